Background: an optimization exercise with open tools, aiming at small area. Do not read the settings as production practice.
Function was checked by simulation only, so behaviour that the tests miss may differ from the original.
Order is by start time. A run may have started before the one above it ended, and the first run may already hold edits.
Some runs may be left out. An edit can pass the tests and still lose a function that they never use.

### flow/run.sh
#!/bin/bash
# synth_recipe.tcl (not shown) runs the flow's synth.tcl, then flattens the netlist and writes it again
# the make line also repeats each setting of config.mk as NAME=value (left out here)
make -C /OpenROAD-flow-scripts/flow DESIGN_CONFIG=/design/flow/config.mk WORK_HOME=/design/flow/orfs CLKGATE_MAP_FILE= SYNTH_SCRIPT=/design/flow/synth_recipe.tcl finish
### flow/config.mk
export PLATFORM = sky130hd
export DESIGN_NAME = fir
export DESIGN_NICKNAME = fir
export VERILOG_FILES = /design/flow/design.v
export SDC_FILE = /design/flow/constraint.sdc
export NUM_CORES = 4
export LEC_CHECK = 0
export CAP_MARGIN = 20
export CORE_MARGIN = 2
export CORE_UTILIZATION = 40
export SLEW_MARGIN = 20
### flow/design.v
`timescale 1ns / 1ps
module fir
#(
    parameter   DIN_WIDTH    = 8    ,    
                FIR_TAP      = 16   ,    
                COEF_WIDTH   = 8    ,    
                DOUT_WIDTH   = 8        
)
(
    input           clk         ,
    input           rst_n       ,
    input           load_sw     ,                
    input       [ DIN_WIDTH-1:0]    data_in ,    
    input       [COEF_WIDTH-1:0]    coff_in ,    
    output      [DOUT_WIDTH-1:0]    data_out     
    );
localparam  PROD_WIDTH   = DIN_WIDTH + COEF_WIDTH,  
            ADD_WIDTH    = PROD_WIDTH + clogb2(FIR_TAP) ; 
reg [DIN_WIDTH-1:0] data_in_r;
wire [ADD_WIDTH-1:0] data_out_w;
reg [COEF_WIDTH-1:0] coff [FIR_TAP-1:0];     
wire [PROD_WIDTH-1:0] prod [FIR_TAP-1:0];    
reg [ADD_WIDTH-1:0] sum [FIR_TAP-1:0];       
always @(posedge clk or negedge rst_n) begin: LOAD
    integer i;
    if (!rst_n) begin
        for (i = 0; i <= FIR_TAP-1; i = i +1) begin
            coff[i] <= 'd0;
        end
        data_in_r <= 'd0;
    end else if(!load_sw) begin      
        coff[FIR_TAP-1] <= coff_in;
        for (i = FIR_TAP-1; i > 0; i = i -1) begin
            coff[i-1] <= coff[i];
        end
    end else begin
        data_in_r <= data_in;        
    end
end
genvar k;
generate
    for (k = 0; k < FIR_TAP; k = k + 1) begin
        assign prod[k] = data_in_r * coff[k];
    end
endgenerate
always @(posedge clk or negedge rst_n) begin: SOP
    integer m;
    if (!rst_n) begin
        for (m = 0; m < FIR_TAP; m = m + 1) begin
            sum[m] <= 'd0;
        end
    end else begin
        sum[FIR_TAP-1] <= prod[FIR_TAP-1];
        for (m = FIR_TAP-1; m > 0; m = m - 1) begin
            sum[m-1] <= prod[m-1] + sum[m];
        end
    end
end
assign data_out_w = sum[0];
assign data_out = data_out_w[ADD_WIDTH-1:ADD_WIDTH-DOUT_WIDTH];
function integer clogb2 (input integer depth);
    begin
        for(clogb2=0; depth>1; clogb2=clogb2+1)
        depth = depth >> 1;
    end
endfunction
endmodule
### flow/constraint.sdc
create_clock -name core_clock -period 7.0 [get_ports {clk}]
set_input_delay 1.4000 -clock core_clock [delete_from_list [all_inputs] [get_ports {clk}]]
set_output_delay 1.4000 -clock core_clock [all_outputs]
set_load 0.01 [all_outputs]
==> results of run 1 <==
## worst max path at each step
stage,to,startpoint,cells past startpoint,slack [ns]
2_1_floorplan,sum[9][18],data_in_r[7],20,1.92
6_report,sum[10][19],data_in_r[5],17,1.28
3_3_place_gp,sum[1][19],data_in_r[4],17,1.42
5_1_grt,sum[10][19],data_in_r[4],17,0.99
3_5_place_dp,sum[0][19],data_in_r[5],17,1.30
4_1_cts,sum[0][16],data_in_r[5],17,1.31
## state kept, by name, indices dropped and copies added (netlist names)
| name | cells |
|---|---|
| sum | 298 |
| data_in_r | 8 |
| coff | 128 |
## worst max-delay path: stages (launching register included)
cell and delay [ns]:
dfrtp_4 1.05, buf_4 0.47, nand2_1 0.13, fa_1 0.53, inv_1 0.06, fa_1 0.48
fa_1 0.49, inv_1 0.05, fa_1 0.47, inv_1 0.04, ha_1 0.20, a2111o_1 0.40
a31oi_1 0.25, o21ai_0 0.21, a31oi_1 0.29, nor2b_1 0.07, o21ai_0 0.24, xnor2_1 0.16
## routing by layer
layer,wire length [µm],up-vias
li1,-,17000
met1,54700,18100
met4,1830,0
met5,0,-
met3,2950,110
met2,55600,375
## layout make-up
cell class,count,area (µm²),share of cell area
clock inverters,26,357,0.00611
repair buffers,63,582,0.00997
flip-flops and latches,434,10900,0.187
multi-input cells,3596,37100,0.636
inverters,1480,5560,0.0952
clock buffers,79,1620,0.0278
well taps,1781,2230,0.0382
## cell families after synthesis
| logic type | after synthesis |
|---|---|
| buffers and inverters | 1711 |
| adders and majority gates | 1427 |
| and+or+nand+nor | 1350 |
| AOI/OAI and AO/OA | 479 |
| DFF | 434 |
| xor gates and xnor gates | 201 |
| muxes | 139 |
## metrics by stage
step,instances,worst slack (ns)
2_1_floorplan,5741,1.92
3_3_place_gp,7354,1.42
4_1_cts,7459,1.31
3_5_place_dp,7354,1.30
6_report,7459,1.28
5_1_grt,7459,0.993
## cells in the final DEF, fill, tap and decap left out, types with 24 or more instances in the layout
| cell | instances |
|---|---|
| mux2_2 | 136 |
| inv_1 | 1480 |
| clkdlybuf4s50_1 | 24 |
| clkbuf_16 | 58 |
| nor2_1 | 94 |
| o21a_1 | 40 |
| a21oi_1 | 135 |
| nand2_1 | 543 |
| dfrtp_1 | 426 |
| xor2_1 | 54 |
| xnor2_1 | 147 |
| buf_4 | 34 |
| and2_1 | 551 |
| a21o_1 | 71 |
| o21ai_0 | 82 |
| nor3_1 | 31 |
| fa_1 | 786 |
| ha_1 | 641 |
| nor2b_1 | 26 |
| nand3_1 | 27 |
==> out/qor.csv, run 1 <==
stage;metric;value;unit
outcome;status;finished clean;
floorplanning;Top Ports;27;
global_route;initial antenna violation count;1;
drt;WL/cell;15.4;µm
yosys;largest family of logic cells by synthesized area;adder cells;
yosys;Unique masters post-synth;78;
worst_setup_path;critical path endpoint category;register;
floorplanning;Die Span Y;373;µm
sta;Final min period;5.72;ns
global_route;global route total overflow;0;
place;port buffer count;26;
layout;share of layout cells above drive strength 1;0.0542;
floorplanning;number of core rows;135;
flow_run;max-cap viol count;0;
hold_path;Min-Delay Endpoint;sum[0][19];
yosys;most instantiated cells after synthesis;1480 x inv_1, 786 x fa_1, 641 x ha_1, 551 x and2_1, 543 x nand2_1;
layout;Core Util, Final;0.431;
clock_tree;TritonCTS Buffers;57;
hold_path;hold depth;1;
clock_tree;CTS hold repair buffers;0;
sta;f_max;0.175;GHz
clock_tree;Setup Buffers After CTS;0;
floorplanning;Initial Util;0.402;
global_route;met2 Use GR;0.302;
drt;initial DRC count;1379;
worst_setup_path;FF-to-FF End;sum[10][19];
layout;Area Growth Syn to Fin;7.26;%
yosys;Post-Syn Area per Cell;9.48;µm²
global_route;first-pass GRT wire length;199000;µm
yosys;synthesized area;54400;µm²
yosys;adder-cell share of the synthesized area;0.437;
yosys;syn_nets;7187;
layout;filler instances;13100;
global_route;gr busiest metal;met2;
sta;Max transition margin;0.346;
drt;Via density;4.77;
yosys;sequential share of the synthesized area;0.200;
floorplanning;die area;139000;µm²
worst_setup_path;Critical Path RT;7.58;ns
global_route;GRT met3 Usage;0.0153;
sta;Worst Tran Pin Value;0.980;ns
global_route;largest net degree at the start of global routing;120;
yosys;Top FF cell, synth;dfrtp_1;
layout;Post-Layout Inst Area;58400;µm²
sta;Final setup viols;0;
drt;drt first pass iters;5;
worst_setup_path;critical path type;register to register;
place;GPL Wtd Cong;0.821;
place;post-DP HPWL;86400;µm
place;Placed Area;56400;µm²
clock_tree;# clock sinks;434;
yosys;synthesis warning total;3;
yosys;post-synthesis simple-gate area fraction;0.125;
yosys;Gate Count Post-Synth;5741;
worst_setup_path;Crit Path Max Fanout;62;
drt;Routed Antenna Nets;0;
worst_setup_path;Register-to-Register Path Depth;17;
clock_tree;clock-pin slew on the worst setup and hold paths;0.06;ns
global_route;met1 usage;0.237;
drt;via count;35600;
yosys;Compound-Gate Fraction of Synth Area;0.0593;
yosys;most common cell in the netlist;inv_1;
sta;Final Hold Viols;0;
yosys;synth top area cells;fa_1 29%, dfrtp_1 20%, ha_1 15%;
floorplanning;CORE AREA;135000;µm²
clock_tree;Worst-Skew Late Latency;0.67;ns
worst_setup_path;r2r setup slk;1.28;ns
yosys;mux cell area share after synthesis;0.0287;
clock_tree;CTS tree;built;
sta;Fin Hold WS;0.432;ns
floorplanning;Chip Width;373;µm
global_route;GRT Resource Usage Total;0.174;
global_route;number of global-route vias before repair;38900;
clock_tree;Root Buffer Master;clkbuf_16;
drt;drt drc;0;
yosys;Post-synth ARST share;1.00;
yosys;xor/xnor cell area share of the yosys netlist;0.0324;
hold_path;worst min-delay path category;register to register;
yosys;top-area cell type share of the netlist area;0.289;
worst_setup_path;Worst R2R Start;data_in_r[5];
clock_tree;clk buf depth;3;
drt;Routed Wire Length;115000;µm
hold_path;min-delay src;sum[1][19];
worst_setup_path;CP arrival;6.30;ns
sta;Final Max Tran Viols;0;
sta;setup tns final;0;ns
clock_tree;post-cts sizing count;0;
layout;n_diodes;0;
clock_tree;H-tree Lvls;2;
sta;RSZ-0062 raised after global routing;false;
yosys;Post-synth EDFFs;0;
worst_setup_path;CP startpoint kind;register;
yosys;number of synthesized register bits;434;
yosys;Synth area leader;fa_1;
layout;Final nets;7078;
sta;fin crit share;0.818;
sta;clock skew;0.0398;ns
Power of run 1 is left out: the tool's default activity adds up to more than one toggle a clock period on the data nets, which glitch-free logic cannot reach.
## Run 2: large edit since run 1, in outline
flow/design.v: 67 -> 3096 lines; modules unchanged: 0
  fir: edited, 66 -> 3092 lines, shown in part
  fa: new, 4 lines
  code outside the modules changed too, not shown
==> module fir, changes in run 2, first 58 of 3154 lines <==
@@ -1,66 +1,3092 @@
-module fir
-#(
-    parameter   DIN_WIDTH    = 8    ,    
-                FIR_TAP      = 16   ,    
-                COEF_WIDTH   = 8    ,    
-                DOUT_WIDTH   = 8        
-)
-(
-    input           clk         ,
-    input           rst_n       ,
-    input           load_sw     ,                
-    input       [ DIN_WIDTH-1:0]    data_in ,    
-    input       [COEF_WIDTH-1:0]    coff_in ,    
-    output      [DOUT_WIDTH-1:0]    data_out     
-    );
-localparam  PROD_WIDTH   = DIN_WIDTH + COEF_WIDTH,  
-            ADD_WIDTH    = PROD_WIDTH + clogb2(FIR_TAP) ; 
-reg [DIN_WIDTH-1:0] data_in_r;
-wire [ADD_WIDTH-1:0] data_out_w;
-reg [COEF_WIDTH-1:0] coff [FIR_TAP-1:0];     
-wire [PROD_WIDTH-1:0] prod [FIR_TAP-1:0];    
-reg [ADD_WIDTH-1:0] sum [FIR_TAP-1:0];       
-always @(posedge clk or negedge rst_n) begin: LOAD
-    integer i;
+module fir (
+    input        clk,
+    input        rst_n,
+    input        load_sw,
+    input  [7:0] data_in,
+    input  [7:0] coff_in,
+    output [7:0] data_out
+);
+reg [7:0] coff [0:15];    
+reg [7:0] smp  [0:15];    
+reg [7:0] dout;
+integer i;
+always @(posedge clk or negedge rst_n) begin
     if (!rst_n) begin
-        for (i = 0; i <= FIR_TAP-1; i = i +1) begin
-            coff[i] <= 'd0;
-        end
-        data_in_r <= 'd0;
-    end else if(!load_sw) begin      
-        coff[FIR_TAP-1] <= coff_in;
-        for (i = FIR_TAP-1; i > 0; i = i -1) begin
-            coff[i-1] <= coff[i];
-        end
-    end else begin
-        data_in_r <= data_in;        
+        for (i = 0; i < 16; i = i + 1) coff[i] <= 8'd0;
+    end else if (!load_sw) begin
+        for (i = 0; i < 15; i = i + 1) coff[i] <= coff[i+1];
+        coff[15] <= coff_in;
     end
 end
-genvar k;
-generate
==> module fa as of run 2 <==
module fa (input a, input b, input c, output s, output co);
assign s = a ^ b ^ c;
assign co = (a & b) | (a & c) | (b & c);
endmodule
--- a/flow/config.mk
+++ b/flow/config.mk
@@ -5,7 +5,9 @@
 export SDC_FILE = /design/flow/constraint.sdc
 export NUM_CORES = 4
 export LEC_CHECK = 0
+export ABC_AREA = 1
 export CAP_MARGIN = 20
 export CORE_MARGIN = 2
 export CORE_UTILIZATION = 40
 export SLEW_MARGIN = 20
+export SYNTH_HIERARCHICAL = 1
==> run 2 against run 1 <==
The layout now fails its checks (setup timing). Worst setup slack lost 4.0 ns. Sequential share of layout area shrank 3.2 points. Final area shrank 33%. Routed wire length grew 9.2%. Synthesized cell count shrank 49%.
==> out/qor.csv, run 2 <==
stage;metric;value;unit
outcome;status;failed layout checks;
outcome;Fail Reasons;setup timing;
hold_path;min-delay src;smp[2][0];
worst_setup_path;Largest stage delay, worst path;0.64;ns
clock_tree;clk buf depth;3;
floorplanning;Top Ports;27;
clock_tree;clock-pin slew on the worst setup and hold paths;0.06;ns
yosys;most instantiated cells after synthesis;1106 x nand2_1, 1004 x fa_1, 257 x clkbuf_1, 136 x dfxtp_1, 128 x dfrtp_1;
yosys;Post-synth EDFFs;0;
drt;drt drc;0;
flow_run;max-cap viol count;0;
drt;initial DRC count;2560;
clock_tree;# clock sinks;264;
clock_tree;CTS tree;built;
floorplanning;Die Span Y;289;µm
worst_setup_path;CP startpoint kind;register;
layout;Final nets;4281;
sta;fin crit share;1.38;
yosys;top-area cell type share of the netlist area;0.618;
hold_path;worst min-delay path category;register to register;
global_route;first-pass GRT wire length;181000;µm
layout;share of layout cells above drive strength 1;0.259;
floorplanning;Initial Util;0.404;
worst_setup_path;CP arrival;10.17;ns
sta;setup slack after layout;-2.68;ns
yosys;synthesis warning total;9;
sta;Max transition margin;0.337;
sta;Final Max Tran Viols;0;
yosys;syn_nets;3957;
sta;clock skew;0.0302;ns
sta;Final setup viols;8;
layout;Area Growth Syn to Fin;20.8;%
worst_setup_path;most frequent CP cell;fa_1;
yosys;Synth area leader;fa_1;
worst_setup_path;FF-to-FF End;dout[6];
sta;RSZ-0062 raised after global routing;true;
clock_tree;Worst-Skew Late Latency;0.58;ns
drt;WL/cell;28.9;µm
floorplanning;die area;83500;µm²
global_route;largest net degree at the start of global routing;133;
yosys;Top FF cell, synth;dfxtp_1;
yosys;number of synthesized register bits;264;
clock_tree;Root Buffer Master;clkbuf_16;
global_route;initial antenna violation count;4;
worst_setup_path;Crit Path Max Fanout;5;
worst_setup_path;Register-to-Register Path Depth;27;
drt;Routed Wire Length;126000;µm
sta;setup tns final;-14.33;ns
hold_path;hold depth;0;
layout;n_diodes;0;
yosys;synth top area cells;fa_1 62%, nand2_1 13%, dfrtp_1 9.9%;
place;port buffer count;26;
worst_setup_path;critical path type;register to register;
sta;f_max;0.103;GHz
layout;Finished Layout Cells;4347;
yosys;most common cell in the netlist;nand2_1;
drt;Via density;5.30;
clock_tree;TritonCTS Buffers;38;
drt;via count;23000;
sta;Final Hold Viols;0;
place;Cells after DPL;4241;
yosys;Post-Syn Area per Cell;11.1;µm²
yosys;synthesized area;32500;µm²
yosys;Gate Count Post-Synth;2933;
yosys;sequential share of the synthesized area;0.182;
sta;Final min period;9.68;ns
worst_setup_path;slowest stage cell, crit path;fa_1;
global_route;number of global-route vias before repair;25300;
floorplanning;CORE AREA;80400;µm²
sta;Worst Tran Pin Value;0.995;ns
layout;commonest non-fill, non-tap cell in the layout;nand2_1;
drt;drt first pass iters;6;
floorplanning;number of core rows;104;
hold_path;Min-Delay Endpoint;smp[3][0];
floorplanning;Chip Width;289;µm
worst_setup_path;Worst R2R Start;coff[2][3];
yosys;Post-synth ARST share;0.485;
yosys;Unique masters post-synth;13;
layout;Top Registers;coff x128, smp x128, dout x8;
global_route;GRT Resource Usage Total;0.316;
worst_setup_path;Critical Path RT;7.48;ns
place;post-DP HPWL;111000;µm
global_route;global route total overflow;0;
drt;Routed Antenna Nets;0;
clock_tree;H-tree Lvls;2;
place;GPL Wtd Cong;1.04;
worst_setup_path;r2r setup slk;-2.68;ns
layout;most frequent cells in the layout;1083 x nand2_1, 892 x fa_1, 493 x buf_4;
worst_setup_path;critical path endpoint category;register;
[run 2: cell types whose count changed in the layout (fill, tap and decap cells not counted), sizes merged, moves of 147 or more]
cell and delta:
nand2 +563, and2 -551, ha -640, inv -1390, buf +504, xnor2 -147, fa +218, dfrtp -306
[run 2: worst max-delay path by stage]
stage / start / endpoint / slack (ns) / cells past startpoint
detailed placement: smp[5][1] / dout[6] / -2.94 / 27
finish: coff[2][3] / dout[6] / -2.68 / 27
CTS: coff[7][1] / dout[6] / -2.69 / 27
floorplan: coff[14][0] / dout[6] / -2.20 / 27
global route: coff[5][1] / dout[6] / -2.85 / 27
global placement: smp[5][1] / dout[6] / -2.97 / 27
[run 2: area by class of cell]
| cell class | count | area [µm²] |
|---|---|---|
| tap | 1060 | 1330 |
| clock buffer | 56 | 1100 |
| inverter | 89 | 334 |
| clock inverter | 14 | 178 |
| multi-input combinational | 2296 | 25500 |
| sequential | 264 | 6070 |
| timing repair buffer | 568 | 4740 |
| fill | 7291 | 41200 |
[run 2: layer usage]
layer  global-route usage  vias to the layer above  routed length [µm]  part of all wire
li1                     -                     9268                   -                 -
met1                0.426                    12300               49000              0.39
met2                0.473                     1207               56000              0.45
met3               0.0915                      262               13200              0.11
met4                0.150                        4                7450             0.059
met5                    0                        -                  27           0.00021
[run 2: kinds of logic (layout without fill, tap and decap cells)]
kind of cell / after synthesis / in the layout / share of synthesized area
adder cells (fa/ha/maj): 1005 / 1005 / 0.619
AO/OA/AOI/OAI: 128 / 128 / 0.0197
buffers and inverters: 373 / 727 / 0.0446
AND/OR/NAND/NOR: 1163 / 1163 / 0.134
flip-flops: 264 / 264 / 0.182
[run 2: repair_timing]
action                     4_1_cts  5_1_grt
pin swaps                       54       28
resized for setup              184       40
setup buffers                   32        5
cloned                           0        0
setup endpoints to repair        8        8
hold buffers                     0        0
[run 2: modules after synthesis (local to each module, per instance)]
module / cells / cell area (µm²) / times used / flops+latches
fa: 1 / 20.0 / 1004 / 0
fir: 1929 / 12400 / 1 / 264
[run 2: through the flow]
| stage | instance area [µm²] | utilization | setup WS, ns | hold WS, ns |
|---|---|---|---|---|
| after CTS | 39100 | 0.487 | -2.69 | 0.414 |
| after global placement | 37200 | 0.463 | -2.97 | 0.448 |
| after global routing | 39200 | 0.488 | -2.85 | 0.425 |
| after detailed placement | 37200 | 0.463 | -2.94 | 0.455 |
| final | 39200 | 0.488 | -2.68 | 0.418 |
| after floorplan | 33300 | - | -2.20 | 0.329 |
[run 2: critical path: cells and delay by family, from the launching register on]
| kind | cells | cell delay (ns) |
|---|---|---|
| adders and majority gates | 20 | 8.44 |
| buffers and inverters | 6 | 0.58 |
| DFF | 1 | 0.44 |
| and+or+nand+nor | 1 | 0.10 |
Power of run 2 is left out for the same reason.
==> run 3: too many edits to list; what changed since run 2 <==
flow/design.v: 3096 -> 3123 lines; modules unchanged: 1
  fir: edited, 3092 -> 3119 lines, shown in part
==> module fir, changes in run 3, first 44 of 1738 lines <==
@@ -8,7 +8,6 @@
 );
 reg [7:0] coff [0:15];    
 reg [7:0] smp  [0:15];    
-reg [7:0] dout;
 integer i;
 always @(posedge clk or negedge rst_n) begin
     if (!rst_n) begin
@@ -1093,13 +1092,13 @@
 wire s1069, c1070;
 fa u_s1069 (.a(s1051), .b(s1053), .c(s1055), .s(s1069), .co(c1070));
 wire s1071, c1072;
-fa u_s1071 (.a(s1057), .b(s1059), .c(c1036), .s(s1071), .co(c1072));
+fa u_s1071 (.a(s1057), .b(s1059), .c(s1061), .s(s1071), .co(c1072));
 wire s1073, c1074;
-fa u_s1073 (.a(c1038), .b(s1061), .c(s1063), .s(s1073), .co(c1074));
+fa u_s1073 (.a(c1036), .b(c1038), .c(s1063), .s(s1073), .co(c1074));
 wire s1075, c1076;
 fa u_s1075 (.a(s1065), .b(s1067), .c(s1069), .s(s1075), .co(c1076));
 wire s1077, c1078;
-fa u_s1077 (.a(c1040), .b(s1071), .c(s1073), .s(s1077), .co(c1078));
+fa u_s1077 (.a(s1071), .b(c1040), .c(s1073), .s(s1077), .co(c1078));
 wire s1079 = ~(s1075 ^ s1077);
 wire c1080 = s1075 | s1077;
 wire s1081, c1082;
@@ -1161,13 +1160,13 @@
 wire s1137, c1138;
 fa u_s1137 (.a(s1123), .b(s1125), .c(s1127), .s(s1137), .co(c1138));
 wire s1139, c1140;
-fa u_s1139 (.a(c1072), .b(c1074), .c(s1129), .s(s1139), .co(c1140));
+fa u_s1139 (.a(c1072), .b(s1129), .c(c1074), .s(s1139), .co(c1140));
 wire s1141, c1142;
 fa u_s1141 (.a(c1076), .b(s1131), .c(s1133), .s(s1141), .co(c1142));
 wire s1143, c1144;
-fa u_s1143 (.a(s1135), .b(s1137), .c(c1078), .s(s1143), .co(c1144));
+fa u_s1143 (.a(s1135), .b(s1137), .c(s1139), .s(s1143), .co(c1144));
 wire s1145, c1146;
-fa u_s1145 (.a(s1139), .b(s1141), .c(c1080), .s(s1145), .co(c1146));
+fa u_s1145 (.a(c1078), .b(s1141), .c(c1080), .s(s1145), .co(c1146));
 wire s1147 = ~(s1143 ^ s1145);
 wire c1148 = s1143 | s1145;
 wire s1149, c1150;
@@ -1251,11 +1250,11 @@
 wire s1227, c1228;
--- a/flow/config.mk
+++ b/flow/config.mk
@@ -8,6 +8,6 @@
 export ABC_AREA = 1
 export CAP_MARGIN = 20
 export CORE_MARGIN = 2
-export CORE_UTILIZATION = 40
+export CORE_UTILIZATION = 50
 export SLEW_MARGIN = 20
 export SYNTH_HIERARCHICAL = 1
==> run 3 against run 2 <==
The layout still fails its checks (setup timing). Core utilization is 11 points higher. Global-route usage is 9.2 points higher. Via count increased by 0.73%. Fmax increased by 35%. Synthesized cell count increased by 0.44%.
==> out/qor.csv, run 3 <==
stage;metric;value;unit
global_route;largest net degree at the start of global routing;122;
layout;commonest non-fill, non-tap cell in the layout;nand2_1;
yosys;synthesis warning total;9;
layout;Multi-input gate area;25600;µm²
worst_setup_path;Crit Path Max Fanout;4;
yosys;top-area cell type share of the netlist area;0.614;
drt;WL/cell;31.9;µm
place;GPL Wtd Cong;1.04;
clock_tree;CTS hold repair buffers;0;
global_route;met1 usage;0.562;
layout;share of layout cells above drive strength 1;0.249;
outcome;Fail Reasons;setup timing;
hold_path;min-delay src;smp[8][2];
clock_tree;clock-pin slew on the worst setup and hold paths;0.06;ns
yosys;sequential share of the synthesized area;0.187;
sta;Fin Hold WS;0.412;ns
yosys;Gate Count Post-Synth;2946;
worst_setup_path;worst path bufs/invs;3;
sta;clock skew;0.0208;ns
sta;fin crit share;1.03;
global_route;global route total overflow;0;
sta;RSZ-0062 raised after global routing;true;
floorplanning;number of core rows;93;
worst_setup_path;CP startpoint kind;register;
clock_tree;# clock sinks;274;
layout;register area;6270;µm²
clock_tree;Root Buffer Master;clkbuf_16;
worst_setup_path;critical path endpoint category;register;
yosys;Post-synth EDFFs;0;
drt;Routed Wire Length;130000;µm
sta;Final Max Tran Viols;0;
global_route;GRT Resource Usage Total;0.408;
sta;Final Hold Viols;0;
sta;setup tns final;-0.243;ns
drt;via count;23200;
floorplanning;Top Ports;27;
sta;Final min period;7.19;ns
floorplanning;Die Span Y;260;µm
floorplanning;Initial Util;0.507;
yosys;number of synthesized register bits;274;
sta;Final setup viols;2;
sta;setup slack after layout;-0.187;ns
sta;Max transition margin;0.349;
outcome;status;failed layout checks;
yosys;Top FF cell, synth;dfxtp_1;
clock_tree;TritonCTS Buffers;37;
worst_setup_path;critical path type;register to register;
yosys;most instantiated cells after synthesis;1107 x nand2_1, 1004 x fa_1, 257 x clkbuf_1, 146 x dfxtp_1, 128 x dfrtp_1;
global_route;initial antenna violation count;1;
global_route;gr busiest metal;met2;
hold_path;worst min-delay path category;register to register;
worst_setup_path;Register-to-Register Path Depth;17;
drt;Routed Antenna Nets;0;
worst_setup_path;CP Depth;17;
place;Place WS;-0.655;ns
yosys;most common cell in the netlist;nand2_1;
floorplanning;die area;67600;µm²
drt;drt drc;0;
yosys;synth top area cells;fa_1 61%, nand2_1 13%, dfrtp_1 9.8%;
worst_setup_path;Critical Path RT;7.52;ns
global_route;first-pass GRT wire length;187000;µm
yosys;Unique masters post-synth;14;
yosys;Post-Syn Area per Cell;11.1;µm²
floorplanning;CORE AREA;64600;µm²
global_route;GRT met3 Usage;0.102;
yosys;synthesized area;32800;µm²
drt;drt first pass iters;5;
place;port buffer count;26;
worst_setup_path;r2r setup slk;-0.19;ns
yosys;Post-synth ARST share;0.467;
sta;f_max;0.139;GHz
worst_setup_path;Worst R2R Start;coff[4][3];
hold_path;hold depth;0;
place;post-DP HPWL;113000;µm
sta;Worst Tran Pin Value;0.977;ns
clock_tree;H-tree Lvls;2;
global_route;met2 Use GR;0.604;
global_route;number of global-route vias before repair;25800;
drt;Via density;5.71;
clock_tree;clk buf depth;3;
yosys;Synth area leader;fa_1;
worst_setup_path;crit path cell chain;buf_4 -> buf_4 -> buf_4 -> nand2_1 -> fa_1 -> fa_1 -> fa_1 -> fa_1 -> fa_1 -> fa_1 -> fa_1 -> fa_1 -> fa_1 -> fa_2 -> fa_2 -> fa_2 -> fa_2;
clock_tree;CTS tree;built;
place;Cells after DPL;3953;
worst_setup_path;CP delay by family, top;adder cells;
layout;filler instances;5365;
layout;Final nets;4206;
worst_setup_path;slowest stage cell, crit path;fa_1;
clock_tree;Worst-Skew Late Latency;0.58;ns
floorplanning;Chip Width;260;µm
worst_setup_path;Largest stage delay, worst path;0.63;ns
layout;Top Registers;coff x128, smp x128;
yosys;syn_nets;3970;
hold_path;Min-Delay Endpoint;smp[9][2];
layout;most frequent cells in the layout;1101 x nand2_1, 823 x fa_1, 419 x buf_4;
worst_setup_path;CP arrival;7.71;ns
flow_run;max-cap viol count;0;
drt;initial DRC count;2610;
worst_setup_path;FF-to-FF End;r12_0;
layout;n_diodes;0;
layout;Area Growth Syn to Fin;17.5;%
worst_setup_path;most frequent CP cell;fa_1;
layout;Finished Layout Cells;4066;
run 3: cell types whose count changed after synthesis:
cell / previous run / this run
buf_6: 0 / 4
nor2_1: 55 / 54
inv_1: 89 / 92
buf_4: 6 / 14
dfxtp_1: 136 / 146
buf_2: 21 / 9
nand2_1: 1106 / 1107
run 3: kinds of logic after synthesis:
kind of cell | after synthesis | share of synthesized area
flops | 274 | 0.187
buf+inv | 376 | 0.0460
simple gates | 1163 | 0.133
fa+ha+maj | 1005 | 0.614
compound gates | 128 | 0.0196
run 3: worst max path at each step:
stage | from | end | slack (ns)
2_1_floorplan | coff[0][4] | r12_0 | 0.002
3_3_place_gp | coff[0][0] | r12_0 | -0.65
3_5_place_dp | coff[0][0] | r12_0 | -0.66
4_1_cts | coff[6][3] | r12_0 | -0.15
5_1_grt | coff[0][0] | r12_0 | -0.23
6_report | coff[4][3] | r12_0 | -0.19
run 3: stage by stage:
| step | utilization | cell area [µm²] |
|---|---|---|
| floorplan | - | 33200 |
| global placement | 0.563 | 36400 |
| detailed placement | 0.563 | 36400 |
| CTS | 0.592 | 38200 |
| global route | 0.596 | 38500 |
| finish | 0.596 | 38500 |
run 3: layout make-up:
class,count,area share
inverter,92,0.00897
sequential,274,0.163
clock inverter,9,0.00208
timing repair buffer,481,0.105
clock buffer,59,0.0286
multi-input combinational,2296,0.665
tap,855,0.0278
run 3: routing by layer:
metal,vias to the layer above,share of wire
met5,-,0.000093
met4,2,0.065
met3,269,0.10
met2,1292,0.44
met1,12500,0.39
li1,9137,-
run 3: worst reg2reg max path, stage by stage, from the launching register on:
cell     delay, ns
dfrtp_2       0.43
buf_4         0.16
buf_4         0.13
buf_4         0.14
nand2_1       0.09
fa_1          0.45
fa_1          0.57
fa_1          0.63
fa_1          0.47
fa_1          0.61
fa_1          0.44
fa_1          0.51
fa_1          0.43
fa_1          0.47
fa_2          0.37
fa_2          0.35
fa_2          0.35
fa_2          0.52
run 3: per-module statistics from Yosys, one instance, submodules excluded:
module / times used / flip-flops and latches / cell area [µm²]
fir: 1 / 274 / 12700
fa: 1004 / 0 / 20.0
run 3: repair_timing:
item                                    in CTS  in global routing
setup buffers                               31                 14
gates resized for setup                    201                 80
endpoints found under the setup margin       3                  3
pin swaps                                   53                 50
Power of run 3 is left out for the same reason.
## Run 4: large edit since run 3, in outline
flow/design.v: 3123 -> 3227 lines; modules unchanged: 1
  fir: edited, 3119 -> 3223 lines, shown in part
==> module fir as of run 4, first 54 of 3223 lines <==
module fir (
    input        clk,
    input        rst_n,
    input        load_sw,
    input  [7:0] data_in,
    input  [7:0] coff_in,
    output [7:0] data_out
);
reg [7:0] coff [0:15];    
reg [7:0] smp  [0:14];    
integer i;
always @(posedge clk or negedge rst_n) begin
    if (!rst_n) begin
        for (i = 0; i < 16; i = i + 1) coff[i] <= 8'd0;
    end else if (!load_sw) begin
        for (i = 0; i < 15; i = i + 1) coff[i] <= coff[i+1];
        coff[15] <= coff_in;
    end
end
always @(posedge clk) begin
    smp[0] <= data_in;
    for (i = 1; i <= 14; i = i + 1) smp[i] <= smp[i-1];
end
wire p1 = ~(coff[8][0] & smp[7][0]);
wire p2 = ~(coff[8][0] & smp[7][1]);
wire p3 = ~(coff[8][0] & smp[7][2]);
wire p4 = ~(coff[8][0] & smp[7][3]);
wire p5 = ~(coff[8][0] & smp[7][4]);
wire p6 = ~(coff[8][0] & smp[7][5]);
wire p7 = ~(coff[8][0] & smp[7][6]);
wire p8 = ~(coff[8][0] & smp[7][7]);
wire p9 = ~(coff[8][1] & smp[7][0]);
wire p10 = ~(coff[8][1] & smp[7][1]);
wire p11 = ~(coff[8][1] & smp[7][2]);
wire p12 = ~(coff[8][1] & smp[7][3]);
wire p13 = ~(coff[8][1] & smp[7][4]);
wire p14 = ~(coff[8][1] & smp[7][5]);
wire p15 = ~(coff[8][1] & smp[7][6]);
wire p16 = ~(coff[8][1] & smp[7][7]);
wire p17 = ~(coff[8][2] & smp[7][0]);
wire p18 = ~(coff[8][2] & smp[7][1]);
wire p19 = ~(coff[8][2] & smp[7][2]);
wire p20 = ~(coff[8][2] & smp[7][3]);
wire p21 = ~(coff[8][2] & smp[7][4]);
wire p22 = ~(coff[8][2] & smp[7][5]);
wire p23 = ~(coff[8][2] & smp[7][6]);
wire p24 = ~(coff[8][2] & smp[7][7]);
wire p25 = ~(coff[8][3] & smp[7][0]);
wire p26 = ~(coff[8][3] & smp[7][1]);
wire p27 = ~(coff[8][3] & smp[7][2]);
wire p28 = ~(coff[8][3] & smp[7][3]);
wire p29 = ~(coff[8][3] & smp[7][4]);
wire p30 = ~(coff[8][3] & smp[7][5]);
wire p31 = ~(coff[8][3] & smp[7][6]);
--- a/flow/config.mk
+++ b/flow/config.mk
@@ -9,5 +9,6 @@
 export CAP_MARGIN = 20
 export CORE_MARGIN = 2
 export CORE_UTILIZATION = 50
+export GPL_TIMING_DRIVEN = 0
 export SLEW_MARGIN = 20
 export SYNTH_HIERARCHICAL = 1
==> run 4 against run 3 <==
The run now finishes clean. Critical path depth is 2 lower. Final cell count about the same. Routed wire length decreased by 14%. Critical path type unchanged. Fmax increased by 14%. Worst setup slack better by 0.88 ns. Register-to-register slack gained 0.88 ns. Sequential share of layout area is 1.8 points higher. Critical endpoint is now r11_1. Die area is 3.4% higher. Via count about the same.
==> out/qor.csv, run 4 <==
stage;metric;value;unit
outcome;status;finished clean;
sta;fin crit share;0.901;
worst_setup_path;Register-to-Register Path Depth;15;
worst_setup_path;CP delay by family, top;adder cells;
global_route;initial antenna violation count;2;
global_route;GRT met3 Usage;0.0808;
layout;n_diodes;0;
drt;drt first pass iters;6;
place;GPL Wtd Cong;0.976;
yosys;Top FF cell, synth;dfxtp_1;
yosys;synth top area cells;fa_1 60%, nand2_1 13%, dfxtp_1 10%;
layout;Finished Layout Cells;4062;
clock_tree;post-cts sizing count;0;
drt;drt drc;0;
global_route;global route total overflow;0;
worst_setup_path;CP arrival;6.77;ns
layout;Top Registers;coff x128, smp x120;
flow_run;max-cap viol count;0;
worst_setup_path;crit path from;smp[7][3];
worst_setup_path;r2r setup slk;0.69;ns
drt;Routed Wire Length;112000;µm
yosys;Synth area leader;fa_1;
floorplanning;Die Span Y;264;µm
yosys;Post-Syn Area per Cell;11.0;µm²
floorplanning;Initial Util;0.505;
worst_setup_path;crit path cell chain;clkbuf_1 -> buf_2 -> nand2_1 -> fa_1 -> fa_1 -> fa_1 -> fa_1 -> fa_1 -> fa_1 -> fa_1 -> fa_1 -> fa_1 -> inv_1 -> ha_1 -> inv_1;
clock_tree;Root Buffer Master;clkbuf_16;
hold_path;hold depth;0;
layout;max FFs per register;128;
layout;register area;6610;µm²
layout;Multi-input gate area;25500;µm²
global_route;first-pass GRT wire length;171000;µm
worst_setup_path;worst path bufs/invs;4;
clock_tree;clock-pin slew on the worst setup and hold paths;0.06;ns
drt;Routed Antenna Nets;0;
layout;most frequent cells in the layout;1159 x nand2_1, 1009 x fa_1, 255 x clkbuf_1;
clock_tree;Setup Buffers After CTS;0;
layout;Reg with most FFs;coff;
worst_setup_path;FF-to-FF End;r11_1;
sta;RSZ-0062 raised after global routing;false;
drt;WL/cell;27.6;µm
clock_tree;CTS tree;built;
yosys;sequential share of the synthesized area;0.195;
yosys;Post-synth ARST share;0.430;
floorplanning;CORE AREA;67200;µm²
drt;via count;23200;
global_route;met1 usage;0.505;
clock_tree;# clock sinks;298;
floorplanning;Top Ports;27;
hold_path;min-delay src;smp[0][2];
place;Cells after DPL;3993;
place;port buffer count;25;
worst_setup_path;most frequent CP cell;fa_1;
layout;filler instances;5878;
worst_setup_path;Worst R2R Start;smp[7][3];
yosys;Post-synth EDFFs;0;
place;post-DP HPWL;94100;µm
global_route;met2 Use GR;0.502;
worst_setup_path;slowest stage cell, crit path;fa_1;
worst_setup_path;Critical Path RT;7.46;ns
hold_path;worst min-delay path category;register to register;
global_route;number of global-route vias before repair;26500;
clock_tree;CTS hold repair buffers;0;
sta;clock skew;0.0268;ns
layout;share of layout cells above drive strength 1;0.0304;
drt;initial DRC count;2657;
floorplanning;number of core rows;95;
drt;Via density;5.71;
yosys;number of synthesized register bits;298;
sta;Worst Tran Pin Value;1.10;ns
global_route;largest net degree at the start of global routing;76;
clock_tree;H-tree Lvls;2;
sta;Final Max Tran Viols;0;
sta;Final setup viols;0;
worst_setup_path;Largest stage delay, worst path;0.54;ns
yosys;most common cell in the netlist;nand2_1;
sta;Final Hold Viols;0;
sta;Final min period;6.31;ns
yosys;most instantiated cells after synthesis;1159 x nand2_1, 1009 x fa_1, 245 x clkbuf_1, 186 x inv_1, 170 x dfxtp_1;
worst_setup_path;Crit Path Max Fanout;10;
global_route;gr busiest metal;met1;
yosys;synthesis warning total;9;
layout;Final nets;4204;
global_route;GRT Resource Usage Total;0.341;
clock_tree;TritonCTS Buffers;38;
layout;commonest non-fill, non-tap cell in the layout;nand2_1;
layout;Area Growth Syn to Fin;7.82;%
hold_path;Min-Delay Endpoint;smp[1][2];
floorplanning;die area;69900;µm²
yosys;Unique masters post-synth;15;
clock_tree;clk buf depth;3;
yosys;syn_nets;4138;
clock_tree;Worst-Skew Late Latency;0.58;ns
yosys;synthesized area;33900;µm²
yosys;Gate Count Post-Synth;3094;
worst_setup_path;critical path type;register to register;
sta;f_max;0.158;GHz
sta;Max transition margin;0.264;
floorplanning;Chip Width;264;µm
worst_setup_path;critical path endpoint category;register;
yosys;top-area cell type share of the netlist area;0.596;
worst_setup_path;CP startpoint kind;register;
run 4: worst max-delay path by stage:
stage                             end  slack (ns)  depth (start not counted)
after floorplan               q1_12_1        1.59                         13
after global placement    coff[13][7]       -1.41                          1
after detailed placement      q1_12_1        0.80                         13
after CTS                       r11_1        0.77                         15
after global routing            r11_1        0.51                         15
final                           r11_1        0.69                         15
run 4: stage by stage:
step | area, µm² | utilization | hold slack (ns) | setup slack (ns) | setup TNS [ns]
after global placement | 35200 | 0.525 | 0.333 | -1.41 | -174.32
final | 36500 | 0.544 | 0.342 | 0.691 | 0
after detailed placement | 35300 | 0.525 | 0.333 | 0.800 | 0
after floorplan | 33900 | - | 0.329 | 1.59 | 0
after global routing | 36500 | 0.544 | 0.346 | 0.513 | 0
after CTS | 36500 | 0.544 | 0.346 | 0.773 | 0
run 4: kinds of logic after synthesis:
logic type / synth area share
xor+xnor: 0.000259
simple gates: 0.129
buf+inv: 0.0537
flops: 0.195
fa+ha+maj: 0.602
compound gates: 0.0199
run 4: per-layer routing:
metal | vias to the layer above | wire length [µm]
met4 | 0 | 4190
met3 | 217 | 12100
met1 | 12400 | 45900
met5 | - | 0
li1 | 9143 | -
met2 | 1402 | 49900
run 4: area by class of cell:
| class | count | share of cell area |
|---|---|---|
| multi-input cells | 2325 | 0.697 |
| clock inverters | 11 | 0.00349 |
| clock buffers | 58 | 0.0314 |
| plain buffers | 285 | 0.0307 |
| repair buffers | 26 | 0.00774 |
| well taps | 873 | 0.0299 |
| flip-flops and latches | 298 | 0.181 |
| inverters | 186 | 0.0191 |
run 4: worst register-to-register path: cells and delay by family (launching register included):
family	cells	cell delay, ns
adder cells (fa/ha/maj)	10	4.74
buffers and inverters	4	0.98
flip-flops	1	0.33
AND/OR/NAND/NOR	1	0.14
run 4: Yosys stat by module (local to each module, per instance):
module / cell area [µm²] / flip-flops and latches / cells / copies in the design
fa: 20.0 / 0 / 1 / 1009
fir: 13700 / 298 / 2085 / 1
Power of run 4 is left out for the same reason.
==> run 5, diff against run 4 <==
--- a/flow/config.mk
+++ b/flow/config.mk
@@ -8,7 +8,7 @@
 export ABC_AREA = 1
 export CAP_MARGIN = 20
 export CORE_MARGIN = 2
-export CORE_UTILIZATION = 50
+export CORE_UTILIZATION = 65
 export GPL_TIMING_DRIVEN = 0
 export SLEW_MARGIN = 20
 export SYNTH_HIERARCHICAL = 1
==> run 5 against run 4 <==
Still clean on timing, DRC and antenna. Flip-flop and latch count unchanged. Routed wire length decreased by 1.2%. Synthesized cell count unchanged. Register-to-register slack worse by 0.03 ns. Final area is 0.76% lower. Critical path depth decreased by 2. Count of clock-buffer cells in the layout shrank 12. Final cell count decreased by 4.8%. Die area down 23%. Critical path type unchanged. Largest cell class unchanged.
==> out/qor.csv, run 5 <==
stage;metric;value;unit
global_route;largest net degree at the start of global routing;98;
floorplanning;Top Ports;27;
layout;share of layout cells above drive strength 1;0.0311;
layout;Top Registers;coff x128, smp x120;
yosys;Post-synth EDFFs;0;
sta;Final Hold Viols;0;
yosys;syn_nets;4138;
clock_tree;Setup Buffers After CTS;0;
place;Placed Area;35000;µm²
worst_setup_path;crit path cell chain;clkbuf_1 -> buf_2 -> nand2_1 -> fa_1 -> fa_1 -> fa_1 -> fa_1 -> fa_1 -> fa_1 -> fa_1 -> fa_1 -> fa_1 -> fa_1;
yosys;synthesized area;33900;µm²
drt;WL/cell;28.7;µm
yosys;sequential share of the synthesized area;0.195;
global_route;global route total overflow;0;
worst_setup_path;Critical Path RT;7.42;ns
yosys;synthesis warning total;9;
worst_setup_path;Register-to-Register Path Depth;13;
flow_run;max-cap viol count;0;
worst_setup_path;slowest stage cell, crit path;fa_1;
yosys;Post-Syn Area per Cell;11.0;µm²
hold_path;hold depth;0;
clock_tree;TritonCTS Buffers;35;
sta;clock skew;0.0234;ns
global_route;number of global-route vias before repair;27600;
clock_tree;CTS hold repair buffers;0;
worst_setup_path;Crit Path Max Fanout;10;
floorplanning;die area;54000;µm²
place;GPL Wtd Cong;0.971;
yosys;most common cell in the netlist;nand2_1;
outcome;status;finished clean;
floorplanning;CORE AREA;51400;µm²
yosys;most instantiated cells after synthesis;1159 x nand2_1, 1009 x fa_1, 245 x clkbuf_1, 186 x inv_1, 170 x dfxtp_1;
sta;Final Max Tran Viols;0;
yosys;Synth area leader;fa_1;
yosys;Unique masters post-synth;15;
sta;Final setup viols;0;
global_route;first-pass GRT wire length;167000;µm
sta;Worst Tran Pin Value;1.12;ns
clock_tree;Root Buffer Master;clkbuf_16;
layout;Area Growth Syn to Fin;7.00;%
yosys;Gate Count Post-Synth;3094;
worst_setup_path;most frequent CP cell;fa_1;
layout;most frequent cells in the layout;1159 x nand2_1, 1009 x fa_1, 249 x clkbuf_1;
layout;Final nets;4201;
yosys;number of synthesized register bits;298;
sta;Max transition margin;0.251;
sta;fin crit share;0.905;
worst_setup_path;r2r setup slk;0.66;ns
global_route;initial antenna violation count;0;
drt;Routed Antenna Nets;0;
worst_setup_path;critical path type;register to register;
layout;Reg with most FFs;coff;
clock_tree;clock-pin slew on the worst setup and hold paths;0.06;ns
global_route;GRT Resource Usage Total;0.439;
clock_tree;H-tree Lvls;2;
floorplanning;Die Span Y;232;µm
layout;commonest non-fill, non-tap cell in the layout;nand2_1;
worst_setup_path;CP startpoint kind;register;
hold_path;worst min-delay path category;register to register;
yosys;Top FF cell, synth;dfxtp_1;
hold_path;min-delay src;smp[11][4];
worst_setup_path;Largest stage delay, worst path;0.54;ns
worst_setup_path;Worst R2R Start;smp[7][4];
floorplanning;Initial Util;0.659;
layout;Post-Layout Inst Area;36300;µm²
clock_tree;Worst-Skew Late Latency;0.59;ns
layout;Core Util, Final;0.705;
drt;drt drc;0;
yosys;Post-synth ARST share;0.430;
clock_tree;CTS tree;built;
clock_tree;# clock sinks;298;
worst_setup_path;FF-to-FF End;q1_8_1;
sta;Final min period;6.34;ns
drt;Via density;6.37;
layout;max FFs per register;128;
drt;via count;24600;
yosys;top-area cell type share of the netlist area;0.596;
drt;drt first pass iters;6;
worst_setup_path;critical path endpoint category;register;
floorplanning;number of core rows;83;
clock_tree;post-cts sizing count;0;
drt;Routed Wire Length;111000;µm
drt;initial DRC count;3142;
place;post-DP HPWL;91200;µm
sta;f_max;0.158;GHz
place;port buffer count;25;
worst_setup_path;CP arrival;6.76;ns
floorplanning;Chip Width;232;µm
yosys;synth top area cells;fa_1 60%, nand2_1 13%, dfxtp_1 10%;
hold_path;Min-Delay Endpoint;smp[12][4];
clock_tree;clk buf depth;3;
sta;RSZ-0062 raised after global routing;false;
[run 5: cell types whose count changed in the layout (fill, tap and decap cells not counted), sizes merged]
cell      change
bufinv        +1
diode         +1
clkbuf       -12
clkinv        +5
clkinvlp      +1
[run 5: kinds of logic after synthesis]
kind of cell	synth area share
compound gates	0.0199
xor+xnor	0.000259
fa+ha+maj	0.602
buf+inv	0.0537
flops	0.195
simple gates	0.129
[run 5: worst max path at each step]
stage / startpoint / endpoint / slack [ns] / cells past startpoint
2_1_floorplan: smp[7][7] / q1_12_1 / 1.59 / 13
3_3_place_gp: rst_n / coff[14][6] / -0.77 / 1
3_5_place_dp: smp[7][4] / q1_8_1 / 0.85 / 13
4_1_cts: smp[7][4] / q1_8_1 / 0.83 / 13
5_1_grt: smp[7][4] / q1_8_1 / 0.59 / 13
6_report: smp[7][4] / q1_8_1 / 0.66 / 13
[run 5: final cells by class]
cell class	instances	area (µm²)
Multi-Input combinational cell	2325	25500
Fill cell	3670	15100
Antenna cell	1	2.50
Timing Repair Buffer	26	283
Buffer	285	1120
Inverter	186	698
Clock inverter	18	238
Clock buffer	46	998
Sequential cell	298	6610
Tap cell	680	851
[run 5: modules after synthesis (local to each module, per instance)]
| module | cells inside | flops+latches | area [µm²] |
|---|---|---|---|
| fa | 1 | 0 | 20.0 |
| fir | 2085 | 298 | 13700 |
[run 5: worst max-delay path: cells and delay by family, from the launching register on]
family	cells	cell delay (ns)
flops	1	0.32
simple gates	1	0.13
buf+inv	2	0.92
fa+ha+maj	10	4.82
[run 5: metal layers]
| metal | wire length, µm | global-route usage |
|---|---|---|
| met1 | 39900 | 0.619 |
| met2 | 48900 | 0.632 |
| met3 | 15600 | 0.138 |
| met4 | 6440 | 0.205 |
| met5 | 0 | 0 |
[run 5: metrics by stage]
| stage | hold WS (ns) | setup slack (ns) | std cells | TNS (ns) |
|---|---|---|---|---|
| floorplan | 0.329 | 1.59 | 3094 | 0 |
| global placement | 0.332 | -0.771 | 3799 | -96.65 |
| detailed placement | 0.333 | 0.854 | 3800 | 0 |
| CTS | 0.349 | 0.826 | 3864 | 0 |
| global route | 0.350 | 0.590 | 3864 | 0 |
| finish | 0.349 | 0.664 | 3865 | 0 |
Power of run 5 is left out for the same reason.
## Run 6: large edit since run 5, in outline
flow/design.v: 3227 -> 2722 lines; modules unchanged: 1
  fir: edited, 3223 -> 2707 lines, shown in part
  sel3: new, 3 lines
  dec: new, 5 lines
  hold: new, 3 lines
==> module fir, changes in run 6, first 32 of 5420 lines <==
@@ -7,3128 +7,2618 @@
     output [7:0] data_out
 );
 reg [7:0] coff [0:15];    
-reg [7:0] smp  [0:14];    
+reg [7:0] smp  [0:15];    
 integer i;
+wire [7:0] cd0;
+hold u_h0_0 (.l(load_sw), .q(coff[0][0]), .n(coff[1][0]), .d(cd0[0]));
+hold u_h0_1 (.l(load_sw), .q(coff[0][1]), .n(coff[1][1]), .d(cd0[1]));
+hold u_h0_2 (.l(load_sw), .q(coff[0][2]), .n(coff[1][2]), .d(cd0[2]));
+hold u_h0_3 (.l(load_sw), .q(coff[0][3]), .n(coff[1][3]), .d(cd0[3]));
+hold u_h0_4 (.l(load_sw), .q(coff[0][4]), .n(coff[1][4]), .d(cd0[4]));
+hold u_h0_5 (.l(load_sw), .q(coff[0][5]), .n(coff[1][5]), .d(cd0[5]));
+hold u_h0_6 (.l(load_sw), .q(coff[0][6]), .n(coff[1][6]), .d(cd0[6]));
+hold u_h0_7 (.l(load_sw), .q(coff[0][7]), .n(coff[1][7]), .d(cd0[7]));
+wire [7:0] cd1;
+hold u_h1_0 (.l(load_sw), .q(coff[1][0]), .n(coff[2][0]), .d(cd1[0]));
+hold u_h1_1 (.l(load_sw), .q(coff[1][1]), .n(coff[2][1]), .d(cd1[1]));
+hold u_h1_2 (.l(load_sw), .q(coff[1][2]), .n(coff[2][2]), .d(cd1[2]));
+hold u_h1_3 (.l(load_sw), .q(coff[1][3]), .n(coff[2][3]), .d(cd1[3]));
+hold u_h1_4 (.l(load_sw), .q(coff[1][4]), .n(coff[2][4]), .d(cd1[4]));
+hold u_h1_5 (.l(load_sw), .q(coff[1][5]), .n(coff[2][5]), .d(cd1[5]));
+hold u_h1_6 (.l(load_sw), .q(coff[1][6]), .n(coff[2][6]), .d(cd1[6]));
+hold u_h1_7 (.l(load_sw), .q(coff[1][7]), .n(coff[2][7]), .d(cd1[7]));
+wire [7:0] cd2;
+hold u_h2_0 (.l(load_sw), .q(coff[2][0]), .n(coff[3][0]), .d(cd2[0]));
+hold u_h2_1 (.l(load_sw), .q(coff[2][1]), .n(coff[3][1]), .d(cd2[1]));
+hold u_h2_2 (.l(load_sw), .q(coff[2][2]), .n(coff[3][2]), .d(cd2[2]));
+hold u_h2_3 (.l(load_sw), .q(coff[2][3]), .n(coff[3][3]), .d(cd2[3]));
+hold u_h2_4 (.l(load_sw), .q(coff[2][4]), .n(coff[3][4]), .d(cd2[4]));
+hold u_h2_5 (.l(load_sw), .q(coff[2][5]), .n(coff[3][5]), .d(cd2[5]));
==> module sel3 as of run 6 <==
module sel3 (input a1, input b1, input a2, input b2, input a3, input b3, output y);
assign y = ~((a1 & b1) | (a2 & b2) | (a3 & b3));
endmodule
==> module dec as of run 6 <==
module dec (input xa, input xb, output sa, output sb, output sab);
assign sa = xa & ~xb;
assign sb = ~xa & xb;
assign sab = xa & xb;
endmodule
==> module hold as of run 6 <==
module hold (input l, input q, input n, output d);
assign d = l ? q : n;
endmodule
removed: flow/run.sh
==> flow/flow/run.sh (new file) <==
#!/bin/bash
# Own layout flow: the standard flow (standard.sh) unchanged, except that
# synthesis maps the RTL helper modules onto single cells (cells_map.v):
# sel3 -> a222oi (y = ~(a1&b1 | a2&b2 | a3&b3)), hold -> mux2, dec -> nor2b/and2,
# which ABC does not find on its own.  Registers, their names and cell types are those
# of the standard synthesis.
set -euo pipefail
W=$(pwd)

# synthesis script: synth_recipe.tcl with one techmap step inserted right
# after ORFS's synthesis (while the hierarchy is still kept)
awk -v map="$W/flow/cells_map.v" -v top="$FLOW_TOP" '
  { print }
  /^source .*synth\.tcl/ { print "techmap -map " map " " top; n++ }
  END { if (n != 1) exit 1 }' synth_recipe.tcl > own_synth.tcl

# standard.sh with that synthesis script
sed "s#SYNTH_SCRIPT=[^ ]*synth_recipe.tcl#SYNTH_SCRIPT=$W/own_synth.tcl#" standard.sh > own_standard.sh
grep -q "SYNTH_SCRIPT=$W/own_synth.tcl" own_standard.sh

bash own_standard.sh synth > synth.log 2>&1
grep -q a222oi orfs/results/*/fir/base/1_2_yosys.v
bash own_standard.sh finish > layout.log 2>&1
test -s out/final.def
==> flow/flow/cells_map.v (new file) <==
// Map the RTL's small helper modules onto single sky130 cells.

// y = ~((a1 & b1) | (a2 & b2) | (a3 & b3))
(* techmap_celltype = "sel3" *)
module _sel3_to_a222oi (a1, b1, a2, b2, a3, b3, y);
  input a1, b1, a2, b2, a3, b3;
  output y;
  sky130_fd_sc_hd__a222oi_1 _TECHMAP_REPLACE_ (
    .A1(a1), .A2(b1), .B1(a2), .B2(b2), .C1(a3), .C2(b3), .Y(y));
endmodule

// d = l ? q : n
(* techmap_celltype = "hold" *)
module _hold_to_mux2 (l, q, n, d);
  input l, q, n;
  output d;
  sky130_fd_sc_hd__mux2_1 _TECHMAP_REPLACE_ (.A0(n), .A1(q), .S(l), .X(d));
endmodule

// sa = xa & ~xb, sb = ~xa & xb, sab = xa & xb
(* techmap_celltype = "dec" *)
module _dec_to_cells (xa, xb, sa, sb, sab);
  input xa, xb;
  output sa, sb, sab;
  sky130_fd_sc_hd__nor2b_1 a (.A(xb), .B_N(xa), .Y(sa));
  sky130_fd_sc_hd__nor2b_1 b (.A(xa), .B_N(xb), .Y(sb));
  sky130_fd_sc_hd__and2_1 ab (.A(xa), .B(xb), .X(sab));
endmodule
==> flow/standard.sh (new file) <==
#!/bin/bash
# synth_recipe.tcl (not shown) runs the flow's synth.tcl, then flattens the netlist and writes it again
# the make line also repeats each setting of config.mk as NAME=value (left out here)
make -C /OpenROAD-flow-scripts/flow DESIGN_CONFIG=/design/flow/config.mk WORK_HOME=/design/flow/orfs CLKGATE_MAP_FILE= SYNTH_SCRIPT=/design/flow/synth_recipe.tcl "${@:-finish}"
--- a/flow/config.mk
+++ b/flow/config.mk
@@ -8,7 +8,7 @@
 export ABC_AREA = 1
 export CAP_MARGIN = 20
 export CORE_MARGIN = 2
-export CORE_UTILIZATION = 65
+export CORE_UTILIZATION = 40
 export GPL_TIMING_DRIVEN = 0
 export SLEW_MARGIN = 20
 export SYNTH_HIERARCHICAL = 1
==> run 6 against run 5 <==
Still clean. Clock skew fell by 0.0038 ns. Via count fell by 13%. Worst setup slack got worse by 0.049 ns. Fmax fell by 0.76%. Sequential share of layout area rose by 6.2 points. First-iteration DRC count rose by 120%. Critical path type unchanged.
==> out/qor.csv, run 6 <==
stage;metric;value;unit
global_route;initial antenna violation count;1;
drt;via count;21400;
global_route;number of global-route vias before repair;22000;
global_route;largest net degree at the start of global routing;67;
floorplanning;Die Span Y;270;µm
clock_tree;CTS hold repair buffers;0;
sta;Max transition margin;0.284;
sta;fin crit share;0.912;
layout;commonest non-fill, non-tap cell in the layout;fa_1;
global_route;global route total overflow;0;
worst_setup_path;Critical Path RT;7.46;ns
yosys;Gate Count Post-Synth;1925;
hold_path;min-delay src;smp[1][0];
clock_tree;TritonCTS Buffers;43;
worst_setup_path;critical path type;register to register;
worst_setup_path;Worst R2R Start;smp[2][1];
layout;Area Growth Syn to Fin;10.3;%
sta;Final min period;6.38;ns
hold_path;worst min-delay path category;register to register;
global_route;first-pass GRT wire length;159000;µm
floorplanning;CORE AREA;70100;µm²
clock_tree;H-tree Lvls;2;
clock_tree;Worst-Skew Late Latency;0.57;ns
sta;RSZ-0062 raised after global routing;false;
sta;Final setup viols;0;
hold_path;hold depth;0;
clock_tree;Setup Buffers After CTS;0;
drt;Top Metal Used;met4;
yosys;synthesis warning total;11;
drt;met2 WL;48800;µm
clock_tree;Root Buffer Master;clkbuf_16;
floorplanning;Initial Util;0.404;
outcome;status;finished clean;
flow_run;max-cap viol count;0;
sta;Fin Hold WS;0.370;ns
drt;met3 routed WL;12800;µm
place;GPL Wtd Cong;0.966;
drt;drt drc;0;
worst_setup_path;CP startpoint kind;register;
sta;Final Max Tran Viols;0;
floorplanning;Top Ports;27;
drt;Routed Antenna Nets;0;
drt;Via density;7.21;
worst_setup_path;CP arrival;6.84;ns
clock_tree;clock-pin slew on the worst setup and hold paths;0.06;ns
sta;Worst Tran Pin Value;1.07;ns
clock_tree;CTS tree;built;
worst_setup_path;critical path endpoint category;register;
worst_setup_path;Register-to-Register Path Depth;12;
floorplanning;die area;73100;µm²
drt;Routed Wire Length;108000;µm
worst_setup_path;Crit Path Max Fanout;8;
floorplanning;number of core rows;97;
place;post-DP HPWL;84900;µm
hold_path;Min-Delay Endpoint;smp[2][0];
yosys;Post-Syn Area per Cell;14.7;µm²
global_route;GRT Resource Usage Total;0.297;
drt;initial DRC count;6824;
worst_setup_path;FF-to-FF End;r8_1;
clock_tree;# clock sinks;350;
layout;n_diodes;0;
drt;WL/cell;36.4;µm
layout;Post-Layout Inst Area;31300;µm²
floorplanning;Chip Width;270;µm
yosys;syn_nets;2572;
layout;Final nets;2645;
worst_setup_path;r2r setup slk;0.62;ns
layout;most frequent cells in the layout;615 x fa_1, 512 x a222oi_1, 222 x dfxtp_1;
layout;share of layout cells above drive strength 1;0.0428;
drt;drt first pass iters;17;
layout;Top Registers;coff x128, smp x128;
drt;met1 wire length;41600;µm
yosys;synthesized area;28400;µm²
place;Placed Area;29900;µm²
sta;clock skew;0.0196;ns
clock_tree;clk buf depth;3;
sta;f_max;0.157;GHz
place;port buffer count;26;
clock_tree;post-cts sizing count;0;
sta;Final Hold Viols;0;
==> run 6: cell types whose count changed in the layout (fill, tap and decap cells not counted), sizes merged, moves of 64 or more <==
cell and change:
nand2 -1089, a222oi +512, fa -394, clkbuf -235, inv -161, o21ai -130
mux2 +128, nor2b +128, and2 +64
==> run 6: final cells by class <==
cell class	count	area, µm²
Buffer	9	51.3
Clock buffer	56	1170
Clock inverter	22	255
Fill cell	6351	38900
Inverter	24	90.1
Multi-Input combinational cell	1542	20600
Sequential cell	350	7650
Tap cell	940	1180
Timing Repair Buffer	28	325
==> run 6: worst max-delay path by stage <==
stage | cells after the start | endpoint | start
finish | 12 | r8_1 | smp[2][1]
detailed placement | 12 | r8_1 | smp[2][1]
global route | 12 | r8_1 | smp[2][1]
global placement | 1 | coff[4][4] | rst_n
CTS | 12 | r8_1 | smp[2][1]
floorplan | 12 | r8_1 | smp[0][3]
==> run 6: stage by stage <==
step                setup TNS, ns  utilization  instances  worst slack (ns)
finish                          0        0.446       2971             0.615
global route                    0        0.446       2971             0.460
CTS                             0        0.446       2971             0.623
detailed placement              0        0.426       2893             0.622
global placement          -154.58        0.425       2891             -1.08
floorplan                       0            -       1925              1.53
==> run 6: critical path, stage by stage (launching register included) <==
cell and delay [ns]:
dfxtp_1 0.44, nor2b_1 0.68, a222oi_1 0.32, fa_1 0.62
fa_1 0.52, fa_1 0.49, fa_1 0.60, fa_1 0.46
fa_1 0.49, fa_1 0.41, fa_1 0.41, fa_1 0.40
fa_1 0.43
==> run 6: per-layer routing <==
metal	GRT usage	up-vias
met3	0.0658	252
met4	0.113	0
li1	-	8181
met1	0.416	11200
met5	0	-
met2	0.453	1754
Power of run 6 is left out for the same reason.
==> run 7, diff against run 6 <==
--- a/flow/config.mk
+++ b/flow/config.mk
@@ -8,7 +8,9 @@
 export ABC_AREA = 1
 export CAP_MARGIN = 20
 export CORE_MARGIN = 2
-export CORE_UTILIZATION = 40
+export CORE_UTILIZATION = 35
+export CTS_BUF_LIST = sky130_fd_sc_hd__clkbuf_4 sky130_fd_sc_hd__clkbuf_8
 export GPL_TIMING_DRIVEN = 0
+export PLACE_DENSITY = 0.45
 export SLEW_MARGIN = 20
 export SYNTH_HIERARCHICAL = 1
==> run 7 against run 6 <==
Non-clock buffer count up 1. Routed wire length up 8.5%. Global-route usage down 1.3 points. Critical endpoint unchanged.
==> out/qor.csv, run 7 <==
stage;metric;value;unit
global_route;initial antenna violation count;4;
outcome;status;finished clean;
hold_path;worst min-delay path category;register to register;
drt;Routed Wire Length;117000;µm
clock_tree;clk buf depth;3;
worst_setup_path;critical path endpoint category;register;
layout;Finished Layout Cells;3141;
layout;Area Growth Syn to Fin;11.3;%
worst_setup_path;CP arrival;6.95;ns
drt;Routed Antenna Nets;0;
worst_setup_path;Critical Path RT;7.54;ns
global_route;global route total overflow;0;
clock_tree;Setup Buffers After CTS;0;
global_route;largest net degree at the start of global routing;76;
clock_tree;# clock sinks;350;
worst_setup_path;CP startpoint kind;register;
yosys;Post-Syn Area per Cell;14.7;µm²
place;Cells after DPL;3013;
floorplanning;Die Span Y;289;µm
drt;Via density;6.85;
clock_tree;CTS tree;built;
sta;Max transition margin;0.341;
flow_run;max-cap viol count;0;
layout;Final nets;2671;
worst_setup_path;worst path bufs/invs;0;
sta;Final min period;6.41;ns
sta;Final setup viols;0;
clock_tree;TritonCTS Buffers;68;
drt;drt drc;0;
clock_tree;H-tree Lvls;3;
clock_tree;Root Buffer Master;clkbuf_8;
drt;WL/cell;37.4;µm
global_route;first-pass GRT wire length;168000;µm
sta;clock skew;0.0452;ns
sta;Final Max Tran Viols;0;
place;Place WS;0.678;ns
clock_tree;clock-pin slew on the worst setup and hold paths;0.07;ns
layout;Top Registers;coff x128, smp x128;
sta;f_max;0.156;GHz
global_route;number of global-route vias before repair;22100;
floorplanning;Chip Width;289;µm
layout;most frequent cells in the layout;615 x fa_1, 512 x a222oi_1, 222 x dfxtp_1;
layout;commonest non-fill, non-tap cell in the layout;fa_1;
drt;drt first pass iters;17;
clock_tree;post-cts sizing count;0;
clock_tree;CTS hold repair buffers;0;
sta;Worst Tran Pin Value;0.989;ns
worst_setup_path;CP delay by family, top;adder cells;
global_route;GRT Resource Usage Total;0.284;
floorplanning;CORE AREA;80400;µm²
layout;share of layout cells above drive strength 1;0.0692;
worst_setup_path;Crit Path Max Fanout;8;
worst_setup_path;crit path cell chain;nor2b_1 -> a222oi_1 -> fa_1 -> fa_1 -> fa_1 -> fa_1 -> fa_1 -> fa_1 -> fa_1 -> fa_1 -> fa_1 -> fa_1;
worst_setup_path;slowest stage cell, crit path;nor2b_1;
yosys;Gate Count Post-Synth;1925;
floorplanning;Initial Util;0.353;
place;post-DP HPWL;92300;µm
floorplanning;die area;83300;µm²
yosys;syn_nets;2572;
worst_setup_path;Largest stage delay, worst path;0.65;ns
worst_setup_path;most frequent CP cell;fa_1;
yosys;synthesized area;28400;µm²
floorplanning;number of core rows;104;
sta;setup slack after layout;0.589;ns
worst_setup_path;critical path type;register to register;
place;GPL Wtd Cong;0.966;
drt;initial DRC count;6568;
place;port buffer count;26;
drt;via count;21500;
sta;fin crit share;0.916;
floorplanning;Top Ports;27;
sta;RSZ-0062 raised after global routing;false;
yosys;synthesis warning total;11;
clock_tree;Worst-Skew Late Latency;0.67;ns
sta;Final Hold Viols;0;
[run 7: cell type report]
cell class | count | area (µm²)
Timing Repair Buffer | 29 | 333
Sequential cell | 350 | 7650
Clock inverter | 16 | 186
Fill cell | 7565 | 48900
Inverter | 24 | 90.1
Buffer | 9 | 51.3
Antenna cell | 1 | 2.50
Tap cell | 1060 | 1330
Multi-Input combinational cell | 1542 | 20600
Clock buffer | 110 | 1350
[run 7: metal layers]
layer / wire, µm / part of all wire / global-route usage
met1: 47300 / 0.40 / 0.397
met2: 53800 / 0.46 / 0.442
met3: 11400 / 0.097 / 0.0579
met4: 4930 / 0.042 / 0.0972
met5: 0 / 0 / 0
[run 7: through the flow]
step | hold slack [ns] | instance area [µm²] | setup TNS (ns) | util
4_1_cts | 0.358 | 31600 | 0 | 0.392
3_3_place_gp | 0.361 | 30000 | -230.82 | 0.372
2_1_floorplan | 0.355 | 28400 | 0 | -
3_5_place_dp | 0.364 | 30000 | 0 | 0.373
6_report | 0.357 | 31600 | 0 | 0.392
5_1_grt | 0.374 | 31600 | 0 | 0.392
[run 7: worst paths after layout]
path,depth (start not counted),slack [ns],start,end
max,12,0.59,smp[2][3],r8_1
min,0,0.36,smp[4][7],smp[5][7]
max reg2reg,12,0.59,smp[2][3],r8_1
min reg2reg,0,0.36,smp[4][7],smp[5][7]
max in group asynchronous,2,5.49,rst_n,coff[5][6]
min in group asynchronous,1,0.64,rst_n,coff[12][3]
Power of run 7 is left out for the same reason.
==> run 8, diff against run 7 <==
--- a/flow/design.v
+++ b/flow/design.v
@@ -179,7 +179,7 @@
     smp[0] <= data_in;
     for (i = 1; i <= 15; i = i + 1) smp[i] <= smp[i-1];
 end
-reg [8:0] ps0;    
+wire [8:0] ps0;    
 wire [8:0] pn0;
 wire [7:0] pc0;
 assign pn0[0] = coff[0][0] ^ coff[1][0];
@@ -192,7 +192,9 @@
 fa u_ps0_6 (.a(coff[0][6]), .b(coff[1][6]), .c(pc0[5]), .s(pn0[6]), .co(pc0[6]));
 fa u_ps0_7 (.a(coff[0][7]), .b(coff[1][7]), .c(pc0[6]), .s(pn0[7]), .co(pc0[7]));
 assign pn0[8] = pc0[7];
-always @(posedge clk) ps0 <= pn0;
+reg [8:1] pr0;
+always @(posedge clk) pr0 <= pn0[8:1];
+assign ps0 = {pr0, pn0[0:0]};
 wire sa0_0, sb0_0, sab0_0;
 dec u_d0_0 (.xa(smp[0][0]), .xb(smp[1][0]), .sa(sa0_0), .sb(sb0_0), .sab(sab0_0));
 wire p1;
@@ -345,7 +347,7 @@
 wire p71;
 sel3 u_p71 (.a1(sa0_7), .b1(coff[0][7]), .a2(sb0_7), .b2(coff[1][7]), .a3(sab0_7), .b3(ps0[7]), .y(p71));
 wire p72 = ~(sab0_7 & ps0[8]);
-reg [8:0] ps1;    
+wire [8:0] ps1;    
 wire [8:0] pn1;
 wire [7:0] pc1;
 assign pn1[0] = coff[2][0] ^ coff[3][0];
@@ -358,7 +360,9 @@
 fa u_ps1_6 (.a(coff[2][6]), .b(coff[3][6]), .c(pc1[5]), .s(pn1[6]), .co(pc1[6]));
 fa u_ps1_7 (.a(coff[2][7]), .b(coff[3][7]), .c(pc1[6]), .s(pn1[7]), .co(pc1[7]));
 assign pn1[8] = pc1[7];
-always @(posedge clk) ps1 <= pn1;
+reg [8:1] pr1;
+always @(posedge clk) pr1 <= pn1[8:1];
+assign ps1 = {pr1, pn1[0:0]};
 wire sa1_0, sb1_0, sab1_0;
 dec u_d1_0 (.xa(smp[2][0]), .xb(smp[3][0]), .sa(sa1_0), .sb(sb1_0), .sab(sab1_0));
 wire p73;
@@ -511,7 +515,7 @@
 wire p143;
 sel3 u_p143 (.a1(sa1_7), .b1(coff[2][7]), .a2(sb1_7), .b2(coff[3][7]), .a3(sab1_7), .b3(ps1[7]), .y(p143));
 wire p144 = ~(sab1_7 & ps1[8]);
-reg [8:0] ps2;    
+wire [8:0] ps2;    
 wire [8:0] pn2;
 wire [7:0] pc2;
 assign pn2[0] = coff[4][0] ^ coff[5][0];
@@ -524,7 +528,9 @@
 fa u_ps2_6 (.a(coff[4][6]), .b(coff[5][6]), .c(pc2[5]), .s(pn2[6]), .co(pc2[6]));
 fa u_ps2_7 (.a(coff[4][7]), .b(coff[5][7]), .c(pc2[6]), .s(pn2[7]), .co(pc2[7]));
 assign pn2[8] = pc2[7];
-always @(posedge clk) ps2 <= pn2;
+reg [8:1] pr2;
+always @(posedge clk) pr2 <= pn2[8:1];
+assign ps2 = {pr2, pn2[0:0]};
 wire sa2_0, sb2_0, sab2_0;
 dec u_d2_0 (.xa(smp[4][0]), .xb(smp[5][0]), .sa(sa2_0), .sb(sb2_0), .sab(sab2_0));
 wire p145;
@@ -677,7 +683,7 @@
 wire p215;
 sel3 u_p215 (.a1(sa2_7), .b1(coff[4][7]), .a2(sb2_7), .b2(coff[5][7]), .a3(sab2_7), .b3(ps2[7]), .y(p215));
 wire p216 = ~(sab2_7 & ps2[8]);
-reg [8:0] ps3;    
+wire [8:0] ps3;    
 wire [8:0] pn3;
 wire [7:0] pc3;
 assign pn3[0] = coff[6][0] ^ coff[7][0];
@@ -690,7 +696,9 @@
 fa u_ps3_6 (.a(coff[6][6]), .b(coff[7][6]), .c(pc3[5]), .s(pn3[6]), .co(pc3[6]));
 fa u_ps3_7 (.a(coff[6][7]), .b(coff[7][7]), .c(pc3[6]), .s(pn3[7]), .co(pc3[7]));
 assign pn3[8] = pc3[7];
-always @(posedge clk) ps3 <= pn3;
+reg [8:1] pr3;
+always @(posedge clk) pr3 <= pn3[8:1];
+assign ps3 = {pr3, pn3[0:0]};
 wire sa3_0, sb3_0, sab3_0;
 dec u_d3_0 (.xa(smp[6][0]), .xb(smp[7][0]), .sa(sa3_0), .sb(sb3_0), .sab(sab3_0));
 wire p217;
@@ -843,7 +851,7 @@
 wire p287;
 sel3 u_p287 (.a1(sa3_7), .b1(coff[6][7]), .a2(sb3_7), .b2(coff[7][7]), .a3(sab3_7), .b3(ps3[7]), .y(p287));
 wire p288 = ~(sab3_7 & ps3[8]);
-reg [8:0] ps4;    
+wire [8:0] ps4;    
 wire [8:0] pn4;
 wire [7:0] pc4;
 assign pn4[0] = coff[8][0] ^ coff[9][0];
@@ -856,7 +864,9 @@
 fa u_ps4_6 (.a(coff[8][6]), .b(coff[9][6]), .c(pc4[5]), .s(pn4[6]), .co(pc4[6]));
 fa u_ps4_7 (.a(coff[8][7]), .b(coff[9][7]), .c(pc4[6]), .s(pn4[7]), .co(pc4[7]));
 assign pn4[8] = pc4[7];
-always @(posedge clk) ps4 <= pn4;
+reg [8:1] pr4;
+always @(posedge clk) pr4 <= pn4[8:1];
+assign ps4 = {pr4, pn4[0:0]};
 wire sa4_0, sb4_0, sab4_0;
 dec u_d4_0 (.xa(smp[8][0]), .xb(smp[9][0]), .sa(sa4_0), .sb(sb4_0), .sab(sab4_0));
 wire p289;
@@ -1009,7 +1019,7 @@
 wire p359;
 sel3 u_p359 (.a1(sa4_7), .b1(coff[8][7]), .a2(sb4_7), .b2(coff[9][7]), .a3(sab4_7), .b3(ps4[7]), .y(p359));
 wire p360 = ~(sab4_7 & ps4[8]);
-reg [8:0] ps5;    
+wire [8:0] ps5;    
 wire [8:0] pn5;
 wire [7:0] pc5;
 assign pn5[0] = coff[10][0] ^ coff[11][0];
@@ -1022,7 +1032,9 @@
 fa u_ps5_6 (.a(coff[10][6]), .b(coff[11][6]), .c(pc5[5]), .s(pn5[6]), .co(pc5[6]));
 fa u_ps5_7 (.a(coff[10][7]), .b(coff[11][7]), .c(pc5[6]), .s(pn5[7]), .co(pc5[7]));
 assign pn5[8] = pc5[7];
-always @(posedge clk) ps5 <= pn5;
+reg [8:1] pr5;
+always @(posedge clk) pr5 <= pn5[8:1];
+assign ps5 = {pr5, pn5[0:0]};
 wire sa5_0, sb5_0, sab5_0;
 dec u_d5_0 (.xa(smp[10][0]), .xb(smp[11][0]), .sa(sa5_0), .sb(sb5_0), .sab(sab5_0));
 wire p361;
@@ -1175,7 +1187,7 @@
 wire p431;
 sel3 u_p431 (.a1(sa5_7), .b1(coff[10][7]), .a2(sb5_7), .b2(coff[11][7]), .a3(sab5_7), .b3(ps5[7]), .y(p431));
 wire p432 = ~(sab5_7 & ps5[8]);
-reg [8:0] ps6;    
+wire [8:0] ps6;    
 wire [8:0] pn6;
 wire [7:0] pc6;
 assign pn6[0] = coff[12][0] ^ coff[13][0];
@@ -1188,7 +1200,9 @@
 fa u_ps6_6 (.a(coff[12][6]), .b(coff[13][6]), .c(pc6[5]), .s(pn6[6]), .co(pc6[6]));
 fa u_ps6_7 (.a(coff[12][7]), .b(coff[13][7]), .c(pc6[6]), .s(pn6[7]), .co(pc6[7]));
 assign pn6[8] = pc6[7];
-always @(posedge clk) ps6 <= pn6;
+reg [8:1] pr6;
+always @(posedge clk) pr6 <= pn6[8:1];
+assign ps6 = {pr6, pn6[0:0]};
 wire sa6_0, sb6_0, sab6_0;
 dec u_d6_0 (.xa(smp[12][0]), .xb(smp[13][0]), .sa(sa6_0), .sb(sb6_0), .sab(sab6_0));
 wire p433;
@@ -1341,7 +1355,7 @@
 wire p503;
 sel3 u_p503 (.a1(sa6_7), .b1(coff[12][7]), .a2(sb6_7), .b2(coff[13][7]), .a3(sab6_7), .b3(ps6[7]), .y(p503));
 wire p504 = ~(sab6_7 & ps6[8]);
-reg [8:0] ps7;    
+wire [8:0] ps7;    
 wire [8:0] pn7;
 wire [7:0] pc7;
 assign pn7[0] = coff[14][0] ^ coff[15][0];
@@ -1354,7 +1368,9 @@
 fa u_ps7_6 (.a(coff[14][6]), .b(coff[15][6]), .c(pc7[5]), .s(pn7[6]), .co(pc7[6]));
 fa u_ps7_7 (.a(coff[14][7]), .b(coff[15][7]), .c(pc7[6]), .s(pn7[7]), .co(pc7[7]));
 assign pn7[8] = pc7[7];
-always @(posedge clk) ps7 <= pn7;
+reg [8:1] pr7;
+always @(posedge clk) pr7 <= pn7[8:1];
+assign ps7 = {pr7, pn7[0:0]};
 wire sa7_0, sb7_0, sab7_0;
 dec u_d7_0 (.xa(smp[14][0]), .xb(smp[15][0]), .sa(sa7_0), .sb(sb7_0), .sab(sab7_0));
 wire p505;
@@ -1516,53 +1532,53 @@
 wire s583 = ~(s579 ^ s581);
 wire c584 = s579 | s581;
 wire s585, c586;
-fa u_s585 (.a(p2), .b(p10), .c(p74), .s(s585), .co(c586));
+fa u_s585 (.a(p2), .b(p74), .c(p146), .s(s585), .co(c586));
 wire s587, c588;
-fa u_s587 (.a(p82), .b(p146), .c(p154), .s(s587), .co(c588));
+fa u_s587 (.a(p218), .b(p290), .c(p362), .s(s587), .co(c588));
 wire s589, c590;
-fa u_s589 (.a(p218), .b(p226), .c(p290), .s(s589), .co(c590));
+fa u_s589 (.a(p434), .b(p506), .c(p10), .s(s589), .co(c590));
 wire s591, c592;
-fa u_s591 (.a(p298), .b(p362), .c(p370), .s(s591), .co(c592));
+fa u_s591 (.a(p82), .b(p154), .c(p226), .s(s591), .co(c592));
 wire s593, c594;
-fa u_s593 (.a(p434), .b(p442), .c(p506), .s(s593), .co(c594));
+fa u_s593 (.a(p298), .b(p370), .c(p442), .s(s593), .co(c594));
 wire s595, c596;
-fa u_s595 (.a(p514), .b(c578), .c(c580), .s(s595), .co(c596));
+fa u_s595 (.a(p514), .b(s585), .c(s587), .s(s595), .co(c596));
 wire s597, c598;
-fa u_s597 (.a(s585), .b(s587), .c(s589), .s(s597), .co(c598));
+fa u_s597 (.a(s589), .b(c578), .c(c580), .s(s597), .co(c598));
 wire s599, c600;
-fa u_s599 (.a(s591), .b(s593), .c(c582), .s(s599), .co(c600));
+fa u_s599 (.a(s591), .b(s593), .c(s595), .s(s599), .co(c600));
 wire s601, c602;
-fa u_s601 (.a(s595), .b(s597), .c(c584), .s(s601), .co(c602));
+fa u_s601 (.a(c582), .b(s597), .c(c584), .s(s601), .co(c602));
 wire s603 = ~(s599 ^ s601);
 wire c604 = s599 | s601;
 wire s605, c606;
-fa u_s605 (.a(p3), .b(p11), .c(p19), .s(s605), .co(c606));
+fa u_s605 (.a(p3), .b(p11), .c(p75), .s(s605), .co(c606));
 wire s607, c608;
-fa u_s607 (.a(p75), .b(p83), .c(p91), .s(s607), .co(c608));
+fa u_s607 (.a(p83), .b(p147), .c(p155), .s(s607), .co(c608));
 wire s609, c610;
-fa u_s609 (.a(p147), .b(p155), .c(p163), .s(s609), .co(c610));
+fa u_s609 (.a(p219), .b(p227), .c(p291), .s(s609), .co(c610));
 wire s611, c612;
-fa u_s611 (.a(p219), .b(p227), .c(p235), .s(s611), .co(c612));
+fa u_s611 (.a(p299), .b(p363), .c(p371), .s(s611), .co(c612));
 wire s613, c614;
-fa u_s613 (.a(p291), .b(p299), .c(p307), .s(s613), .co(c614));
+fa u_s613 (.a(p435), .b(p443), .c(p507), .s(s613), .co(c614));
 wire s615, c616;
-fa u_s615 (.a(p363), .b(p371), .c(p379), .s(s615), .co(c616));
+fa u_s615 (.a(p515), .b(p19), .c(p91), .s(s615), .co(c616));
 wire s617, c618;
-fa u_s617 (.a(p435), .b(p443), .c(p451), .s(s617), .co(c618));
+fa u_s617 (.a(p163), .b(p235), .c(p307), .s(s617), .co(c618));
 wire s619, c620;
-fa u_s619 (.a(p507), .b(p515), .c(p523), .s(s619), .co(c620));
+fa u_s619 (.a(p379), .b(p451), .c(p523), .s(s619), .co(c620));
 wire s621, c622;
-fa u_s621 (.a(c586), .b(c588), .c(c590), .s(s621), .co(c622));
+fa u_s621 (.a(c586), .b(c588), .c(s605), .s(s621), .co(c622));
 wire s623, c624;
-fa u_s623 (.a(c592), .b(c594), .c(s605), .s(s623), .co(c624));
+fa u_s623 (.a(s607), .b(s609), .c(s611), .s(s623), .co(c624));
 wire s625, c626;
-fa u_s625 (.a(s607), .b(s609), .c(s611), .s(s625), .co(c626));
+fa u_s625 (.a(s613), .b(c590), .c(c592), .s(s625), .co(c626));
 wire s627, c628;
-fa u_s627 (.a(s613), .b(s615), .c(s617), .s(s627), .co(c628));
+fa u_s627 (.a(c594), .b(s615), .c(s617), .s(s627), .co(c628));
 wire s629, c630;
-fa u_s629 (.a(s619), .b(c596), .c(c598), .s(s629), .co(c630));
+fa u_s629 (.a(s619), .b(c596), .c(s621), .s(s629), .co(c630));
 wire s631, c632;
-fa u_s631 (.a(s621), .b(s623), .c(s625), .s(s631), .co(c632));
+fa u_s631 (.a(s623), .b(s625), .c(c598), .s(s631), .co(c632));
 wire s633, c634;
 fa u_s633 (.a(s627), .b(c600), .c(s629), .s(s633), .co(c634));
 wire s635, c636;
@@ -1572,47 +1588,47 @@
 wire s639, c640;
 fa u_s639 (.a(p4), .b(p12), .c(p20), .s(s639), .co(c640));
 wire s641, c642;
-fa u_s641 (.a(p28), .b(p76), .c(p84), .s(s641), .co(c642));
+fa u_s641 (.a(p76), .b(p84), .c(p92), .s(s641), .co(c642));
 wire s643, c644;
-fa u_s643 (.a(p92), .b(p100), .c(p148), .s(s643), .co(c644));
+fa u_s643 (.a(p148), .b(p156), .c(p164), .s(s643), .co(c644));
 wire s645, c646;
-fa u_s645 (.a(p156), .b(p164), .c(p172), .s(s645), .co(c646));
+fa u_s645 (.a(p220), .b(p228), .c(p236), .s(s645), .co(c646));
 wire s647, c648;
-fa u_s647 (.a(p220), .b(p228), .c(p236), .s(s647), .co(c648));
+fa u_s647 (.a(p292), .b(p300), .c(p308), .s(s647), .co(c648));
 wire s649, c650;
-fa u_s649 (.a(p244), .b(p292), .c(p300), .s(s649), .co(c650));
+fa u_s649 (.a(p364), .b(p372), .c(p380), .s(s649), .co(c650));
 wire s651, c652;
-fa u_s651 (.a(p308), .b(p316), .c(p364), .s(s651), .co(c652));
+fa u_s651 (.a(p436), .b(p444), .c(p452), .s(s651), .co(c652));
 wire s653, c654;
-fa u_s653 (.a(p372), .b(p380), .c(p388), .s(s653), .co(c654));
+fa u_s653 (.a(p508), .b(p516), .c(p524), .s(s653), .co(c654));
 wire s655, c656;
-fa u_s655 (.a(p436), .b(p444), .c(p452), .s(s655), .co(c656));
+fa u_s655 (.a(p28), .b(p100), .c(p172), .s(s655), .co(c656));
 wire s657, c658;
-fa u_s657 (.a(p460), .b(p508), .c(p516), .s(s657), .co(c658));
+fa u_s657 (.a(p244), .b(p316), .c(p388), .s(s657), .co(c658));
 wire s659, c660;
-fa u_s659 (.a(p524), .b(p532), .c(c606), .s(s659), .co(c660));
+fa u_s659 (.a(p460), .b(p532), .c(c606), .s(s659), .co(c660));
 wire s661, c662;
 fa u_s661 (.a(c608), .b(c610), .c(c612), .s(s661), .co(c662));
 wire s663, c664;
-fa u_s663 (.a(c614), .b(c616), .c(c618), .s(s663), .co(c664));
+fa u_s663 (.a(c614), .b(s639), .c(s641), .s(s663), .co(c664));
 wire s665, c666;
-fa u_s665 (.a(c620), .b(s639), .c(s641), .s(s665), .co(c666));
+fa u_s665 (.a(s643), .b(s645), .c(s647), .s(s665), .co(c666));
 wire s667, c668;
-fa u_s667 (.a(s643), .b(s645), .c(s647), .s(s667), .co(c668));
+fa u_s667 (.a(s649), .b(s651), .c(s653), .s(s667), .co(c668));
 wire s669, c670;
-fa u_s669 (.a(s649), .b(s651), .c(s653), .s(s669), .co(c670));
+fa u_s669 (.a(c616), .b(c618), .c(c620), .s(s669), .co(c670));
 wire s671, c672;
 fa u_s671 (.a(s655), .b(s657), .c(s659), .s(s671), .co(c672));
 wire s673, c674;
-fa u_s673 (.a(c622), .b(c624), .c(c626), .s(s673), .co(c674));
+fa u_s673 (.a(c622), .b(c624), .c(s661), .s(s673), .co(c674));
 wire s675, c676;
-fa u_s675 (.a(c628), .b(s661), .c(s663), .s(s675), .co(c676));
+fa u_s675 (.a(s663), .b(s665), .c(s667), .s(s675), .co(c676));
 wire s677, c678;
-fa u_s677 (.a(s665), .b(s667), .c(s669), .s(s677), .co(c678));
+fa u_s677 (.a(c626), .b(c628), .c(s669), .s(s677), .co(c678));
 wire s679, c680;
-fa u_s679 (.a(s671), .b(c630), .c(c632), .s(s679), .co(c680));
+fa u_s679 (.a(s671), .b(c630), .c(s673), .s(s679), .co(c680));
 wire s681, c682;
-fa u_s681 (.a(s673), .b(s675), .c(s677), .s(s681), .co(c682));
+fa u_s681 (.a(s675), .b(c632), .c(s677), .s(s681), .co(c682));
 wire s683, c684;
 fa u_s683 (.a(c634), .b(s679), .c(s681), .s(s683), .co(c684));
 wire s685, c686;
@@ -1620,29 +1636,29 @@
 wire s687, c688;
 fa u_s687 (.a(p5), .b(p13), .c(p21), .s(s687), .co(c688));
 wire s689, c690;
-fa u_s689 (.a(p29), .b(p37), .c(p77), .s(s689), .co(c690));
+fa u_s689 (.a(p29), .b(p77), .c(p85), .s(s689), .co(c690));
 wire s691, c692;
-fa u_s691 (.a(p85), .b(p93), .c(p101), .s(s691), .co(c692));
+fa u_s691 (.a(p93), .b(p101), .c(p149), .s(s691), .co(c692));
 wire s693, c694;
-fa u_s693 (.a(p109), .b(p149), .c(p157), .s(s693), .co(c694));
+fa u_s693 (.a(p157), .b(p165), .c(p173), .s(s693), .co(c694));
 wire s695, c696;
-fa u_s695 (.a(p165), .b(p173), .c(p181), .s(s695), .co(c696));
+fa u_s695 (.a(p221), .b(p229), .c(p237), .s(s695), .co(c696));
 wire s697, c698;
-fa u_s697 (.a(p221), .b(p229), .c(p237), .s(s697), .co(c698));
+fa u_s697 (.a(p245), .b(p293), .c(p301), .s(s697), .co(c698));
 wire s699, c700;
-fa u_s699 (.a(p245), .b(p253), .c(p293), .s(s699), .co(c700));
+fa u_s699 (.a(p309), .b(p317), .c(p365), .s(s699), .co(c700));
 wire s701, c702;
-fa u_s701 (.a(p301), .b(p309), .c(p317), .s(s701), .co(c702));
+fa u_s701 (.a(p373), .b(p381), .c(p389), .s(s701), .co(c702));
 wire s703, c704;
-fa u_s703 (.a(p325), .b(p365), .c(p373), .s(s703), .co(c704));
+fa u_s703 (.a(p437), .b(p445), .c(p453), .s(s703), .co(c704));
 wire s705, c706;
-fa u_s705 (.a(p381), .b(p389), .c(p397), .s(s705), .co(c706));
+fa u_s705 (.a(p461), .b(p509), .c(p517), .s(s705), .co(c706));
 wire s707, c708;
-fa u_s707 (.a(p437), .b(p445), .c(p453), .s(s707), .co(c708));
+fa u_s707 (.a(p525), .b(p533), .c(p37), .s(s707), .co(c708));
 wire s709, c710;
-fa u_s709 (.a(p461), .b(p469), .c(p509), .s(s709), .co(c710));
+fa u_s709 (.a(p109), .b(p181), .c(p253), .s(s709), .co(c710));
 wire s711, c712;
-fa u_s711 (.a(p517), .b(p525), .c(p533), .s(s711), .co(c712));
+fa u_s711 (.a(p325), .b(p397), .c(p469), .s(s711), .co(c712));
 wire s713, c714;
 fa u_s713 (.a(p541), .b(c640), .c(c642), .s(s713), .co(c714));
 wire s715, c716;
@@ -1650,33 +1666,33 @@
 wire s717, c718;
 fa u_s717 (.a(c650), .b(c652), .c(c654), .s(s717), .co(c718));
 wire s719, c720;
-fa u_s719 (.a(c656), .b(c658), .c(s687), .s(s719), .co(c720));
+fa u_s719 (.a(s687), .b(s689), .c(s691), .s(s719), .co(c720));
 wire s721, c722;
-fa u_s721 (.a(s689), .b(s691), .c(s693), .s(s721), .co(c722));
+fa u_s721 (.a(s693), .b(s695), .c(s697), .s(s721), .co(c722));
 wire s723, c724;
-fa u_s723 (.a(s695), .b(s697), .c(s699), .s(s723), .co(c724));
+fa u_s723 (.a(s699), .b(s701), .c(s703), .s(s723), .co(c724));
 wire s725, c726;
-fa u_s725 (.a(s701), .b(s703), .c(s705), .s(s725), .co(c726));
+fa u_s725 (.a(s705), .b(s707), .c(c656), .s(s725), .co(c726));
 wire s727, c728;
-fa u_s727 (.a(s707), .b(s709), .c(s711), .s(s727), .co(c728));
+fa u_s727 (.a(c658), .b(s709), .c(s711), .s(s727), .co(c728));
 wire s729, c730;
 fa u_s729 (.a(c660), .b(c662), .c(c664), .s(s729), .co(c730));
 wire s731, c732;
-fa u_s731 (.a(c666), .b(c668), .c(c670), .s(s731), .co(c732));
+fa u_s731 (.a(c666), .b(c668), .c(s713), .s(s731), .co(c732));
 wire s733, c734;
-fa u_s733 (.a(s713), .b(s715), .c(s717), .s(s733), .co(c734));
+fa u_s733 (.a(s715), .b(s717), .c(s719), .s(s733), .co(c734));
 wire s735, c736;
-fa u_s735 (.a(s719), .b(s721), .c(s723), .s(s735), .co(c736));
+fa u_s735 (.a(s721), .b(s723), .c(c670), .s(s735), .co(c736));
 wire s737, c738;
 fa u_s737 (.a(s725), .b(s727), .c(c672), .s(s737), .co(c738));
 wire s739, c740;
-fa u_s739 (.a(c674), .b(c676), .c(s729), .s(s739), .co(c740));
+fa u_s739 (.a(c674), .b(s729), .c(c676), .s(s739), .co(c740));
 wire s741, c742;
-fa u_s741 (.a(c678), .b(s731), .c(s733), .s(s741), .co(c742));
+fa u_s741 (.a(s731), .b(s733), .c(s735), .s(s741), .co(c742));
 wire s743, c744;
-fa u_s743 (.a(s735), .b(s737), .c(c680), .s(s743), .co(c744));
+fa u_s743 (.a(c678), .b(s737), .c(c680), .s(s743), .co(c744));
 wire s745, c746;
-fa u_s745 (.a(s739), .b(c682), .c(s741), .s(s745), .co(c746));
+fa u_s745 (.a(s739), .b(s741), .c(c682), .s(s745), .co(c746));
 wire s747, c748;
 fa u_s747 (.a(s743), .b(c684), .c(s745), .s(s747), .co(c748));
 wire s749 = ~(s747 ^ c686);
@@ -1684,35 +1700,35 @@
 wire s751, c752;
 fa u_s751 (.a(p6), .b(p14), .c(p22), .s(s751), .co(c752));
 wire s753, c754;
-fa u_s753 (.a(p30), .b(p38), .c(p46), .s(s753), .co(c754));
+fa u_s753 (.a(p30), .b(p38), .c(p78), .s(s753), .co(c754));
 wire s755, c756;
-fa u_s755 (.a(p78), .b(p86), .c(p94), .s(s755), .co(c756));
+fa u_s755 (.a(p86), .b(p94), .c(p102), .s(s755), .co(c756));
 wire s757, c758;
-fa u_s757 (.a(p102), .b(p110), .c(p118), .s(s757), .co(c758));
+fa u_s757 (.a(p110), .b(p150), .c(p158), .s(s757), .co(c758));
 wire s759, c760;
-fa u_s759 (.a(p150), .b(p158), .c(p166), .s(s759), .co(c760));
+fa u_s759 (.a(p166), .b(p174), .c(p182), .s(s759), .co(c760));
 wire s761, c762;
-fa u_s761 (.a(p174), .b(p182), .c(p190), .s(s761), .co(c762));
+fa u_s761 (.a(p222), .b(p230), .c(p238), .s(s761), .co(c762));
 wire s763, c764;
-fa u_s763 (.a(p222), .b(p230), .c(p238), .s(s763), .co(c764));
+fa u_s763 (.a(p246), .b(p254), .c(p294), .s(s763), .co(c764));
 wire s765, c766;
-fa u_s765 (.a(p246), .b(p254), .c(p262), .s(s765), .co(c766));
+fa u_s765 (.a(p302), .b(p310), .c(p318), .s(s765), .co(c766));
 wire s767, c768;
-fa u_s767 (.a(p294), .b(p302), .c(p310), .s(s767), .co(c768));
+fa u_s767 (.a(p326), .b(p366), .c(p374), .s(s767), .co(c768));
 wire s769, c770;
-fa u_s769 (.a(p318), .b(p326), .c(p334), .s(s769), .co(c770));
+fa u_s769 (.a(p382), .b(p390), .c(p398), .s(s769), .co(c770));
 wire s771, c772;
-fa u_s771 (.a(p366), .b(p374), .c(p382), .s(s771), .co(c772));
+fa u_s771 (.a(p438), .b(p446), .c(p454), .s(s771), .co(c772));
 wire s773, c774;
-fa u_s773 (.a(p390), .b(p398), .c(p406), .s(s773), .co(c774));
+fa u_s773 (.a(p462), .b(p470), .c(p510), .s(s773), .co(c774));
 wire s775, c776;
-fa u_s775 (.a(p438), .b(p446), .c(p454), .s(s775), .co(c776));
+fa u_s775 (.a(p518), .b(p526), .c(p534), .s(s775), .co(c776));
 wire s777, c778;
-fa u_s777 (.a(p462), .b(p470), .c(p478), .s(s777), .co(c778));
+fa u_s777 (.a(p542), .b(p46), .c(p118), .s(s777), .co(c778));
 wire s779, c780;
-fa u_s779 (.a(p510), .b(p518), .c(p526), .s(s779), .co(c780));
+fa u_s779 (.a(p190), .b(p262), .c(p334), .s(s779), .co(c780));
 wire s781, c782;
-fa u_s781 (.a(p534), .b(p542), .c(p550), .s(s781), .co(c782));
+fa u_s781 (.a(p406), .b(p478), .c(p550), .s(s781), .co(c782));
 wire s783, c784;
 fa u_s783 (.a(c688), .b(c690), .c(c692), .s(s783), .co(c784));
 wire s785, c786;
@@ -1720,41 +1736,41 @@
 wire s787, c788;
 fa u_s787 (.a(c700), .b(c702), .c(c704), .s(s787), .co(c788));
 wire s789, c790;
-fa u_s789 (.a(c706), .b(c708), .c(c710), .s(s789), .co(c790));
+fa u_s789 (.a(c706), .b(s751), .c(s753), .s(s789), .co(c790));
 wire s791, c792;
-fa u_s791 (.a(c712), .b(s751), .c(s753), .s(s791), .co(c792));
+fa u_s791 (.a(s755), .b(s757), .c(s759), .s(s791), .co(c792));
 wire s793, c794;
-fa u_s793 (.a(s755), .b(s757), .c(s759), .s(s793), .co(c794));
+fa u_s793 (.a(s761), .b(s763), .c(s765), .s(s793), .co(c794));
 wire s795, c796;
-fa u_s795 (.a(s761), .b(s763), .c(s765), .s(s795), .co(c796));
+fa u_s795 (.a(s767), .b(s769), .c(s771), .s(s795), .co(c796));
 wire s797, c798;
-fa u_s797 (.a(s767), .b(s769), .c(s771), .s(s797), .co(c798));
+fa u_s797 (.a(s773), .b(s775), .c(c708), .s(s797), .co(c798));
 wire s799, c800;
-fa u_s799 (.a(s773), .b(s775), .c(s777), .s(s799), .co(c800));
+fa u_s799 (.a(c710), .b(c712), .c(s777), .s(s799), .co(c800));
 wire s801, c802;
 fa u_s801 (.a(s779), .b(s781), .c(c714), .s(s801), .co(c802));
 wire s803, c804;
 fa u_s803 (.a(c716), .b(c718), .c(c720), .s(s803), .co(c804));
 wire s805, c806;
-fa u_s805 (.a(c722), .b(c724), .c(c726), .s(s805), .co(c806));
+fa u_s805 (.a(c722), .b(c724), .c(s783), .s(s805), .co(c806));
 wire s807, c808;
-fa u_s807 (.a(c728), .b(s783), .c(s785), .s(s807), .co(c808));
+fa u_s807 (.a(s785), .b(s787), .c(s789), .s(s807), .co(c808));
 wire s809, c810;
-fa u_s809 (.a(s787), .b(s789), .c(s791), .s(s809), .co(c810));
+fa u_s809 (.a(s791), .b(s793), .c(s795), .s(s809), .co(c810));
 wire s811, c812;
-fa u_s811 (.a(s793), .b(s795), .c(s797), .s(s811), .co(c812));
+fa u_s811 (.a(s797), .b(c726), .c(c728), .s(s811), .co(c812));
 wire s813, c814;
 fa u_s813 (.a(s799), .b(s801), .c(c730), .s(s813), .co(c814));
 wire s815, c816;
 fa u_s815 (.a(c732), .b(c734), .c(s803), .s(s815), .co(c816));
 wire s817, c818;
-fa u_s817 (.a(c736), .b(s805), .c(s807), .s(s817), .co(c818));
+fa u_s817 (.a(s805), .b(s807), .c(s809), .s(s817), .co(c818));
 wire s819, c820;
-fa u_s819 (.a(s809), .b(s811), .c(c738), .s(s819), .co(c820));
+fa u_s819 (.a(c736), .b(s811), .c(c738), .s(s819), .co(c820));
 wire s821, c822;
 fa u_s821 (.a(s813), .b(c740), .c(s815), .s(s821), .co(c822));
 wire s823, c824;
-fa u_s823 (.a(c742), .b(s817), .c(s819), .s(s823), .co(c824));
+fa u_s823 (.a(s817), .b(c742), .c(s819), .s(s823), .co(c824));
 wire s825, c826;
 fa u_s825 (.a(c744), .b(s821), .c(c746), .s(s825), .co(c826));
 wire s827, c828;
@@ -1766,39 +1782,39 @@
 wire s833, c834;
 fa u_s833 (.a(p31), .b(p39), .c(p47), .s(s833), .co(c834));
 wire s835, c836;
-fa u_s835 (.a(p55), .b(p79), .c(p87), .s(s835), .co(c836));
+fa u_s835 (.a(p79), .b(p87), .c(p95), .s(s835), .co(c836));
 wire s837, c838;
-fa u_s837 (.a(p95), .b(p103), .c(p111), .s(s837), .co(c838));
+fa u_s837 (.a(p103), .b(p111), .c(p119), .s(s837), .co(c838));
 wire s839, c840;
-fa u_s839 (.a(p119), .b(p127), .c(p151), .s(s839), .co(c840));
+fa u_s839 (.a(p151), .b(p159), .c(p167), .s(s839), .co(c840));
 wire s841, c842;
-fa u_s841 (.a(p159), .b(p167), .c(p175), .s(s841), .co(c842));
+fa u_s841 (.a(p175), .b(p183), .c(p191), .s(s841), .co(c842));
 wire s843, c844;
-fa u_s843 (.a(p183), .b(p191), .c(p199), .s(s843), .co(c844));
+fa u_s843 (.a(p223), .b(p231), .c(p239), .s(s843), .co(c844));
 wire s845, c846;
-fa u_s845 (.a(p223), .b(p231), .c(p239), .s(s845), .co(c846));
+fa u_s845 (.a(p247), .b(p255), .c(p263), .s(s845), .co(c846));
 wire s847, c848;
-fa u_s847 (.a(p247), .b(p255), .c(p263), .s(s847), .co(c848));
+fa u_s847 (.a(p295), .b(p303), .c(p311), .s(s847), .co(c848));
 wire s849, c850;
-fa u_s849 (.a(p271), .b(p295), .c(p303), .s(s849), .co(c850));
+fa u_s849 (.a(p319), .b(p327), .c(p335), .s(s849), .co(c850));
 wire s851, c852;
-fa u_s851 (.a(p311), .b(p319), .c(p327), .s(s851), .co(c852));
+fa u_s851 (.a(p367), .b(p375), .c(p383), .s(s851), .co(c852));
 wire s853, c854;
-fa u_s853 (.a(p335), .b(p343), .c(p367), .s(s853), .co(c854));
+fa u_s853 (.a(p391), .b(p399), .c(p407), .s(s853), .co(c854));
 wire s855, c856;
-fa u_s855 (.a(p375), .b(p383), .c(p391), .s(s855), .co(c856));
+fa u_s855 (.a(p439), .b(p447), .c(p455), .s(s855), .co(c856));
 wire s857, c858;
-fa u_s857 (.a(p399), .b(p407), .c(p415), .s(s857), .co(c858));
+fa u_s857 (.a(p463), .b(p471), .c(p479), .s(s857), .co(c858));
 wire s859, c860;
-fa u_s859 (.a(p439), .b(p447), .c(p455), .s(s859), .co(c860));
+fa u_s859 (.a(p511), .b(p519), .c(p527), .s(s859), .co(c860));
 wire s861, c862;
-fa u_s861 (.a(p463), .b(p471), .c(p479), .s(s861), .co(c862));
+fa u_s861 (.a(p535), .b(p543), .c(p551), .s(s861), .co(c862));
 wire s863, c864;
-fa u_s863 (.a(p487), .b(p511), .c(p519), .s(s863), .co(c864));
+fa u_s863 (.a(p55), .b(p127), .c(p199), .s(s863), .co(c864));
 wire s865, c866;
-fa u_s865 (.a(p527), .b(p535), .c(p543), .s(s865), .co(c866));
+fa u_s865 (.a(p271), .b(p343), .c(p415), .s(s865), .co(c866));
 wire s867, c868;
-fa u_s867 (.a(p551), .b(p559), .c(c752), .s(s867), .co(c868));
+fa u_s867 (.a(p487), .b(p559), .c(c752), .s(s867), .co(c868));
 wire s869, c870;
 fa u_s869 (.a(c754), .b(c756), .c(c758), .s(s869), .co(c870));
 wire s871, c872;
@@ -1808,53 +1824,53 @@
 wire s875, c876;
 fa u_s875 (.a(c772), .b(c774), .c(c776), .s(s875), .co(c876));
 wire s877, c878;
-fa u_s877 (.a(c778), .b(c780), .c(c782), .s(s877), .co(c878));
+fa u_s877 (.a(s831), .b(s833), .c(s835), .s(s877), .co(c878));
 wire s879, c880;
-fa u_s879 (.a(s831), .b(s833), .c(s835), .s(s879), .co(c880));
+fa u_s879 (.a(s837), .b(s839), .c(s841), .s(s879), .co(c880));
 wire s881, c882;
-fa u_s881 (.a(s837), .b(s839), .c(s841), .s(s881), .co(c882));
+fa u_s881 (.a(s843), .b(s845), .c(s847), .s(s881), .co(c882));
 wire s883, c884;
-fa u_s883 (.a(s843), .b(s845), .c(s847), .s(s883), .co(c884));
+fa u_s883 (.a(s849), .b(s851), .c(s853), .s(s883), .co(c884));
 wire s885, c886;
-fa u_s885 (.a(s849), .b(s851), .c(s853), .s(s885), .co(c886));
+fa u_s885 (.a(s855), .b(s857), .c(s859), .s(s885), .co(c886));
 wire s887, c888;
-fa u_s887 (.a(s855), .b(s857), .c(s859), .s(s887), .co(c888));
+fa u_s887 (.a(s861), .b(c778), .c(c780), .s(s887), .co(c888));
 wire s889, c890;
-fa u_s889 (.a(s861), .b(s863), .c(s865), .s(s889), .co(c890));
+fa u_s889 (.a(c782), .b(s863), .c(s865), .s(s889), .co(c890));
 wire s891, c892;
 fa u_s891 (.a(s867), .b(c784), .c(c786), .s(s891), .co(c892));
 wire s893, c894;
 fa u_s893 (.a(c788), .b(c790), .c(c792), .s(s893), .co(c894));
 wire s895, c896;
-fa u_s895 (.a(c794), .b(c796), .c(c798), .s(s895), .co(c896));
+fa u_s895 (.a(c794), .b(c796), .c(s869), .s(s895), .co(c896));
 wire s897, c898;
-fa u_s897 (.a(c800), .b(s869), .c(s871), .s(s897), .co(c898));
+fa u_s897 (.a(s871), .b(s873), .c(s875), .s(s897), .co(c898));
 wire s899, c900;
-fa u_s899 (.a(s873), .b(s875), .c(s877), .s(s899), .co(c900));
+fa u_s899 (.a(c798), .b(s877), .c(s879), .s(s899), .co(c900));
 wire s901, c902;
-fa u_s901 (.a(s879), .b(s881), .c(s883), .s(s901), .co(c902));
+fa u_s901 (.a(s881), .b(s883), .c(s885), .s(s901), .co(c902));
 wire s903, c904;
-fa u_s903 (.a(s885), .b(s887), .c(s889), .s(s903), .co(c904));
+fa u_s903 (.a(c800), .b(s887), .c(s889), .s(s903), .co(c904));
 wire s905, c906;
 fa u_s905 (.a(c802), .b(c804), .c(c806), .s(s905), .co(c906));
 wire s907, c908;
-fa u_s907 (.a(c808), .b(c810), .c(s891), .s(s907), .co(c908));
+fa u_s907 (.a(c808), .b(s891), .c(c810), .s(s907), .co(c908));
 wire s909, c910;
-fa u_s909 (.a(s893), .b(c812), .c(s895), .s(s909), .co(c910));
+fa u_s909 (.a(s893), .b(s895), .c(s897), .s(s909), .co(c910));
 wire s911, c912;
-fa u_s911 (.a(s897), .b(s899), .c(s901), .s(s911), .co(c912));
+fa u_s911 (.a(s899), .b(s901), .c(c812), .s(s911), .co(c912));
 wire s913, c914;
 fa u_s913 (.a(s903), .b(c814), .c(c816), .s(s913), .co(c914));
 wire s915, c916;
-fa u_s915 (.a(s905), .b(s907), .c(c818), .s(s915), .co(c916));
+fa u_s915 (.a(s905), .b(c818), .c(s907), .s(s915), .co(c916));
 wire s917, c918;
 fa u_s917 (.a(s909), .b(s911), .c(c820), .s(s917), .co(c918));
 wire s919, c920;
 fa u_s919 (.a(s913), .b(c822), .c(s915), .s(s919), .co(c920));
 wire s921, c922;
-fa u_s921 (.a(c824), .b(s917), .c(c826), .s(s921), .co(c922));
+fa u_s921 (.a(c824), .b(s917), .c(s919), .s(s921), .co(c922));
 wire s923, c924;
-fa u_s923 (.a(s919), .b(c828), .c(s921), .s(s923), .co(c924));
+fa u_s923 (.a(c826), .b(s921), .c(c828), .s(s923), .co(c924));
 wire s925 = ~(c830 ^ s923);
 wire c926 = c830 | s923;
 wire s927, c928;
@@ -1862,43 +1878,43 @@
 wire s929, c930;
 fa u_s929 (.a(p32), .b(p40), .c(p48), .s(s929), .co(c930));
 wire s931, c932;
-fa u_s931 (.a(p56), .b(p64), .c(p80), .s(s931), .co(c932));
+fa u_s931 (.a(p56), .b(p80), .c(p88), .s(s931), .co(c932));
 wire s933, c934;
-fa u_s933 (.a(p88), .b(p96), .c(p104), .s(s933), .co(c934));
+fa u_s933 (.a(p96), .b(p104), .c(p112), .s(s933), .co(c934));
 wire s935, c936;
-fa u_s935 (.a(p112), .b(p120), .c(p128), .s(s935), .co(c936));
+fa u_s935 (.a(p120), .b(p128), .c(p152), .s(s935), .co(c936));
 wire s937, c938;
-fa u_s937 (.a(p136), .b(p152), .c(p160), .s(s937), .co(c938));
+fa u_s937 (.a(p160), .b(p168), .c(p176), .s(s937), .co(c938));
 wire s939, c940;
-fa u_s939 (.a(p168), .b(p176), .c(p184), .s(s939), .co(c940));
+fa u_s939 (.a(p184), .b(p192), .c(p200), .s(s939), .co(c940));
 wire s941, c942;
-fa u_s941 (.a(p192), .b(p200), .c(p208), .s(s941), .co(c942));
+fa u_s941 (.a(p224), .b(p232), .c(p240), .s(s941), .co(c942));
 wire s943, c944;
-fa u_s943 (.a(p224), .b(p232), .c(p240), .s(s943), .co(c944));
+fa u_s943 (.a(p248), .b(p256), .c(p264), .s(s943), .co(c944));
 wire s945, c946;
-fa u_s945 (.a(p248), .b(p256), .c(p264), .s(s945), .co(c946));
+fa u_s945 (.a(p272), .b(p296), .c(p304), .s(s945), .co(c946));
 wire s947, c948;
-fa u_s947 (.a(p272), .b(p280), .c(p296), .s(s947), .co(c948));
+fa u_s947 (.a(p312), .b(p320), .c(p328), .s(s947), .co(c948));
 wire s949, c950;
-fa u_s949 (.a(p304), .b(p312), .c(p320), .s(s949), .co(c950));
+fa u_s949 (.a(p336), .b(p344), .c(p368), .s(s949), .co(c950));
 wire s951, c952;
-fa u_s951 (.a(p328), .b(p336), .c(p344), .s(s951), .co(c952));
+fa u_s951 (.a(p376), .b(p384), .c(p392), .s(s951), .co(c952));
 wire s953, c954;
-fa u_s953 (.a(p352), .b(p368), .c(p376), .s(s953), .co(c954));
+fa u_s953 (.a(p400), .b(p408), .c(p416), .s(s953), .co(c954));
 wire s955, c956;
-fa u_s955 (.a(p384), .b(p392), .c(p400), .s(s955), .co(c956));
+fa u_s955 (.a(p440), .b(p448), .c(p456), .s(s955), .co(c956));
 wire s957, c958;
-fa u_s957 (.a(p408), .b(p416), .c(p424), .s(s957), .co(c958));
+fa u_s957 (.a(p464), .b(p472), .c(p480), .s(s957), .co(c958));
 wire s959, c960;
-fa u_s959 (.a(p440), .b(p448), .c(p456), .s(s959), .co(c960));
+fa u_s959 (.a(p488), .b(p512), .c(p520), .s(s959), .co(c960));
 wire s961, c962;
-fa u_s961 (.a(p464), .b(p472), .c(p480), .s(s961), .co(c962));
+fa u_s961 (.a(p528), .b(p536), .c(p544), .s(s961), .co(c962));
 wire s963, c964;
-fa u_s963 (.a(p488), .b(p496), .c(p512), .s(s963), .co(c964));
+fa u_s963 (.a(p552), .b(p560), .c(p64), .s(s963), .co(c964));
 wire s965, c966;
-fa u_s965 (.a(p520), .b(p528), .c(p536), .s(s965), .co(c966));
+fa u_s965 (.a(p136), .b(p208), .c(p280), .s(s965), .co(c966));
 wire s967, c968;
-fa u_s967 (.a(p544), .b(p552), .c(p560), .s(s967), .co(c968));
+fa u_s967 (.a(p352), .b(p424), .c(p496), .s(s967), .co(c968));
 wire s969, c970;
 fa u_s969 (.a(p568), .b(c832), .c(c834), .s(s969), .co(c970));
 wire s971, c972;
@@ -1910,21 +1926,21 @@
 wire s977, c978;
 fa u_s977 (.a(c854), .b(c856), .c(c858), .s(s977), .co(c978));
 wire s979, c980;
-fa u_s979 (.a(c860), .b(c862), .c(c864), .s(s979), .co(c980));
+fa u_s979 (.a(c860), .b(c862), .c(s927), .s(s979), .co(c980));
 wire s981, c982;
-fa u_s981 (.a(c866), .b(s927), .c(s929), .s(s981), .co(c982));
+fa u_s981 (.a(s929), .b(s931), .c(s933), .s(s981), .co(c982));
 wire s983, c984;
-fa u_s983 (.a(s931), .b(s933), .c(s935), .s(s983), .co(c984));
+fa u_s983 (.a(s935), .b(s937), .c(s939), .s(s983), .co(c984));
 wire s985, c986;
-fa u_s985 (.a(s937), .b(s939), .c(s941), .s(s985), .co(c986));
+fa u_s985 (.a(s941), .b(s943), .c(s945), .s(s985), .co(c986));
 wire s987, c988;
-fa u_s987 (.a(s943), .b(s945), .c(s947), .s(s987), .co(c988));
+fa u_s987 (.a(s947), .b(s949), .c(s951), .s(s987), .co(c988));
 wire s989, c990;
-fa u_s989 (.a(s949), .b(s951), .c(s953), .s(s989), .co(c990));
+fa u_s989 (.a(s953), .b(s955), .c(s957), .s(s989), .co(c990));
 wire s991, c992;
-fa u_s991 (.a(s955), .b(s957), .c(s959), .s(s991), .co(c992));
+fa u_s991 (.a(s959), .b(s961), .c(s963), .s(s991), .co(c992));
 wire s993, c994;
-fa u_s993 (.a(s961), .b(s963), .c(s965), .s(s993), .co(c994));
+fa u_s993 (.a(c864), .b(c866), .c(s965), .s(s993), .co(c994));
 wire s995, c996;
 fa u_s995 (.a(s967), .b(c868), .c(c870), .s(s995), .co(c996));
 wire s997, c998;
@@ -1932,35 +1948,35 @@
 wire s999, c1000;
 fa u_s999 (.a(c878), .b(c880), .c(c882), .s(s999), .co(c1000));
 wire s1001, c1002;
-fa u_s1001 (.a(c884), .b(c886), .c(c888), .s(s1001), .co(c1002));
+fa u_s1001 (.a(c884), .b(c886), .c(s969), .s(s1001), .co(c1002));
 wire s1003, c1004;
-fa u_s1003 (.a(c890), .b(s969), .c(s971), .s(s1003), .co(c1004));
+fa u_s1003 (.a(s971), .b(s973), .c(s975), .s(s1003), .co(c1004));
 wire s1005, c1006;
-fa u_s1005 (.a(s973), .b(s975), .c(s977), .s(s1005), .co(c1006));
+fa u_s1005 (.a(s977), .b(s979), .c(s981), .s(s1005), .co(c1006));
 wire s1007, c1008;
-fa u_s1007 (.a(s979), .b(s981), .c(s983), .s(s1007), .co(c1008));
+fa u_s1007 (.a(s983), .b(s985), .c(s987), .s(s1007), .co(c1008));
 wire s1009, c1010;
-fa u_s1009 (.a(s985), .b(s987), .c(s989), .s(s1009), .co(c1010));
+fa u_s1009 (.a(s989), .b(s991), .c(c888), .s(s1009), .co(c1010));
 wire s1011, c1012;
-fa u_s1011 (.a(s991), .b(s993), .c(s995), .s(s1011), .co(c1012));
+fa u_s1011 (.a(c890), .b(s993), .c(s995), .s(s1011), .co(c1012));
 wire s1013, c1014;
 fa u_s1013 (.a(c892), .b(c894), .c(c896), .s(s1013), .co(c1014));
 wire s1015, c1016;
-fa u_s1015 (.a(c898), .b(c900), .c(s997), .s(s1015), .co(c1016));
+fa u_s1015 (.a(c898), .b(s997), .c(c900), .s(s1015), .co(c1016));
 wire s1017, c1018;
-fa u_s1017 (.a(c902), .b(c904), .c(s999), .s(s1017), .co(c1018));
+fa u_s1017 (.a(c902), .b(s999), .c(s1001), .s(s1017), .co(c1018));
 wire s1019, c1020;
-fa u_s1019 (.a(s1001), .b(s1003), .c(s1005), .s(s1019), .co(c1020));
+fa u_s1019 (.a(s1003), .b(s1005), .c(s1007), .s(s1019), .co(c1020));
 wire s1021, c1022;
-fa u_s1021 (.a(s1007), .b(s1009), .c(s1011), .s(s1021), .co(c1022));
+fa u_s1021 (.a(s1009), .b(c904), .c(s1011), .s(s1021), .co(c1022));
 wire s1023, c1024;
 fa u_s1023 (.a(c906), .b(c908), .c(s1013), .s(s1023), .co(c1024));
 wire s1025, c1026;
-fa u_s1025 (.a(s1015), .b(c910), .c(c912), .s(s1025), .co(c1026));
+fa u_s1025 (.a(c910), .b(s1015), .c(s1017), .s(s1025), .co(c1026));
 wire s1027, c1028;
-fa u_s1027 (.a(s1017), .b(s1019), .c(s1021), .s(s1027), .co(c1028));
+fa u_s1027 (.a(s1019), .b(c912), .c(s1021), .s(s1027), .co(c1028));
 wire s1029, c1030;
-fa u_s1029 (.a(c914), .b(c916), .c(s1023), .s(s1029), .co(c1030));
+fa u_s1029 (.a(c914), .b(s1023), .c(c916), .s(s1029), .co(c1030));
 wire s1031, c1032;
 fa u_s1031 (.a(s1025), .b(c918), .c(s1027), .s(s1031), .co(c1032));
 wire s1033, c1034;
@@ -2024,23 +2040,23 @@
 wire s1091, c1092;
 fa u_s1091 (.a(c956), .b(c958), .c(c960), .s(s1091), .co(c1092));
 wire s1093, c1094;
-fa u_s1093 (.a(c962), .b(c964), .c(c966), .s(s1093), .co(c1094));
+fa u_s1093 (.a(c962), .b(s1039), .c(s1041), .s(s1093), .co(c1094));
 wire s1095, c1096;
-fa u_s1095 (.a(c968), .b(s1039), .c(s1041), .s(s1095), .co(c1096));
+fa u_s1095 (.a(s1043), .b(s1045), .c(s1047), .s(s1095), .co(c1096));
 wire s1097, c1098;
-fa u_s1097 (.a(s1043), .b(s1045), .c(s1047), .s(s1097), .co(c1098));
+fa u_s1097 (.a(s1049), .b(s1051), .c(s1053), .s(s1097), .co(c1098));
 wire s1099, c1100;
-fa u_s1099 (.a(s1049), .b(s1051), .c(s1053), .s(s1099), .co(c1100));
+fa u_s1099 (.a(s1055), .b(s1057), .c(s1059), .s(s1099), .co(c1100));
 wire s1101, c1102;
-fa u_s1101 (.a(s1055), .b(s1057), .c(s1059), .s(s1101), .co(c1102));
+fa u_s1101 (.a(s1061), .b(s1063), .c(s1065), .s(s1101), .co(c1102));
 wire s1103, c1104;
-fa u_s1103 (.a(s1061), .b(s1063), .c(s1065), .s(s1103), .co(c1104));
+fa u_s1103 (.a(s1067), .b(s1069), .c(s1071), .s(s1103), .co(c1104));
 wire s1105, c1106;
-fa u_s1105 (.a(s1067), .b(s1069), .c(s1071), .s(s1105), .co(c1106));
+fa u_s1105 (.a(s1073), .b(s1075), .c(s1077), .s(s1105), .co(c1106));
 wire s1107, c1108;
-fa u_s1107 (.a(s1073), .b(s1075), .c(s1077), .s(s1107), .co(c1108));
+fa u_s1107 (.a(s1079), .b(c964), .c(c966), .s(s1107), .co(c1108));
 wire s1109, c1110;
-fa u_s1109 (.a(s1079), .b(c970), .c(c972), .s(s1109), .co(c1110));
+fa u_s1109 (.a(c968), .b(c970), .c(c972), .s(s1109), .co(c1110));
 wire s1111, c1112;
 fa u_s1111 (.a(c974), .b(c976), .c(c978), .s(s1111), .co(c1112));
 wire s1113, c1114;
@@ -2048,27 +2064,27 @@
 wire s1115, c1116;
 fa u_s1115 (.a(c986), .b(c988), .c(c990), .s(s1115), .co(c1116));
 wire s1117, c1118;
-fa u_s1117 (.a(c992), .b(c994), .c(s1081), .s(s1117), .co(c1118));
+fa u_s1117 (.a(s1081), .b(s1083), .c(s1085), .s(s1117), .co(c1118));
 wire s1119, c1120;
-fa u_s1119 (.a(s1083), .b(s1085), .c(s1087), .s(s1119), .co(c1120));
+fa u_s1119 (.a(s1087), .b(s1089), .c(s1091), .s(s1119), .co(c1120));
 wire s1121, c1122;
-fa u_s1121 (.a(s1089), .b(s1091), .c(s1093), .s(s1121), .co(c1122));
+fa u_s1121 (.a(s1093), .b(s1095), .c(s1097), .s(s1121), .co(c1122));
 wire s1123, c1124;
-fa u_s1123 (.a(s1095), .b(s1097), .c(s1099), .s(s1123), .co(c1124));
+fa u_s1123 (.a(s1099), .b(s1101), .c(s1103), .s(s1123), .co(c1124));
 wire s1125, c1126;
-fa u_s1125 (.a(s1101), .b(s1103), .c(s1105), .s(s1125), .co(c1126));
+fa u_s1125 (.a(s1105), .b(c992), .c(s1107), .s(s1125), .co(c1126));
 wire s1127, c1128;
-fa u_s1127 (.a(s1107), .b(c996), .c(c998), .s(s1127), .co(c1128));
+fa u_s1127 (.a(c994), .b(c996), .c(c998), .s(s1127), .co(c1128));
 wire s1129, c1130;
 fa u_s1129 (.a(c1000), .b(c1002), .c(c1004), .s(s1129), .co(c1130));
 wire s1131, c1132;
 fa u_s1131 (.a(c1006), .b(s1109), .c(s1111), .s(s1131), .co(c1132));
 wire s1133, c1134;
-fa u_s1133 (.a(c1008), .b(c1010), .c(s1113), .s(s1133), .co(c1134));
+fa u_s1133 (.a(c1008), .b(s1113), .c(s1115), .s(s1133), .co(c1134));
 wire s1135, c1136;
-fa u_s1135 (.a(s1115), .b(s1117), .c(s1119), .s(s1135), .co(c1136));
+fa u_s1135 (.a(s1117), .b(s1119), .c(s1121), .s(s1135), .co(c1136));
 wire s1137, c1138;
-fa u_s1137 (.a(s1121), .b(s1123), .c(s1125), .s(s1137), .co(c1138));
+fa u_s1137 (.a(s1123), .b(s1125), .c(c1010), .s(s1137), .co(c1138));
 wire s1139, c1140;
 fa u_s1139 (.a(c1012), .b(s1127), .c(c1014), .s(s1139), .co(c1140));
 wire s1141, c1142;
@@ -2160,35 +2176,35 @@
 wire s1227, c1228;
 fa u_s1227 (.a(c1100), .b(c1102), .c(c1104), .s(s1227), .co(c1228));
 wire s1229, c1230;
-fa u_s1229 (.a(c1106), .b(c1108), .c(s1195), .s(s1229), .co(c1230));
+fa u_s1229 (.a(c1106), .b(s1195), .c(s1197), .s(s1229), .co(c1230));
 wire s1231, c1232;
-fa u_s1231 (.a(s1197), .b(s1199), .c(s1201), .s(s1231), .co(c1232));
+fa u_s1231 (.a(s1199), .b(s1201), .c(s1203), .s(s1231), .co(c1232));
 wire s1233, c1234;
-fa u_s1233 (.a(s1203), .b(s1205), .c(s1207), .s(s1233), .co(c1234));
+fa u_s1233 (.a(s1205), .b(s1207), .c(s1209), .s(s1233), .co(c1234));
 wire s1235, c1236;
-fa u_s1235 (.a(s1209), .b(s1211), .c(s1213), .s(s1235), .co(c1236));
+fa u_s1235 (.a(s1211), .b(s1213), .c(s1215), .s(s1235), .co(c1236));
 wire s1237, c1238;
-fa u_s1237 (.a(s1215), .b(s1217), .c(s1219), .s(s1237), .co(c1238));
+fa u_s1237 (.a(s1217), .b(c1108), .c(s1219), .s(s1237), .co(c1238));
 wire s1239, c1240;
 fa u_s1239 (.a(c1110), .b(c1112), .c(c1114), .s(s1239), .co(c1240));
 wire s1241, c1242;
 fa u_s1241 (.a(c1116), .b(c1118), .c(c1120), .s(s1241), .co(c1242));
 wire s1243, c1244;
-fa u_s1243 (.a(c1122), .b(s1221), .c(s1223), .s(s1243), .co(c1244));
+fa u_s1243 (.a(s1221), .b(s1223), .c(c1122), .s(s1243), .co(c1244));
 wire s1245, c1246;
-fa u_s1245 (.a(c1124), .b(c1126), .c(s1225), .s(s1245), .co(c1246));
+fa u_s1245 (.a(c1124), .b(s1225), .c(s1227), .s(s1245), .co(c1246));
 wire s1247, c1248;
-fa u_s1247 (.a(s1227), .b(s1229), .c(s1231), .s(s1247), .co(c1248));
+fa u_s1247 (.a(s1229), .b(s1231), .c(s1233), .s(s1247), .co(c1248));
 wire s1249, c1250;
-fa u_s1249 (.a(s1233), .b(s1235), .c(c1128), .s(s1249), .co(c1250));
+fa u_s1249 (.a(s1235), .b(c1126), .c(c1128), .s(s1249), .co(c1250));
 wire s1251, c1252;
 fa u_s1251 (.a(s1237), .b(c1130), .c(c1132), .s(s1251), .co(c1252));
 wire s1253, c1254;
 fa u_s1253 (.a(s1239), .b(s1241), .c(c1134), .s(s1253), .co(c1254));
 wire s1255, c1256;
-fa u_s1255 (.a(c1136), .b(s1243), .c(c1138), .s(s1255), .co(c1256));
+fa u_s1255 (.a(c1136), .b(s1243), .c(s1245), .s(s1255), .co(c1256));
 wire s1257, c1258;
-fa u_s1257 (.a(s1245), .b(s1247), .c(s1249), .s(s1257), .co(c1258));
+fa u_s1257 (.a(s1247), .b(c1138), .c(s1249), .s(s1257), .co(c1258));
 wire s1259, c1260;
 fa u_s1259 (.a(c1140), .b(c1142), .c(s1251), .s(s1259), .co(c1260));
 wire s1261, c1262;
--- a/flow/flow/run.sh
+++ b/flow/flow/run.sh
@@ -20,5 +20,6 @@
 
 bash own_standard.sh synth > synth.log 2>&1
 grep -q a222oi orfs/results/*/fir/base/1_2_yosys.v
-bash own_standard.sh finish > layout.log 2>&1
+# port buffers: the smallest buffer instead of ORFS's pick (clkdlybuf4s50_1)
+bash own_standard.sh "BUFFER_PORTS_ARGS=-buffer_cell sky130_fd_sc_hd__buf_1" finish > layout.log 2>&1
 test -s out/final.def
--- a/flow/config.mk
+++ b/flow/config.mk
@@ -8,9 +8,9 @@
 export ABC_AREA = 1
 export CAP_MARGIN = 20
 export CORE_MARGIN = 2
-export CORE_UTILIZATION = 35
-export CTS_BUF_LIST = sky130_fd_sc_hd__clkbuf_4 sky130_fd_sc_hd__clkbuf_8
+export CORE_UTILIZATION = 40
+export CTS_CLUSTER_DIAMETER = 100
+export CTS_CLUSTER_SIZE = 16
 export GPL_TIMING_DRIVEN = 0
-export PLACE_DENSITY = 0.45
 export SLEW_MARGIN = 20
 export SYNTH_HIERARCHICAL = 1
==> run 8 against run 7 <==
Still clean on timing, DRC and antenna. Fmax is 4.5% lower. Synthesized area shrank 0.56%. Non-clock buffer count is 5 higher. Via count is 0.33% higher. Core utilization rose by 4.5 points. Worst setup slack worse by 0.30 ns. Global-route usage is 1.8 points higher. Die area fell by 13%. Worst hold slack improved by 0.015 ns. Count of clock-buffer cells in the layout is 66 lower. Clock skew decreased by 0.030 ns. Critical endpoint unchanged. Highest routed layer unchanged.
==> out/qor.csv, run 8 <==
stage;metric;value;unit
sta;f_max;0.149;GHz
drt;drt first pass iters;23;
clock_tree;Worst-Skew Late Latency;0.62;ns
layout;Post-Layout Inst Area;30600;µm²
yosys;synthesized area;28200;µm²
worst_setup_path;CP delay by family, top;adder cells;
clock_tree;Root Buffer Master;clkbuf_16;
global_route;global route total overflow;0;
drt;initial DRC count;7023;
worst_setup_path;worst path bufs/invs;0;
worst_setup_path;critical path endpoint category;register;
yosys;synthesis warning total;11;
global_route;initial antenna violation count;0;
sta;Final min period;6.71;ns
hold_path;worst min-delay path category;register to register;
worst_setup_path;CP arrival;7.20;ns
flow_run;max-cap viol count;0;
floorplanning;Top Ports;27;
worst_setup_path;Crit Path Max Fanout;11;
clock_tree;Setup Buffers After CTS;0;
worst_setup_path;r2r setup slk;0.29;ns
layout;Finished Layout Cells;2943;
sta;Final setup viols;0;
floorplanning;Die Span Y;270;µm
drt;Routed Wire Length;111000;µm
worst_setup_path;slowest stage cell, crit path;a222oi_1;
layout;share of layout cells above drive strength 1;0.0305;
layout;commonest non-fill, non-tap cell in the layout;fa_1;
global_route;number of global-route vias before repair;22100;
sta;Final Hold Viols;0;
clock_tree;clock-pin slew on the worst setup and hold paths;0.08;ns
place;Cells after DPL;2891;
clock_tree;CTS hold repair buffers;0;
drt;Via density;7.33;
worst_setup_path;Critical Path RT;7.49;ns
layout;Top Registers;coff x128, smp x128;
sta;Max transition margin;0.289;
clock_tree;clk buf depth;3;
worst_setup_path;crit path cell chain;ha_1 -> a222oi_1 -> fa_1 -> fa_1 -> fa_1 -> fa_1 -> fa_1 -> fa_1 -> fa_1 -> fa_1 -> fa_1 -> fa_1;
yosys;syn_nets;2564;
sta;Worst Tran Pin Value;1.07;ns
outcome;status;finished clean;
worst_setup_path;CP startpoint kind;register;
worst_setup_path;critical path type;register to register;
layout;most frequent cells in the layout;615 x fa_1, 512 x a222oi_1, 214 x dfxtp_1;
worst_setup_path;most frequent CP cell;fa_1;
clock_tree;TritonCTS Buffers;28;
global_route;largest net degree at the start of global routing;32;
floorplanning;die area;72600;µm²
clock_tree;post-cts sizing count;0;
place;Placed Area;29600;µm²
drt;Routed Antenna Nets;0;
layout;Area Growth Syn to Fin;8.37;%
worst_setup_path;Largest stage delay, worst path;0.85;ns
layout;n_diodes;0;
sta;clock skew;0.0152;ns
sta;fin crit share;0.959;
clock_tree;# clock sinks;342;
place;post-DP HPWL;87200;µm
place;port buffer count;26;
drt;WL/cell;37.6;µm
sta;Final Max Tran Viols;0;
floorplanning;number of core rows;97;
drt;via count;21600;
yosys;Gate Count Post-Synth;1917;
layout;Final nets;2628;
drt;drt drc;0;
global_route;first-pass GRT wire length;161000;µm
floorplanning;Initial Util;0.403;
place;GPL Wtd Cong;0.999;
clock_tree;H-tree Lvls;1;
global_route;GRT Resource Usage Total;0.302;
floorplanning;Chip Width;270;µm
yosys;Post-Syn Area per Cell;14.7;µm²
clock_tree;CTS tree;built;
sta;RSZ-0062 raised after global routing;false;
floorplanning;CORE AREA;69900;µm²
-- run 8: final cells by class --
| cell class | instances | area (µm²) |
|---|---|---|
| Tap cell | 940 | 1180 |
| Sequential cell | 342 | 7490 |
| Inverter | 24 | 90.1 |
| Clock inverter | 8 | 120 |
| Multi-Input combinational cell | 1542 | 20600 |
| Buffer | 9 | 51.3 |
| Clock buffer | 44 | 803 |
| Timing Repair Buffer | 34 | 260 |
| Fill cell | 6419 | 39300 |
-- run 8: worst paths after layout --
kind,startpoint,to,cells after the start
max,coff[5][0],r8_1,12
min in group asynchronous,rst_n,coff[13][0],1
min reg2reg,smp[5][3],smp[6][3],0
min,smp[5][3],smp[6][3],0
max reg2reg,coff[5][0],r8_1,12
max in group asynchronous,rst_n,coff[4][7],3
-- run 8: metrics by stage --
stage / hold slack [ns] / setup TNS [ns] / setup slack [ns] / util
after detailed placement: 0.364 / 0 / 0.476 / 0.424
after CTS: 0.368 / 0 / 0.445 / 0.437
after global routing: 0.384 / 0 / 0.212 / 0.437
final: 0.372 / 0 / 0.285 / 0.437
after global placement: 0.361 / -327.11 / -1.97 / 0.422
after floorplan: 0.355 / 0 / 1.46 / -
-- run 8: routing by layer --
| metal | global-route usage | up-vias | routed length (µm) |
|---|---|---|---|
| li1 | - | 8117 | - |
| met1 | 0.422 | 11300 | 42000 |
| met2 | 0.468 | 1907 | 50200 |
| met3 | 0.0623 | 236 | 13400 |
| met4 | 0.108 | 0 | 4980 |
| met5 | 0 | - | 0 |
Power of run 8 is left out for the same reason.
==> run 9, diff against run 8 <==
--- a/flow/config.mk
+++ b/flow/config.mk
@@ -9,8 +9,6 @@
 export CAP_MARGIN = 20
 export CORE_MARGIN = 2
 export CORE_UTILIZATION = 40
-export CTS_CLUSTER_DIAMETER = 100
-export CTS_CLUSTER_SIZE = 16
 export GPL_TIMING_DRIVEN = 0
 export SLEW_MARGIN = 20
 export SYNTH_HIERARCHICAL = 1
==> run 9 against run 8 <==
Register-to-register slack better by 0.096 ns. Synthesized area stayed put. Flip-flop and latch count stayed put. Worst hold slack worse by 0.0036 ns. Fmax is 1.4% higher. Die area stayed put. Routed wire length is 0.22% higher. Non-clock buffer count stayed put. Worst setup slack better by 0.096 ns. Clock skew is 0.016 ns higher. Critical path type unchanged.
==> out/qor.csv, run 9 <==
stage;metric;value;unit
worst_setup_path;CP startpoint kind;register;
sta;Final Max Tran Viols;0;
global_route;initial antenna violation count;1;
floorplanning;number of core rows;97;
floorplanning;Top Ports;27;
worst_setup_path;critical path type;register to register;
sta;Final Hold Viols;0;
worst_setup_path;most frequent CP cell;fa_1;
sta;f_max;0.151;GHz
sta;RSZ-0062 raised after global routing;false;
worst_setup_path;Largest stage delay, worst path;0.81;ns
worst_setup_path;CP arrival;7.07;ns
global_route;GRT Resource Usage Total;0.304;
hold_path;worst min-delay path category;register to register;
layout;Area Growth Syn to Fin;10.2;%
global_route;first-pass GRT wire length;161000;µm
drt;Routed Wire Length;111000;µm
floorplanning;Die Span Y;270;µm
layout;commonest non-fill, non-tap cell in the layout;fa_1;
global_route;global route total overflow;0;
drt;drt drc;0;
floorplanning;Initial Util;0.403;
worst_setup_path;slowest stage cell, crit path;a222oi_1;
drt;via count;21700;
clock_tree;clock-pin slew on the worst setup and hold paths;0.07;ns
sta;Final setup viols;0;
worst_setup_path;Worst R2R Start;coff[5][0];
flow_run;max-cap viol count;0;
clock_tree;CTS tree;built;
clock_tree;clk buf depth;3;
sta;clock skew;0.0308;ns
drt;WL/cell;37.4;µm
clock_tree;Root Buffer Master;clkbuf_16;
yosys;Post-Syn Area per Cell;14.7;µm²
yosys;Gate Count Post-Synth;1917;
hold_path;hold depth;0;
place;Cells after DPL;2891;
worst_setup_path;Register-to-Register Path Depth;12;
hold_path;Min-Delay Endpoint;smp[6][3];
layout;Final nets;2641;
place;port buffer count;26;
clock_tree;Worst-Skew Late Latency;0.59;ns
drt;Routed Antenna Nets;0;
layout;filler instances;6373;
clock_tree;Setup Buffers After CTS;0;
worst_setup_path;r2r setup slk;0.38;ns
worst_setup_path;critical path endpoint category;register;
floorplanning;die area;72600;µm²
place;GPL Wtd Cong;0.999;
sta;Max transition margin;0.253;
drt;drt first pass iters;19;
place;post-DP HPWL;87200;µm
worst_setup_path;crit path cell chain;ha_1 -> a222oi_1 -> fa_1 -> fa_1 -> fa_1 -> fa_1 -> fa_1 -> fa_1 -> fa_1 -> fa_1 -> fa_1 -> fa_1;
layout;share of layout cells above drive strength 1;0.0454;
layout;Finished Layout Cells;2968;
worst_setup_path;crit path from;coff[5][0];
sta;Final min period;6.62;ns
yosys;syn_nets;2564;
drt;Via density;7.33;
clock_tree;post-cts sizing count;0;
yosys;synthesized area;28200;µm²
global_route;number of global-route vias before repair;22200;
worst_setup_path;FF-to-FF End;r8_1;
clock_tree;# clock sinks;342;
drt;initial DRC count;6360;
sta;Worst Tran Pin Value;1.12;ns
floorplanning;CORE AREA;69900;µm²
clock_tree;CTS hold repair buffers;0;
clock_tree;TritonCTS Buffers;41;
worst_setup_path;Critical Path RT;7.46;ns
layout;most frequent cells in the layout;615 x fa_1, 512 x a222oi_1, 214 x dfxtp_1;
worst_setup_path;Crit Path Max Fanout;11;
layout;Top Registers;coff x128, smp x128;
yosys;synthesis warning total;11;
global_route;largest net degree at the start of global routing;32;
sta;fin crit share;0.946;
hold_path;min-delay src;smp[5][3];
clock_tree;H-tree Lvls;2;
floorplanning;Chip Width;270;µm
outcome;status;finished clean;
run 9: how the worst max path moves through the flow:
| stage | to | cells past startpoint |
|---|---|---|
| 3_5_place_dp | r8_1 | 12 |
| 2_1_floorplan | r8_1 | 12 |
| 6_report | r8_1 | 12 |
| 3_3_place_gp | coff[4][4] | 1 |
| 4_1_cts | r8_1 | 12 |
| 5_1_grt | r8_1 | 12 |
run 9: final cells by class:
type                    instances  area [µm²]  area share
flip-flops and latches        342        7490       0.241
multi-input cells            1542       20600       0.662
well taps                     940        1180      0.0378
repair buffers                 34         260     0.00837
plain buffers                   9        51.3     0.00165
clock inverters                22         273     0.00878
clock buffers                  54        1170      0.0376
inverters                      24        90.1     0.00290
diodes                          1        2.50   0.0000805
run 9: metal layers:
| layer | up-vias | GRT usage | wire (µm) |
|---|---|---|---|
| met5 | - | 0 | 13 |
| met4 | 2 | 0.110 | 5000 |
| met3 | 259 | 0.0615 | 12800 |
| met2 | 1866 | 0.472 | 50500 |
| met1 | 11500 | 0.424 | 42600 |
| li1 | 8156 | - | - |
run 9: critical path: cells and delay by family, from the launching register on:
kind | cells | cell delay, ns
adder cells (fa/ha/maj) | 11 | 5.03
AO/OA/AOI/OAI | 1 | 0.81
flip-flops | 1 | 0.66
run 9: through the flow:
step	hold WS [ns]	util	worst slack, ns	TNS [ns]	cell area (µm²)
6_report	0.368	0.445	0.381	0	31100
5_1_grt	0.383	0.445	0.203	0	31100
4_1_cts	0.372	0.445	0.465	0	31100
3_5_place_dp	0.364	0.424	0.476	0	29600
3_3_place_gp	0.361	0.422	-1.97	-327.11	29500
2_1_floorplan	0.355	-	1.46	0	28200
Power of run 9 is left out for the same reason.
==> run 10, diff against run 9 <==
--- a/flow/config.mk
+++ b/flow/config.mk
@@ -9,6 +9,8 @@
 export CAP_MARGIN = 20
 export CORE_MARGIN = 2
 export CORE_UTILIZATION = 40
+export CTS_CLUSTER_DIAMETER = 100
+export CTS_CLUSTER_SIZE = 22
 export GPL_TIMING_DRIVEN = 0
 export SLEW_MARGIN = 20
 export SYNTH_HIERARCHICAL = 1
==> run 10 against run 9 <==
Still clean on timing, DRC and antenna. Register-to-register slack got worse by 0.08 ns. Worst hold slack lost 0.0054 ns. Sequential share of layout area up 0.51 points. First-iteration DRC count is 2.9% higher. Clock skew is 0.0091 ns lower. Non-clock buffer count unchanged. Via count shrank 0.93%. Count of clock-buffer cells in the layout is 21 lower. Global-route usage is 0.21 points lower. Critical endpoint unchanged. Largest cell class unchanged. Highest routed layer unchanged.
==> out/qor.csv, run 10 <==
stage;metric;value;unit
floorplanning;Chip Width;270;µm
yosys;Gate Count Post-Synth;1917;
worst_setup_path;crit path from;coff[5][0];
drt;drt first pass iters;17;
hold_path;worst min-delay path category;register to register;
layout;Post-Layout Inst Area;30400;µm²
drt;initial DRC count;6544;
yosys;syn_nets;2564;
clock_tree;CTS tree;built;
worst_setup_path;Register-to-Register Path Depth;12;
clock_tree;Worst-Skew Late Latency;0.60;ns
worst_setup_path;Largest stage delay, worst path;0.82;ns
floorplanning;Die Span Y;270;µm
sta;Final Hold Viols;0;
yosys;Post-Syn Area per Cell;14.7;µm²
place;Cells after DPL;2891;
sta;Final setup viols;0;
global_route;number of global-route vias before repair;22100;
sta;Max transition margin;0.283;
floorplanning;Initial Util;0.403;
floorplanning;CORE AREA;69900;µm²
sta;Final Max Tran Viols;0;
place;port buffer count;26;
layout;commonest non-fill, non-tap cell in the layout;fa_1;
global_route;GRT Resource Usage Total;0.302;
place;Place WS;0.476;ns
layout;Area Growth Syn to Fin;7.93;%
place;Placed Area;29600;µm²
drt;drt drc;0;
clock_tree;H-tree Lvls;1;
drt;via count;21500;
place;GPL Wtd Cong;0.999;
worst_setup_path;critical path endpoint category;register;
layout;Top Registers;coff x128, smp x128;
layout;most frequent cells in the layout;615 x fa_1, 512 x a222oi_1, 214 x dfxtp_1;
outcome;status;finished clean;
sta;Final min period;6.70;ns
sta;fin crit share;0.957;
sta;RSZ-0062 raised after global routing;false;
global_route;initial antenna violation count;3;
layout;share of layout cells above drive strength 1;0.0286;
sta;Worst Tran Pin Value;1.07;ns
yosys;synthesis warning total;11;
worst_setup_path;Crit Path Max Fanout;11;
drt;WL/cell;37.6;µm
yosys;synthesized area;28200;µm²
hold_path;hold depth;0;
clock_tree;CTS hold repair buffers;0;
clock_tree;clock-pin slew on the worst setup and hold paths;0.10;ns
floorplanning;Top Ports;27;
layout;Multi-input gate area;20600;µm²
layout;Final nets;2624;
clock_tree;Setup Buffers After CTS;0;
flow_run;max-cap viol count;0;
global_route;first-pass GRT wire length;160000;µm
clock_tree;TritonCTS Buffers;24;
layout;filler instances;6425;
worst_setup_path;critical path type;register to register;
worst_setup_path;Critical Path RT;7.48;ns
sta;setup slack after layout;0.302;ns
drt;Routed Wire Length;110000;µm
global_route;global route total overflow;0;
drt;Via density;7.34;
sta;clock skew;0.0218;ns
drt;Routed Antenna Nets;0;
clock_tree;Root Buffer Master;clkbuf_16;
layout;Finished Layout Cells;2934;
global_route;largest net degree at the start of global routing;32;
clock_tree;# clock sinks;342;
worst_setup_path;most frequent CP cell;fa_1;
clock_tree;post-cts sizing count;0;
place;post-DP HPWL;87200;µm
worst_setup_path;CP arrival;7.17;ns
layout;register area;7490;µm²
clock_tree;clk buf depth;3;
worst_setup_path;crit path cell chain;ha_1 -> a222oi_1 -> fa_1 -> fa_1 -> fa_1 -> fa_1 -> fa_1 -> fa_1 -> fa_1 -> fa_1 -> fa_1 -> fa_1;
sta;Fin Hold WS;0.363;ns
floorplanning;number of core rows;97;
floorplanning;die area;72600;µm²
hold_path;min-delay src;smp[0][2];
sta;f_max;0.149;GHz
worst_setup_path;Worst R2R Start;coff[5][0];
worst_setup_path;slowest stage cell, crit path;a222oi_1;
worst_setup_path;CP startpoint kind;register;
run 10: worst max-delay path: cells and delay by family (launching register included):
kind | cells | cell delay (ns)
AO/OA/AOI/OAI | 1 | 0.82
flip-flops | 1 | 0.70
adder cells (fa/ha/maj) | 11 | 5.04
run 10: metrics by stage:
step                      TNS [ns]  utilization
after floorplan                  0            -
after global placement     -327.11        0.422
after detailed placement         0        0.424
after CTS                        0        0.435
after global routing             0        0.435
final                            0        0.435
run 10: final timing paths:
| path | end | slack, ns |
|---|---|---|
| max in group asynchronous | coff[3][1] | 5.41 |
| setup / recovery | r8_1 | 0.30 |
| hold reg to reg | smp[1][2] | 0.36 |
| min in group asynchronous | coff[13][0] | 0.77 |
| hold / removal | smp[1][2] | 0.36 |
| setup reg to reg | r8_1 | 0.30 |
run 10: area by class of cell:
class                      instances  share of cell area
antenna                            1           0.0000822
buffer                             9             0.00169
clock buffer                      33              0.0215
clock inverter                     9             0.00469
inverter                          24             0.00296
multi-input combinational       1542               0.676
sequential                       342               0.246
tap                              940              0.0386
timing repair buffer              34             0.00855
run 10: layer usage:
layer,vias to the layer above,share of wire,global-route usage
met5,-,0.00024,0
met4,4,0.046,0.108
met3,243,0.12,0.0649
met2,1857,0.45,0.467
met1,11300,0.38,0.420
li1,8091,-,-
Power of run 10 is left out for the same reason.
==> run 11, diff against run 10 <==
--- a/flow/config.mk
+++ b/flow/config.mk
@@ -10,7 +10,7 @@
 export CORE_MARGIN = 2
 export CORE_UTILIZATION = 40
 export CTS_CLUSTER_DIAMETER = 100
-export CTS_CLUSTER_SIZE = 22
+export CTS_CLUSTER_SIZE = 28
 export GPL_TIMING_DRIVEN = 0
 export SLEW_MARGIN = 20
 export SYNTH_HIERARCHICAL = 1
==> run 11 against run 10 <==
Non-clock buffer count stayed put. Final cell count is 0.24% lower. Sequential share of layout area hardly changed. Die area stayed put. Worst setup slack worse by 0.074 ns. Flip-flop and latch count stayed put. Final area is 0.20% lower. Largest cell class unchanged.
==> out/qor.csv, run 11 <==
stage;metric;value;unit
outcome;status;finished clean;
clock_tree;# clock sinks;342;
layout;Area Growth Syn to Fin;7.71;%
place;Placed Area;29600;µm²
worst_setup_path;CP startpoint kind;register;
worst_setup_path;CP arrival;7.23;ns
clock_tree;Setup Buffers After CTS;0;
floorplanning;Top Ports;27;
drt;Routed Antenna Nets;0;
worst_setup_path;Worst R2R Start;coff[5][0];
layout;filler instances;6415;
clock_tree;CTS hold repair buffers;0;
global_route;global route total overflow;0;
sta;f_max;0.148;GHz
yosys;Gate Count Post-Synth;1917;
floorplanning;Die Span Y;270;µm
drt;initial DRC count;6493;
worst_setup_path;CP Depth;12;
sta;Final Max Tran Viols;0;
sta;Final setup viols;0;
sta;Final min period;6.77;ns
layout;Finished Layout Cells;2927;
global_route;GRT Resource Usage Total;0.301;
clock_tree;Root Buffer Master;clkbuf_16;
yosys;Post-Syn Area per Cell;14.7;µm²
worst_setup_path;most frequent CP cell;fa_1;
yosys;synthesized area;28200;µm²
drt;drt first pass iters;17;
flow_run;max-cap viol count;0;
clock_tree;post-cts sizing count;0;
global_route;initial antenna violation count;1;
global_route;largest net degree at the start of global routing;32;
floorplanning;Initial Util;0.403;
layout;n_diodes;0;
place;Cells after DPL;2891;
layout;share of layout cells above drive strength 1;0.0282;
hold_path;worst min-delay path category;register to register;
place;GPL Wtd Cong;0.999;
clock_tree;TritonCTS Buffers;20;
place;post-DP HPWL;87200;µm
floorplanning;number of core rows;97;
clock_tree;Worst-Skew Late Latency;0.59;ns
sta;RSZ-0062 raised after global routing;false;
worst_setup_path;slowest stage cell, crit path;a222oi_1;
sta;clock skew;0.0290;ns
clock_tree;H-tree Lvls;1;
global_route;number of global-route vias before repair;22000;
sta;fin crit share;0.967;
drt;drt drc;0;
layout;Post-Layout Inst Area;30400;µm²
clock_tree;clk buf depth;3;
clock_tree;CTS tree;built;
sta;Max transition margin;0.277;
global_route;first-pass GRT wire length;160000;µm
clock_tree;clock-pin slew on the worst setup and hold paths;0.11;ns
floorplanning;die area;72600;µm²
floorplanning;CORE AREA;69900;µm²
worst_setup_path;CP delay by family, top;adder cells;
sta;setup tns final;0;ns
yosys;syn_nets;2564;
worst_setup_path;Largest stage delay, worst path;0.89;ns
worst_setup_path;critical path endpoint category;register;
worst_setup_path;critical path type;register to register;
yosys;synthesis warning total;11;
drt;via count;21500;
drt;Via density;7.36;
layout;Top Registers;coff x128, smp x128;
layout;commonest non-fill, non-tap cell in the layout;fa_1;
hold_path;hold depth;0;
worst_setup_path;crit path cell chain;ha_1 -> a222oi_1 -> fa_1 -> fa_1 -> fa_1 -> fa_1 -> fa_1 -> fa_1 -> fa_1 -> fa_1 -> fa_1 -> fa_1;
sta;Final Hold Viols;0;
worst_setup_path;Crit Path Max Fanout;11;
layout;Final nets;2620;
hold_path;min-delay src;smp[0][3];
worst_setup_path;Register-to-Register Path Depth;12;
sta;Worst Tran Pin Value;1.08;ns
drt;Routed Wire Length;110000;µm
layout;most frequent cells in the layout;615 x fa_1, 512 x a222oi_1, 214 x dfxtp_1;
drt;WL/cell;37.6;µm
worst_setup_path;worst path bufs/invs;0;
worst_setup_path;crit path from;coff[5][0];
floorplanning;Chip Width;270;µm
worst_setup_path;Critical Path RT;7.45;ns
place;port buffer count;26;
==> run 11: path summary, 6_finish.rpt <==
kind,to,slack [ns]
max in group asynchronous,coff[2][0],5.39
setup reg to reg,r8_1,0.23
setup / recovery,r8_1,0.23
hold / removal,smp[1][3],0.38
min in group asynchronous,coff[13][2],0.78
hold reg to reg,smp[1][3],0.38
==> run 11: metal layers <==
layer	vias up	GRT usage	part of all wire
li1	8089	-	-
met1	11300	0.421	0.38
met2	1875	0.465	0.45
met3	255	0.0640	0.12
met4	2	0.104	0.048
met5	-	0	0.00014
==> run 11: area by class of cell <==
class / count / area [µm²] / area share
Sequential cell: 342 / 7490 / 0.246
Buffer: 9 / 51.3 / 0.00169
Inverter: 24 / 90.1 / 0.00297
Multi-Input combinational cell: 1542 / 20600 / 0.677
Timing Repair Buffer: 34 / 260 / 0.00857
Tap cell: 940 / 1180 / 0.0387
Clock inverter: 11 / 178 / 0.00585
Clock buffer: 25 / 562 / 0.0185
==> run 11: per-stage QoR <==
step,utilization,worst slack [ns],hold WS (ns)
final,0.435,0.228,0.378
after global routing,0.435,0.198,0.385
after CTS,0.435,0.456,0.377
after detailed placement,0.424,0.476,0.364
after global placement,0.422,-1.97,0.361
after floorplan,-,1.46,0.355
==> run 11: worst register-to-register path, delay by kind of cell, from the launching register on <==
kind	cells	cell delay, ns
AOI/OAI and AO/OA	1	0.89
adders and majority gates	11	5.06
DFF	1	0.70
Power of run 11 is left out for the same reason.
==> run 12, diff against run 11 <==
--- a/flow/flow/run.sh
+++ b/flow/flow/run.sh
@@ -21,5 +21,8 @@
 bash own_standard.sh synth > synth.log 2>&1
 grep -q a222oi orfs/results/*/fir/base/1_2_yosys.v
 # port buffers: the smallest buffer instead of ORFS's pick (clkdlybuf4s50_1)
-bash own_standard.sh "BUFFER_PORTS_ARGS=-buffer_cell sky130_fd_sc_hd__buf_1" finish > layout.log 2>&1
+# clock tree: ORFS's own CTS arguments (sink clustering from CTS_CLUSTER_SIZE
+# and CTS_CLUSTER_DIAMETER in config.mk) without CTS's dummy balancing loads
+CTS="-sink_clustering_enable -repair_clock_nets -sink_clustering_size 16 -sink_clustering_max_diameter 100 -dont_use_dummy_load"
+bash own_standard.sh "BUFFER_PORTS_ARGS=-buffer_cell sky130_fd_sc_hd__buf_1" "CTS_ARGS=$CTS" finish > layout.log 2>&1
 test -s out/final.def
--- a/flow/config.mk
+++ b/flow/config.mk
@@ -10,7 +10,7 @@
 export CORE_MARGIN = 2
 export CORE_UTILIZATION = 40
 export CTS_CLUSTER_DIAMETER = 100
-export CTS_CLUSTER_SIZE = 28
+export CTS_CLUSTER_SIZE = 16
 export GPL_TIMING_DRIVEN = 0
 export SLEW_MARGIN = 20
 export SYNTH_HIERARCHICAL = 1
==> run 12 against run 11 <==
Still clean. Final cell count decreased by 0.24%. First-iteration DRC count rose by 4.7%. Core utilization decreased by 0.052 points. Non-clock buffer count is the same. Synthesized area unchanged. Via count about the same.
==> out/qor.csv, run 12 <==
stage;metric;value;unit
global_route;largest net degree at the start of global routing;32;
global_route;initial antenna violation count;2;
worst_setup_path;Crit Path Max Fanout;11;
global_route;global route total overflow;0;
yosys;synthesized area;28200;µm²
layout;commonest non-fill, non-tap cell in the layout;fa_1;
floorplanning;Chip Width;270;µm
clock_tree;H-tree Lvls;1;
clock_tree;CTS tree;built;
drt;WL/cell;37.8;µm
layout;Final nets;2628;
hold_path;min-delay src;smp[5][3];
worst_setup_path;most frequent CP cell;fa_1;
floorplanning;CORE AREA;69900;µm²
floorplanning;Initial Util;0.403;
worst_setup_path;slowest stage cell, crit path;a222oi_1;
clock_tree;post-cts sizing count;0;
sta;Final Max Tran Viols;0;
worst_setup_path;CP arrival;7.14;ns
place;GPL Wtd Cong;0.999;
flow_run;max-cap viol count;0;
hold_path;hold depth;0;
floorplanning;Die Span Y;270;µm
layout;Top Registers;coff x128, smp x128;
sta;f_max;0.150;GHz
worst_setup_path;crit path from;coff[5][0];
sta;Max transition margin;0.274;
worst_setup_path;crit path cell chain;ha_1 -> a222oi_1 -> fa_1 -> fa_1 -> fa_1 -> fa_1 -> fa_1 -> fa_1 -> fa_1 -> fa_1 -> fa_1 -> fa_1;
worst_setup_path;critical path type;register to register;
worst_setup_path;Worst R2R Start;coff[5][0];
drt;drt first pass iters;17;
global_route;first-pass GRT wire length;160000;µm
global_route;number of global-route vias before repair;22100;
worst_setup_path;CP startpoint kind;register;
worst_setup_path;critical path endpoint category;register;
global_route;GRT Resource Usage Total;0.302;
floorplanning;Top Ports;27;
clock_tree;CTS hold repair buffers;0;
yosys;synthesis warning total;11;
yosys;Gate Count Post-Synth;1917;
drt;initial DRC count;6797;
drt;Routed Antenna Nets;0;
worst_setup_path;Register-to-Register Path Depth;12;
sta;fin crit share;0.952;
worst_setup_path;Largest stage delay, worst path;0.80;ns
place;port buffer count;26;
yosys;Post-Syn Area per Cell;14.7;µm²
sta;Final min period;6.66;ns
clock_tree;TritonCTS Buffers;28;
clock_tree;Worst-Skew Late Latency;0.62;ns
sta;Final Hold Viols;0;
layout;Area Growth Syn to Fin;7.59;%
yosys;syn_nets;2564;
clock_tree;# clock sinks;342;
drt;Via density;7.37;
clock_tree;Root Buffer Master;clkbuf_16;
clock_tree;Setup Buffers After CTS;0;
layout;filler instances;6431;
place;post-DP HPWL;87200;µm
worst_setup_path;Critical Path RT;7.48;ns
clock_tree;clock-pin slew on the worst setup and hold paths;0.07;ns
outcome;status;finished clean;
drt;drt drc;0;
sta;setup tns final;0;ns
sta;Worst Tran Pin Value;1.09;ns
sta;RSZ-0062 raised after global routing;false;
drt;via count;21500;
layout;share of layout cells above drive strength 1;0.0258;
hold_path;worst min-delay path category;register to register;
sta;clock skew;0.0447;ns
drt;Routed Wire Length;110000;µm
sta;Final setup viols;0;
clock_tree;clk buf depth;3;
floorplanning;die area;72600;µm²
floorplanning;number of core rows;97;
layout;most frequent cells in the layout;615 x fa_1, 512 x a222oi_1, 214 x dfxtp_1;
## run 12: area by class of cell
type	count	area, µm²	area share
diodes	1	2.50	0.0000825
plain buffers	9	51.3	0.00169
clock buffers	28	701	0.0231
inverters	24	90.1	0.00297
multi-input cells	1542	20600	0.678
flip-flops and latches	342	7490	0.247
well taps	940	1180	0.0388
repair buffers	34	260	0.00858
## run 12: metrics by stage
step | worst slack (ns) | cells | hold WS (ns) | util | instance area (µm²)
floorplan | 1.46 | 1917 | 0.355 | - | 28200
global placement | -1.97 | 2883 | 0.361 | 0.422 | 29500
detailed placement | 0.476 | 2891 | 0.364 | 0.424 | 29600
CTS | 0.453 | 2919 | 0.369 | 0.434 | 30300
global route | 0.215 | 2919 | 0.384 | 0.434 | 30300
finish | 0.337 | 2920 | 0.371 | 0.434 | 30300
## run 12: worst max-delay path: cells and delay by family (launching register included)
kind | cells | cell delay [ns]
adders and majority gates | 11 | 5.05
DFF | 1 | 0.68
AOI/OAI and AO/OA | 1 | 0.80
## run 12: layer usage
| layer | vias up | track usage | part of all wire |
|---|---|---|---|
| met1 | 11300 | 0.424 | 0.38 |
| met5 | - | 0 | 0.00021 |
| met3 | 262 | 0.0587 | 0.12 |
| met4 | 4 | 0.109 | 0.047 |
| met2 | 1840 | 0.467 | 0.45 |
| li1 | 8084 | - | - |
## run 12: final timing paths
check,endpoint,slack (ns)
min reg2reg,smp[6][3],0.37
max in group asynchronous,coff[3][0],5.39
min in group asynchronous,coff[13][0],0.76
max,r8_1,0.34
min,smp[6][3],0.37
max reg2reg,r8_1,0.34
Power of run 12 is left out for the same reason.
==> run 13, diff against run 12 <==
--- a/flow/flow/run.sh
+++ b/flow/flow/run.sh
@@ -23,6 +23,6 @@
 # port buffers: the smallest buffer instead of ORFS's pick (clkdlybuf4s50_1)
 # clock tree: ORFS's own CTS arguments (sink clustering from CTS_CLUSTER_SIZE
 # and CTS_CLUSTER_DIAMETER in config.mk) without CTS's dummy balancing loads
-CTS="-sink_clustering_enable -repair_clock_nets -sink_clustering_size 16 -sink_clustering_max_diameter 100 -dont_use_dummy_load"
+CTS="-sink_clustering_enable -repair_clock_nets -sink_clustering_size 26 -sink_clustering_max_diameter 100 -dont_use_dummy_load"
 bash own_standard.sh "BUFFER_PORTS_ARGS=-buffer_cell sky130_fd_sc_hd__buf_1" "CTS_ARGS=$CTS" finish > layout.log 2>&1
 test -s out/final.def
--- a/flow/config.mk
+++ b/flow/config.mk
@@ -10,7 +10,7 @@
 export CORE_MARGIN = 2
 export CORE_UTILIZATION = 40
 export CTS_CLUSTER_DIAMETER = 100
-export CTS_CLUSTER_SIZE = 16
+export CTS_CLUSTER_SIZE = 26
 export GPL_TIMING_DRIVEN = 0
 export SLEW_MARGIN = 20
 export SYNTH_HIERARCHICAL = 1
==> run 13 against run 12 <==
Core utilization down 0.25 points. Final area decreased by 0.59%. Die area unchanged. Fmax is 0.93% lower. Synthesized area unchanged. Non-clock buffer count unchanged. Clock skew rose by 0.031 ns. Sequential share of layout area is 0.15 points higher. Routed wire length fell by 0.41%. Critical path depth did not move. Final cell count is 0.27% lower. Flip-flop and latch count unchanged. Critical path type unchanged. Largest cell class unchanged.
==> out/qor.csv, run 13 <==
stage;metric;value;unit
layout;Final nets;2621;
place;Cells after DPL;2891;
floorplanning;Chip Width;270;µm
clock_tree;H-tree Lvls;1;
global_route;largest net degree at the start of global routing;32;
layout;most frequent cells in the layout;615 x fa_1, 512 x a222oi_1, 214 x dfxtp_1;
clock_tree;Worst-Skew Late Latency;0.60;ns
sta;Final Max Tran Viols;0;
worst_setup_path;critical path type;register to register;
global_route;first-pass GRT wire length;159000;µm
worst_setup_path;CP startpoint kind;register;
layout;Finished Layout Cells;2912;
sta;Max transition margin;0.241;
sta;Worst Tran Pin Value;1.14;ns
yosys;synthesized area;28200;µm²
flow_run;max-cap viol count;0;
clock_tree;clock-pin slew on the worst setup and hold paths;0.10;ns
sta;RSZ-0062 raised after global routing;false;
layout;share of layout cells above drive strength 1;0.0223;
clock_tree;# clock sinks;342;
yosys;Gate Count Post-Synth;1917;
hold_path;worst min-delay path category;register to register;
yosys;syn_nets;2564;
sta;setup slack after layout;0.275;ns
sta;f_max;0.149;GHz
clock_tree;Root Buffer Master;clkbuf_16;
worst_setup_path;Crit Path Max Fanout;11;
floorplanning;die area;72600;µm²
sta;Final setup viols;0;
worst_setup_path;Critical Path RT;7.44;ns
global_route;GRT Resource Usage Total;0.300;
layout;commonest non-fill, non-tap cell in the layout;fa_1;
sta;fin crit share;0.961;
drt;via count;21400;
global_route;number of global-route vias before repair;22000;
floorplanning;Die Span Y;270;µm
place;Place WS;0.476;ns
drt;Via density;7.35;
floorplanning;number of core rows;97;
place;post-DP HPWL;87200;µm
yosys;Post-Syn Area per Cell;14.7;µm²
layout;Top Registers;coff x128, smp x128;
worst_setup_path;CP arrival;7.16;ns
clock_tree;Setup Buffers After CTS;0;
drt;drt drc;0;
floorplanning;Top Ports;27;
drt;WL/cell;37.7;µm
layout;n_diodes;0;
floorplanning;CORE AREA;69900;µm²
sta;Final min period;6.73;ns
drt;drt first pass iters;20;
global_route;initial antenna violation count;0;
layout;register area;7490;µm²
place;GPL Wtd Cong;0.999;
drt;Routed Antenna Nets;0;
layout;Multi-input gate area;20600;µm²
clock_tree;CTS tree;built;
sta;Final Hold Viols;0;
clock_tree;TritonCTS Buffers;21;
layout;Area Growth Syn to Fin;6.96;%
outcome;status;finished clean;
sta;clock skew;0.0757;ns
global_route;global route total overflow;0;
place;port buffer count;26;
clock_tree;CTS hold repair buffers;0;
floorplanning;Initial Util;0.403;
clock_tree;clk buf depth;3;
clock_tree;post-cts sizing count;0;
layout;filler instances;6437;
drt;initial DRC count;6572;
yosys;synthesis warning total;11;
worst_setup_path;critical path endpoint category;register;
drt;Routed Wire Length;110000;µm
## run 13: path summary, 6_finish.rpt
check | from | to | slack (ns) | cells past startpoint
max | coff[5][0] | r8_1 | 0.27 | 12
min | smp[12][5] | smp[13][5] | 0.33 | 0
max reg2reg | coff[5][0] | r8_1 | 0.27 | 12
min reg2reg | smp[12][5] | smp[13][5] | 0.33 | 0
max in group asynchronous | rst_n | coff[3][0] | 5.34 | 3
min in group asynchronous | rst_n | coff[13][3] | 0.78 | 1
## run 13: final cells by class
class                      instances  share of cell area
buffer                             9             0.00170
sequential                       342               0.248
timing repair buffer              34             0.00863
inverter                          24             0.00299
clock buffer                      21              0.0174
tap                              940              0.0390
multi-input combinational       1542               0.682
## run 13: per-layer routing
layer,vias up,wire (µm),global-route usage
li1,8071,-,-
met1,11300,42100,0.421
met2,1834,49800,0.466
met3,229,13000,0.0617
met4,0,4920,0.101
met5,-,0,0
## run 13: critical path: stages (launching register included)
cell and delay (ns):
dfrtp_1 0.68, ha_1 0.48, a222oi_1 0.86, fa_1 0.68
fa_1 0.45, fa_1 0.53, fa_1 0.43, fa_1 0.41
fa_1 0.43, fa_1 0.41, fa_1 0.38, fa_1 0.39
fa_1 0.45
## run 13: per-stage QoR
stage / utilization / TNS (ns) / area (µm²) / hold WS (ns)
final: 0.432 / 0 / 30200 / 0.334
after global placement: 0.422 / -327.11 / 29500 / 0.361
after floorplan: - / 0 / 28200 / 0.355
after global routing: 0.432 / 0 / 30200 / 0.336
after CTS: 0.432 / 0 / 30200 / 0.335
after detailed placement: 0.424 / 0 / 29600 / 0.364
Power of run 13 is left out for the same reason.
==> run 14, diff against run 13 <==
--- a/flow/flow/run.sh
+++ b/flow/flow/run.sh
@@ -23,6 +23,6 @@
 # port buffers: the smallest buffer instead of ORFS's pick (clkdlybuf4s50_1)
 # clock tree: ORFS's own CTS arguments (sink clustering from CTS_CLUSTER_SIZE
 # and CTS_CLUSTER_DIAMETER in config.mk) without CTS's dummy balancing loads
-CTS="-sink_clustering_enable -repair_clock_nets -sink_clustering_size 26 -sink_clustering_max_diameter 100 -dont_use_dummy_load"
+CTS="-sink_clustering_enable -repair_clock_nets -sink_clustering_size 16 -sink_clustering_max_diameter 100 -dont_use_dummy_load"
 bash own_standard.sh "BUFFER_PORTS_ARGS=-buffer_cell sky130_fd_sc_hd__buf_1" "CTS_ARGS=$CTS" finish > layout.log 2>&1
 test -s out/final.def
--- a/flow/config.mk
+++ b/flow/config.mk
@@ -6,11 +6,11 @@
 export NUM_CORES = 4
 export LEC_CHECK = 0
 export ABC_AREA = 1
-export CAP_MARGIN = 20
+export CAP_MARGIN = 10
 export CORE_MARGIN = 2
 export CORE_UTILIZATION = 40
 export CTS_CLUSTER_DIAMETER = 100
-export CTS_CLUSTER_SIZE = 26
+export CTS_CLUSTER_SIZE = 16
 export GPL_TIMING_DRIVEN = 0
-export SLEW_MARGIN = 20
+export SLEW_MARGIN = 10
 export SYNTH_HIERARCHICAL = 1
==> run 14 against run 13 <==
Via count about the same. Final area up 0.59%. Routed wire length up 0.40%. Count of clock-buffer cells in the layout up 7. First-iteration DRC count down 1.7%. Synthesized area unchanged. Highest routed layer unchanged. Core utilization up 0.25 points. Worst hold slack better by 0.027 ns. Worst setup slack better by 0.033 ns. Sequential share of layout area down 0.15 points. Final cell count up 0.27%. Global-route usage up 0.14 points.
==> out/qor.csv, run 14 <==
stage;metric;value;unit
outcome;status;finished clean;
global_route;largest net degree at the start of global routing;36;
drt;drt drc;0;
worst_setup_path;critical path type;register to register;
sta;Final Hold Viols;0;
worst_setup_path;Critical Path RT;7.47;ns
place;GPL Wtd Cong;0.999;
sta;Final Max Tran Viols;0;
global_route;first-pass GRT wire length;160000;µm
worst_setup_path;critical path endpoint category;register;
drt;Via density;7.33;
layout;commonest non-fill, non-tap cell in the layout;fa_1;
floorplanning;Initial Util;0.403;
place;post-DP HPWL;87200;µm
global_route;global route total overflow;0;
clock_tree;CTS tree;built;
clock_tree;Root Buffer Master;clkbuf_16;
layout;Multi-input gate area;20600;µm²
layout;Core Util, Final;0.434;
clock_tree;Setup Buffers After CTS;0;
drt;Routed Antenna Nets;0;
layout;Finished Layout Cells;2920;
layout;register area;7490;µm²
sta;Max transition margin;0.282;
sta;fin crit share;0.956;
global_route;number of global-route vias before repair;22000;
sta;f_max;0.149;GHz
layout;Top Registers;coff x128, smp x128;
worst_setup_path;CP arrival;7.16;ns
drt;drt first pass iters;20;
hold_path;worst min-delay path category;register to register;
clock_tree;CTS hold repair buffers;0;
flow_run;max-cap viol count;0;
sta;setup tns final;0;ns
floorplanning;Chip Width;270;µm
layout;share of layout cells above drive strength 1;0.0258;
clock_tree;H-tree Lvls;1;
clock_tree;# clock sinks;342;
global_route;GRT Resource Usage Total;0.302;
floorplanning;Top Ports;27;
sta;RSZ-0062 raised after global routing;false;
yosys;synthesized area;28200;µm²
yosys;Gate Count Post-Synth;1917;
floorplanning;number of core rows;97;
place;port buffer count;26;
drt;Routed Wire Length;110000;µm
drt;initial DRC count;6458;
clock_tree;post-cts sizing count;0;
layout;Final nets;2628;
sta;Final setup viols;0;
yosys;syn_nets;2564;
yosys;Post-Syn Area per Cell;14.7;µm²
worst_setup_path;Crit Path Max Fanout;11;
clock_tree;TritonCTS Buffers;28;
floorplanning;Die Span Y;270;µm
floorplanning;CORE AREA;69900;µm²
clock_tree;clock-pin slew on the worst setup and hold paths;0.08;ns
floorplanning;die area;72600;µm²
layout;filler instances;6390;
drt;WL/cell;37.8;µm
drt;via count;21400;
sta;clock skew;0.0447;ns
clock_tree;clk buf depth;3;
place;Cells after DPL;2891;
layout;Area Growth Syn to Fin;7.59;%
clock_tree;Worst-Skew Late Latency;0.61;ns
sta;Worst Tran Pin Value;1.08;ns
yosys;synthesis warning total;11;
sta;Fin Hold WS;0.362;ns
global_route;initial antenna violation count;0;
sta;Final min period;6.69;ns
worst_setup_path;CP startpoint kind;register;
worst_setup_path;r2r setup slk;0.31;ns
layout;most frequent cells in the layout;615 x fa_1, 512 x a222oi_1, 214 x dfxtp_1;
-- run 14: layer usage --
metal	wire [µm]	track usage	vias up
met3	12700	0.0556	230
met4	4980	0.106	0
li1	-	-	8077
met2	50200	0.471	1773
met5	0	0	-
met1	42400	0.424	11300
-- run 14: worst paths after layout --
path                               end  startpoint  cells past startpoint
max                               r8_1  coff[5][0]                     12
min                          smp[2][6]   smp[1][6]                      0
max reg2reg                       r8_1  coff[5][0]                     12
min reg2reg                  smp[2][6]   smp[1][6]                      0
max in group asynchronous   coff[3][3]       rst_n                      3
min in group asynchronous  coff[12][4]       rst_n                      1
-- run 14: worst max-delay path, cell delays in order, from the launching register on --
cell	delay [ns]
dfrtp_1	0.69
ha_1	0.48
a222oi_1	0.82
fa_1	0.68
fa_1	0.45
fa_1	0.54
fa_1	0.43
fa_1	0.41
fa_1	0.43
fa_1	0.41
fa_1	0.38
fa_1	0.39
fa_1	0.45
-- run 14: per-stage QoR --
step,worst slack (ns),instance area (µm²)
after floorplan,1.46,28200
after global placement,-1.97,29500
after detailed placement,0.430,29600
after CTS,0.407,30300
after global routing,0.241,30300
final,0.307,30300
-- run 14: final cells by class --
| type | instances | share of cell area |
|---|---|---|
| tap | 940 | 0.0388 |
| clock buffer | 28 | 0.0231 |
| antenna | 1 | 0.0000825 |
| buffer | 9 | 0.00169 |
| sequential | 342 | 0.247 |
| multi-input combinational | 1542 | 0.678 |
| timing repair buffer | 34 | 0.00858 |
| inverter | 24 | 0.00297 |
Power of run 14 is left out for the same reason.

[static timing again, ports no longer ideal]
Ports are ideal in the flow. The routed layouts listed here were re-timed in OpenROAD. Step 1 (the two cells are an assumption about what drives the block):
set clk [get_ports {clk}]
set_driving_cell -lib_cell sky130_fd_sc_hd__clkbuf_16 $clk
set_driving_cell -lib_cell sky130_fd_sc_hd__buf_2 [delete_from_list [all_inputs] $clk]
Step 2 also shifts input and output timing later by t, the mid clock arrival at the registers, as if the neighbouring blocks saw the same clock. a / b / c = ideal ports / drivers / drivers and shift; a / b = the first two.
run	t (ns)	setup WS [ns]	worst setup path after step 2
run 1	0.724	1.276 / 1.276 / 1.276	register to register
run 2	0.637	-2.683 / -2.683 / -2.683	register to register
run 3	0.642	-0.187 / -0.187 / -0.187	register to register
run 4	0.621	0.691 / 0.691 / 0.691	register to register
run 5	0.639	0.664 / 0.664 / 0.664	register to register
run 6	0.631	0.615 / 0.615 / 0.615	register to register
run 7	0.718	0.589 / 0.589 / 0.589	register to register
run 8	0.675	0.285 / 0.285 / 0.285	register to register
run 9	0.642	0.381 / 0.381 / 0.381	register to register
run 10	0.657	0.302 / 0.302 / 0.302	register to register
run 11	0.639	0.228 / 0.228 / 0.228	register to register
run 12	0.657	0.337 / 0.337 / 0.337	register to register
run 13	0.621	0.275 / 0.275 / 0.275	register to register
run 14	0.651	0.307 / 0.307 / 0.307	register to register
